What follows belongs to an exercise in optimizing a design on an open flow for small area; a production flow would make more cautious choices.
RTL that was checked went through simulation tests only; none was proved equivalent to the original.
Runs are listed by start time; runs that overlapped did not see each other's results, and the first one shown may already differ from the original design.
Some runs may be left out. An edit can pass the tests and still lose a function that they never use.
The RTL of run 6 was laid out without a check of its function. The flow treats the clock pin as an ideal source, which a real chip does not have.

### design/flow/design.v
module routerfifo(clk,rstn,re,we,din,lfd_state,softrst,empty,dout,full);
input clk,rstn,re,we,softrst,lfd_state;
input [7:0]din;
output empty,full;
output reg [7:0]dout;
reg [8:0] mem [0:15];
reg [4:0]wr_ptr,rd_ptr;
reg lfd_state_s;
reg [6:0]count;
integer i;
always@(posedge clk)
begin
	if(!rstn)
		lfd_state_s<=1'b0;
	else
		lfd_state_s<=lfd_state;
end
always@(posedge clk)
begin
	if(!rstn)
		count<=7'b0;
	else if(softrst)
		count<=7'b0;
	else if(re && ~empty)
	begin 
	if(mem[rd_ptr[3:0]][8]==1'b1)
		count<=mem[rd_ptr[3:0]][7:2]+1'b1;
	else if(count!=0)
		count<=count-1'b1;
		end
end
always@(posedge clk)
begin
	if(!rstn)
		dout<=0;
	else if(softrst)
		dout<=8'h00;
	else if(re&&!empty)
		dout<=mem[rd_ptr[3:0]][7:0];
		else
		dout<=8'h00;
end
always@(posedge clk)
begin
	if(!rstn)
	begin
	for(i=0;i<16;i=i+1)
		mem[i]<=9'h0;
	end
	else if(softrst)
		mem[wr_ptr[3:0]][8:0]<=9'h0;
	else if(we &&!full )
	if(lfd_state_s)
	begin
		mem[wr_ptr[3:0]][8]<=1'b1;
		mem[wr_ptr[3:0]][7:0]<=din;
		end
		else
		begin
		mem[wr_ptr[3:0]][8]<=1'b0;
		mem[wr_ptr[3:0]][7:0]<=din;
		end
		end
always@(posedge clk)
begin
	if(!rstn)
		wr_ptr<=0;
	else if(softrst)
		wr_ptr<=0;
	else if(we && !full)
		wr_ptr<=wr_ptr+1'b1;
end
always@(posedge clk)
begin
	if(!rstn)
		rd_ptr<=0;
	else if(softrst)
		rd_ptr<=0;
	else if(re && !empty)
		rd_ptr<=rd_ptr+1'b1;
end
assign full=(wr_ptr=={~rd_ptr[4],rd_ptr[3:0]}&&rd_ptr==0)?1'b1:1'b0;
assign empty=(wr_ptr==rd_ptr)?1'b1:1'b0;
endmodule
module fsm_r(clk,rstn,pkt_valid,low_pkt_valid,sftrst_0,sftrst_1,sftrst_2,fifo_full,fifo_empty0,fifo_empty1,fifo_empty2,parity_done,din,busy,detect_add,ld_state,laf_state,full_state,we_reg,rst_int_reg,lfd_state);
input clk,rstn,pkt_valid,low_pkt_valid,sftrst_0,sftrst_1,sftrst_2,fifo_full,fifo_empty0,fifo_empty1,fifo_empty2,parity_done;
input [1:0]din;
output busy,detect_add,ld_state,laf_state,full_state,we_reg,rst_int_reg,lfd_state;
parameter DECODE_ADDR=3'b000,
	  LOAD_FIRST_DATA=3'b001,
	  WAIT_TILL_EMPTY=3'b010,
	  LOAD_DATA=3'b011,
     LOAD_PARITY=3'b100,
	  FIFO_FULL_STATE=3'b101,
	  LOAD_AFTER_FULL=3'b110,
	  CHECK_PARITY_ERROR=3'b111;
reg [1:0]addr;
reg [2:0]state,nxt;
always @(posedge clk)
begin
	if(!rstn)
		addr<=0;
	else
		addr<=din;
end
always@(posedge clk)
begin
	if(!rstn)
		state<=DECODE_ADDR;
		else if(sftrst_0||sftrst_1||sftrst_2)
		state<=DECODE_ADDR;
	else
		state<=nxt;
end
always@(*)
begin
nxt=DECODE_ADDR;
	case(state)
		DECODE_ADDR:
		begin
			if((pkt_valid & (din[1:0]==0) & fifo_empty0)|(pkt_valid & (din[1:0]==1) & fifo_empty1)|(pkt_valid & (din[1:0]==2) & fifo_empty2))
				nxt=LOAD_FIRST_DATA;
			else if((pkt_valid & (din[1:0]==0) & !fifo_empty0)|(pkt_valid & (din[1:0]==1) & !fifo_empty1)|(pkt_valid & (din[1:0]==2) & !fifo_empty2))
				nxt=WAIT_TILL_EMPTY;
			else
				nxt=DECODE_ADDR;
		end
		LOAD_FIRST_DATA:nxt=LOAD_DATA;
		WAIT_TILL_EMPTY:
		begin
			if(fifo_empty0 &&(addr==0)||fifo_empty1 &&(addr==1)||fifo_empty2 &&(addr==2))
				nxt=LOAD_FIRST_DATA;
			else
				nxt=WAIT_TILL_EMPTY;
		end
		LOAD_DATA:
		begin
			if(!fifo_full&&!pkt_valid)
				nxt=LOAD_PARITY;
			else if(fifo_full)
				nxt=FIFO_FULL_STATE;
			else
				nxt=LOAD_DATA;
		end
		LOAD_PARITY:nxt=CHECK_PARITY_ERROR;
		FIFO_FULL_STATE:
		begin
			if(!fifo_full)
				nxt=LOAD_AFTER_FULL;
			else 
				nxt=FIFO_FULL_STATE;
		end
		LOAD_AFTER_FULL:
		     begin
				if(!parity_done && low_pkt_valid)
				    nxt=LOAD_PARITY;
			        else if(!parity_done && !low_pkt_valid)
				     nxt=LOAD_DATA;
			        else if(parity_done)
				     nxt=DECODE_ADDR;
		     end
		CHECK_PARITY_ERROR:
		begin
			if(!fifo_full)
				nxt=DECODE_ADDR;
			else if(fifo_full)
				nxt=FIFO_FULL_STATE;
		end
	endcase
end
assign lfd_state=(state==LOAD_FIRST_DATA)?1'b1:1'b0;
assign detect_add=(state==DECODE_ADDR)?1'b1:1'b0;
assign ld_state=(state==LOAD_DATA)?1'b1:1'b0;
assign full_state=(state==FIFO_FULL_STATE)?1'b1:1'b0;
assign laf_state=(state==LOAD_AFTER_FULL)?1'b1:1'b0;
assign we_reg=((state==LOAD_DATA)||(state==LOAD_PARITY)||(state==LOAD_AFTER_FULL))?1'b1:1'b0;
assign rst_int_reg=(state==CHECK_PARITY_ERROR)?1'b1:1'b0;
assign busy=((state==DECODE_ADDR)||(state==LOAD_DATA))? 1'b0:1'b1;
endmodule
module registerR(clk,rstn,pkt_valid,din,fifo_full,rst_int_reg,detect_add,ld_state,laf_state,full_state,lfd_state,parity_done,low_pkt_valid,error,dout);
input clk,rstn,pkt_valid,fifo_full,rst_int_reg,detect_add,ld_state,laf_state,full_state,lfd_state;
input [7:0]din;
output reg parity_done,low_pkt_valid,error;
output reg [7:0]dout;
reg [7:0]pkt_parity,internal_parity,header_byte,fifo_full_state;
always@(posedge clk)
begin
	if(!rstn)
	begin
		dout<=0;
	end
	else if(lfd_state)
		dout<=header_byte;
	else if(pkt_valid&&ld_state&&!fifo_full)
		dout<=din;
	else if(ld_state&&fifo_full)
	begin
		fifo_full_state<=din;
		if(laf_state)
			dout<=fifo_full_state;
			end
	else if(~pkt_valid)
		dout<=din;
	else
		dout<=dout;
end
always@(posedge clk)
begin
	if(!rstn)
		header_byte<=0;
	else if(detect_add && pkt_valid && din[1:0]!=2'b11)
		header_byte<=din;
	else
		header_byte<=header_byte;
end
always@(posedge clk)
begin
	if(!rstn)
		low_pkt_valid<=0;
	else if(rst_int_reg)
		low_pkt_valid<=0;
	else if(ld_state && !pkt_valid)
		low_pkt_valid<=1;
	else
		low_pkt_valid<=low_pkt_valid;
end
always@(posedge clk)
begin
	if(!rstn)
		pkt_parity<=0;
	else if(detect_add)
		pkt_parity<=0;
	else if((ld_state&&!pkt_valid&&!fifo_full)||(laf_state&&!parity_done&&low_pkt_valid))
		pkt_parity<=din;
	else
		pkt_parity<=pkt_parity;
end
always@(posedge clk)
begin
	if(!rstn)
		internal_parity<=0;
	else if(detect_add)
		internal_parity<=0;
	else if(lfd_state&&pkt_valid)
		internal_parity<=internal_parity^header_byte;
	else if(ld_state&&pkt_valid&&!full_state)
		internal_parity<=internal_parity^din;
	else
		internal_parity<=internal_parity;
end
always@(posedge clk)
begin
	if(!rstn)
		parity_done<=0;
	else if(detect_add)
		parity_done<=0;
	else if((ld_state&&!pkt_valid&&!fifo_full)||(laf_state&&!parity_done&&low_pkt_valid))
		parity_done<=1;
        else
		parity_done<=0;
end
always@(posedge clk)
begin
	if(!rstn)
		error<=0;
	else if(parity_done)
	begin
		if(internal_parity==pkt_parity)
			error<=0;
		else
			error<=1;
	end
	else
		error<=0;
end
endmodule
module synch(clk,rstn,we_reg,det_addr,re0,re1,re2,empty0,empty1,empty2,full0,full1,full2,din,wr_enb,fifo_full,vld0,vld1,vld2,sft0,sft1,sft2);
input clk,rstn,we_reg,det_addr,re0,re1,re2,empty0,empty1,empty2,full0,full1,full2;
input [1:0]din;
output vld0,vld1,vld2;
output reg sft0,sft1,sft2,fifo_full;
output reg[2:0]wr_enb;
reg [1:0]fifo_addr;
reg [4:0]count_sft0;
reg [4:0]count_sft1;
reg [4:0]count_sft2;
always@(posedge clk)
begin
	if(!rstn)
		fifo_addr<=0;
	else if(det_addr)
		fifo_addr<=din;
end
always @(*)
begin
	if(!we_reg)
		wr_enb=0;
	else 
	begin
		case(fifo_addr)
			2'b00:wr_enb=3'b001;
			2'b01:wr_enb=3'b010;
			2'b10:wr_enb=3'b100;
			default:wr_enb=3'b000;
		endcase
	end
end
always@(*)
begin
	case(fifo_addr)
		2'b00:fifo_full=full0;
		2'b01:fifo_full=full1;
		2'b10:fifo_full=full2;
		default:fifo_full=1'b0;
	endcase
end
assign vld0=!empty0;
assign vld1=!empty1;
assign vld2=!empty2;
always@(posedge clk)
begin
	if(!rstn)
	begin
		count_sft0<=5'b1;
		sft0<=0;
	end
	else if(!vld0)
	begin
		count_sft0<=5'b1;
		sft0<=0;
	end
	else if(re0)
	begin
		count_sft0<=5'b1;
		sft0<=0;
	end
	else if(count_sft0==30)
	begin
		count_sft0<=5'b1;
		sft0<=1;
	end
	else
	begin
		count_sft0<=count_sft0+1'b1;
		sft0<=0;
	end
end
always@(posedge clk)
begin
	if(!rstn)
	begin
		count_sft1<=5'b1;
		sft1<=0;
	end
	else if(!vld1)
	begin
		count_sft1<=5'b1;
		sft1<=0;
	end
	else if(re1)
	begin
		count_sft1<=5'b1;
		sft1<=0;
	end
	else if(count_sft1==30)
	begin
		count_sft1<=5'b1;
		sft1<=1;
	end
	else
	begin
		count_sft1<=count_sft1+1'b1;
		sft1<=0;
	end
end
always@(posedge clk)
begin
	if(!rstn)
	begin
		count_sft2<=5'b1;
		sft2<=0;
	end
	else if(!vld2)
	begin
		count_sft2<=5'b1;
		sft2<=0;
	end
	else if(re2)
	begin
		count_sft2<=5'b1;
		sft2<=0;
	end
	else if(count_sft2==30)
	begin
		count_sft2<=5'b1;
		sft2<=1;
	end
	else
	begin
		count_sft2<=count_sft2+1'b1;
		sft2<=0;
	end
end
endmodule
module rtop(clk,rstn,re0,re1,re2,din,pkt_valid,dout0,dout1,dout2,vld0,vld1,vld2,error,busy);
input clk,rstn,re0,re1,re2,pkt_valid;
input [7:0]din;
output vld0,vld1,vld2,error,busy;
output [7:0]dout0,dout1,dout2;
wire [2:0]we_enb;
wire [7:0]dout;
wire empty0,empty1,empty2,full0,full1,full2;
wire sft0,sft1,sft2;
wire detect_add,ld_state,laf_state,full_state,we_reg,rst_int_reg,lfd_state;
wire low_pkt_valid,parity_done,fifo_full;
fsm_r FSM(clk,rstn,pkt_valid,low_pkt_valid,sft0,sft1,sft2,fifo_full,empty0,empty1,empty2,parity_done,din[1:0],busy,detect_add,ld_state,laf_state,full_state,we_reg,rst_int_reg,lfd_state);
synch SYNC(clk,rstn,we_reg,detect_add,re0,re1,re2,empty0,empty1,empty2,full0,full1,full2,din[1:0],we_enb,fifo_full,vld0,vld1,vld2,sft0,sft1,sft2);
routerfifo FIFO_0(clk,rstn,re0,we_enb[0],dout,lfd_state,sft0,empty0,dout0,full0);
routerfifo FIFO_1(clk,rstn,re1,we_enb[1],dout,lfd_state,sft1,empty1,dout1,full1);
routerfifo FIFO_2(clk,rstn,re2,we_enb[2],dout,lfd_state,sft2,empty2,dout2,full2);
registerR REGISTER(clk,rstn,pkt_valid,din,fifo_full,rst_int_reg,detect_add,ld_state,laf_state,full_state,lfd_state,parity_done,low_pkt_valid,error,dout);
endmodule
### design/flow/run.sh
#!/bin/bash
# synth_recipe.tcl (not shown) runs the flow's synth.tcl, then flattens the netlist and writes it again
# the make line also repeats each setting of config.mk as NAME=value (left out here)
make -C /OpenROAD-flow-scripts/flow DESIGN_CONFIG=/design/flow/config.mk WORK_HOME=/design/flow/orfs CLKGATE_MAP_FILE= SYNTH_SCRIPT=/design/flow/synth_recipe.tcl finish
### design/flow/config.mk
export PLATFORM = sky130hd
export DESIGN_NAME = rtop
export DESIGN_NICKNAME = rtop
export VERILOG_FILES = /design/flow/design.v
export SDC_FILE = /design/flow/constraint.sdc
export NUM_CORES = 4
export LEC_CHECK = 0
export CAP_MARGIN = 20
export CORE_MARGIN = 2
export CORE_UTILIZATION = 40
export SLEW_MARGIN = 20
### design/flow/constraint.sdc
create_clock -name core_clock -period 5.0 [get_ports {clk}]
set_input_delay 1.0000 -clock core_clock [delete_from_list [all_inputs] [get_ports {clk}]]
set_output_delay 1.0000 -clock core_clock [all_outputs]
set_load 0.01 [all_outputs]
==> impl_metrics.json, run 1 <==
{
  "outcome": "timing/DRC/antenna clean",
  "path_class": "reg -> reg",
  "final_max_slew_viol_count": 0,
  "cts_sinks": 498,
  "cts_resized": 0,
  "cts_tree": "done",
  "cts_hold_buf": 0,
  "grt-ovfl-total": 0,
  "insertedDiodeCount": 0,
  "synthAdderAreaFrac": 0.0136,
  "fin_nets": 1708,
  "place.gp.congestion": 0.822,
  "grt_usage": 0.190,
  "drt-total-wl_mm": 53.7,
  "tns_ps": 0,
  "start_util": 0.403,
  "antenna_found_initial": 1,
  "drt_iter0_markers": 1350,
  "clkTransAtPathRegs_ps": 60,
  "cts_setup_buffers": 0,
  "io_buffer_count": 42,
  "via_per_inst": 5.50,
  "drc": 0,
  "cp-start-kind": "register",
  "cap_violations": 0,
  "gr-usage-met3": 0.0343,
  "grt_pass1_wl_mm": 81.8,
  "grt_max_degree": 38,
  "synth_async_sr_flop_share": 0,
  "worstPathRequired_ps": 5260,
  "slew_headroom": 0.302,
  "netlist.area_leader.share": 0.522,
  "grtUsageMet2": 0.302,
  "r2r_slack_ps": 960,
  "core_um2": 54900,
  "yosysSeqAreaShare": 0.625,
  "dr.pass1.iters": 5,
  "insertion_delay_ps": 600,
  "drt-wirelength-per-cell_um": 22.2,
  "fin_crit_sh": 0.808,
  "fin_area_um2": 24700,
  "htree_num_levels": 2,
  "hp-class": "reg -> reg",
  "drive_gt1_frac": 0.158,
  "grt_pass1_vias": 13000,
  "n_fill_cell": 4918,
  "dominantRegCellSynth": "edfxtp_1",
  "fin_hold_ws_ps": 462,
  "period_minus_slack_ps": 4040,
  "row_count": 86,
  "dieHeight_um": 239,
  "placement.cell_area_um2": 23000,
  "ys_types": 64,
  "setup_viol": 0,
  "yosys_warnings": 4,
  "synth-seq-cells": 498,
  "synth-xor-area-share": 0.0230,
  "dp_hpwl_mm": 35.8,
  "die_area_um2": 57100,
  "synthToLayoutAreaGrowth_pct": 11.9,
  "crit_path_end_kind": "register",
  "synthMuxAreaShare": 0.131,
  "fin_skew_ps": 13.1,
  "instances_no_fill": 2417,
  "dp_cells": 2321,
  "hold_viol": 0,
  "layout_commonest_cell": "nor2_1",
  "syn-cell-area_um2": 22100,
  "clock_path_buffers": 3,
  "top_usage_layer": "met2",
  "yosys.area_share.simple": 0.153,
  "root_buffer": "clkbuf_16",
  "yosys-top-cells-area": "edfxtp_1, mux4_2, dfxtp_1",
  "mostFrequentLayoutCells": "nor2_1, edfxtp_1, mux4_2",
  "synth_compound_area_frac": 0.0271,
  "cts-buffers-inserted": 51,
  "worst_pin_slew_ps": 1040,
  "netlist_instances": 1665,
  "syn_avg_cell_area_um2": 13.3,
  "ant_nets": 0,
  "critPathArrivalTime_ps": 4300,
  "met1_usage": 0.273,
  "ios": 43,
  "path_max_fanout": 19,
  "die_w_um": 239,
  "num_vias": 13300,
  "fmax_ghz": 0.248,
  "rsz0062_at_grt": "no",
  "yosysTopAreaCell": "edfxtp_1",
  "synth_edf_count": 384,
  "synth_top_family_by_area": "simple AND/OR/NAND/NOR gates"
}
worst max-delay path, stage by stage (launching register included):
cell and delay (ps):
dfxtp_1 770, and3b_1 530, o21ai_0 210, a31oi_2 400
o21a_1 860, nand4_1 480, nand2_1 450
worst paths after layout:
| check | start | end | cells past startpoint |
|---|---|---|---|
| worst max-delay path | FSM.state[1] | FIFO_1.mem[15][2] | 6 |
| worst min-delay path | REGISTER.parity_done | REGISTER.error | 2 |
| worst max register to register | FSM.state[1] | FIFO_1.mem[15][2] | 6 |
| worst min register to register | REGISTER.parity_done | REGISTER.error | 2 |
synth_stat cells, types with 7 or more instances:
master	count
ha_1	24
dfxtp_1	114
nor2_1	455
xnor2_1	19
a211oi_1	7
xor2_1	39
mux4_2	120
clkbuf_1	48
o21ai_0	9
nand2_2	8
nor2b_1	45
a21oi_1	27
nand2b_1	9
or3_1	10
mux2i_1	19
a221oi_1	7
nand2_1	101
buf_1	12
buf_6	9
nand3_1	35
inv_1	19
edfxtp_1	384
nand3_2	20
nand4_1	22
buf_2	28
stage by stage:
stage / util / worst slack [ps]
6_report: 0.450 / 960
3_3_place_gp: 0.419 / 1190
2_1_floorplan: - / 2140
4_1_cts: 0.450 / 904
5_1_grt: 0.450 / 753
3_5_place_dp: 0.419 / 1050
routing by layer:
metal	part of all wire	routed length (um)
met1	0.43	23400
met2	0.47	25200
met3	0.077	4160
met4	0.019	1020
met5	0.00024	13
kinds of logic after synthesis:
logic type / count (synthesis)
flip-flops: 498
AND/OR/NAND/NOR: 741
buffers and inverters: 124
XOR/XNOR: 58
AO/OA/AOI/OAI: 81
adder cells (fa/ha/maj): 24
multiplexers: 139
final cells by class:
| class | instances | area [um^2] | area share |
|---|---|---|---|
| sequential | 498 | 13800 | 0.559 |
| clock inverter | 28 | 264 | 0.0107 |
| tap | 704 | 881 | 0.0356 |
| clock buffer | 68 | 1480 | 0.0597 |
| timing repair buffer | 55 | 513 | 0.0208 |
| inverter | 21 | 78.8 | 0.00319 |
| multi-input combinational | 1043 | 7690 | 0.311 |
Power of run 1 is not shown: the default activity estimate is doubtful for this run.
==> run 2, diff against run 1 <==
==> design/flow/design.v (replaced) <==
module routerfifo(clk,rstn,re,we,din,softrst,empty,dout,full);
input clk,rstn,re,we,softrst;
input [7:0]din;
output empty,full;
output reg [7:0]dout;
reg [7:0] mem [0:15];
reg [4:0]wr_ptr,rd_ptr;
wire rd=re&&!empty;
wire wr=we&&!full;
always@(posedge clk)
	if(wr)
		mem[wr_ptr[3:0]]<=din;
always@(posedge clk)
	if(!rstn||softrst||!rd)
		dout<=8'h00;
	else
		dout<=mem[rd_ptr[3:0]];
always@(posedge clk)
	if(!rstn||softrst)
		wr_ptr<=0;
	else if(wr)
		wr_ptr<=wr_ptr+1'b1;
always@(posedge clk)
	if(!rstn||softrst)
		rd_ptr<=0;
	else if(rd)
		rd_ptr<=rd_ptr+1'b1;
assign full=(wr_ptr==5'b10000)&&(rd_ptr==5'b00000);
assign empty=(wr_ptr==rd_ptr);
endmodule
module fsm_r(clk,rstn,pkt_valid,low_pkt_valid,sftrst,fifo_full,fifo_empty0,fifo_empty1,fifo_empty2,parity_done,din,busy,detect_add,ld_state,laf_state,we_reg,rst_int_reg,lfd_state);
input clk,rstn,pkt_valid,low_pkt_valid,sftrst,fifo_full,fifo_empty0,fifo_empty1,fifo_empty2,parity_done;
input [1:0]din;
output busy,detect_add,ld_state,laf_state,we_reg,rst_int_reg,lfd_state;
parameter DECODE_ADDR=3'b000,
	  LOAD_FIRST_DATA=3'b001,
	  WAIT_TILL_EMPTY=3'b010,
	  LOAD_DATA=3'b011,
	  LOAD_PARITY=3'b100,
	  FIFO_FULL_STATE=3'b101,
	  LOAD_AFTER_FULL=3'b110,
	  CHECK_PARITY_ERROR=3'b111;
reg [1:0]addr;
reg [2:0]state,nxt;
always @(posedge clk)
	if(!rstn)
		addr<=0;
	else
		addr<=din;
always@(posedge clk)
	if(!rstn||sftrst)
		state<=DECODE_ADDR;
	else
		state<=nxt;
wire empty_din=(din==2'd0)?fifo_empty0:(din==2'd1)?fifo_empty1:fifo_empty2;
wire empty_addr=(addr==2'd0)?fifo_empty0:(addr==2'd1)?fifo_empty1:(addr==2'd2)?fifo_empty2:1'b0;
always@(*)
begin
	nxt=DECODE_ADDR;
	case(state)
		DECODE_ADDR:
			if(pkt_valid&&din!=2'd3)
				nxt=empty_din?LOAD_FIRST_DATA:WAIT_TILL_EMPTY;
		LOAD_FIRST_DATA:nxt=LOAD_DATA;
		WAIT_TILL_EMPTY:
			nxt=empty_addr?LOAD_FIRST_DATA:WAIT_TILL_EMPTY;
		LOAD_DATA:
			if(fifo_full)
				nxt=FIFO_FULL_STATE;
			else if(!pkt_valid)
				nxt=LOAD_PARITY;
			else
				nxt=LOAD_DATA;
		LOAD_PARITY:nxt=CHECK_PARITY_ERROR;
		FIFO_FULL_STATE:
			nxt=fifo_full?FIFO_FULL_STATE:LOAD_AFTER_FULL;
		LOAD_AFTER_FULL:
			if(parity_done)
				nxt=DECODE_ADDR;
			else if(low_pkt_valid)
				nxt=LOAD_PARITY;
			else
				nxt=LOAD_DATA;
		CHECK_PARITY_ERROR:
			nxt=fifo_full?FIFO_FULL_STATE:DECODE_ADDR;
	endcase
end
assign lfd_state=(state==LOAD_FIRST_DATA);
assign detect_add=(state==DECODE_ADDR);
assign ld_state=(state==LOAD_DATA);
assign laf_state=(state==LOAD_AFTER_FULL);
assign we_reg=(state==LOAD_DATA)||(state==LOAD_PARITY)||(state==LOAD_AFTER_FULL);
assign rst_int_reg=(state==CHECK_PARITY_ERROR);
assign busy=!((state==DECODE_ADDR)||(state==LOAD_DATA));
endmodule
module registerR(clk,rstn,pkt_valid,din,fifo_full,rst_int_reg,detect_add,ld_state,laf_state,lfd_state,parity_done,low_pkt_valid,error,dout);
input clk,rstn,pkt_valid,fifo_full,rst_int_reg,detect_add,ld_state,laf_state,lfd_state;
input [7:0]din;
output reg parity_done,low_pkt_valid,error;
output reg [7:0]dout;
reg [7:0]internal_parity,header_byte;
reg parity_mismatch;
always@(posedge clk)
	if(!rstn)
		dout<=0;
	else if(lfd_state)
		dout<=header_byte;
	else if(ld_state?!fifo_full:!pkt_valid)
		dout<=din;
always@(posedge clk)
	if(!rstn)
		header_byte<=0;
	else if(detect_add&&pkt_valid&&din[1:0]!=2'b11)
		header_byte<=din;
always@(posedge clk)
	if(!rstn||rst_int_reg)
		low_pkt_valid<=0;
	else if(ld_state&&!pkt_valid)
		low_pkt_valid<=1;
always@(posedge clk)
	if(!rstn||detect_add)
		internal_parity<=0;
	else if(lfd_state&&pkt_valid)
		internal_parity<=internal_parity^header_byte;
	else if(ld_state&&pkt_valid)
		internal_parity<=internal_parity^din;
always@(posedge clk)
	parity_mismatch<=(internal_parity!=din);
always@(posedge clk)
	if(!rstn||detect_add)
		parity_done<=0;
	else
		parity_done<=(ld_state&&!pkt_valid&&!fifo_full)||(laf_state&&!parity_done&&low_pkt_valid);
always@(posedge clk)
	if(!rstn)
		error<=0;
	else
		error<=parity_done&&parity_mismatch;
endmodule
module synch(clk,rstn,we_reg,det_addr,re0,re1,re2,empty0,empty1,empty2,full0,full1,full2,din,wr_enb,fifo_full,vld0,vld1,vld2,sft0,sft1,sft2);
input clk,rstn,we_reg,det_addr,re0,re1,re2,empty0,empty1,empty2,full0,full1,full2;
input [1:0]din;
output vld0,vld1,vld2;
output sft0,sft1,sft2;
output fifo_full;
output [2:0]wr_enb;
reg [1:0]fifo_addr;
always@(posedge clk)
	if(!rstn)
		fifo_addr<=0;
	else if(det_addr)
		fifo_addr<=din;
assign wr_enb={we_reg&&fifo_addr==2'd2,we_reg&&fifo_addr==2'd1,we_reg&&fifo_addr==2'd0};
assign fifo_full=(fifo_addr==2'd0)?full0:(fifo_addr==2'd1)?full1:(fifo_addr==2'd2)?full2:1'b0;
assign vld0=!empty0;
assign vld1=!empty1;
assign vld2=!empty2;
timeout T0(clk,rstn,vld0,re0,sft0);
timeout T1(clk,rstn,vld1,re1,sft1);
timeout T2(clk,rstn,vld2,re2,sft2);
endmodule
module timeout(clk,rstn,vld,re,sft);
input clk,rstn,vld,re;
output reg sft;
reg [4:0]count;
always@(posedge clk)
	if(!rstn||!vld||re||count==30)
		count<=5'd1;
	else
		count<=count+1'b1;
always@(posedge clk)
	sft<=rstn&&vld&&!re&&count==30;
endmodule
module rtop(clk,rstn,re0,re1,re2,din,pkt_valid,dout0,dout1,dout2,vld0,vld1,vld2,error,busy);
input clk,rstn,re0,re1,re2,pkt_valid;
input [7:0]din;
output vld0,vld1,vld2,error,busy;
output [7:0]dout0,dout1,dout2;
wire [2:0]we_enb;
wire [7:0]dout;
wire empty0,empty1,empty2,full0,full1,full2;
wire sft0,sft1,sft2;
wire detect_add,ld_state,laf_state,we_reg,rst_int_reg,lfd_state;
wire low_pkt_valid,parity_done,fifo_full;
fsm_r FSM(clk,rstn,pkt_valid,low_pkt_valid,sft0||sft1||sft2,fifo_full,empty0,empty1,empty2,parity_done,din[1:0],busy,detect_add,ld_state,laf_state,we_reg,rst_int_reg,lfd_state);
synch SYNC(clk,rstn,we_reg,detect_add,re0,re1,re2,empty0,empty1,empty2,full0,full1,full2,din[1:0],we_enb,fifo_full,vld0,vld1,vld2,sft0,sft1,sft2);
routerfifo FIFO_0(clk,rstn,re0,we_enb[0],dout,sft0,empty0,dout0,full0);
routerfifo FIFO_1(clk,rstn,re1,we_enb[1],dout,sft1,empty1,dout1,full1);
routerfifo FIFO_2(clk,rstn,re2,we_enb[2],dout,sft2,empty2,dout2,full2);
registerR REGISTER(clk,rstn,pkt_valid,din,fifo_full,rst_int_reg,detect_add,ld_state,laf_state,lfd_state,parity_done,low_pkt_valid,error,dout);
endmodule
--- a/design/flow/config.mk
+++ b/design/flow/config.mk
@@ -8,4 +8,5 @@
 export CAP_MARGIN = 20
 export CORE_MARGIN = 2
 export CORE_UTILIZATION = 40
+export CTS_BUF_LIST = sky130_fd_sc_hd__clkbuf_4 sky130_fd_sc_hd__clkbuf_8
 export SLEW_MARGIN = 20
==> run 2 against run 1 <==
Still clean on timing, DRC and antenna. Register-to-register slack improved by 610 ps. Maximum frequency rose by 5.0%. Via count fell by 24%. Sequential share of layout area rose by 4.5 points. Global-route usage fell by 2.5 points. Wire length fell by 21%. Cell count fell by 19%. Hold slack improved by 3.2 ps. Sequential cell count fell by 7. Critical endpoint is now vld0. Highest routed layer is now met4.
==> impl_metrics.json, run 2 <==
{
  "outcome": "timing/DRC/antenna clean",
  "synthAdderAreaFrac": 0.0150,
  "path_max_fanout": 12,
  "cts-buffers-inserted": 81,
  "dominantRegCellSynth": "edfxtp_1",
  "rsz0062_at_grt": "no",
  "cts_resized": 0,
  "fin_crit_sh": 0.769,
  "tns_ps": 0,
  "place.gp.congestion": 0.782,
  "pre_cts_slack_ps": 1530,
  "drt_iter0_markers": 762,
  "grt_usage": 0.165,
  "ys_types": 63,
  "io_buffer_count": 42,
  "num_vias": 10200,
  "fin_nets": 1248,
  "syn-cell-area_um2": 20000,
  "synth-seq-cells": 491,
  "drive_gt1_frac": 0.170,
  "clkTransAtPathRegs_ps": 60,
  "syn_avg_cell_area_um2": 17.8,
  "cts_tree": "done",
  "grt_max_degree": 50,
  "synth-xor-area-share": 0.0258,
  "grt_pass1_vias": 10500,
  "mostFrequentLayoutCells": "edfxtp_1, dfxtp_1, nor2_1",
  "insertion_delay_ps": 660,
  "die_area_um2": 51900,
  "dp_cells": 1799,
  "synth_async_sr_flop_share": 0,
  "ant_nets": 0,
  "period_minus_slack_ps": 3850,
  "cts_hold_buf": 0,
  "start_util": 0.402,
  "root_buffer": "clkbuf_8",
  "cap_violations": 0,
  "layout_commonest_cell": "edfxtp_1",
  "antenna_found_initial": 0,
  "clock_path_buffers": 3,
  "yosys-top-cells-area": "edfxtp_1, mux4_1, dfxtp_1",
  "crit_path_end_kind": "output port",
  "yosys.area_share.simple": 0.0682,
  "netlist.area_leader.share": 0.575,
  "netlist_instances": 1129,
  "setup_viol": 0,
  "core_um2": 49900,
  "via_per_inst": 5.22,
  "drt-wirelength-per-cell_um": 21.8,
  "yosys-top-cells-count": "edfxtp_1, dfxtp_1, nor2_1",
  "yosysSeqAreaShare": 0.682,
  "row_count": 82,
  "htree_num_levels": 3,
  "synth_most_common_cell": "edfxtp_1",
  "dieHeight_um": 228,
  "dp_hpwl_mm": 26.0,
  "cts_sinks": 491,
  "worst_pin_slew_ps": 1060,
  "synthToLayoutAreaGrowth_pct": 13.2,
  "yosysTopAreaCell": "edfxtp_1",
  "insertedDiodeCount": 0,
  "fmax_ghz": 0.260,
  "fin_skew_ps": 26.8,
  "instances_no_fill": 1946,
  "final_max_slew_viol_count": 0,
  "cp-start-kind": "register",
  "critPathArrivalTime_ps": 2850,
  "drt-total-wl_mm": 42.5,
  "hp-class": "reg -> reg",
  "drc": 0,
  "n_fill_cell": 4378,
  "slew_headroom": 0.294,
  "yosys_warnings": 5,
  "ios": 43,
  "worstPathRequired_ps": 4000,
  "die_w_um": 228,
  "synth_top_family_by_area": "multiplexers",
  "hold_viol": 0,
  "synth_compound_area_frac": 0.0269,
  "grt_pass1_wl_mm": 64.2,
  "synthMuxAreaShare": 0.158,
  "path_class": "reg -> out",
  "fin_ws_ps": 1150,
  "cts_setup_buffers": 0,
  "dr.pass1.iters": 5,
  "grt-ovfl-total": 0,
  "synth_edf_count": 384
}
## run 2: final cells by class
| class | instances | area (um^2) | area share |
|---|---|---|---|
| flip-flops and latches | 491 | 13700 | 0.604 |
| inverters | 29 | 109 | 0.00480 |
| clock inverters | 31 | 183 | 0.00805 |
| well taps | 672 | 841 | 0.0371 |
| repair buffers | 58 | 541 | 0.0238 |
| multi-input cells | 549 | 5910 | 0.261 |
| clock buffers | 116 | 1400 | 0.0618 |
## run 2: cell families (layout without fill, tap and decap cells)
group,count (synthesis),after routing
buf+inv,89,234
fa+ha+maj,24,24
xor+xnor,59,59
compound gates,76,76
simple gates,256,256
mux,134,134
flops,491,491
## run 2: routing by layer
layer  wire length, um  vias to the layer above  global-route usage
met5                 0                        -                   0
met4              1200                        0              0.0676
met3              2080                       83              0.0355
met2             21000                      248               0.271
met1             18300                     5166               0.215
li1                  -                     4653                   -
## run 2: per-stage QoR
| stage | util | area, um^2 | hold slack (ps) |
|---|---|---|---|
| floorplan | - | 20000 | 444 |
| global placement | 0.423 | 21100 | 450 |
| detailed placement | 0.423 | 21100 | 454 |
| CTS | 0.455 | 22700 | 470 |
| global route | 0.455 | 22700 | 489 |
| finish | 0.455 | 22700 | 466 |
## run 2: final timing paths
| path | start | to | slack [ps] | cells after the start |
|---|---|---|---|---|
| min | REGISTER.parity_mismatch | REGISTER.error | 470 | 1 |
| max | FIFO_0.rd_ptr[2] | vld0 | 1150 | 5 |
| max reg2reg | FIFO_0.rd_ptr[0] | FIFO_0.mem[2][4] | 1570 | 8 |
| min reg2reg | REGISTER.parity_mismatch | REGISTER.error | 470 | 1 |
## run 2: critical path, cell delays in order, from the launching register on
cell and delay (ps):
dfxtp_1 820, xnor2_1 190, nand3_1 150, nor2_1 340, inv_1 170, clkdlybuf4s50_1 510
Power of run 2 is not shown: the default activity estimate is doubtful for this run.
==> run 3, diff against run 2 <==
--- a/design/flow/config.mk
+++ b/design/flow/config.mk
@@ -8,5 +8,4 @@
 export CAP_MARGIN = 20
 export CORE_MARGIN = 2
 export CORE_UTILIZATION = 40
-export CTS_BUF_LIST = sky130_fd_sc_hd__clkbuf_4 sky130_fd_sc_hd__clkbuf_8
 export SLEW_MARGIN = 20
==> run 3 against run 2 <==
Still clean on timing, DRC and antenna. Non-clock buffer count did not move. First-iteration DRC count fell by 3.1%. Wire length fell by 1.5%. Utilization barely moved. Die area did not move. Hold slack got worse by 1.9 ps. Count of clock-buffer cells in the layout fell by 49. Worst setup slack improved by 99 ps. Via count fell by 1.5%. Sequential cell count did not move. Synthesized cell count did not move. Critical endpoint unchanged.
==> impl_metrics.json, run 3 <==
{
  "insertion_delay_ps": 590,
  "htree_num_levels": 2,
  "num_vias": 9998,
  "final_max_slew_viol_count": 0,
  "setup_viol": 0,
  "dr.pass1.iters": 5,
  "synthToLayoutAreaGrowth_pct": 13.1,
  "routed-wl-met3_mm": 2.16,
  "placement.cell_area_um2": 21100,
  "worstPathRequired_ps": 4000,
  "die_area_um2": 51900,
  "yosysSeqAreaShare": 0.682,
  "drc": 0,
  "r2r-start": "FIFO_0.rd_ptr[0]",
  "drt-total-wl_mm": 41.8,
  "crit_path_end_kind": "output port",
  "grt_max_degree": 50,
  "synth_compound_area_frac": 0.0269,
  "yosys-top-cells-area": "edfxtp_1, mux4_1, dfxtp_1",
  "start_util": 0.402,
  "dr_wl_met2_mm": 20.8,
  "clock_path_buffers": 3,
  "synth_top_family_by_area": "multiplexers",
  "min_path_cells": 1,
  "routed.top_layer": "met4",
  "critPathArrivalTime_ps": 2750,
  "holdPathEnd": "REGISTER.error",
  "netlist.area_leader.share": 0.575,
  "place.gp.congestion": 0.782,
  "ant_nets": 0,
  "cap_violations": 0,
  "yosys_warnings": 5,
  "syn_avg_cell_area_um2": 17.8,
  "dp_hpwl_mm": 26.0,
  "ys_types": 63,
  "synth_edf_count": 384,
  "layout_commonest_cell": "edfxtp_1",
  "dominantRegCellSynth": "edfxtp_1",
  "drive_gt1_frac": 0.128,
  "core_um2": 49900,
  "outcome": "timing/DRC/antenna clean",
  "yosysTopAreaCell": "edfxtp_1",
  "r2r_slack_ps": 1560,
  "die_w_um": 228,
  "grt_pass1_wl_mm": 63.5,
  "fin_crit_sh": 0.750,
  "syn-cell-area_um2": 20000,
  "worst_pin_slew_ps": 1050,
  "cts_sinks": 491,
  "fin_area_um2": 22700,
  "cts_hold_buf": 0,
  "via_per_inst": 5.28,
  "cts-buffers-inserted": 50,
  "root_buffer": "clkbuf_16",
  "period_minus_slack_ps": 3750,
  "cp-start-kind": "register",
  "path_class": "reg -> out",
  "row_count": 82,
  "grt-ovfl-total": 0,
  "cts_setup_buffers": 0,
  "rsz0062_at_grt": "no",
  "mostFrequentLayoutCells": "edfxtp_1, dfxtp_1, nor2_1",
  "dieHeight_um": 228,
  "netlist_instances": 1129,
  "path_max_fanout": 12,
  "synthAdderAreaFrac": 0.0150,
  "clkTransAtPathRegs_ps": 60,
  "wl_met1_mm": 17.8,
  "drt-wirelength-per-cell_um": 22.1,
  "hp-class": "reg -> reg",
  "drt_iter0_markers": 738,
  "grt_usage": 0.163,
  "hold_path.startpoint": "REGISTER.parity_mismatch",
  "synth_async_sr_flop_share": 0,
  "io_buffer_count": 42,
  "hold_viol": 0,
  "synth-seq-cells": 491,
  "ios": 43,
  "synth-xor-area-share": 0.0258,
  "startpoint": "FIFO_0.rd_ptr[2]",
  "r2r_cells": 8,
  "slew_headroom": 0.291,
  "fin_skew_ps": 21.0,
  "synthMuxAreaShare": 0.158,
  "grt_pass1_vias": 10300,
  "synth_most_common_cell": "edfxtp_1",
  "fin_nets": 1217,
  "cts_resized": 0,
  "yosys-top-cells-count": "edfxtp_1, dfxtp_1, nor2_1",
  "yosys.area_share.simple": 0.0682,
  "r2r_end": "FIFO_0.mem[2][0]",
  "cts_tree": "done",
  "antenna_found_initial": 0,
  "tns_ps": 0,
  "fmax_ghz": 0.267
}
-- run 3: changes by cell type in the layout (fill, tap and decap cells not counted), sizes merged --
cell,before,now
clkinv,25,22
bufinv,1,3
clkbuf,116,67
diode,0,1
clkinvlp,3,0
-- run 3: kinds of logic (layout without fill, tap and decap cells) --
family	Yosys count	count (layout)
flip-flops	491	491
AND/OR/NAND/NOR	256	256
adder cells (fa/ha/maj)	24	24
other	0	1
multiplexers	134	134
buffers and inverters	89	181
AO/OA/AOI/OAI	76	76
XOR/XNOR	59	59
-- run 3: layer usage --
metal | global-route usage | up-vias
li1 | - | 4582
met1 | 0.215 | 5131
met2 | 0.271 | 219
met3 | 0.0338 | 66
met4 | 0.0507 | 0
met5 | 0 | -
-- run 3: worst max-delay path by stage --
stage | slack (ps) | cells after the start | endpoint
2_1_floorplan | 2110 | 10 | FIFO_0.mem[0][0]
3_3_place_gp | 1600 | 8 | FIFO_0.mem[0][3]
3_5_place_dp | 1530 | 8 | FIFO_0.mem[0][3]
4_1_cts | 1180 | 4 | vld1
5_1_grt | 980 | 5 | vld0
6_report | 1250 | 5 | vld0
-- run 3: cell type report --
type	count	area [um^2]
multi-input combinational	549	5910
sequential	491	13700
fill	4352	27200
clock inverter	27	216
antenna	1	2.50
timing repair buffer	58	541
clock buffer	67	1360
tap	672	841
inverter	29	109
-- run 3: critical path, stage by stage, from the launching register on --
cell and delay (ps):
dfxtp_1 820, xnor2_1 190, nand3_1 150, nor2_1 330
inv_1 170, clkdlybuf4s50_1 510
-- run 3: through the flow --
step | hold WS [ps] | utilization | std cells | setup WS [ps]
6_report | 464 | 0.455 | 1894 | 1250
5_1_grt | 482 | 0.455 | 1893 | 983
4_1_cts | 469 | 0.454 | 1893 | 1180
3_5_place_dp | 454 | 0.423 | 1799 | 1530
3_3_place_gp | 450 | 0.423 | 1799 | 1600
2_1_floorplan | 444 | - | 1129 | 2110
Power of run 3 is not shown: the default activity estimate is doubtful for this run.
==> run 4, diff against run 3 <==
--- a/design/flow/design.v
+++ b/design/flow/design.v
@@ -7,14 +7,20 @@
 reg [4:0]wr_ptr,rd_ptr;
 wire rd=re&&!empty;
 wire wr=we&&!full;
+wire ld=rstn&&!softrst&&rd;
 always@(posedge clk)
 	if(wr)
 		mem[wr_ptr[3:0]]<=din;
+reg [7:0]rdata;
+integer i;
+always@(*)
+begin
+	rdata=8'h00;
+	for(i=0;i<16;i=i+1)
+		rdata=rdata|({8{ld&&rd_ptr[3:0]==i}}&mem[i]);
+end
 always@(posedge clk)
-	if(!rstn||softrst||!rd)
-		dout<=8'h00;
-	else
-		dout<=mem[rd_ptr[3:0]];
+	dout<=rdata;
 always@(posedge clk)
 	if(!rstn||softrst)
 		wr_ptr<=0;
@@ -98,30 +104,25 @@
 input [7:0]din;
 output reg parity_done,low_pkt_valid,error;
 output reg [7:0]dout;
-reg [7:0]internal_parity,header_byte;
+reg [7:0]internal_parity;
 reg parity_mismatch;
 always@(posedge clk)
 	if(!rstn)
 		dout<=0;
 	else if(lfd_state)
-		dout<=header_byte;
+		dout<=internal_parity;
 	else if(ld_state?!fifo_full:!pkt_valid)
 		dout<=din;
-always@(posedge clk)
-	if(!rstn)
-		header_byte<=0;
-	else if(detect_add&&pkt_valid&&din[1:0]!=2'b11)
-		header_byte<=din;
 always@(posedge clk)
 	if(!rstn||rst_int_reg)
 		low_pkt_valid<=0;
 	else if(ld_state&&!pkt_valid)
 		low_pkt_valid<=1;
 always@(posedge clk)
-	if(!rstn||detect_add)
+	if(detect_add)
+		internal_parity<=din;
+	else if(lfd_state&&!pkt_valid)
 		internal_parity<=0;
-	else if(lfd_state&&pkt_valid)
-		internal_parity<=internal_parity^header_byte;
 	else if(ld_state&&pkt_valid)
 		internal_parity<=internal_parity^din;
 always@(posedge clk)
@@ -163,13 +164,14 @@
 input clk,rstn,vld,re;
 output reg sft;
 reg [4:0]count;
+wire hit=(count[4]|count[2]|count[1]|count[0])==1'b0;
 always@(posedge clk)
-	if(!rstn||!vld||re||count==30)
-		count<=5'd1;
+	if(!rstn||!vld||re||hit)
+		count<=5'b00001;
 	else
-		count<=count+1'b1;
+		count<={count[3:0],count[4]^count[2]};
 always@(posedge clk)
-	sft<=rstn&&vld&&!re&&count==30;
+	sft<=rstn&&vld&&!re&&hit;
 endmodule
 module rtop(clk,rstn,re0,re1,re2,din,pkt_valid,dout0,dout1,dout2,vld0,vld1,vld2,error,busy);
 input clk,rstn,re0,re1,re2,pkt_valid;
==> design/flow/flow/run.sh (new file) <==
#!/bin/bash
# Standard ORFS layout, with a leaner clock tree (no dummy balancing loads,
# larger sink clusters) and the smallest buffer on each port.
set -euo pipefail
export CTS_ARGS="-sink_clustering_enable -repair_clock_nets -dont_use_dummy_load -sink_clustering_size ${CTS_SIZE:-30} -sink_clustering_max_diameter ${CTS_DIAM:-100}"
export BUFFER_PORTS_ARGS="-buffer_cell sky130_fd_sc_hd__buf_1"
bash standard.sh > standard.log 2>&1
==> design/flow/standard.sh (new file) <==
#!/bin/bash
# synth_recipe.tcl (not shown) runs the flow's synth.tcl, then flattens the netlist and writes it again
# the make line also repeats each setting of config.mk as NAME=value (left out here)
make -C /OpenROAD-flow-scripts/flow DESIGN_CONFIG=/design/flow/config.mk WORK_HOME=/design/flow/orfs CLKGATE_MAP_FILE= SYNTH_SCRIPT=/design/flow/synth_recipe.tcl "${@:-finish}"
removed: design/flow/run.sh
==> run 4 against run 3 <==
Via count rose by 23%. Count of clock-buffer cells in the layout fell by 46. Maximum frequency is 3.1% lower. Critical endpoint is now vld2. Cell area down 6.0%. Synthesized area fell by 0.86%.
==> impl_metrics.json, run 4 <==
{
  "netlist.area_leader.share": 0.592,
  "synth_async_sr_flop_share": 0,
  "clock_path_buffers": 3,
  "rsz0062_at_grt": "no",
  "setup_viol": 0,
  "hp-class": "reg -> reg",
  "worst_pin_slew_ps": 1110,
  "num_vias": 12300,
  "final_max_slew_viol_count": 0,
  "via_per_inst": 5.87,
  "fin_nets": 1465,
  "outcome": "timing/DRC/antenna clean",
  "clkTransAtPathRegs_ps": 110,
  "grt_pass1_wl_mm": 75.3,
  "synth_most_common_cell": "edfxtp_1",
  "grt_usage": 0.194,
  "cts_tree": "done",
  "cts_setup_buffers": 0,
  "cts_sinks": 483,
  "syn_avg_cell_area_um2": 14.0,
  "dp_hpwl_mm": 32.1,
  "ant_nets": 0,
  "drc": 0,
  "start_util": 0.406,
  "yosysSeqAreaShare": 0.684,
  "root_buffer": "clkbuf_16",
  "netlist_instances": 1416,
  "yosys-top-cells-count": "edfxtp_1, nor2_1, dfxtp_1",
  "grt_pass1_vias": 11700,
  "tns_ps": 0,
  "drive_gt1_frac": 0.0837,
  "path_class": "reg -> out",
  "cts-buffers-inserted": 21,
  "die_w_um": 227,
  "dr.pass1.iters": 7,
  "mostFrequentLayoutCells": "edfxtp_1, nor2_1, dfxtp_1",
  "drt_iter0_markers": 1349,
  "place.gp.congestion": 0.888,
  "period_minus_slack_ps": 3870,
  "synth_edf_count": 392,
  "cts_hold_buf": 0,
  "fin_crit_sh": 0.774,
  "yosysTopAreaCell": "edfxtp_1",
  "layout_commonest_cell": "edfxtp_1",
  "fmax_ghz": 0.259,
  "antenna_found_initial": 0,
  "yosys-top-cells-area": "edfxtp_1, dfxtp_1, a22oi_1",
  "worstPathRequired_ps": 4000,
  "row_count": 81,
  "die_area_um2": 51500,
  "n_fill_cell": 4409,
  "insertion_delay_ps": 580,
  "ys_types": 83,
  "crit_path_end_kind": "output port",
  "synthToLayoutAreaGrowth_pct": 7.22,
  "hold_viol": 0,
  "path_max_fanout": 30,
  "grt-ovfl-total": 0,
  "syn-cell-area_um2": 19900,
  "ios": 43,
  "slew_headroom": 0.259,
  "critPathArrivalTime_ps": 2870,
  "cp-start-kind": "register",
  "drt-wirelength-per-cell_um": 24.2,
  "core_um2": 49000,
  "io_buffer_count": 42,
  "yosys_warnings": 5,
  "synth-seq-cells": 483,
  "fin_skew_ps": 65.6,
  "dominantRegCellSynth": "edfxtp_1",
  "cts_resized": 0,
  "dieHeight_um": 227,
  "htree_num_levels": 1,
  "grt_max_degree": 50,
  "drt-total-wl_mm": 50.4,
  "cap_violations": 0
}
run 4: layer usage:
metal / vias to the layer above / global-route usage / part of all wire
met4: 0 / 0.0465 / 0.019
met5: - / 0 / 0
met3: 61 / 0.0259 / 0.072
met2: 504 / 0.302 / 0.45
li1: 5499 / - / -
met1: 6193 / 0.289 / 0.45
run 4: final cells by class:
class | instances | area, um^2 | area share
inverter | 33 | 124 | 0.00581
clock buffer | 21 | 526 | 0.0247
antenna | 1 | 2.50 | 0.000117
timing repair buffer | 68 | 373 | 0.0175
tap | 664 | 831 | 0.0390
sequential | 483 | 13600 | 0.638
multi-input combinational | 817 | 5850 | 0.274
run 4: kinds of logic after synthesis:
group                      count (synthesis)  synth area share
AOI/OAI and AO/OA                        319             0.123
xor gates and xnor gates                  43            0.0189
adders and majority gates                 27            0.0170
buffers and inverters                    116            0.0246
DFF                                      483             0.684
muxes                                     62            0.0361
and+or+nand+nor                          366            0.0963
run 4: worst max-delay path, cell delays in order, from the launching register on:
cell and delay [ps]:
dfxtp_1 320, buf_4 400, xnor2_1 200, nand4_1 230
nor2_1 680, inv_2 260, buf_1 200
run 4: worst paths after layout:
check | cells after the start | slack [ps] | start | end
min | 1 | 440 | SYNC.T0.count[0] | SYNC.T0.count[1]
max | 6 | 1130 | FIFO_2.rd_ptr[3] | vld2
max reg2reg | 4 | 1730 | FSM.state[0] | FIFO_0.mem[9][5]
min reg2reg | 1 | 440 | SYNC.T0.count[0] | SYNC.T0.count[1]
run 4: through the flow:
| stage | instances | cell area [um^2] | hold WS (ps) | setup WS (ps) | utilization |
|---|---|---|---|---|---|
| after floorplan | 1416 | 19900 | 425 | 2330 | - |
| final | 2087 | 21300 | 440 | 1130 | 0.435 |
| after CTS | 2085 | 21300 | 443 | 1170 | 0.434 |
| after detailed placement | 2064 | 20700 | 440 | 1610 | 0.424 |
| after global routing | 2086 | 21300 | 456 | 988 | 0.435 |
| after global placement | 2064 | 20700 | 435 | 1630 | 0.423 |
Power of run 4 is not shown: the default activity estimate is doubtful for this run.
==> run 5, diff against run 4 <==
--- a/design/flow/design.v
+++ b/design/flow/design.v
@@ -7,20 +7,14 @@
 reg [4:0]wr_ptr,rd_ptr;
 wire rd=re&&!empty;
 wire wr=we&&!full;
-wire ld=rstn&&!softrst&&rd;
 always@(posedge clk)
 	if(wr)
 		mem[wr_ptr[3:0]]<=din;
-reg [7:0]rdata;
-integer i;
-always@(*)
-begin
-	rdata=8'h00;
-	for(i=0;i<16;i=i+1)
-		rdata=rdata|({8{ld&&rd_ptr[3:0]==i}}&mem[i]);
-end
 always@(posedge clk)
-	dout<=rdata;
+	if(!rstn||softrst||!rd)
+		dout<=8'h00;
+	else
+		dout<=mem[rd_ptr[3:0]];
 always@(posedge clk)
 	if(!rstn||softrst)
 		wr_ptr<=0;
--- a/design/flow/config.mk
+++ b/design/flow/config.mk
@@ -9,3 +9,4 @@
 export CORE_MARGIN = 2
 export CORE_UTILIZATION = 40
 export SLEW_MARGIN = 20
+export SYNTH_HIERARCHICAL = 1
==> run 5 against run 4 <==
Still clean on timing, DRC and antenna. Global-route usage shrank 3.6 points. Clock skew decreased by 12 ps. Die area is 2.3% lower. Hold slack about the same. Critical endpoint is now vld1.
==> impl_metrics.json, run 5 <==
{
  "outcome": "timing/DRC/antenna clean",
  "drt-total-wl_mm": 39.5,
  "grt-ovfl-total": 0,
  "synth_async_sr_flop_share": 0,
  "worstPathRequired_ps": 4000,
  "clkTransAtPathRegs_ps": 110,
  "insertedDiodeCount": 0,
  "yosysSeqAreaShare": 0.701,
  "r2r_slack_ps": 1580,
  "r2r_cells": 8,
  "clock_path_buffers": 3,
  "layout_commonest_cell": "edfxtp_1",
  "dp_hpwl_mm": 25.0,
  "ant_nets": 0,
  "io_buffer_count": 42,
  "critPathArrivalTime_ps": 2770,
  "setup_viol": 0,
  "yosys_warnings": 11,
  "ys_types": 57,
  "cts_setup_buffers": 0,
  "cts_resized": 0,
  "r2r-start": "FIFO_1.rd_ptr[2]",
  "tns_ps": 0,
  "cts_tree": "done",
  "yosys-top-cells-count": "edfxtp_1, mux4_2, dfxtp_1",
  "grt_pass1_vias": 9927,
  "antenna_found_initial": 0,
  "grt_pass1_wl_mm": 60.8,
  "cp-start-kind": "register",
  "root_buffer": "clkbuf_16",
  "final_max_slew_viol_count": 0,
  "register_area_um2": 13600,
  "synth_most_common_cell": "edfxtp_1",
  "cts_hold_buf": 0,
  "period_minus_slack_ps": 3770,
  "netlist.area_leader.share": 0.607,
  "multi_input_area_um2": 5320,
  "hold_viol": 0,
  "fmax_ghz": 0.265,
  "final_util": 0.430,
  "via_per_inst": 5.54,
  "crit_path_end_kind": "output port",
  "fin_hold_ws_ps": 441,
  "cap_violations": 0,
  "core_um2": 47800,
  "dr.pass1.iters": 5,
  "ios": 43,
  "n_fill_cell": 4231,
  "drt-wirelength-per-cell_um": 22.2,
  "place.gp.congestion": 0.737,
  "netlist_instances": 1148,
  "worst_pin_slew_ps": 1090,
  "cts_sinks": 483,
  "fin_skew_ps": 53.4,
  "syn-cell-area_um2": 19400,
  "holdPathEnd": "SYNC.T2.count[3]",
  "num_vias": 9849,
  "path_max_fanout": 23,
  "die_w_um": 224,
  "hold_path.startpoint": "SYNC.T2.count[2]",
  "drc": 0,
  "insertion_delay_ps": 560,
  "grt_usage": 0.158,
  "htree_num_levels": 1,
  "hp-class": "reg -> reg",
  "row_count": 80,
  "synth_edf_count": 392,
  "grt_max_degree": 50,
  "dominantRegCellSynth": "edfxtp_1",
  "rsz0062_at_grt": "no",
  "fin_nets": 1200,
  "dieHeight_um": 224,
  "synth-seq-cells": 483,
  "mostFrequentLayoutCells": "edfxtp_1, mux4_2, dfxtp_1",
  "drt_iter0_markers": 911,
  "yosysTopAreaCell": "edfxtp_1",
  "fin_crit_sh": 0.754,
  "min_path_cells": 1,
  "syn_avg_cell_area_um2": 16.9,
  "path_class": "reg -> out",
  "synthToLayoutAreaGrowth_pct": 6.13,
  "slew_headroom": 0.271,
  "drive_gt1_frac": 0.135,
  "yosys-top-cells-area": "edfxtp_1, mux4_2, dfxtp_1",
  "start_util": 0.405,
  "r2r_end": "REGISTER.dout[0]",
  "cts-buffers-inserted": 20,
  "die_area_um2": 50300
}
==> run 5: cell count changes in the layout (fill, tap and decap cells not counted), moves of 19 or more <==
cell,change
o21ai_0,-23
mux2_2,-26
mux4_2,+88
o22ai_1,+39
a22o_1,-21
nand2_1,-28
nor2_1,-45
a21oi_1,-19
a22oi_1,-58
==> run 5: logic make-up after synthesis <==
family	Yosys count	synth area share
DFF	483	0.701
and+or+nand+nor	264	0.0732
AOI/OAI and AO/OA	137	0.0491
muxes	121	0.125
buffers and inverters	93	0.0255
xor gates and xnor gates	29	0.0131
adders and majority gates	21	0.0135
==> run 5: worst max path at each step <==
stage,from,endpoint,slack [ps],depth (start not counted)
finish,FIFO_1.rd_ptr[2],vld1,1230,5
detailed placement,FIFO_1.rd_ptr[2],REGISTER.dout[5],1590,8
global route,FIFO_1.rd_ptr[2],vld1,980,5
floorplan,FSM.state[0],FIFO_0.mem[15][0],2570,7
global placement,FIFO_1.rd_ptr[2],REGISTER.dout[7],1710,8
CTS,FIFO_1.rd_ptr[2],vld1,1140,5
==> run 5: cell type report <==
type                            instances  share of cell area
Tap cell                              615              0.0374
Timing Repair Buffer                   52              0.0123
Sequential cell                       483               0.661
Inverter                               36             0.00656
Clock buffer                           20              0.0243
Multi-Input combinational cell        572               0.258
==> run 5: per-stage QoR <==
stage,area [um^2],instances,setup slack (ps)
finish,20600,1778,1230
global route,20600,1778,981
CTS,20600,1777,1140
detailed placement,20100,1757,1590
global placement,20100,1757,1710
floorplan,19400,1148,2570
==> run 5: Yosys stat by module (local to each module, per instance) <==
| module | cells inside | flops+latches | cell area [um^2] |
|---|---|---|---|
| fsm_r | 54 | 5 | 412 |
| synch | 15 | 2 | 134 |
| timeout | 18 | 6 | 203 |
| rtop | 1 | 0 | 6.26 |
| registerR | 100 | 20 | 1070 |
| routerfifo | 308 | 146 | 5720 |
==> run 5: metal layers <==
metal,vias up,part of all wire,track usage
met2,186,0.49,0.262
met1,5154,0.46,0.231
met4,0,0.013,0.0293
li1,4477,-,-
met3,32,0.040,0.0154
met5,-,0,0
==> run 5: worst max-delay path, stage by stage (launching register included) <==
cell     delay, ps
dfxtp_1       1040
xor2_1         170
nor3_2         430
and2_1         330
inv_1          110
buf_1          140
Power of run 5 is not shown: the default activity estimate is doubtful for this run.
==> run 6, diff against run 5 <==
--- a/design/flow/design.v
+++ b/design/flow/design.v
@@ -4,29 +4,179 @@
 output empty,full;
 output reg [7:0]dout;
 reg [7:0] mem [0:15];
-reg [4:0]wr_ptr,rd_ptr;
-wire rd=re&&!empty;
-wire wr=we&&!full;
-always@(posedge clk)
-	if(wr)
-		mem[wr_ptr[3:0]]<=din;
-always@(posedge clk)
-	if(!rstn||softrst||!rd)
-		dout<=8'h00;
-	else
-		dout<=mem[rd_ptr[3:0]];
-always@(posedge clk)
-	if(!rstn||softrst)
-		wr_ptr<=0;
-	else if(wr)
-		wr_ptr<=wr_ptr+1'b1;
-always@(posedge clk)
-	if(!rstn||softrst)
-		rd_ptr<=0;
-	else if(rd)
-		rd_ptr<=rd_ptr+1'b1;
-assign full=(wr_ptr==5'b10000)&&(rd_ptr==5'b00000);
-assign empty=(wr_ptr==rd_ptr);
+wire [4:0]wr_ptr,rd_ptr;
+wire wr,ld;
+wire [15:0]wsel,rsel;
+wire [7:0]rdata;
+fifoctl CTL(clk,!rstn||softrst,re,we,wr_ptr,rd_ptr,wr,ld,empty,full);
+dec16 WDEC(wr,wr_ptr[3:0],wsel);
+dec16 RDEC(ld,rd_ptr[3:0],rsel);
+integer k;
+always@(posedge clk)
+	for(k=0;k<16;k=k+1)
+		if(wsel[k])
+			mem[k]<=din;
+genvar b;
+generate for(b=0;b<8;b=b+1) begin:RB
+	sel16 SEL(rsel,{mem[15][b],mem[14][b],mem[13][b],mem[12][b],mem[11][b],mem[10][b],mem[9][b],mem[8][b],
+	               mem[7][b],mem[6][b],mem[5][b],mem[4][b],mem[3][b],mem[2][b],mem[1][b],mem[0][b]},rdata[b]);
+end endgenerate
+always@(posedge clk)
+	dout<=rdata;
+endmodule
+module fifoctl(clk,clr,re,we,wr_ptr,rd_ptr,wr,ld,empty,full);
+input clk,clr,re,we;
+output reg [4:0]wr_ptr,rd_ptr;
+output wr,ld,empty,full;
+wire rd;
+wire [4:0]x;
+wire e0,e1,zw,zr;
+wire [4:0]wn,rn;
+g_xor2 X0(wr_ptr[0],rd_ptr[0],x[0]);
+g_xor2 X1(wr_ptr[1],rd_ptr[1],x[1]);
+g_xor2 X2(wr_ptr[2],rd_ptr[2],x[2]);
+g_xor2 X3(wr_ptr[3],rd_ptr[3],x[3]);
+g_xor2 X4(wr_ptr[4],rd_ptr[4],x[4]);
+g_nor3 E0(x[0],x[1],x[2],e0);
+g_nor2 E1(x[3],x[4],e1);
+g_and2 E2(e0,e1,empty);
+g_nor4 F0(wr_ptr[0],wr_ptr[1],wr_ptr[2],wr_ptr[3],zw);
+g_nor4 F1(rd_ptr[0],rd_ptr[1],rd_ptr[2],rd_ptr[3],zr);
+g_and4b F2(rd_ptr[4],wr_ptr[4],zw,zr,full);
+g_nor2b S0(full,we,wr);
+g_nor2b S1(empty,re,rd);
+g_nor3b S2(empty,clr,re,ld);
+cnt5 WC(clr,wr,wr_ptr,wn);
+cnt5 RC(clr,rd,rd_ptr,rn);
+always@(posedge clk)
+begin
+	wr_ptr<=wn;
+	rd_ptr<=rn;
+end
+endmodule
+module cnt5(clr,en,b,n);
+input clr,en;
+input [4:0]b;
+output [4:0]n;
+wire nt1,t2,nt3,t4;
+wire [4:0]q;
+g_nand2 C1(en,b[0],nt1);
+g_nor2b C2(nt1,b[1],t2);
+g_nand2 C3(t2,b[2],nt3);
+g_nor2b C4(nt3,b[3],t4);
+g_xnor2 Q0(b[0],en,q[0]);
+g_xor2 Q1(b[1],nt1,q[1]);
+g_xnor2 Q2(b[2],t2,q[2]);
+g_xor2 Q3(b[3],nt3,q[3]);
+g_xnor2 Q4(b[4],t4,q[4]);
+g_nor2 N0(clr,q[0],n[0]);
+g_nor2 N1(clr,q[1],n[1]);
+g_nor2 N2(clr,q[2],n[2]);
+g_nor2 N3(clr,q[3],n[3]);
+g_nor2 N4(clr,q[4],n[4]);
+endmodule
+module dec16(en,a,y);
+input en;
+input [3:0]a;
+output [15:0]y;
+wire [3:0]nl,nh;
+predec2 L(1'b1,a[1:0],nl);
+predec2 H(en,a[3:2],nh);
+genvar i,j;
+generate for(i=0;i<4;i=i+1) begin:HI
+	for(j=0;j<4;j=j+1) begin:LO
+		g_nor2 N(nh[i],nl[j],y[4*i+j]);
+	end
+end endgenerate
+endmodule
+module predec2(en,a,ny);
+input en;
+input [1:0]a;
+output [3:0]ny;
+assign ny[0]=!(en&&a==2'd0);
+assign ny[1]=!(en&&a==2'd1);
+assign ny[2]=!(en&&a==2'd2);
+assign ny[3]=!(en&&a==2'd3);
+endmodule
+module sel16(s,d,y);
+input [15:0]s,d;
+output y;
+wire [5:0]n;
+wire o0,o1;
+g_a222oi A0(s[0],d[0],s[1],d[1],s[2],d[2],n[0]);
+g_a222oi A1(s[3],d[3],s[4],d[4],s[5],d[5],n[1]);
+g_a222oi A2(s[6],d[6],s[7],d[7],s[8],d[8],n[2]);
+g_a222oi A3(s[9],d[9],s[10],d[10],s[11],d[11],n[3]);
+g_a222oi A4(s[12],d[12],s[13],d[13],s[14],d[14],n[4]);
+g_nand2 A5(s[15],d[15],n[5]);
+g_nand3 B0(n[0],n[1],n[2],o0);
+g_nand3 B1(n[3],n[4],n[5],o1);
+g_or2 C0(o0,o1,y);
+endmodule
+module g_a222oi(a1,a2,b1,b2,c1,c2,y);
+input a1,a2,b1,b2,c1,c2;
+output y;
+assign y=!(a1&&a2||b1&&b2||c1&&c2);
+endmodule
+module g_nand2(a,b,y);
+input a,b;
+output y;
+assign y=!(a&&b);
+endmodule
+module g_nand3(a,b,c,y);
+input a,b,c;
+output y;
+assign y=!(a&&b&&c);
+endmodule
+module g_nor2(a,b,y);
+input a,b;
+output y;
+assign y=!(a||b);
+endmodule
+module g_or2(a,b,y);
+input a,b;
+output y;
+assign y=a||b;
+endmodule
+module g_xor2(a,b,y);
+input a,b;
+output y;
+assign y=a^b;
+endmodule
+module g_xnor2(a,b,y);
+input a,b;
+output y;
+assign y=!(a^b);
+endmodule
+module g_nor3(a,b,c,y);
+input a,b,c;
+output y;
+assign y=!(a||b||c);
+endmodule
+module g_nor4(a,b,c,d,y);
+input a,b,c,d;
+output y;
+assign y=!(a||b||c||d);
+endmodule
+module g_and2(a,b,y);
+input a,b;
+output y;
+assign y=a&&b;
+endmodule
+module g_and4b(an,b,c,d,y);
+input an,b,c,d;
+output y;
+assign y=!an&&b&&c&&d;
+endmodule
+module g_nor2b(a,bn,y);
+input a,bn;
+output y;
+assign y=!a&&bn;
+endmodule
+module g_nor3b(a,b,cn,y);
+input a,b,cn;
+output y;
+assign y=!a&&!b&&cn;
 endmodule
 module fsm_r(clk,rstn,pkt_valid,low_pkt_valid,sftrst,fifo_full,fifo_empty0,fifo_empty1,fifo_empty2,parity_done,din,busy,detect_add,ld_state,laf_state,we_reg,rst_int_reg,lfd_state);
 input clk,rstn,pkt_valid,low_pkt_valid,sftrst,fifo_full,fifo_empty0,fifo_empty1,fifo_empty2,parity_done;
==> design/flow/flow/run.sh (replaced) <==
#!/bin/bash
# Standard ORFS layout, with: every combinational cell first set to the
# smallest cell of its family (repair upsizes where needed), a leaner clock
# tree (no dummy balancing loads, larger sink clusters) and the smallest
# buffer on each port.
set -euo pipefail
here=$(pwd)
export PRE_FLOORPLAN_TCL=$here/flow/downsize.tcl
export CTS_ARGS="-sink_clustering_enable -repair_clock_nets -dont_use_dummy_load -sink_clustering_size ${CTS_SIZE:-30} -sink_clustering_max_diameter ${CTS_DIAM:-100}"
export BUFFER_PORTS_ARGS="-buffer_cell sky130_fd_sc_hd__buf_1"
bash standard.sh > standard.log 2>&1
==> design/flow/flow/downsize.tcl (new file) <==
# Resize every combinational cell to the smallest-area cell of its family
# (same name up to the drive suffix); timing and design repair later in the
# flow upsize where needed. Flip-flops, clock cells and tie cells are left.
set lib_area {}
set fam_best {}
foreach lib [get_libs *] {
  foreach cell [get_lib_cells [get_name $lib]/*] {
    set name [get_name $cell]
    if {![regexp {^(sky130_fd_sc_hd__[a-z0-9]+)_([0-9]+)$} $name -> fam drv]} { continue }
    if {[regexp {__(df|edf|sdf|sedf|dl|sdl|ebuf|einv)} $fam]} { continue }
    if {[regexp {clk|probe|lpflow|dly|conb|tap|fill|decap|diode} $fam]} { continue }
    set area [get_property $cell area]
    if {![dict exists $fam_best $fam]} {
      dict set fam_best $fam [list $name $area $drv]
    } else {
      lassign [dict get $fam_best $fam] bn ba bd
      if {$area < $ba - 1e-6 || (abs($area - $ba) < 1e-6 && $drv > $bd)} {
        dict set fam_best $fam [list $name $area $drv]
      }
    }
  }
}
set n 0
set before 0.0
set after 0.0
foreach inst [get_cells *] {
  set master [get_property $inst ref_name]
  if {![regexp {^(sky130_fd_sc_hd__[a-z0-9]+)_([0-9]+)$} $master -> fam drv]} { continue }
  if {![dict exists $fam_best $fam]} { continue }
  set best [lindex [dict get $fam_best $fam] 0]
  if {$best ne $master} {
    replace_cell $inst $best
    incr n
  }
}
puts "downsize: resized $n cells"
==> run 6 against run 5 <==
Via count is 5.4% higher. Sequential share of layout area up 3.5 points. Critical path type is now reg -> reg. Cell area down 5.0%. Wire length is 1.1% lower. Still clean.
==> impl_metrics.json, run 6 <==
{
  "outcome": "timing/DRC/antenna clean",
  "yosys_warnings": 13,
  "dp_hpwl_mm": 24.6,
  "row_count": 77,
  "cpPeakStageDelay_ps": 740,
  "cts_tree": "done",
  "cp_slowest_cell": "nor2_1",
  "num_vias": 10400,
  "rsz0062_at_grt": "no",
  "slew_headroom": 0.294,
  "hp-class": "reg -> reg",
  "path_class": "reg -> reg",
  "crit_chain": "nand2_1, nor2_1, a21o_1, and3b_1, nor2b_1, or3b_2, nor2_1",
  "antenna_found_initial": 1,
  "period_minus_slack_ps": 3590,
  "grt_max_degree": 50,
  "fmax_ghz": 0.279,
  "fin_area_um2": 19600,
  "netlist_instances": 1157,
  "dieHeight_um": 216,
  "cp_common_cell": "nor2_1",
  "cap_violations": 0,
  "cts_setup_buffers": 0,
  "grt_usage": 0.166,
  "die_area_um2": 46800,
  "fin_skew_ps": 43.3,
  "die_w_um": 216,
  "fin_nets": 1253,
  "fin_crit_sh": 0.717,
  "cts_sinks": 483,
  "placement.cell_area_um2": 19000,
  "tns_ps": 0,
  "place.gp.congestion": 0.842,
  "htree_num_levels": 1,
  "final_max_slew_viol_count": 0,
  "insertion_delay_ps": 550,
  "start_util": 0.407,
  "setup_viol": 0,
  "drive_gt1_frac": 0.0810,
  "hold_viol": 0,
  "critPathBufInv": 0,
  "drt-wirelength-per-cell_um": 21.4,
  "grt_pass1_wl_mm": 60.7,
  "crit_path_end_kind": "register",
  "drc": 0,
  "clock_path_buffers": 3,
  "path_max_fanout": 14,
  "worst_pin_slew_ps": 1060,
  "cts-buffers-inserted": 20,
  "cts_resized": 0,
  "n_fill_cell": 3975,
  "insertedDiodeCount": 0,
  "ios": 43,
  "ant_nets": 0,
  "grt_pass1_vias": 10100,
  "mostFrequentLayoutCells": "edfxtp_1, nor2_1, a222oi_1",
  "via_per_inst": 5.68,
  "grt-ovfl-total": 0,
  "critPathTopFamily": "simple AND/OR/NAND/NOR gates",
  "worstPathRequired_ps": 5180,
  "layout_commonest_cell": "edfxtp_1",
  "clkTransAtPathRegs_ps": 120,
  "cts_hold_buf": 0,
  "io_buffer_count": 42,
  "drt-total-wl_mm": 39.0,
  "critPathArrivalTime_ps": 3770,
  "drt_iter0_markers": 1248,
  "cp-start-kind": "register",
  "dr.pass1.iters": 8,
  "root_buffer": "clkbuf_16",
  "core_um2": 44300
}
[run 6: cell types whose count changed in the layout (fill, tap and decap cells not counted), moves of 23 or more]
cell,before,now
o22ai_1,48,1
a222oi_1,0,120
nand3_1,5,62
conb_1,0,24
mux4_2,93,0
nor3_1,31,8
nor2_1,57,133
inv_1,36,0
[run 6: final timing paths]
check	depth (start not counted)	start	endpoint	slack [ps]
max	7	FSM.state[0]	FIFO_1.mem[3][1]	1410
min	1	SYNC.T1.count[1]	SYNC.T1.count[2]	420
min reg2reg	1	SYNC.T1.count[1]	SYNC.T1.count[2]	420
max reg2reg	7	FSM.state[0]	FIFO_1.mem[3][1]	1410
[run 6: cell type report]
cell class,instances,area [um^2],area share
Clock buffer,20,500,0.0256
Inverter,15,56.3,0.00288
Multi-Input combinational cell,668,4410,0.226
Sequential cell,483,13600,0.696
Tap cell,592,741,0.0379
Timing Repair Buffer,48,243,0.0124
[run 6: worst register-to-register path: stages (launching register included)]
cell	delay [ps]
dfxtp_1	630
nand2_1	120
nor2_1	350
a21o_1	200
and3b_1	210
nor2b_1	420
or3b_2	550
nor2_1	740
[run 6: per-layer routing]
layer,global-route usage,vias up,wire [um]
met5,0,-,0
met1,0.235,5253,17000
met4,0.0324,0,728
met3,0.0194,47,2370
li1,-,4748,-
met2,0.279,331,18900
[run 6: per-stage QoR]
stage	utilization	setup WS [ps]	cells	hold slack, ps
floorplan	-	2140	1175	421
global placement	0.429	1090	1804	426
detailed placement	0.429	1080	1804	436
CTS	0.440	1360	1824	425
global route	0.441	1210	1826	440
finish	0.441	1410	1826	419
Power of run 6 is not shown: the default activity estimate is doubtful for this run.
==> run 7, diff against run 6 <==
--- a/design/flow/design.v
+++ b/design/flow/design.v
@@ -80,7 +80,7 @@
 input [3:0]a;
 output [15:0]y;
 wire [3:0]nl,nh;
-predec2 L(1'b1,a[1:0],nl);
+predec2n L(a[1:0],nl);
 predec2 H(en,a[3:2],nh);
 genvar i,j;
 generate for(i=0;i<4;i=i+1) begin:HI
@@ -89,6 +89,14 @@
 	end
 end endgenerate
 endmodule
+module predec2n(a,ny);
+input [1:0]a;
+output [3:0]ny;
+assign ny[0]=!(a==2'd0);
+assign ny[1]=!(a==2'd1);
+assign ny[2]=!(a==2'd2);
+assign ny[3]=!(a==2'd3);
+endmodule
 module predec2(en,a,ny);
 input en;
 input [1:0]a;
@@ -250,10 +258,9 @@
 output reg [7:0]dout;
 reg [7:0]internal_parity;
 reg parity_mismatch;
+wire [7:0]x=internal_parity^din;
 always@(posedge clk)
-	if(!rstn)
-		dout<=0;
-	else if(lfd_state)
+	if(lfd_state)
 		dout<=internal_parity;
 	else if(ld_state?!fifo_full:!pkt_valid)
 		dout<=din;
@@ -268,19 +275,16 @@
 	else if(lfd_state&&!pkt_valid)
 		internal_parity<=0;
 	else if(ld_state&&pkt_valid)
-		internal_parity<=internal_parity^din;
+		internal_parity<=x;
 always@(posedge clk)
-	parity_mismatch<=(internal_parity!=din);
+	parity_mismatch<=|x;
 always@(posedge clk)
 	if(!rstn||detect_add)
 		parity_done<=0;
 	else
 		parity_done<=(ld_state&&!pkt_valid&&!fifo_full)||(laf_state&&!parity_done&&low_pkt_valid);
 always@(posedge clk)
-	if(!rstn)
-		error<=0;
-	else
-		error<=parity_done&&parity_mismatch;
+	error<=rstn&&parity_done&&parity_mismatch;
 endmodule
 module synch(clk,rstn,we_reg,det_addr,re0,re1,re2,empty0,empty1,empty2,full0,full1,full2,din,wr_enb,fifo_full,vld0,vld1,vld2,sft0,sft1,sft2);
 input clk,rstn,we_reg,det_addr,re0,re1,re2,empty0,empty1,empty2,full0,full1,full2;
==> run 7 against run 6 <==
Maximum frequency decreased by 0.40%. Synthesized cell count fell by 2.1%. Utilization fell by 0.31 points. Hold slack better by 24 ps. Critical path type unchanged. Critical endpoint is now FIFO_1.mem[3][3].
==> impl_metrics.json, run 7 <==
{
  "outcome": "timing/DRC/antenna clean",
  "ant_nets": 0,
  "instances_no_fill": 1793,
  "layout_commonest_cell": "edfxtp_1",
  "crit_path_end_kind": "register",
  "fin_ws_ps": 1400,
  "worstPathRequired_ps": 5180,
  "die_area_um2": 46500,
  "place.gp.congestion": 0.832,
  "cpPeakStageDelay_ps": 760,
  "start_util": 0.405,
  "core_um2": 44200,
  "drive_gt1_frac": 0.0800,
  "cts_resized": 0,
  "fin_crit_sh": 0.720,
  "critPathTopFamily": "simple AND/OR/NAND/NOR gates",
  "mostFrequentLayoutCells": "edfxtp_1, nor2_1, a222oi_1",
  "fmax_ghz": 0.278,
  "row_count": 77,
  "clock_path_buffers": 3,
  "io_buffer_count": 42,
  "netlist_instances": 1133,
  "dieHeight_um": 216,
  "rsz0062_at_grt": "no",
  "path_max_fanout": 14,
  "grt_usage": 0.164,
  "dp_cells": 1772,
  "critPathArrivalTime_ps": 3780,
  "dp_hpwl_mm": 24.4,
  "die_w_um": 216,
  "drt-total-wl_mm": 38.6,
  "drt_iter0_markers": 1365,
  "dr.pass1.iters": 6,
  "ios": 43,
  "cts_hold_buf": 0,
  "cts-buffers-inserted": 20,
  "setup_viol": 0,
  "hp-class": "reg -> reg",
  "period_minus_slack_ps": 3600,
  "final_max_slew_viol_count": 0,
  "crit_chain": "nand2_1, nor2_1, a21o_1, and3b_1, nor2b_1, or3b_2, nor2_1",
  "clkTransAtPathRegs_ps": 110,
  "fin_skew_ps": 54.5,
  "slew_headroom": 0.347,
  "htree_num_levels": 1,
  "fin_nets": 1219,
  "cts_setup_buffers": 0,
  "pre_cts_slack_ps": 811,
  "antenna_found_initial": 0,
  "cap_violations": 0,
  "cp-start-kind": "register",
  "cp_slowest_cell": "nor2_1",
  "insertion_delay_ps": 560,
  "grt-ovfl-total": 0,
  "via_per_inst": 5.59,
  "drt-wirelength-per-cell_um": 21.5,
  "path_class": "reg -> reg",
  "grt_max_degree": 49,
  "cts_tree": "done",
  "root_buffer": "clkbuf_16",
  "critPathBufInv": 0,
  "cp_common_cell": "nor2_1",
  "worst_pin_slew_ps": 977,
  "drc": 0,
  "yosys_warnings": 13,
  "hold_viol": 0,
  "cts_sinks": 483,
  "grt_pass1_vias": 9806,
  "tns_ps": 0,
  "num_vias": 10000,
  "grt_pass1_wl_mm": 59.3
}
==> run 7: layout make-up <==
| cell class | instances | area [um^2] |
|---|---|---|
| sequential | 483 | 13700 |
| fill | 3865 | 24800 |
| tap | 592 | 741 |
| timing repair buffer | 53 | 240 |
| multi-input combinational | 629 | 4170 |
| antenna | 1 | 2.50 |
| inverter | 15 | 56.3 |
| clock buffer | 20 | 500 |
==> run 7: worst reg2reg max path: cells and delay by family (launching register included) <==
family	cells	cell delay [ps]
compound gates	1	190
simple gates	6	2450
flops	1	600
==> run 7: metal layers <==
layer | part of all wire | track usage
met1 | 0.45 | 0.231
met2 | 0.48 | 0.274
met3 | 0.051 | 0.0214
met4 | 0.016 | 0.0333
met5 | 0 | 0
==> run 7: through the flow <==
step           area, um^2   util  hold slack, ps
2_1_floorplan       17900      -             421
6_report            19400  0.438             442
4_1_cts             19400  0.438             449
5_1_grt             19400  0.438             468
3_5_place_dp        18900  0.427             435
3_3_place_gp        18900  0.427             425
==> run 7: worst paths after layout <==
check | from | end | slack [ps] | depth (start not counted)
worst max-delay path | FSM.state[0] | FIFO_1.mem[3][3] | 1400 | 7
worst min-delay path | SYNC.T1.count[0] | SYNC.T1.count[1] | 440 | 1
worst max register to register | FSM.state[0] | FIFO_1.mem[3][3] | 1400 | 7
worst min register to register | SYNC.T1.count[0] | SYNC.T1.count[1] | 440 | 1
Power of run 7 is not shown: the default activity estimate is doubtful for this run.
==> run 8, diff against run 7 <==
--- a/design/flow/flow/run.sh
+++ b/design/flow/flow/run.sh
@@ -6,6 +6,6 @@
 set -euo pipefail
 here=$(pwd)
 export PRE_FLOORPLAN_TCL=$here/flow/downsize.tcl
-export CTS_ARGS="-sink_clustering_enable -repair_clock_nets -dont_use_dummy_load -sink_clustering_size ${CTS_SIZE:-30} -sink_clustering_max_diameter ${CTS_DIAM:-100}"
+export CTS_ARGS="-sink_clustering_enable -repair_clock_nets -dont_use_dummy_load -sink_clustering_size ${CTS_SIZE:-20} -sink_clustering_max_diameter ${CTS_DIAM:-60} -buf_list sky130_fd_sc_hd__clkbuf_8"
 export BUFFER_PORTS_ARGS="-buffer_cell sky130_fd_sc_hd__buf_1"
 bash standard.sh > standard.log 2>&1
==> run 8 against run 7 <==
Clock skew is 25 ps higher. Utilization decreased by 0.079 points. Cell count up 0.73%. Critical path depth unchanged. Die area unchanged. Count of clock-buffer cells in the layout is 14 higher. Maximum frequency is essentially flat. Sequential share of layout area up 0.13 points. Wire length rose by 1.1%.
==> impl_metrics.json, run 8 <==
{
  "io_buffer_count": 42,
  "pre_cts_slack_ps": 811,
  "worst_pin_slew_ps": 948,
  "fin_ws_ps": 1400,
  "cts_resized": 0,
  "row_count": 77,
  "drc": 0,
  "path_max_fanout": 14,
  "drt-wirelength-per-cell_um": 21.6,
  "clock_path_buffers": 3,
  "tns_ps": 0,
  "drt-total-wl_mm": 39.0,
  "cts_sinks": 483,
  "cts_hold_buf": 0,
  "cts-buffers-inserted": 34,
  "root_buffer": "clkbuf_8",
  "slew_headroom": 0.365,
  "grt_pass1_wl_mm": 59.9,
  "dr.pass1.iters": 6,
  "r2r_cells": 7,
  "via_per_inst": 5.59,
  "clkTransAtPathRegs_ps": 110,
  "grt_pass1_vias": 9910,
  "dieHeight_um": 216,
  "holdPathEnd": "SYNC.T0.count[2]",
  "grt_max_degree": 49,
  "n_fill_cell": 3892,
  "setup_viol": 0,
  "mostFrequentLayoutCells": "edfxtp_1, nor2_1, a222oi_1",
  "die_w_um": 216,
  "hold_path.startpoint": "SYNC.T0.count[1]",
  "path_class": "reg -> reg",
  "place.gp.congestion": 0.832,
  "final_max_slew_viol_count": 0,
  "core_um2": 44200,
  "insertedDiodeCount": 0,
  "die_area_um2": 46500,
  "critPathArrivalTime_ps": 3800,
  "insertion_delay_ps": 590,
  "rsz0062_at_grt": "no",
  "r2r_slack_ps": 1400,
  "crit_path_end_kind": "register",
  "cp-start-kind": "register",
  "num_vias": 10100,
  "drive_gt1_frac": 0.0906,
  "grt_usage": 0.167,
  "layout_commonest_cell": "edfxtp_1",
  "outcome": "timing/DRC/antenna clean",
  "fmax_ghz": 0.278,
  "htree_num_levels": 2,
  "r2r_end": "FIFO_1.mem[3][5]",
  "fin_crit_sh": 0.720,
  "cts_tree": "done",
  "min_path_cells": 1,
  "fin_skew_ps": 79.2,
  "yosys_warnings": 13,
  "worstPathRequired_ps": 5200,
  "fin_nets": 1233,
  "start_util": 0.405,
  "ios": 43,
  "hp-class": "reg -> reg",
  "period_minus_slack_ps": 3600,
  "cap_violations": 0,
  "hold_viol": 0,
  "antenna_found_initial": 0,
  "ant_nets": 0,
  "dp_hpwl_mm": 24.4,
  "netlist_instances": 1133,
  "drt_iter0_markers": 1249,
  "cts_setup_buffers": 0,
  "r2r-start": "FSM.state[0]",
  "grt-ovfl-total": 0
}
[run 8: how the worst max path moves through the flow]
stage / startpoint / end / cells past startpoint
3_5_place_dp: rstn / FIFO_0.dout[7] / 8
3_3_place_gp: rstn / FIFO_0.dout[2] / 8
5_1_grt: FSM.state[0] / FIFO_1.mem[3][6] / 7
6_report: FSM.state[0] / FIFO_1.mem[3][5] / 7
4_1_cts: FSM.state[0] / FIFO_1.mem[3][6] / 7
2_1_floorplan: FSM.state[0] / FIFO_0.mem[0][0] / 8
[run 8: layout make-up]
cell class | instances | area [um^2] | share of cell area
Tap cell | 592 | 741 | 0.0383
Sequential cell | 483 | 13700 | 0.707
Timing Repair Buffer | 53 | 240 | 0.0124
Inverter | 15 | 56.3 | 0.00291
Clock buffer | 34 | 468 | 0.0242
Multi-Input combinational cell | 629 | 4170 | 0.215
[run 8: worst max-delay path, cell delays in order, from the launching register on]
cell and delay, ps:
dfxtp_1 610, nand2_1 140, nor2_1 360, a21o_1 200
and3b_1 210, nor2b_1 420, or3b_2 550, nor2_1 740
[run 8: metrics by stage]
stage	std cells	utilization	hold WS (ps)	area, um^2
5_1_grt	1806	0.438	427	19300
6_report	1806	0.438	411	19300
4_1_cts	1806	0.438	414	19300
3_3_place_gp	1772	0.427	425	18900
3_5_place_dp	1772	0.427	435	18900
2_1_floorplan	1133	-	421	17900
[run 8: metal layers]
layer  vias up  share of wire  global-route usage  wire (um)
met3        47          0.059              0.0286       2320
li1       4656              -                   -          -
met5         -              0                   0          0
met1      5079           0.44               0.232      17300
met2       314           0.48               0.275      18700
met4         0          0.018              0.0400        688
Power of run 8 is not shown: the default activity estimate is doubtful for this run.
==> run 9, diff against run 8 <==
--- a/design/flow/design.v
+++ b/design/flow/design.v
@@ -191,26 +191,23 @@
 input [1:0]din;
 output busy,detect_add,ld_state,laf_state,we_reg,rst_int_reg,lfd_state;
 parameter DECODE_ADDR=3'b000,
-	  LOAD_FIRST_DATA=3'b001,
+	  LOAD_FIRST_DATA=3'b011,
 	  WAIT_TILL_EMPTY=3'b010,
-	  LOAD_DATA=3'b011,
-	  LOAD_PARITY=3'b100,
-	  FIFO_FULL_STATE=3'b101,
-	  LOAD_AFTER_FULL=3'b110,
-	  CHECK_PARITY_ERROR=3'b111;
+	  LOAD_DATA=3'b100,
+	  LOAD_PARITY=3'b101,
+	  FIFO_FULL_STATE=3'b110,
+	  LOAD_AFTER_FULL=3'b111,
+	  CHECK_PARITY_ERROR=3'b001;
 reg [1:0]addr;
 reg [2:0]state,nxt;
 always @(posedge clk)
-	if(!rstn)
-		addr<=0;
-	else
-		addr<=din;
+	addr<=din;
 always@(posedge clk)
 	if(!rstn||sftrst)
 		state<=DECODE_ADDR;
 	else
 		state<=nxt;
-wire empty_din=(din==2'd0)?fifo_empty0:(din==2'd1)?fifo_empty1:fifo_empty2;
+wire empty_din=din[1]?fifo_empty2:din[0]?fifo_empty1:fifo_empty0;
 wire empty_addr=(addr==2'd0)?fifo_empty0:(addr==2'd1)?fifo_empty1:(addr==2'd2)?fifo_empty2:1'b0;
 always@(*)
 begin
@@ -295,12 +292,10 @@
 output [2:0]wr_enb;
 reg [1:0]fifo_addr;
 always@(posedge clk)
-	if(!rstn)
-		fifo_addr<=0;
-	else if(det_addr)
+	if(det_addr)
 		fifo_addr<=din;
-assign wr_enb={we_reg&&fifo_addr==2'd2,we_reg&&fifo_addr==2'd1,we_reg&&fifo_addr==2'd0};
-assign fifo_full=(fifo_addr==2'd0)?full0:(fifo_addr==2'd1)?full1:(fifo_addr==2'd2)?full2:1'b0;
+assign wr_enb={we_reg&&fifo_addr[1],we_reg&&fifo_addr[0],we_reg&&fifo_addr==2'd0};
+assign fifo_full=fifo_addr[1]?full2:fifo_addr[0]?full1:full0;
 assign vld0=!empty0;
 assign vld1=!empty1;
 assign vld2=!empty2;
==> design/flow/flow/run.sh (replaced) <==
#!/bin/bash
# Standard ORFS layout, with: every combinational cell first set to the
# smallest cell of its family (repair upsizes where needed), a leaner clock
# tree (no dummy balancing loads, larger sink clusters) and the smallest
# buffer on each port.
set -euo pipefail
here=$(pwd)
export PRE_FLOORPLAN_TCL=$here/flow/downsize.tcl
export CTS_ARGS="-sink_clustering_enable -repair_clock_nets -dont_use_dummy_load -sink_clustering_size ${CTS_SIZE:-30} -sink_clustering_max_diameter ${CTS_DIAM:-100}"
export BUFFER_PORTS_ARGS="-buffer_cell sky130_fd_sc_hd__buf_1"
bash standard.sh > standard.log 2>&1
==> run 9 against run 8 <==
Hold slack lost 11 ps. Worst setup slack gained 430 ps. Sequential share of layout area grew 0.36 points. Utilization shrank 0.063 points. Via count shrank 1.0%. Global-route usage shrank 0.34 points. Highest routed layer unchanged.
==> impl_metrics.json, run 9 <==
{
  "drc": 0,
  "setup_viol": 0,
  "root_buffer": "clkbuf_16",
  "die_area_um2": 46200,
  "r2r_slack_ps": 1830,
  "r2r-start": "FSM.state[2]",
  "min_path_cells": 1,
  "dp_hpwl_mm": 24.6,
  "grt_max_degree": 49,
  "hold_viol": 0,
  "layout_commonest_cell": "edfxtp_1",
  "fin_skew_ps": 53.2,
  "via_per_inst": 5.62,
  "period_minus_slack_ps": 3170,
  "final_max_slew_viol_count": 0,
  "dieHeight_um": 215,
  "antenna_found_initial": 0,
  "htree_num_levels": 1,
  "outcome": "timing/DRC/antenna clean",
  "fmax_ghz": 0.315,
  "place.gp.congestion": 0.875,
  "tns_ps": 0,
  "ios": 43,
  "drt-wirelength-per-cell_um": 21.8,
  "grtUsageMet2": 0.263,
  "crit_path_end_kind": "register",
  "critPathArrivalTime_ps": 3340,
  "r2r_cells": 6,
  "cts_setup_buffers": 0,
  "n_fill_cell": 3925,
  "num_vias": 9992,
  "path_class": "reg -> reg",
  "cts_tree": "done",
  "dr.pass1.iters": 7,
  "path_max_fanout": 8,
  "grt_pass1_wl_mm": 58.4,
  "row_count": 77,
  "hp-class": "reg -> reg",
  "netlist_instances": 1117,
  "top_usage_layer": "met2",
  "mostFrequentLayoutCells": "edfxtp_1, nor2_1, a222oi_1",
  "grt_usage": 0.164,
  "drt-total-wl_mm": 38.7,
  "die_w_um": 215,
  "drive_gt1_frac": 0.0818,
  "hold_path.startpoint": "SYNC.T1.count[3]",
  "insertedDiodeCount": 0,
  "clkTransAtPathRegs_ps": 110,
  "cts-buffers-inserted": 20,
  "cap_violations": 0,
  "core_um2": 44100,
  "io_buffer_count": 42,
  "worst_pin_slew_ps": 899,
  "fin_nets": 1205,
  "yosys_warnings": 13,
  "rsz0062_at_grt": "no",
  "holdPathEnd": "SYNC.T1.count[4]",
  "cts_resized": 0,
  "r2r_end": "FIFO_0.mem[3][5]",
  "insertion_delay_ps": 540,
  "cts_hold_buf": 0,
  "gr-usage-met3": 0.0205,
  "clock_path_buffers": 3,
  "cp-start-kind": "register",
  "slew_headroom": 0.398,
  "worstPathRequired_ps": 5170,
  "cts_sinks": 483,
  "fin_crit_sh": 0.635,
  "drt_iter0_markers": 1677,
  "grt-ovfl-total": 0,
  "start_util": 0.404,
  "met1_usage": 0.240,
  "ant_nets": 0,
  "grt_pass1_vias": 9549
}
-- run 9: area by class of cell --
class	instances	area, um^2	area share
sequential	483	13700	0.710
multi-input combinational	613	4040	0.209
tap	592	741	0.0384
clock buffer	20	500	0.0260
timing repair buffer	54	248	0.0129
inverter	16	60.1	0.00312
-- run 9: worst max-delay path: stages (launching register included) --
cell	delay, ps
dfxtp_1	500
inv_2	110
a21oi_1	200
nor3b_1	340
nor2b_1	470
or3b_2	540
nor2_1	650
-- run 9: metal layers --
layer,vias up,routed length [um]
met3,40,2000
met1,5064,17800
met4,0,718
met2,312,18200
li1,4576,-
met5,-,0
-- run 9: how the worst max path moves through the flow --
stage,from,to,slack (ps),cells after the start
floorplan,rstn,FIFO_0.dout[0],2280,7
global placement,rstn,FIFO_1.dout[3],1380,8
detailed placement,rstn,FIFO_1.dout[3],1310,8
CTS,FSM.state[2],FIFO_0.mem[3][5],1790,6
global route,FIFO_1.CTL.rd_ptr[2],FIFO_1.dout[3],1560,9
finish,FSM.state[2],FIFO_0.mem[3][5],1830,6
-- run 9: through the flow --
stage | hold slack (ps) | instances | area, um^2 | utilization | setup WS, ps
2_1_floorplan | 421 | 1117 | 17800 | - | 2280
3_3_place_gp | 426 | 1758 | 18800 | 0.426 | 1380
3_5_place_dp | 438 | 1758 | 18800 | 0.426 | 1310
4_1_cts | 410 | 1778 | 19300 | 0.437 | 1790
5_1_grt | 408 | 1778 | 19300 | 0.437 | 1560
6_report | 399 | 1778 | 19300 | 0.437 | 1830
Power of run 9 is not shown: the default activity estimate is doubtful for this run.
==> run 10, diff against run 9 <==
--- a/design/flow/config.mk
+++ b/design/flow/config.mk
@@ -7,6 +7,6 @@
 export LEC_CHECK = 0
 export CAP_MARGIN = 20
 export CORE_MARGIN = 2
-export CORE_UTILIZATION = 40
+export CORE_UTILIZATION = 65
 export SLEW_MARGIN = 20
 export SYNTH_HIERARCHICAL = 1
==> run 10 against run 9 <==
Global-route usage rose by 9.3 points. Clock skew rose by 17 ps. Sequential share of layout area rose by 1.3 points. Cell area fell by 1.8%. Wire length fell by 5.6%. Maximum frequency fell by 8.7%. Still clean. Die area fell by 38%. Critical path depth rose by 2. First-iteration DRC count fell by 12%. Synthesized cell count did not move. Largest cell class unchanged. Utilization rose by 27 points.
==> impl_metrics.json, run 10 <==
{
  "fin_skew_ps": 70.3,
  "die_area_um2": 28700,
  "dieHeight_um": 170,
  "drc": 0,
  "final_max_slew_viol_count": 0,
  "cts-buffers-inserted": 20,
  "setup_viol": 0,
  "grt_usage": 0.257,
  "placement.cell_area_um2": 18400,
  "ios": 43,
  "start_util": 0.661,
  "cts_hold_buf": 0,
  "grt_pass1_vias": 9732,
  "grt_pass1_wl_mm": 55.6,
  "dr.pass1.iters": 6,
  "cap_violations": 0,
  "via_per_inst": 6.61,
  "netlist_instances": 1117,
  "insertion_delay_ps": 530,
  "grt-ovfl-total": 0,
  "critPathTopFamily": "simple AND/OR/NAND/NOR gates",
  "mostFrequentLayoutCells": "edfxtp_1, nor2_1, a222oi_1",
  "layout_commonest_cell": "edfxtp_1",
  "r2r_end": "FIFO_0.mem[3][3]",
  "drive_gt1_frac": 0.0787,
  "cp_slowest_cell": "nor3b_1",
  "path_max_fanout": 13,
  "drt-total-wl_mm": 36.5,
  "dp_hpwl_mm": 22.7,
  "cts_tree": "done",
  "pre_cts_slack_ps": 1060,
  "crit_chain": "buf_1, nand2b_1, nor3b_1, or3b_2, nor2_1, a222oi_1, nand3_1, or2_2",
  "cts_sinks": 483,
  "crit_path_end_kind": "register",
  "cpPeakStageDelay_ps": 550,
  "path_class": "in -> reg",
  "fmax_ghz": 0.288,
  "io_buffer_count": 42,
  "fin_nets": 1201,
  "r2r-start": "FSM.state[2]",
  "ant_nets": 0,
  "outcome": "timing/DRC/antenna clean",
  "min_path_cells": 1,
  "core_um2": 27000,
  "rsz0062_at_grt": "no",
  "row_count": 60,
  "hp-class": "reg -> reg",
  "clock_path_buffers": 3,
  "num_vias": 10100,
  "cts_setup_buffers": 0,
  "holdPathEnd": "SYNC.T1.count[2]",
  "die_w_um": 170,
  "clkTransAtPathRegs_ps": 110,
  "htree_num_levels": 1,
  "critPathArrivalTime_ps": 3970,
  "hold_path.startpoint": "SYNC.T1.count[1]",
  "r2r_cells": 6,
  "grt_max_degree": 49,
  "drt-wirelength-per-cell_um": 24.0,
  "fin_area_um2": 18900,
  "fin_ws_ps": 1530,
  "fin_crit_sh": 0.695,
  "r2r_slack_ps": 1880,
  "tns_ps": 0,
  "yosys_warnings": 13,
  "hold_viol": 0,
  "worst_pin_slew_ps": 886,
  "worstPathRequired_ps": 5500,
  "antenna_found_initial": 0,
  "drt_iter0_markers": 1483,
  "cp-start-kind": "input port",
  "cts_resized": 0,
  "slew_headroom": 0.407,
  "root_buffer": "clkbuf_16",
  "critPathBufInv": 1,
  "insertedDiodeCount": 0,
  "period_minus_slack_ps": 3470,
  "place.gp.congestion": 0.822
}
[run 10: cell type report]
cell class / instances / area (um^2)
sequential: 483 / 13700
fill: 1777 / 8020
multi-input combinational: 613 / 4040
clock buffer: 20 / 500
tap: 341 / 427
timing repair buffer: 50 / 218
inverter: 16 / 60.1
[run 10: worst max path at each step]
stage | slack (ps) | to | startpoint | depth (start not counted)
final | 1530 | FIFO_1.dout[5] | rstn | 8
after global routing | 1350 | FIFO_1.dout[4] | rstn | 8
after CTS | 1620 | FIFO_1.dout[5] | rstn | 8
after detailed placement | 1060 | FIFO_1.dout[5] | rstn | 8
after global placement | 1160 | FIFO_1.dout[5] | rstn | 8
after floorplan | 2280 | FIFO_0.dout[0] | rstn | 7
[run 10: stage by stage]
| step | utilization | instances | hold WS [ps] |
|---|---|---|---|
| 2_1_floorplan | - | 1117 | 421 |
| 3_3_place_gp | 0.684 | 1503 | 428 |
| 3_5_place_dp | 0.684 | 1503 | 439 |
| 4_1_cts | 0.703 | 1523 | 458 |
| 5_1_grt | 0.703 | 1523 | 482 |
| 6_report | 0.703 | 1523 | 458 |
[run 10: per-layer routing]
layer,up-vias,GRT usage,part of all wire
li1,4572,-,-
met1,5001,0.388,0.43
met2,460,0.414,0.47
met3,37,0.0333,0.079
met4,0,0.0468,0.015
met5,-,0,0
Power of run 10 is not shown: the default activity estimate is doubtful for this run.
==> run 11, diff against run 10 <==
--- a/design/flow/design.v
+++ b/design/flow/design.v
@@ -255,26 +255,31 @@
 output reg [7:0]dout;
 reg [7:0]internal_parity;
 reg parity_mismatch;
-wire [7:0]x=internal_parity^din;
+wire [7:0]x,ip_d,dout_d;
+wire m0,m1,mismatch;
+wire nlfd=!lfd_state;
+genvar i;
+generate for(i=0;i<8;i=i+1) begin:B
+	g_xor2 X(internal_parity[i],din[i],x[i]);
+	g_a22o P(detect_add,din[i],ld_state,x[i],ip_d[i]);
+	g_a22o D(lfd_state,internal_parity[i],nlfd,din[i],dout_d[i]);
+end endgenerate
+g_nor4 M0(x[0],x[1],x[2],x[3],m0);
+g_nor4 M1(x[4],x[5],x[6],x[7],m1);
+g_nand2 M2(m0,m1,mismatch);
 always@(posedge clk)
-	if(lfd_state)
-		dout<=internal_parity;
-	else if(ld_state?!fifo_full:!pkt_valid)
-		dout<=din;
+	if(lfd_state||(ld_state?!fifo_full:!pkt_valid))
+		dout<=dout_d;
+always@(posedge clk)
+	if(detect_add||(lfd_state&&!pkt_valid)||(ld_state&&pkt_valid))
+		internal_parity<=ip_d;
 always@(posedge clk)
 	if(!rstn||rst_int_reg)
 		low_pkt_valid<=0;
 	else if(ld_state&&!pkt_valid)
 		low_pkt_valid<=1;
 always@(posedge clk)
-	if(detect_add)
-		internal_parity<=din;
-	else if(lfd_state&&!pkt_valid)
-		internal_parity<=0;
-	else if(ld_state&&pkt_valid)
-		internal_parity<=x;
-always@(posedge clk)
-	parity_mismatch<=|x;
+	parity_mismatch<=mismatch;
 always@(posedge clk)
 	if(!rstn||detect_add)
 		parity_done<=0;
@@ -283,6 +288,11 @@
 always@(posedge clk)
 	error<=rstn&&parity_done&&parity_mismatch;
 endmodule
+module g_a22o(a1,a2,b1,b2,y);
+input a1,a2,b1,b2;
+output y;
+assign y=a1&&a2||b1&&b2;
+endmodule
 module synch(clk,rstn,we_reg,det_addr,re0,re1,re2,empty0,empty1,empty2,full0,full1,full2,din,wr_enb,fifo_full,vld0,vld1,vld2,sft0,sft1,sft2);
 input clk,rstn,we_reg,det_addr,re0,re1,re2,empty0,empty1,empty2,full0,full1,full2;
 input [1:0]din;
@@ -307,14 +317,28 @@
 input clk,rstn,vld,re;
 output reg sft;
 reg [4:0]count;
-wire hit=(count[4]|count[2]|count[1]|count[0])==1'b0;
+wire hit,fb,load0,load;
+wire [4:0]d;
+g_nor4 H(count[4],count[2],count[1],count[0],hit);
+g_or3b L0(!vld,re,rstn,load0);
+g_or2 L1(load0,hit,load);
+g_xor2 F(count[4],count[2],fb);
+g_or2 D0(load,fb,d[0]);
+g_nor2b D1(load,count[0],d[1]);
+g_nor2b D2(load,count[1],d[2]);
+g_nor2b D3(load,count[2],d[3]);
+g_nor2b D4(load,count[3],d[4]);
+always@(posedge clk)
+	count<=d;
+wire sft_d;
+g_nor2b S(load0,hit,sft_d);
 always@(posedge clk)
-	if(!rstn||!vld||re||hit)
-		count<=5'b00001;
-	else
-		count<={count[3:0],count[4]^count[2]};
-always@(posedge clk)
-	sft<=rstn&&vld&&!re&&hit;
+	sft<=sft_d;
+endmodule
+module g_or3b(a,b,cn,y);
+input a,b,cn;
+output y;
+assign y=a||b||!cn;
 endmodule
 module rtop(clk,rstn,re0,re1,re2,din,pkt_valid,dout0,dout1,dout2,vld0,vld1,vld2,error,busy);
 input clk,rstn,re0,re1,re2,pkt_valid;
==> run 11 against run 10 <==
Worst setup slack better by 88 ps. Critical path depth stayed put. Maximum frequency rose by 2.6%. Count of clock-buffer cells in the layout did not move. First-iteration DRC count is 0.34% higher. Cell area shrank 0.77%. Sequential cell count unchanged. Via count decreased by 1.7%.
==> impl_metrics.json, run 11 <==
{
  "slew_headroom": 0.371,
  "cts_hold_buf": 0,
  "yosys_warnings": 13,
  "period_minus_slack_ps": 3390,
  "netlist_instances": 1092,
  "setup_viol": 0,
  "drive_gt1_frac": 0.0767,
  "worstPathRequired_ps": 5490,
  "cts_tree": "done",
  "drc": 0,
  "critPathTopFamily": "simple AND/OR/NAND/NOR gates",
  "dr.pass1.iters": 8,
  "dp_hpwl_mm": 22.9,
  "drt-wirelength-per-cell_um": 24.2,
  "cp_slowest_cell": "nor3b_1",
  "via_per_inst": 6.59,
  "register_area_um2": 13700,
  "dieHeight_um": 169,
  "cts_sinks": 483,
  "outcome": "timing/DRC/antenna clean",
  "start_util": 0.659,
  "grt_max_degree": 49,
  "cts_resized": 0,
  "htree_num_levels": 1,
  "grt_pass1_wl_mm": 55.4,
  "path_class": "in -> reg",
  "die_w_um": 169,
  "tns_ps": 0,
  "antenna_found_initial": 0,
  "rsz0062_at_grt": "no",
  "worst_pin_slew_ps": 940,
  "n_fill_cell": 1846,
  "grt-ovfl-total": 0,
  "cpPeakStageDelay_ps": 570,
  "fin_crit_sh": 0.677,
  "mostFrequentLayoutCells": "edfxtp_1, nor2_1, a222oi_1",
  "clkTransAtPathRegs_ps": 100,
  "crit_chain": "buf_1, nand2b_1, nor3b_1, or3b_2, nor2_1, a222oi_1, nand3_1, or2_2",
  "ant_nets": 0,
  "hold_viol": 0,
  "hp-class": "reg -> reg",
  "cts_setup_buffers": 0,
  "root_buffer": "clkbuf_16",
  "num_vias": 9899,
  "cap_violations": 0,
  "multi_input_area_um2": 3910,
  "die_area_um2": 28500,
  "cts-buffers-inserted": 20,
  "core_um2": 26800,
  "fmax_ghz": 0.295,
  "critPathArrivalTime_ps": 3880,
  "cp-start-kind": "input port",
  "clock_path_buffers": 3,
  "io_buffer_count": 42,
  "fin_nets": 1176,
  "insertion_delay_ps": 540,
  "fin_skew_ps": 74.2,
  "critPathBufInv": 1,
  "grt_usage": 0.258,
  "drt-total-wl_mm": 36.4,
  "place.gp.congestion": 0.824,
  "drt_iter0_markers": 1488,
  "grt_pass1_vias": 9374,
  "row_count": 60,
  "layout_commonest_cell": "edfxtp_1",
  "ios": 43,
  "crit_path_end_kind": "register",
  "final_max_slew_viol_count": 0,
  "path_max_fanout": 11,
  "insertedDiodeCount": 0
}
-- run 11: path summary, 6_finish.rpt --
path	cells past startpoint	end	from	slack [ps]
max	8	FIFO_1.dout[2]	rstn	1610
min	1	SYNC.T0.count[4]	SYNC.T0.count[3]	360
max reg2reg	9	FIFO_1.dout[2]	FIFO_1.CTL.rd_ptr[0]	1900
min reg2reg	1	SYNC.T0.count[4]	SYNC.T0.count[3]	360
-- run 11: routing by layer --
metal / vias up / GRT usage / wire length, um
met2: 430 / 0.419 / 17700
met4: 0 / 0.0495 / 677
met5: - / 0 / 0
met3: 40 / 0.0288 / 2620
met1: 4935 / 0.390 / 15400
li1: 4494 / - / -
-- run 11: stage by stage --
| step | hold WS (ps) | area [um^2] | std cells | worst slack (ps) | utilization |
|---|---|---|---|---|---|
| 6_report | 363 | 18800 | 1501 | 1610 | 0.701 |
| 2_1_floorplan | 414 | 17700 | 1092 | 2280 | - |
| 4_1_cts | 365 | 18800 | 1501 | 1640 | 0.701 |
| 3_5_place_dp | 432 | 18300 | 1481 | 1060 | 0.682 |
| 5_1_grt | 361 | 18800 | 1501 | 1350 | 0.701 |
| 3_3_place_gp | 418 | 18300 | 1481 | 1190 | 0.682 |
-- run 11: area by class of cell --
| cell class | instances | share of cell area |
|---|---|---|
| multi-input combinational | 595 | 0.208 |
| sequential | 483 | 0.729 |
| timing repair buffer | 50 | 0.0116 |
| clock buffer | 20 | 0.0266 |
| tap | 341 | 0.0227 |
| inverter | 12 | 0.00240 |
Power of run 11 is not shown: the default activity estimate is doubtful for this run.
==> run 12, diff against run 11 <==
--- a/design/flow/flow/run.sh
+++ b/design/flow/flow/run.sh
@@ -6,6 +6,6 @@
 set -euo pipefail
 here=$(pwd)
 export PRE_FLOORPLAN_TCL=$here/flow/downsize.tcl
-export CTS_ARGS="-sink_clustering_enable -repair_clock_nets -dont_use_dummy_load -sink_clustering_size ${CTS_SIZE:-30} -sink_clustering_max_diameter ${CTS_DIAM:-100}"
+export CTS_ARGS="-sink_clustering_enable -repair_clock_nets -dont_use_dummy_load -sink_clustering_size ${CTS_SIZE:-24} -sink_clustering_max_diameter ${CTS_DIAM:-60} -buf_list \"sky130_fd_sc_hd__clkbuf_8 sky130_fd_sc_hd__clkbuf_16\""
 export BUFFER_PORTS_ARGS="-buffer_cell sky130_fd_sc_hd__buf_1"
 bash standard.sh > standard.log 2>&1
==> run 12 against run 11 <==
Cell area grew 1.9%. Maximum frequency shrank 1.1%. Die area is the same. Global-route usage grew 0.39 points. Synthesized cell count is the same. Count of clock-buffer cells in the layout grew 14. Clock skew shrank 24 ps. Sequential cell count is the same. Worst setup slack lost 37 ps. Sequential share of layout area shrank 1.3 points. Critical endpoint is now FIFO_1.dout[6]. Highest routed layer is now met5.
==> impl_metrics.json, run 12 <==
{
  "fin_nets": 1190,
  "cts_hold_buf": 0,
  "dieHeight_um": 169,
  "cts_resized": 0,
  "worst_pin_slew_ps": 936,
  "r2r_slack_ps": 1900,
  "grt-ovfl-total": 0,
  "yosys_warnings": 13,
  "critPathArrivalTime_ps": 3880,
  "die_w_um": 169,
  "setup_viol": 0,
  "antenna_found_initial": 1,
  "drt-total-wl_mm": 36.7,
  "fin_crit_sh": 0.685,
  "core_um2": 26800,
  "worstPathRequired_ps": 5460,
  "rsz0062_at_grt": "no",
  "netlist_instances": 1092,
  "cts_tree": "done",
  "register_area_um2": 13700,
  "min_path_cells": 1,
  "hold_viol": 0,
  "hold_path.startpoint": "SYNC.T0.count[3]",
  "mostFrequentLayoutCells": "edfxtp_1, nor2_1, a222oi_1",
  "pre_cts_slack_ps": 1060,
  "fmax_ghz": 0.292,
  "insertedDiodeCount": 0,
  "final_util": 0.714,
  "cts_sinks": 483,
  "die_area_um2": 28500,
  "fin_ws_ps": 1580,
  "place.gp.congestion": 0.824,
  "tns_ps": 0,
  "path_class": "in -> reg",
  "start_util": 0.659,
  "period_minus_slack_ps": 3420,
  "r2r-start": "FIFO_1.CTL.wr_ptr[0]",
  "drc": 0,
  "grt_pass1_vias": 9552,
  "multi_input_area_um2": 3910,
  "fin_area_um2": 19100,
  "final_max_slew_viol_count": 0,
  "holdPathEnd": "SYNC.T0.count[4]",
  "fin_skew_ps": 49.8,
  "drt_iter0_markers": 1414,
  "layout_commonest_cell": "edfxtp_1",
  "num_vias": 9973,
  "grt_usage": 0.262,
  "clkTransAtPathRegs_ps": 80,
  "slew_headroom": 0.374,
  "r2r_end": "FIFO_1.dout[6]",
  "htree_num_levels": 2,
  "r2r_cells": 9,
  "row_count": 60,
  "dp_hpwl_mm": 22.9,
  "clock_path_buffers": 3,
  "cap_violations": 0,
  "outcome": "timing/DRC/antenna clean",
  "grt_max_degree": 49,
  "insertion_delay_ps": 540,
  "cts_setup_buffers": 0,
  "n_fill_cell": 1796,
  "cts-buffers-inserted": 34,
  "dr.pass1.iters": 8,
  "hp-class": "reg -> reg",
  "drt-wirelength-per-cell_um": 24.2,
  "placement.cell_area_um2": 18300,
  "root_buffer": "clkbuf_16",
  "via_per_inst": 6.58,
  "grt_pass1_wl_mm": 55.9,
  "ios": 43,
  "cp-start-kind": "input port",
  "path_max_fanout": 11,
  "crit_path_end_kind": "register",
  "ant_nets": 0,
  "io_buffer_count": 42,
  "drive_gt1_frac": 0.0877
}
-- run 12: worst max-delay path, stage by stage --
cell and delay, ps:
buf_1 350, nand2b_1 390, nor3b_1 570, or3b_2 550, nor2_1 500, a222oi_1 240, nand3_1 150, or2_2 110
-- run 12: how the worst max path moves through the flow --
stage | startpoint | end | slack [ps] | cells past startpoint
finish | rstn | FIFO_1.dout[6] | 1580 | 8
global route | rstn | FIFO_1.dout[4] | 1260 | 8
CTS | rstn | FIFO_1.dout[4] | 1590 | 8
detailed placement | rstn | FIFO_1.dout[4] | 1060 | 8
global placement | rstn | FIFO_1.dout[4] | 1190 | 8
floorplan | rstn | FIFO_0.dout[0] | 2280 | 7
-- run 12: final cells by class --
cell class	count	share of cell area
well taps	341	0.0223
inverters	12	0.00235
clock buffers	34	0.0445
flip-flops and latches	483	0.715
repair buffers	50	0.0114
multi-input cells	595	0.204
-- run 12: layer usage --
| layer | part of all wire | GRT usage | wire (um) |
|---|---|---|---|
| met4 | 0.019 | 0.0633 | 715 |
| met5 | 0.00049 | 0 | 18 |
| met3 | 0.083 | 0.0395 | 3050 |
| met1 | 0.41 | 0.388 | 15200 |
| met2 | 0.48 | 0.419 | 17700 |
-- run 12: stage by stage --
stage          instances  hold slack (ps)
2_1_floorplan       1092              414
3_5_place_dp        1481              432
3_3_place_gp        1481              418
4_1_cts             1515              423
6_report            1515              418
5_1_grt             1515              428
Power of run 12 is not shown: the default activity estimate is doubtful for this run.
==> run 13, diff against run 12 <==
==> design/flow/flow/run.sh (replaced) <==
#!/bin/bash
# Standard ORFS layout, with: every combinational cell first set to the
# smallest cell of its family (repair upsizes where needed), a leaner clock
# tree (no dummy balancing loads, larger sink clusters) and the smallest
# buffer on each port.
set -euo pipefail
here=$(pwd)
export PRE_FLOORPLAN_TCL=$here/flow/downsize.tcl
export CTS_ARGS="-sink_clustering_enable -repair_clock_nets -dont_use_dummy_load -sink_clustering_size ${CTS_SIZE:-30} -sink_clustering_max_diameter ${CTS_DIAM:-100}"
export BUFFER_PORTS_ARGS="-buffer_cell sky130_fd_sc_hd__buf_1"
bash standard.sh > standard.log 2>&1
==> design/flow/config.mk (replaced) <==
export PLATFORM = sky130hd
export DESIGN_NAME = rtop
export DESIGN_NICKNAME = rtop
export VERILOG_FILES = /design/flow/design.v
export SDC_FILE = /design/flow/constraint.sdc
export NUM_CORES = 4
export LEC_CHECK = 0
export CAP_MARGIN = 0
export CORE_MARGIN = 2
export CORE_UTILIZATION = 65
export SLEW_MARGIN = 0
export SYNTH_HIERARCHICAL = 1
==> run 13 against run 12 <==
Register-to-register slack barely moved. Hold slack got worse by 55 ps. Cell area fell by 1.8%. Count of clock-buffer cells in the layout fell by 14. Non-clock buffer count did not move. Critical path type unchanged.
==> impl_metrics.json, run 13 <==
{
  "r2r-start": "FIFO_1.CTL.rd_ptr[0]",
  "cp-start-kind": "input port",
  "clkTransAtPathRegs_ps": 100,
  "cap_violations": 0,
  "cts_tree": "done",
  "grt_max_degree": 49,
  "path_max_fanout": 11,
  "num_vias": 9899,
  "drt-total-wl_mm": 36.4,
  "drt-wirelength-per-cell_um": 24.2,
  "r2r_end": "FIFO_1.dout[2]",
  "fin_ws_ps": 1610,
  "worstPathRequired_ps": 5490,
  "setup_viol": 0,
  "die_w_um": 169,
  "cts-buffers-inserted": 20,
  "r2r_slack_ps": 1900,
  "slew_headroom": 0.371,
  "yosys_warnings": 13,
  "ios": 43,
  "drc": 0,
  "drive_gt1_frac": 0.0767,
  "ant_nets": 0,
  "insertion_delay_ps": 540,
  "insertedDiodeCount": 0,
  "netlist_instances": 1092,
  "htree_num_levels": 1,
  "place.gp.congestion": 0.824,
  "cts_resized": 0,
  "crit_path_end_kind": "register",
  "core_um2": 26800,
  "cp-endpoint": "FIFO_1.dout[2]",
  "cts_sinks": 483,
  "clock_path_buffers": 3,
  "final_max_slew_viol_count": 0,
  "n_fill_cell": 1846,
  "dr.pass1.iters": 8,
  "drt_iter0_markers": 1488,
  "hold_viol": 0,
  "dieHeight_um": 169,
  "critPathArrivalTime_ps": 3880,
  "fin_nets": 1176,
  "grt_usage": 0.258,
  "layout_commonest_cell": "edfxtp_1",
  "pre_cts_slack_ps": 1060,
  "grt-ovfl-total": 0,
  "via_per_inst": 6.59,
  "hp-class": "reg -> reg",
  "tns_ps": 0,
  "rsz0062_at_grt": "no",
  "antenna_found_initial": 0,
  "grt_pass1_wl_mm": 55.4,
  "fin_skew_ps": 74.2,
  "grt_pass1_vias": 9374,
  "root_buffer": "clkbuf_16",
  "row_count": 60,
  "r2r_cells": 9,
  "period_minus_slack_ps": 3390,
  "mostFrequentLayoutCells": "edfxtp_1, nor2_1, a222oi_1",
  "path_class": "in -> reg",
  "fmax_ghz": 0.295,
  "start_util": 0.659,
  "outcome": "timing/DRC/antenna clean",
  "io_buffer_count": 42,
  "fin_crit_sh": 0.677,
  "worst_pin_slew_ps": 940,
  "die_area_um2": 28500,
  "cts_setup_buffers": 0,
  "dp_hpwl_mm": 22.9,
  "startpoint": "rstn",
  "cts_hold_buf": 0
}
## run 13: how the worst min path moves through the flow
stage                           from               end  slack (ps)  depth (start not counted)
floorplan           SYNC.T0.count[3]  SYNC.T0.count[4]         410                          1
global placement    SYNC.T0.count[3]  SYNC.T0.count[4]         420                          1
detailed placement  SYNC.T0.count[3]  SYNC.T0.count[4]         430                          1
CTS                 SYNC.T0.count[3]  SYNC.T0.count[4]         360                          1
global route        SYNC.T0.count[3]  SYNC.T0.count[4]         360                          1
finish              SYNC.T0.count[3]  SYNC.T0.count[4]         360                          1
## run 13: cell type report
cell class | count | area [um^2] | share of cell area
Tap cell | 341 | 427 | 0.0227
Timing Repair Buffer | 50 | 218 | 0.0116
Multi-Input combinational cell | 595 | 3910 | 0.208
Sequential cell | 483 | 13700 | 0.729
Inverter | 12 | 45.0 | 0.00240
Clock buffer | 20 | 500 | 0.0266
## run 13: routing by layer
layer	GRT usage	routed length [um]	part of all wire	vias to the layer above
li1	-	-	-	4494
met1	0.390	15400	0.42	4935
met2	0.419	17700	0.49	430
met3	0.0288	2620	0.072	40
met4	0.0495	677	0.019	0
met5	0	0	0	-
## run 13: critical path, cell delays in order
cell	delay, ps
buf_1	350
nand2b_1	390
nor3b_1	570
or3b_2	550
nor2_1	510
a222oi_1	270
nand3_1	140
or2_2	110
## run 13: stage by stage
step | cells | hold slack [ps] | util | area, um^2
3_3_place_gp | 1481 | 418 | 0.682 | 18300
6_report | 1501 | 363 | 0.701 | 18800
3_5_place_dp | 1481 | 432 | 0.682 | 18300
4_1_cts | 1501 | 365 | 0.701 | 18800
5_1_grt | 1501 | 361 | 0.701 | 18800
2_1_floorplan | 1092 | 414 | - | 17700
Power of run 13 is not shown: the default activity estimate is doubtful for this run.
==> run 14, diff against run 13 <==
--- a/design/flow/design.v
+++ b/design/flow/design.v
@@ -110,7 +110,7 @@
 input [15:0]s,d;
 output y;
 wire [5:0]n;
-wire o0,o1;
+wire o0;
 g_a222oi A0(s[0],d[0],s[1],d[1],s[2],d[2],n[0]);
 g_a222oi A1(s[3],d[3],s[4],d[4],s[5],d[5],n[1]);
 g_a222oi A2(s[6],d[6],s[7],d[7],s[8],d[8],n[2]);
@@ -118,8 +118,7 @@
 g_a222oi A4(s[12],d[12],s[13],d[13],s[14],d[14],n[4]);
 g_nand2 A5(s[15],d[15],n[5]);
 g_nand3 B0(n[0],n[1],n[2],o0);
-g_nand3 B1(n[3],n[4],n[5],o1);
-g_or2 C0(o0,o1,y);
+g_nand4b B1(o0,n[3],n[4],n[5],y);
 endmodule
 module g_a222oi(a1,a2,b1,b2,c1,c2,y);
 input a1,a2,b1,b2,c1,c2;
@@ -186,6 +185,11 @@
 output y;
 assign y=!a&&!b&&cn;
 endmodule
+module g_nand4b(an,b,c,d,y);
+input an,b,c,d;
+output y;
+assign y=!(!an&&b&&c&&d);
+endmodule
 module fsm_r(clk,rstn,pkt_valid,low_pkt_valid,sftrst,fifo_full,fifo_empty0,fifo_empty1,fifo_empty2,parity_done,din,busy,detect_add,ld_state,laf_state,we_reg,rst_int_reg,lfd_state);
 input clk,rstn,pkt_valid,low_pkt_valid,sftrst,fifo_full,fifo_empty0,fifo_empty1,fifo_empty2,parity_done;
 input [1:0]din;
--- a/design/flow/config.mk
+++ b/design/flow/config.mk
@@ -5,8 +5,8 @@
 export SDC_FILE = /design/flow/constraint.sdc
 export NUM_CORES = 4
 export LEC_CHECK = 0
-export CAP_MARGIN = 0
+export CAP_MARGIN = 20
 export CORE_MARGIN = 2
 export CORE_UTILIZATION = 65
-export SLEW_MARGIN = 0
+export SLEW_MARGIN = 20
 export SYNTH_HIERARCHICAL = 1
==> run 14 against run 13 <==
Global-route usage down 0.33 points. Clock skew rose by 2.7 ps. Cell count decreased by 1.6%. Utilization is essentially flat. Sequential cell count unchanged. Synthesized cell count decreased by 2.2%. First-iteration DRC count barely moved. Critical path depth unchanged. Critical path type unchanged. Critical endpoint is now FIFO_0.dout[3]. Largest cell class unchanged. Highest routed layer unchanged.
==> impl_metrics.json, run 14 <==
{
  "critPathArrivalTime_ps": 3810,
  "grt_pass1_vias": 9485,
  "tns_ps": 0,
  "cts_hold_buf": 0,
  "path_max_fanout": 11,
  "insertedDiodeCount": 0,
  "yosys_warnings": 13,
  "antenna_found_initial": 0,
  "insertion_delay_ps": 550,
  "final_max_slew_viol_count": 0,
  "outcome": "timing/DRC/antenna clean",
  "min_path_cells": 1,
  "mostFrequentLayoutCells": "edfxtp_1, nor2_1, a222oi_1",
  "die_w_um": 169,
  "place.gp.congestion": 0.860,
  "netlist_instances": 1068,
  "cts_tree": "done",
  "critPathBufInv": 1,
  "io_buffer_count": 42,
  "period_minus_slack_ps": 3340,
  "drt-total-wl_mm": 36.0,
  "grt-ovfl-total": 0,
  "dp_hpwl_mm": 22.6,
  "cp_slowest_cell": "nor3b_1",
  "drc": 0,
  "clock_path_buffers": 3,
  "cap_violations": 0,
  "drt_iter0_markers": 1489,
  "worstPathRequired_ps": 5470,
  "instances_no_fill": 1477,
  "layout_commonest_cell": "edfxtp_1",
  "setup_viol": 0,
  "root_buffer": "clkbuf_16",
  "cts-buffers-inserted": 20,
  "htree_num_levels": 1,
  "grt_usage": 0.255,
  "slew_headroom": 0.381,
  "cp-endpoint": "FIFO_0.dout[3]",
  "drive_gt1_frac": 0.0572,
  "r2r-start": "FIFO_0.CTL.rd_ptr[0]",
  "core_um2": 26700,
  "fin_crit_sh": 0.667,
  "row_count": 60,
  "grt_max_degree": 49,
  "via_per_inst": 6.63,
  "worst_pin_slew_ps": 926,
  "die_area_um2": 28400,
  "start_util": 0.658,
  "dp_cells": 1457,
  "hold_viol": 0,
  "final_util": 0.701,
  "r2r_slack_ps": 1920,
  "cts_resized": 0,
  "cts_setup_buffers": 0,
  "path_class": "in -> reg",
  "cts_sinks": 483,
  "rsz0062_at_grt": "no",
  "ant_nets": 0,
  "crit_path_end_kind": "register",
  "hp-class": "reg -> reg",
  "r2r_cells": 9,
  "crit_chain": "buf_1, nand2b_1, nor3b_1, or3b_2, nor2_1, a222oi_1, nand3_1, nand4b_1",
  "r2r_end": "FIFO_0.dout[3]",
  "clkTransAtPathRegs_ps": 110,
  "critPathTopFamily": "simple AND/OR/NAND/NOR gates",
  "cpPeakStageDelay_ps": 570,
  "fmax_ghz": 0.300,
  "fin_nets": 1152,
  "dieHeight_um": 169,
  "num_vias": 9793,
  "fin_skew_ps": 76.9,
  "hold_path.startpoint": "SYNC.T0.count[3]",
  "startpoint": "rstn",
  "grt_pass1_wl_mm": 54.8,
  "cp.depth": 8,
  "cp-start-kind": "input port",
  "dr.pass1.iters": 6,
  "drt-wirelength-per-cell_um": 24.4,
  "ios": 43
}
run 14: worst min-delay path by stage:
| stage | end | slack [ps] |
|---|---|---|
| final | SYNC.T0.count[4] | 360 |
| after global routing | SYNC.T0.count[4] | 360 |
| after CTS | SYNC.T0.count[4] | 360 |
| after detailed placement | SYNC.T1.count[4] | 430 |
| after global placement | SYNC.T2.count[4] | 420 |
| after floorplan | SYNC.T0.count[4] | 410 |
run 14: metal layers:
metal  track usage  vias to the layer above  part of all wire
met5             0                        -                 0
met4        0.0667                        0             0.027
met3        0.0253                       67             0.064
met2         0.425                      407              0.49
met1         0.369                     4873              0.42
li1              -                     4446                 -
run 14: through the flow:
stage / instance area (um^2) / worst slack (ps) / hold WS, ps
after floorplan: 17600 / 2260 / 414
after detailed placement: 18200 / 1100 / 425
final: 18700 / 1660 / 358
after CTS: 18700 / 1670 / 358
after global placement: 18200 / 1170 / 420
after global routing: 18700 / 1380 / 356
run 14: final cells by class:
type                            instances  area (um^2)
Tap cell                              341          427
Timing Repair Buffer                   50          218
Sequential cell                       483        13700
Fill cell                            1789         8000
Clock buffer                           20          500
Inverter                               12         45.0
Multi-Input combinational cell        571         3840
run 14: worst register-to-register path, cell delays in order, from the launching register on:
cell and delay, ps:
dfxtp_1 550, xor2_1 180, nor3_1 60, and2_1 210, nor3b_1 490, or3b_2 550
nor2_1 460, a222oi_1 240, nand3_1 150, nand4b_1 130
Power of run 14 is not shown: the default activity estimate is doubtful for this run.
==> run 15, diff against run 14 <==
--- a/design/flow/flow/run.sh
+++ b/design/flow/flow/run.sh
@@ -6,6 +6,6 @@
 set -euo pipefail
 here=$(pwd)
 export PRE_FLOORPLAN_TCL=$here/flow/downsize.tcl
-export CTS_ARGS="-sink_clustering_enable -repair_clock_nets -dont_use_dummy_load -sink_clustering_size ${CTS_SIZE:-30} -sink_clustering_max_diameter ${CTS_DIAM:-100}"
+export CTS_ARGS="-sink_clustering_enable -repair_clock_nets -dont_use_dummy_load -sink_clustering_size ${CTS_SIZE:-34} -sink_clustering_max_diameter ${CTS_DIAM:-100}"
 export BUFFER_PORTS_ARGS="-buffer_cell sky130_fd_sc_hd__buf_1"
 bash standard.sh > standard.log 2>&1
==> run 15 against run 14 <==
Non-clock buffer count unchanged. Hold slack improved by 98 ps. Maximum frequency increased by 0.63%. Sequential share of layout area increased by 0.20 points. Critical path type unchanged. Critical endpoint is now FIFO_1.dout[1].
==> impl_metrics.json, run 15 <==
{
  "outcome": "timing/DRC/antenna clean",
  "core_um2": 26700,
  "cap_violations": 0,
  "drt-wirelength-per-cell_um": 24.4,
  "critPathArrivalTime_ps": 3810,
  "drt_iter0_markers": 1482,
  "r2r_cells": 9,
  "clock_path_buffers": 3,
  "cts_hold_buf": 0,
  "place.gp.congestion": 0.860,
  "insertedDiodeCount": 0,
  "die_area_um2": 28400,
  "grt_max_degree": 49,
  "cp-start-kind": "input port",
  "cts-buffers-inserted": 18,
  "r2r_end": "FIFO_1.dout[1]",
  "ios": 43,
  "drc": 0,
  "antenna_found_initial": 0,
  "cts_resized": 0,
  "dr.pass1.iters": 8,
  "tns_ps": 0,
  "htree_num_levels": 1,
  "mostFrequentLayoutCells": "edfxtp_1, nor2_1, a222oi_1",
  "via_per_inst": 6.60,
  "num_vias": 9736,
  "r2r-start": "FIFO_1.CTL.rd_ptr[0]",
  "path_max_fanout": 11,
  "grt-ovfl-total": 0,
  "cts_sinks": 483,
  "fin_area_um2": 18700,
  "dp_hpwl_mm": 22.6,
  "netlist_instances": 1068,
  "dieHeight_um": 169,
  "final_max_slew_viol_count": 0,
  "path_class": "in -> reg",
  "placement.cell_area_um2": 18200,
  "r2r_slack_ps": 1950,
  "startpoint": "rstn",
  "start_util": 0.658,
  "root_buffer": "clkbuf_16",
  "cts_setup_buffers": 0,
  "fin_crit_sh": 0.663,
  "clkTransAtPathRegs_ps": 120,
  "slew_headroom": 0.420,
  "worstPathRequired_ps": 5490,
  "fin_skew_ps": 78.4,
  "drive_gt1_frac": 0.0556,
  "die_w_um": 169,
  "insertion_delay_ps": 540,
  "period_minus_slack_ps": 3320,
  "grt_pass1_vias": 9452,
  "cts_tree": "done",
  "rsz0062_at_grt": "no",
  "hold_viol": 0,
  "crit_path_end_kind": "register",
  "grt_usage": 0.255,
  "io_buffer_count": 42,
  "row_count": 60,
  "layout_commonest_cell": "edfxtp_1",
  "setup_viol": 0,
  "cp-endpoint": "FIFO_1.dout[1]",
  "hp-class": "reg -> reg",
  "yosys_warnings": 13,
  "fmax_ghz": 0.302,
  "grt_pass1_wl_mm": 54.9,
  "worst_pin_slew_ps": 867,
  "ant_nets": 0,
  "fin_nets": 1150,
  "drt-total-wl_mm": 36.1
}
-- run 15: cell count changes in the layout (fill, tap and decap cells not counted) --
cell	previous run	this run
clkbuf_16	20	18
-- run 15: metrics by stage --
stage / std cells / hold WS [ps] / setup WS, ps / utilization
floorplan: 1068 / 414 / 2260 / -
detailed placement: 1457 / 425 / 1100 / 0.682
finish: 1475 / 456 / 1680 / 0.699
CTS: 1475 / 459 / 1670 / 0.699
global route: 1475 / 466 / 1380 / 0.699
global placement: 1457 / 420 / 1170 / 0.682
-- run 15: per-layer routing --
layer  vias to the layer above  routed length [um]  GRT usage
li1                       4433                   -          -
met1                      4861               15200      0.371
met2                       384               17700      0.428
met3                        58                2410     0.0288
met4                         0                 793     0.0551
met5                         -                   0          0
-- run 15: critical path, stage by stage --
cell	delay (ps)
buf_1	350
nand2b_1	390
nor3b_1	480
or3b_2	540
nor2_1	500
a222oi_1	250
nand3_1	160
nand4b_1	120
-- run 15: final cells by class --
type	count	area [um^2]
Multi-Input combinational cell	571	3840
Tap cell	341	427
Sequential cell	483	13700
Inverter	12	45.0
Timing Repair Buffer	50	218
Fill cell	1792	8050
Clock buffer	18	450
-- run 15: worst min-delay path by stage --
stage / from / endpoint / slack (ps) / depth (start not counted)
5_1_grt: SYNC.T0.count[3] / SYNC.T0.count[4] / 470 / 1
4_1_cts: SYNC.T0.count[3] / SYNC.T0.count[4] / 460 / 1
3_5_place_dp: SYNC.T1.count[3] / SYNC.T1.count[4] / 430 / 1
3_3_place_gp: SYNC.T2.count[3] / SYNC.T2.count[4] / 420 / 1
6_report: SYNC.T0.count[3] / SYNC.T0.count[4] / 460 / 1
2_1_floorplan: SYNC.T0.count[3] / SYNC.T0.count[4] / 410 / 1
Power of run 15 is not shown: the default activity estimate is doubtful for this run.
==> run 16, diff against run 15 <==
--- a/design/flow/flow/run.sh
+++ b/design/flow/flow/run.sh
@@ -6,6 +6,6 @@
 set -euo pipefail
 here=$(pwd)
 export PRE_FLOORPLAN_TCL=$here/flow/downsize.tcl
-export CTS_ARGS="-sink_clustering_enable -repair_clock_nets -dont_use_dummy_load -sink_clustering_size ${CTS_SIZE:-34} -sink_clustering_max_diameter ${CTS_DIAM:-100}"
+export CTS_ARGS="-sink_clustering_enable -repair_clock_nets -dont_use_dummy_load -sink_clustering_size ${CTS_SIZE:-34} -sink_clustering_max_diameter ${CTS_DIAM:-50}"
 export BUFFER_PORTS_ARGS="-buffer_cell sky130_fd_sc_hd__buf_1"
 bash standard.sh > standard.log 2>&1
==> run 16 against run 15 <==
Still clean. Sequential cell count unchanged. Cell count is 1.3% higher. Cell area is 2.5% higher. Critical path depth is the same. Critical endpoint unchanged. Largest cell class unchanged.
==> impl_metrics.json, run 16 <==
{
  "grt_pass1_vias": 9646,
  "worst_pin_slew_ps": 878,
  "hold_viol": 0,
  "start_util": 0.658,
  "tns_ps": 0,
  "clkTransAtPathRegs_ps": 70,
  "critPathBufInv": 1,
  "pre_cts_slack_ps": 1100,
  "slew_headroom": 0.413,
  "via_per_inst": 6.61,
  "r2r_cells": 9,
  "cp-start-kind": "input port",
  "htree_num_levels": 2,
  "cts-buffers-inserted": 37,
  "root_buffer": "clkbuf_16",
  "insertedDiodeCount": 0,
  "drt-wirelength-per-cell_um": 24.4,
  "n_fill_cell": 1744,
  "cts_tree": "done",
  "num_vias": 9869,
  "ant_nets": 0,
  "fin_ws_ps": 1640,
  "die_w_um": 169,
  "mostFrequentLayoutCells": "edfxtp_1, nor2_1, a222oi_1",
  "cp_slowest_cell": "or3b_2",
  "drive_gt1_frac": 0.0711,
  "dieHeight_um": 169,
  "cts_setup_buffers": 0,
  "rsz0062_at_grt": "no",
  "outcome": "timing/DRC/antenna clean",
  "period_minus_slack_ps": 3360,
  "fin_nets": 1169,
  "fin_skew_ps": 36.9,
  "layout_commonest_cell": "edfxtp_1",
  "dr.pass1.iters": 6,
  "fin_crit_sh": 0.672,
  "grt_max_degree": 49,
  "hp-class": "reg -> reg",
  "row_count": 60,
  "critPathArrivalTime_ps": 3820,
  "cp.depth": 8,
  "ios": 43,
  "core_um2": 26700,
  "crit_path_end_kind": "register",
  "antenna_found_initial": 0,
  "netlist_instances": 1068,
  "fmax_ghz": 0.297,
  "path_max_fanout": 11,
  "cts_resized": 0,
  "grt_usage": 0.260,
  "fin_hold_ws_ps": 434,
  "cap_violations": 0,
  "clock_path_buffers": 3,
  "min_path_cells": 1,
  "dp_hpwl_mm": 22.6,
  "io_buffer_count": 42,
  "drt_iter0_markers": 1426,
  "drt-total-wl_mm": 36.4,
  "drc": 0,
  "grt-ovfl-total": 0,
  "die_area_um2": 28400,
  "cpPeakStageDelay_ps": 540,
  "insertion_delay_ps": 540,
  "yosys_warnings": 13,
  "critPathTopFamily": "simple AND/OR/NAND/NOR gates",
  "final_max_slew_viol_count": 0,
  "worstPathRequired_ps": 5460,
  "final_util": 0.717,
  "cts_sinks": 483,
  "crit_chain": "buf_1, nand2b_1, nor3b_1, or3b_2, nor2_1, a222oi_1, nand3_1, nand4b_1",
  "place.gp.congestion": 0.860,
  "cts_hold_buf": 0,
  "setup_viol": 0,
  "grt_pass1_wl_mm": 55.5,
  "path_class": "in -> reg"
}
run 16: metrics by stage:
step	instances	instance area (um^2)
2_1_floorplan	1068	17600
3_3_place_gp	1457	18200
3_5_place_dp	1457	18200
4_1_cts	1494	19200
5_1_grt	1494	19200
6_report	1494	19200
run 16: worst register-to-register path, cell delays in order (launching register included):
cell and delay (ps):
dfxtp_1 490, xor2_1 180, nor3_1 70, and2_1 250, nor3b_1 400, or3b_2 540
nor2_1 490, a222oi_1 260, nand3_1 170, nand4b_1 120
run 16: final timing paths:
check / slack, ps / startpoint / to
setup / recovery: 1640 / rstn / FIFO_1.dout[1]
hold / removal: 430 / SYNC.T0.count[3] / SYNC.T0.count[4]
hold reg to reg: 430 / SYNC.T0.count[3] / SYNC.T0.count[4]
setup reg to reg: 1970 / FIFO_1.CTL.wr_ptr[1] / FIFO_1.dout[1]
run 16: area by class of cell:
type,instances,area (um^2),area share
multi-input combinational,571,3840,0.201
timing repair buffer,50,218,0.0114
sequential,483,13700,0.715
inverter,12,45.0,0.00235
clock buffer,37,926,0.0483
tap,341,427,0.0223
run 16: routing by layer:
metal  global-route usage  routed length (um)
met5                    0                   0
met4               0.0753                 933
met3               0.0334                2580
met2                0.429               17800
met1                0.373               15100
Power of run 16 is not shown: the default activity estimate is doubtful for this run.
==> run 17, diff against run 16 <==
--- a/design/flow/flow/run.sh
+++ b/design/flow/flow/run.sh
@@ -6,6 +6,6 @@
 set -euo pipefail
 here=$(pwd)
 export PRE_FLOORPLAN_TCL=$here/flow/downsize.tcl
-export CTS_ARGS="-sink_clustering_enable -repair_clock_nets -dont_use_dummy_load -sink_clustering_size ${CTS_SIZE:-34} -sink_clustering_max_diameter ${CTS_DIAM:-50}"
+export CTS_ARGS="-sink_clustering_enable -repair_clock_nets -dont_use_dummy_load -sink_clustering_size ${CTS_SIZE:-30} -sink_clustering_max_diameter ${CTS_DIAM:-100} -root_buf sky130_fd_sc_hd__clkbuf_4 -tree_buf sky130_fd_sc_hd__clkbuf_4 -sink_clustering_buffer sky130_fd_sc_hd__clkbuf_16"
 export BUFFER_PORTS_ARGS="-buffer_cell sky130_fd_sc_hd__buf_1"
 bash standard.sh > standard.log 2>&1
==> run 17 against run 16 <==
Still clean. Hold slack got worse by 76 ps. Synthesized cell count unchanged. Die area did not move. Clock skew rose by 53 ps. Sequential share of layout area increased by 1.8 points. Global-route usage is 0.64 points lower. Critical endpoint is now vld1.
==> impl_metrics.json, run 17 <==
{
  "worst_pin_slew_ps": 868,
  "grt_max_degree": 49,
  "start_util": 0.658,
  "setup_viol": 0,
  "cap_violations": 0,
  "place.gp.congestion": 0.860,
  "min_path_cells": 1,
  "ant_nets": 0,
  "hp-class": "reg -> reg",
  "layout_commonest_cell": "edfxtp_1",
  "path_max_fanout": 8,
  "r2r_end": "FIFO_0.dout[3]",
  "final_max_slew_viol_count": 0,
  "cp-start-kind": "register",
  "row_count": 60,
  "drt-total-wl_mm": 36.0,
  "grt_pass1_wl_mm": 54.7,
  "hold_viol": 0,
  "clkTransAtPathRegs_ps": 110,
  "root_buffer": "clkbuf_4",
  "drt_iter0_markers": 1536,
  "fmax_ghz": 0.317,
  "cts_sinks": 483,
  "core_um2": 26700,
  "worstPathRequired_ps": 4000,
  "cts_hold_buf": 0,
  "critPathArrivalTime_ps": 2150,
  "r2r_slack_ps": 1940,
  "io_buffer_count": 42,
  "die_area_um2": 28400,
  "insertion_delay_ps": 780,
  "dp_hpwl_mm": 22.6,
  "tns_ps": 0,
  "fin_skew_ps": 89.9,
  "antenna_found_initial": 1,
  "htree_num_levels": 1,
  "clock_path_buffers": 3,
  "num_vias": 9783,
  "drt-wirelength-per-cell_um": 24.4,
  "crit_path_end_kind": "output port",
  "grt-ovfl-total": 0,
  "holdPathEnd": "SYNC.T0.count[4]",
  "period_minus_slack_ps": 3150,
  "grt_pass1_vias": 9463,
  "netlist_instances": 1068,
  "via_per_inst": 6.62,
  "dr.pass1.iters": 8,
  "r2r_cells": 9,
  "rsz0062_at_grt": "no",
  "outcome": "timing/DRC/antenna clean",
  "ios": 43,
  "cts_resized": 0,
  "grt_usage": 0.254,
  "die_w_um": 169,
  "r2r-start": "FIFO_0.CTL.rd_ptr[0]",
  "path_class": "reg -> out",
  "cts_setup_buffers": 0,
  "drc": 0,
  "fin_ws_ps": 1850,
  "pre_cts_slack_ps": 1100,
  "slew_headroom": 0.419,
  "cts-buffers-inserted": 20,
  "cts_tree": "done",
  "n_fill_cell": 1799,
  "mostFrequentLayoutCells": "edfxtp_1, nor2_1, a222oi_1",
  "fin_crit_sh": 0.631,
  "hold_path.startpoint": "SYNC.T0.count[3]",
  "yosys_warnings": 13,
  "drive_gt1_frac": 0.0572,
  "fin_nets": 1152,
  "dieHeight_um": 169
}
==> run 17: worst max-delay path by stage <==
stage | to | startpoint | slack (ps)
2_1_floorplan | FIFO_0.dout[0] | rstn | 2260
3_3_place_gp | FIFO_1.dout[5] | rstn | 1170
3_5_place_dp | FIFO_1.dout[7] | rstn | 1100
5_1_grt | FIFO_1.dout[0] | rstn | 1630
6_report | vld1 | FIFO_1.CTL.rd_ptr[1] | 1850
4_1_cts | vld1 | FIFO_1.CTL.rd_ptr[1] | 1790
==> run 17: stage by stage <==
stage	instance area (um^2)	utilization	hold slack (ps)	cells
2_1_floorplan	17600	-	414	1068
3_3_place_gp	18200	0.682	420	1457
3_5_place_dp	18200	0.682	425	1457
4_1_cts	18700	0.699	357	1477
5_1_grt	18700	0.699	355	1478
6_report	18700	0.699	358	1478
==> run 17: routing by layer <==
layer  GRT usage  vias to the layer above  part of all wire
met5           0                        -                 0
met4      0.0611                        0             0.024
met3      0.0238                       58             0.068
met2       0.426                      405              0.49
met1       0.369                     4878              0.42
li1            -                     4442                 -
==> run 17: area by class of cell <==
class                   instances  area, um^2  share of cell area
clock buffers                  20         448              0.0240
inverters                      12        45.0             0.00241
multi-input cells             571        3840               0.206
well taps                     341         427              0.0228
flip-flops and latches        483       13700               0.733
diodes                          1        2.50            0.000134
repair buffers                 50         218              0.0117
==> run 17: worst max-delay path, cell delays in order, from the launching register on <==
cell	delay [ps]
dfxtp_1	510
xor2_1	110
nor3_1	190
and2_1	350
inv_2	70
buf_1	150
Power of run 17 is not shown: the default activity estimate is doubtful for this run.
==> run 18, diff against run 17 <==
--- a/design/flow/design.v
+++ b/design/flow/design.v
@@ -1,14 +1,14 @@
-module routerfifo(clk,rstn,re,we,din,softrst,empty,dout,full);
+module routerfifo(clk,rstn,re,we,din,softrst,vld,dout,full);
 input clk,rstn,re,we,softrst;
 input [7:0]din;
-output empty,full;
+output vld,full;
 output reg [7:0]dout;
 reg [7:0] mem [0:15];
 wire [4:0]wr_ptr,rd_ptr;
 wire wr,ld;
 wire [15:0]wsel,rsel;
 wire [7:0]rdata;
-fifoctl CTL(clk,!rstn||softrst,re,we,wr_ptr,rd_ptr,wr,ld,empty,full);
+fifoctl CTL(clk,!rstn||softrst,re,we,wr_ptr,rd_ptr,wr,ld,vld,full);
 dec16 WDEC(wr,wr_ptr[3:0],wsel);
 dec16 RDEC(ld,rd_ptr[3:0],rsel);
 integer k;
@@ -24,10 +24,10 @@
 always@(posedge clk)
 	dout<=rdata;
 endmodule
-module fifoctl(clk,clr,re,we,wr_ptr,rd_ptr,wr,ld,empty,full);
+module fifoctl(clk,clr,re,we,wr_ptr,rd_ptr,wr,ld,vld,full);
 input clk,clr,re,we;
 output reg [4:0]wr_ptr,rd_ptr;
-output wr,ld,empty,full;
+output wr,ld,vld,full;
 wire rd;
 wire [4:0]x;
 wire e0,e1,zw,zr;
@@ -39,13 +39,13 @@
 g_xor2 X4(wr_ptr[4],rd_ptr[4],x[4]);
 g_nor3 E0(x[0],x[1],x[2],e0);
 g_nor2 E1(x[3],x[4],e1);
-g_and2 E2(e0,e1,empty);
+g_nand2 E2(e0,e1,vld);
 g_nor4 F0(wr_ptr[0],wr_ptr[1],wr_ptr[2],wr_ptr[3],zw);
 g_nor4 F1(rd_ptr[0],rd_ptr[1],rd_ptr[2],rd_ptr[3],zr);
 g_and4b F2(rd_ptr[4],wr_ptr[4],zw,zr,full);
 g_nor2b S0(full,we,wr);
-g_nor2b S1(empty,re,rd);
-g_nor3b S2(empty,clr,re,ld);
+g_and2 S1(re,vld,rd);
+g_and3b S2(clr,re,vld,ld);
 cnt5 WC(clr,wr,wr_ptr,wn);
 cnt5 RC(clr,rd,rd_ptr,rn);
 always@(posedge clk)
@@ -190,8 +190,18 @@
 output y;
 assign y=!(!an&&b&&c&&d);
 endmodule
-module fsm_r(clk,rstn,pkt_valid,low_pkt_valid,sftrst,fifo_full,fifo_empty0,fifo_empty1,fifo_empty2,parity_done,din,busy,detect_add,ld_state,laf_state,we_reg,rst_int_reg,lfd_state);
-input clk,rstn,pkt_valid,low_pkt_valid,sftrst,fifo_full,fifo_empty0,fifo_empty1,fifo_empty2,parity_done;
+module g_and3b(an,b,c,y);
+input an,b,c;
+output y;
+assign y=!an&&b&&c;
+endmodule
+module g_nand3b(an,b,c,y);
+input an,b,c;
+output y;
+assign y=!(!an&&b&&c);
+endmodule
+module fsm_r(clk,rstn,pkt_valid,low_pkt_valid,sftrst,fifo_full,vld0,vld1,vld2,parity_done,din,busy,detect_add,ld_state,laf_state,we_reg,rst_int_reg,lfd_state);
+input clk,rstn,pkt_valid,low_pkt_valid,sftrst,fifo_full,vld0,vld1,vld2,parity_done;
 input [1:0]din;
 output busy,detect_add,ld_state,laf_state,we_reg,rst_int_reg,lfd_state;
 parameter DECODE_ADDR=3'b000,
@@ -211,8 +221,8 @@
 		state<=DECODE_ADDR;
 	else
 		state<=nxt;
-wire empty_din=din[1]?fifo_empty2:din[0]?fifo_empty1:fifo_empty0;
-wire empty_addr=(addr==2'd0)?fifo_empty0:(addr==2'd1)?fifo_empty1:(addr==2'd2)?fifo_empty2:1'b0;
+wire empty_din=!(din[1]?vld2:din[0]?vld1:vld0);
+wire empty_addr=(addr==2'd0)?!vld0:(addr==2'd1)?!vld1:(addr==2'd2)?!vld2:1'b0;
 always@(*)
 begin
 	nxt=DECODE_ADDR;
@@ -297,10 +307,9 @@
 output y;
 assign y=a1&&a2||b1&&b2;
 endmodule
-module synch(clk,rstn,we_reg,det_addr,re0,re1,re2,empty0,empty1,empty2,full0,full1,full2,din,wr_enb,fifo_full,vld0,vld1,vld2,sft0,sft1,sft2);
-input clk,rstn,we_reg,det_addr,re0,re1,re2,empty0,empty1,empty2,full0,full1,full2;
+module synch(clk,rstn,we_reg,det_addr,re0,re1,re2,vld0,vld1,vld2,full0,full1,full2,din,wr_enb,fifo_full,sft0,sft1,sft2);
+input clk,rstn,we_reg,det_addr,re0,re1,re2,vld0,vld1,vld2,full0,full1,full2;
 input [1:0]din;
-output vld0,vld1,vld2;
 output sft0,sft1,sft2;
 output fifo_full;
 output [2:0]wr_enb;
@@ -310,9 +319,6 @@
 		fifo_addr<=din;
 assign wr_enb={we_reg&&fifo_addr[1],we_reg&&fifo_addr[0],we_reg&&fifo_addr==2'd0};
 assign fifo_full=fifo_addr[1]?full2:fifo_addr[0]?full1:full0;
-assign vld0=!empty0;
-assign vld1=!empty1;
-assign vld2=!empty2;
 timeout T0(clk,rstn,vld0,re0,sft0);
 timeout T1(clk,rstn,vld1,re1,sft1);
 timeout T2(clk,rstn,vld2,re2,sft2);
@@ -324,7 +330,7 @@
 wire hit,fb,load0,load;
 wire [4:0]d;
 g_nor4 H(count[4],count[2],count[1],count[0],hit);
-g_or3b L0(!vld,re,rstn,load0);
+g_nand3b L0(re,vld,rstn,load0);
 g_or2 L1(load0,hit,load);
 g_xor2 F(count[4],count[2],fb);
 g_or2 D0(load,fb,d[0]);
@@ -339,11 +345,6 @@
 always@(posedge clk)
 	sft<=sft_d;
 endmodule
-module g_or3b(a,b,cn,y);
-input a,b,cn;
-output y;
-assign y=a||b||!cn;
-endmodule
 module rtop(clk,rstn,re0,re1,re2,din,pkt_valid,dout0,dout1,dout2,vld0,vld1,vld2,error,busy);
 input clk,rstn,re0,re1,re2,pkt_valid;
 input [7:0]din;
@@ -351,14 +352,14 @@
 output [7:0]dout0,dout1,dout2;
 wire [2:0]we_enb;
 wire [7:0]dout;
-wire empty0,empty1,empty2,full0,full1,full2;
+wire full0,full1,full2;
 wire sft0,sft1,sft2;
 wire detect_add,ld_state,laf_state,we_reg,rst_int_reg,lfd_state;
 wire low_pkt_valid,parity_done,fifo_full;
-fsm_r FSM(clk,rstn,pkt_valid,low_pkt_valid,sft0||sft1||sft2,fifo_full,empty0,empty1,empty2,parity_done,din[1:0],busy,detect_add,ld_state,laf_state,we_reg,rst_int_reg,lfd_state);
-synch SYNC(clk,rstn,we_reg,detect_add,re0,re1,re2,empty0,empty1,empty2,full0,full1,full2,din[1:0],we_enb,fifo_full,vld0,vld1,vld2,sft0,sft1,sft2);
-routerfifo FIFO_0(clk,rstn,re0,we_enb[0],dout,sft0,empty0,dout0,full0);
-routerfifo FIFO_1(clk,rstn,re1,we_enb[1],dout,sft1,empty1,dout1,full1);
-routerfifo FIFO_2(clk,rstn,re2,we_enb[2],dout,sft2,empty2,dout2,full2);
+fsm_r FSM(clk,rstn,pkt_valid,low_pkt_valid,sft0||sft1||sft2,fifo_full,vld0,vld1,vld2,parity_done,din[1:0],busy,detect_add,ld_state,laf_state,we_reg,rst_int_reg,lfd_state);
+synch SYNC(clk,rstn,we_reg,detect_add,re0,re1,re2,vld0,vld1,vld2,full0,full1,full2,din[1:0],we_enb,fifo_full,sft0,sft1,sft2);
+routerfifo FIFO_0(clk,rstn,re0,we_enb[0],dout,sft0,vld0,dout0,full0);
+routerfifo FIFO_1(clk,rstn,re1,we_enb[1],dout,sft1,vld1,dout1,full1);
+routerfifo FIFO_2(clk,rstn,re2,we_enb[2],dout,sft2,vld2,dout2,full2);
 registerR REGISTER(clk,rstn,pkt_valid,din,fifo_full,rst_int_reg,detect_add,ld_state,laf_state,lfd_state,parity_done,low_pkt_valid,error,dout);
 endmodule
==> design/flow/flow/run.sh (replaced) <==
#!/bin/bash
# Standard ORFS layout, with: every combinational cell first set to the
# smallest cell of its family (repair upsizes where needed), a leaner clock
# tree (no dummy balancing loads, larger sink clusters, smaller buffers
# above the leaf level) and the smallest
# buffer on each port.
set -euo pipefail
here=$(pwd)
export PRE_FLOORPLAN_TCL=$here/flow/downsize.tcl
export CTS_ARGS="-sink_clustering_enable -repair_clock_nets -dont_use_dummy_load -sink_clustering_size ${CTS_SIZE:-30} -sink_clustering_max_diameter ${CTS_DIAM:-100} -root_buf sky130_fd_sc_hd__clkbuf_8 -tree_buf sky130_fd_sc_hd__clkbuf_8 -sink_clustering_buffer sky130_fd_sc_hd__clkbuf_16"
export BUFFER_PORTS_ARGS="-buffer_cell sky130_fd_sc_hd__buf_1"
bash standard.sh > standard.log 2>&1
==> run 18 against run 17 <==
Still clean. Wire length rose by 0.85%. Sequential cell count did not move. Global-route usage rose by 0.38 points. First-iteration DRC count rose by 12%. Maximum frequency fell by 0.20%. Clock skew fell by 24 ps. Count of clock-buffer cells in the layout did not move. Register-to-register slack got worse by 50 ps. Non-clock buffer count did not move. Die area barely moved. Cell area barely moved. Sequential share of layout area barely moved. Highest routed layer unchanged.
==> impl_metrics.json, run 18 <==
{
  "insertedDiodeCount": 0,
  "die_area_um2": 28400,
  "grt-ovfl-total": 0,
  "worst_pin_slew_ps": 946,
  "pre_cts_slack_ps": 1180,
  "place.gp.congestion": 0.862,
  "slew_headroom": 0.367,
  "cap_violations": 0,
  "final_max_slew_viol_count": 0,
  "worstPathRequired_ps": 5540,
  "fin_ws_ps": 1840,
  "cts_resized": 0,
  "path_class": "in -> reg",
  "netlist_instances": 1063,
  "cp_slowest_cell": "nor2_1",
  "fin_area_um2": 18700,
  "mostFrequentLayoutCells": "edfxtp_1, nor2_1, a222oi_1",
  "ios": 43,
  "hold_viol": 0,
  "rsz0062_at_grt": "no",
  "grt_pass1_wl_mm": 55.2,
  "period_minus_slack_ps": 3160,
  "clkTransAtPathRegs_ps": 100,
  "grt_pass1_vias": 9503,
  "path_max_fanout": 11,
  "cts_hold_buf": 0,
  "antenna_found_initial": 0,
  "cpPeakStageDelay_ps": 530,
  "fin_skew_ps": 66.0,
  "clock_path_buffers": 3,
  "start_util": 0.658,
  "cts_setup_buffers": 0,
  "dieHeight_um": 168,
  "dp_hpwl_mm": 22.5,
  "crit_path_end_kind": "register",
  "htree_num_levels": 1,
  "insertion_delay_ps": 610,
  "outcome": "timing/DRC/antenna clean",
  "tns_ps": 0,
  "layout_commonest_cell": "edfxtp_1",
  "fin_nets": 1146,
  "crit_chain": "buf_1, nand2b_1, and3b_1, or3b_2, nor2_1, a222oi_1, nand3_1, nand4b_1",
  "drt-total-wl_mm": 36.3,
  "drive_gt1_frac": 0.0487,
  "hp-class": "reg -> reg",
  "critPathArrivalTime_ps": 3700,
  "ant_nets": 0,
  "dr.pass1.iters": 7,
  "yosys_warnings": 13,
  "root_buffer": "clkbuf_8",
  "grt_max_degree": 49,
  "core_um2": 26700,
  "fmax_ghz": 0.317,
  "drt-wirelength-per-cell_um": 24.7,
  "fin_crit_sh": 0.632,
  "die_w_um": 168,
  "cp-start-kind": "input port",
  "setup_viol": 0,
  "placement.cell_area_um2": 18200,
  "drt_iter0_markers": 1725,
  "row_count": 60,
  "cts_sinks": 483,
  "cts-buffers-inserted": 20,
  "num_vias": 9761,
  "grt_usage": 0.258,
  "drc": 0,
  "io_buffer_count": 42,
  "cts_tree": "done",
  "via_per_inst": 6.64
}
run 18: routing by layer:
layer | vias to the layer above | share of wire | GRT usage
li1 | 4442 | - | -
met1 | 4890 | 0.42 | 0.378
met2 | 380 | 0.49 | 0.433
met3 | 49 | 0.070 | 0.0253
met4 | 0 | 0.017 | 0.0502
met5 | - | 0 | 0
run 18: cell type report:
type / instances / area (um^2)
clock buffer: 20 / 467
sequential: 483 / 13700
tap: 341 / 427
inverter: 5 / 18.8
timing repair buffer: 50 / 218
fill: 1784 / 8040
multi-input combinational: 572 / 3860
run 18: per-stage QoR:
step / hold WS (ps) / utilization / instances
floorplan: 414 / - / 1063
global placement: 418 / 0.682 / 1451
detailed placement: 438 / 0.682 / 1451
CTS: 463 / 0.699 / 1471
global route: 470 / 0.699 / 1471
finish: 459 / 0.699 / 1471
run 18: worst paths after layout:
kind,startpoint,to,slack [ps],cells after the start
max,rstn,FIFO_1.dout[0],1840,8
min,SYNC.T0.count[3],SYNC.T0.count[4],460,1
max reg2reg,FSM.state[2],FIFO_0.mem[1][2],1890,6
min reg2reg,SYNC.T0.count[3],SYNC.T0.count[4],460,1
run 18: critical path: cells and delay by family:
kind | cells | cell delay, ps
AOI/OAI and AO/OA | 1 | 230
and+or+nand+nor | 6 | 2070
buffers and inverters | 1 | 410
Power of run 18 is not shown: the default activity estimate is doubtful for this run.
==> run 19, diff against run 18 <==
==> design/flow/flow/run.sh (replaced) <==
#!/bin/bash
# Standard ORFS layout, with: every combinational cell first set to the
# smallest cell of its family (repair upsizes where needed), a leaner clock
# tree (no dummy balancing loads, larger sink clusters, smaller buffers
# above the leaf level) and the smallest
# buffer on each port.
set -euo pipefail
here=$(pwd)
export PRE_FLOORPLAN_TCL=$here/flow/downsize.tcl
export CTS_ARGS="-sink_clustering_enable -repair_clock_nets -dont_use_dummy_load -sink_clustering_size ${CTS_SIZE:-34} -sink_clustering_max_diameter ${CTS_DIAM:-100} -root_buf sky130_fd_sc_hd__clkbuf_8 -tree_buf sky130_fd_sc_hd__clkbuf_8 -sink_clustering_buffer sky130_fd_sc_hd__clkbuf_16"
export BUFFER_PORTS_ARGS="-buffer_cell sky130_fd_sc_hd__buf_1"
bash standard.sh > standard.log 2>&1
--- a/design/flow/config.mk
+++ b/design/flow/config.mk
@@ -7,6 +7,6 @@
 export LEC_CHECK = 0
 export CAP_MARGIN = 20
 export CORE_MARGIN = 2
-export CORE_UTILIZATION = 65
+export CORE_UTILIZATION = 80
 export SLEW_MARGIN = 20
 export SYNTH_HIERARCHICAL = 1
==> run 19 against run 18 <==
Still clean. Register-to-register slack barely moved. First-iteration DRC count increased by 27%. Synthesized cell count is the same. Cell count fell by 4.3%. Count of clock-buffer cells in the layout shrank 2. Non-clock buffer count is the same. Global-route usage rose by 6.2 points. Sequential cell count unchanged. Largest cell class unchanged.
==> impl_metrics.json, run 19 <==
{
  "grt_pass1_wl_mm": 56.9,
  "grt_pass1_vias": 9859,
  "worstPathRequired_ps": 5560,
  "clkTransAtPathRegs_ps": 120,
  "via_per_inst": 7.35,
  "met1_usage": 0.470,
  "dp_hpwl_mm": 23.7,
  "grt-ovfl-total": 0,
  "worst_pin_slew_ps": 860,
  "cts-buffers-inserted": 18,
  "setup_viol": 0,
  "drive_gt1_frac": 0.0470,
  "fin_skew_ps": 93.2,
  "yosys_warnings": 13,
  "ios": 43,
  "row_count": 54,
  "insertedDiodeCount": 0,
  "drt-total-wl_mm": 37.1,
  "grt_usage": 0.320,
  "tns_ps": 0,
  "grt_max_degree": 49,
  "drt_iter0_markers": 2195,
  "fin_crit_sh": 0.659,
  "mostFrequentLayoutCells": "edfxtp_1, nor2_1, a222oi_1",
  "fin_nets": 1144,
  "dr.pass1.iters": 8,
  "fin_area_um2": 18600,
  "register_area_um2": 13700,
  "placement.cell_area_um2": 18100,
  "start_util": 0.811,
  "drt-wirelength-per-cell_um": 26.3,
  "slew_headroom": 0.424,
  "clock_path_buffers": 3,
  "cts_tree": "done",
  "critPathArrivalTime_ps": 3860,
  "crit_path_end_kind": "register",
  "rsz0062_at_grt": "no",
  "cts_setup_buffers": 0,
  "num_vias": 10300,
  "fmax_ghz": 0.303,
  "die_area_um2": 23200,
  "core_um2": 21700,
  "cap_violations": 0,
  "root_buffer": "clkbuf_8",
  "outcome": "timing/DRC/antenna clean",
  "grtUsageMet2": 0.522,
  "multi_input_area_um2": 3860,
  "insertion_delay_ps": 620,
  "cts_resized": 0,
  "ant_nets": 0,
  "place.gp.congestion": 0.860,
  "die_w_um": 152,
  "hp-class": "reg -> reg",
  "fin_hold_ws_ps": 406,
  "period_minus_slack_ps": 3300,
  "dieHeight_um": 152,
  "htree_num_levels": 1,
  "path_class": "in -> reg",
  "cts_hold_buf": 0,
  "drc": 0,
  "antenna_found_initial": 0,
  "gr-usage-met3": 0.0438,
  "path_max_fanout": 11,
  "cts_sinks": 483,
  "io_buffer_count": 42,
  "cp-start-kind": "input port",
  "top_usage_layer": "met2",
  "hold_viol": 0,
  "final_max_slew_viol_count": 0,
  "netlist_instances": 1063,
  "layout_commonest_cell": "edfxtp_1",
  "n_fill_cell": 993
}
run 19: cell types whose count changed in the layout (fill, tap and decap cells not counted), sizes merged:
cell,change
clkbuf,-2
run 19: worst max-delay path, cell delays in order:
cell and delay, ps:
buf_1 390, nand2b_1 390, and3b_1 380, or3b_2 530
nor2_1 570, a222oi_1 320, nand3_1 150, nand4b_1 120
run 19: worst paths after layout:
| check | slack, ps | cells past startpoint | startpoint | end |
|---|---|---|---|---|
| hold reg to reg | 410 | 1 | REGISTER.parity_mismatch | REGISTER.error |
| setup / recovery | 1700 | 8 | rstn | FIFO_1.dout[2] |
| hold / removal | 410 | 1 | REGISTER.parity_mismatch | REGISTER.error |
| setup reg to reg | 1880 | 6 | FSM.state[0] | FIFO_0.mem[3][2] |
run 19: layer usage:
| layer | routed length, um | vias to the layer above |
|---|---|---|
| met5 | 0 | - |
| met4 | 1200 | 0 |
| met3 | 4410 | 104 |
| met2 | 17800 | 790 |
| met1 | 13600 | 5020 |
| li1 | - | 4433 |
run 19: cell type report:
type / count / area share
Sequential cell: 483 / 0.738
Tap cell: 280 / 0.0189
Multi-Input combinational cell: 572 / 0.208
Timing Repair Buffer: 50 / 0.0117
Clock buffer: 18 / 0.0225
Inverter: 5 / 0.00101
run 19: per-stage QoR:
step | cells | setup slack, ps | util
2_1_floorplan | 1063 | 2360 | -
3_3_place_gp | 1390 | 1370 | 0.836
3_5_place_dp | 1390 | 1140 | 0.836
4_1_cts | 1408 | 1780 | 0.856
5_1_grt | 1408 | 1640 | 0.856
6_report | 1408 | 1700 | 0.856
Power of run 19 is not shown: the default activity estimate is doubtful for this run.

[separate check: timing with driven ports]
The flow's constraints put no driver on any port. The routed layouts listed below were extracted and timed again, unchanged, in two steps.
Step 1 (the two cells are an assumption about what drives the block):
set clk [get_ports {clk}]
set_driving_cell -lib_cell sky130_fd_sc_hd__clkbuf_16 $clk
set_driving_cell -lib_cell sky130_fd_sc_hd__buf_2 [delete_from_list [all_inputs] $clk]
Step 2 times the ports against the registers' clock, not the clock port: input delays grow and output delays shrink by t, the midpoint of the rising clock arrivals with the driver on.
a / b / c = no drivers / after step 1 / after step 2; a / b = the first two.
run | shift t [ns] | setup slack, ns | worst register clock-pin slew, ns | cell pins on the clock port's net
run 1 | 0.647 | 0.960 / 0.936 / 0.960 | 0.07 / 0.07 | 1
run 2 | 0.702 | 1.153 / 1.101 / 1.568 | 0.07 / 0.07 | 1
run 3 | 0.634 | 1.252 / 1.200 / 1.561 | 0.06 / 0.06 | 1
run 4 | 0.599 | 1.132 / 1.079 / 1.628 | 0.12 / 0.12 | 1
run 5 | 0.582 | 1.232 / 1.178 / 1.585 | 0.12 / 0.12 | 1
run 6 | 0.587 | 1.413 / 1.413 / 1.081 | 0.12 / 0.12 | 1
run 7 | 0.585 | 1.399 / 1.399 / 0.830 | 0.11 / 0.11 | 1
run 8 | 0.607 | 1.400 / 1.400 / 0.812 | 0.12 / 0.12 | 1
run 9 | 0.564 | 1.827 / 1.827 / 1.283 | 0.11 / 0.11 | 1
run 10 | 0.555 | 1.526 / 1.554 / 0.998 | 0.12 / 0.12 | 1
run 11 | 0.551 | 1.614 / 1.641 / 1.090 | 0.11 / 0.11 | 1
run 12 | 0.561 | 1.577 / 1.606 / 1.045 | 0.09 / 0.09 | 1
run 13 | 0.551 | 1.614 / 1.641 / 1.090 | 0.11 / 0.11 | 1
run 14 | 0.556 | 1.663 / 1.689 / 1.133 | 0.11 / 0.11 | 1
run 15 | 0.557 | 1.684 / 1.713 / 1.156 | 0.12 / 0.12 | 1
run 16 | 0.565 | 1.638 / 1.665 / 1.100 | 0.08 / 0.08 | 1
run 17 | 0.781 | 1.847 / 1.803 / 1.150 | 0.12 / 0.12 | 1
run 18 | 0.626 | 1.841 / 1.856 / 1.230 | 0.11 / 0.11 | 1
run 19 | 0.616 | 1.704 / 1.720 / 1.104 | 0.12 / 0.12 | 1
After both steps every run listed still meets setup and hold. For run 17, which loses most, drivers alone change the setup slack by -0.044 ns; drivers and shift together by -0.697 ns.
